What follows belongs to an exercise in optimizing a design on an open flow for small area and a short achievable clock period; a production flow would make more cautious choices. In this exercise RTL edits were held to simulation tests only and were not proved equivalent to the original. Runs are listed by start time; runs that overlapped did not see each other's results, and the first one shown may already differ from the original design. Some runs may be left out. An edit can pass the tests and still lose a function that they never use. The clock cells of runs 5 and 6 come from the design's own scripts or RTL, not from TritonCTS. The clock input has no modelled driver; a real chip could not lean on it and would need a root buffer or a full tree. Power is estimated from default activity; no workload was simulated.

`flow/config.mk`:
```
export PLATFORM = sky130hd
export DESIGN_NAME = Binary_mul_16_1_uni
export DESIGN_NICKNAME = Binary_mul_16_1_uni
export VERILOG_FILES = /design/flow/design.v
export SDC_FILE = /design/flow/constraint.sdc
export NUM_CORES = 4
export LEC_CHECK = 0
export CAP_MARGIN = 20
export CORE_MARGIN = 2
export CORE_UTILIZATION = 40
export SLEW_MARGIN = 20
```
`flow/run.sh`:
```
#!/bin/bash
# synth_recipe.tcl (not shown) runs the flow's synth.tcl, then flattens the netlist and writes it again
# the make line also repeats each setting of config.mk as NAME=value (left out here)
make -C /OpenROAD-flow-scripts/flow DESIGN_CONFIG=/design/flow/config.mk WORK_HOME=/design/flow/orfs CLKGATE_MAP_FILE= SYNTH_SCRIPT=/design/flow/synth_recipe.tcl finish
```
`flow/design.v`:
```
module FA (Sum, Cout, A, B, Cin);
   input A;
   input B;
   input Cin;   
   output Sum;
   output Cout;
	wire	w1;
	wire	w2;
	wire	w3;
	wire	w4;
	xor	x1(w1, A, B);
	xor	x2(Sum, w1, Cin);
	nand    n1(w2, A, B);
	nand    n2(w3, A, Cin);
	nand	n3(w4, B, Cin);
	nand	n4(Cout, w2, w3, w4);
endmodule  
module MFA (Sum, Cout, A, B, Sin, Cin);
   input A;
   input B;
   input Sin;
   input Cin;   
   output Sum;
   output Cout;
	wire    w0;
	wire	w1;
	wire	w2;
	wire	w3;
	wire	w4;
	and     a1(w0, A, B);
	xor	x1(w1, w0, Sin);
	xor	x2(Sum, w1, Cin);
	nand    n1(w2, w0, Sin);
	nand    n2(w3, w0, Cin);
	nand	n3(w4, Sin, Cin);
	nand	n4(Cout, w2, w3, w4);
endmodule  
module MHA (Sum, Cout, A, B, Sin);
   input A;
   input B;
   input Sin;
   output Sum;
   output Cout;
	wire	w1;
	and	a0(w1, A, B);
	xor	x1(Sum, w1, Sin);
	and	a1(Cout, w1, Sin);
endmodule  
module Binary_mul_16_1_uni (P, A, B, clk, rst_n, en);
    input unsigned [15:0] A;  
    input unsigned [15:0] B;  
    input clk, rst_n, en;
    output reg unsigned [31:0] P;  
    wire  wa10, wa20, wa30, wa40, wa50, wa60, wa70, wa80, wa90, wa100, wa110, wa120, wa130, wa140, wa150, wa160, wa170, wa180, wa190, wa200, wa210, wa220, wa230, wa240, wa250, wa260, wa270, wa280, wa290, wa300, wa310, product_comb_0;
    reg    wa10_p1,wa20_p1,wa30_p1,wa40_p1,wa50_p1,wa60_p1,wa70_p1,wa80_p1,wa90_p1,wa100_p1,wa110_p1,wa120_p1,wa130_p1,wa140_p1,wa150_p1,wa160_p1,wa170_p1,wa180_p1,wa190_p1,wa200_p1,wa210_p1,wa220_p1,wa230_p1,wa240_p1,wa250_p1,wa260_p1,wa270_p1,wa280_p1,wa290_p1,wa300_p1,wa310_p1;
    wire  wmhc001, wmhc101, wmhc201, wmhc301, wmhc401, wmhc501, wmhc601, wmhc701, wmhc801, wmhc901, wmhc1001, wmhc1101, wmhc1201, wmhc1301, wmhc1401, wmhc1501, wmhc1601, wmhc1701, wmhc1801, wmhc1901, wmhc2001, wmhc2101, wmhc2201, wmhc2301, wmhc2401, wmhc2501, wmhc2601, wmhc2701, wmhc2801, wmhc2901, wmhc3001;
    wire  wmhs101, wmhs201, wmhs301, wmhs401, wmhs501, wmhs601, wmhs701, wmhs801, wmhs901, wmhs1001, wmhs1101, wmhs1201, wmhs1301, wmhs1401, wmhs1501, wmhs1601, wmhs1701, wmhs1801, wmhs1901, wmhs2001, wmhs2101, wmhs2201, wmhs2301, wmhs2401, wmhs2501, wmhs2601, wmhs2701, wmhs2801, wmhs2901, wmhs3001, product_comb_1;
    reg   wmhs101_p2,wmhs201_p2,wmhs301_p2,wmhs401_p2,wmhs501_p2,wmhs601_p2,wmhs701_p2,wmhs801_p2,wmhs901_p2,wmhs1001_p2,wmhs1101_p2,wmhs1201_p2,wmhs1301_p2,wmhs1401_p2,wmhs1501_p2,wmhs1601_p2,wmhs1701_p2,wmhs1801_p2,wmhs1901_p2,wmhs2001_p2,wmhs2101_p2,wmhs2201_p2,wmhs2301_p2,wmhs2401_p2,wmhs2501_p2,wmhs2601_p2,wmhs2701_p2,wmhs2801_p2,wmhs2901_p2,wmhs3001_p2;
    reg   wmhc001_p2,wmhc101_p2,wmhc201_p2,wmhc301_p2,wmhc401_p2,wmhc501_p2,wmhc601_p2,wmhc701_p2,wmhc801_p2,wmhc901_p2,wmhc1001_p2,wmhc1101_p2,wmhc1201_p2,wmhc1301_p2,wmhc1401_p2,wmhc1501_p2,wmhc1601_p2,wmhc1701_p2,wmhc1801_p2,wmhc1901_p2,wmhc2001_p2,wmhc2101_p2,wmhc2201_p2,wmhc2301_p2,wmhc2401_p2,wmhc2501_p2,wmhc2601_p2,wmhc2701_p2,wmhc2801_p2,wmhc2901_p2,wmhc3001_p2;
    wire  wmfc002, wmfc102, wmfc202, wmfc302, wmfc402, wmfc502, wmfc602, wmfc702, wmfc802, wmfc902, wmfc1002, wmfc1102, wmfc1202, wmfc1302, wmfc1402, wmfc1502, wmfc1602, wmfc1702, wmfc1802, wmfc1902, wmfc2002, wmfc2102, wmfc2202, wmfc2302, wmfc2402, wmfc2502, wmfc2602, wmfc2702, wmfc2802, wmfc2902;
    wire  wmfs102, wmfs202, wmfs302, wmfs402, wmfs502, wmfs602, wmfs702, wmfs802, wmfs902, wmfs1002, wmfs1102, wmfs1202, wmfs1302, wmfs1402, wmfs1502, wmfs1602, wmfs1702, wmfs1802, wmfs1902, wmfs2002, wmfs2102, wmfs2202, wmfs2302, wmfs2402, wmfs2502, wmfs2602, wmfs2702, wmfs2802, wmfs2902, product_comb_2;
    reg   wmfs102_p3,wmfs202_p3,wmfs302_p3,wmfs402_p3,wmfs502_p3,wmfs602_p3,wmfs702_p3,wmfs802_p3,wmfs902_p3,wmfs1002_p3,wmfs1102_p3,wmfs1202_p3,wmfs1302_p3,wmfs1402_p3,wmfs1502_p3,wmfs1602_p3,wmfs1702_p3,wmfs1802_p3,wmfs1902_p3,wmfs2002_p3,wmfs2102_p3,wmfs2202_p3,wmfs2302_p3,wmfs2402_p3,wmfs2502_p3,wmfs2602_p3,wmfs2702_p3,wmfs2802_p3,wmfs2902_p3;
    reg   wmfc002_p3,wmfc102_p3,wmfc202_p3,wmfc302_p3,wmfc402_p3,wmfc502_p3,wmfc602_p3,wmfc702_p3,wmfc802_p3,wmfc902_p3,wmfc1002_p3,wmfc1102_p3,wmfc1202_p3,wmfc1302_p3,wmfc1402_p3,wmfc1502_p3,wmfc1602_p3,wmfc1702_p3,wmfc1802_p3,wmfc1902_p3,wmfc2002_p3,wmfc2102_p3,wmfc2202_p3,wmfc2302_p3,wmfc2402_p3,wmfc2502_p3,wmfc2602_p3,wmfc2702_p3,wmfc2802_p3,wmfc2902_p3;
    wire  wmfc003, wmfc103, wmfc203, wmfc303, wmfc403, wmfc503, wmfc603, wmfc703, wmfc803, wmfc903, wmfc1003, wmfc1103, wmfc1203, wmfc1303, wmfc1403, wmfc1503, wmfc1603, wmfc1703, wmfc1803, wmfc1903, wmfc2003, wmfc2103, wmfc2203, wmfc2303, wmfc2403, wmfc2503, wmfc2603, wmfc2703, wmfc2803;
    wire  wmfs103, wmfs203, wmfs303, wmfs403, wmfs503, wmfs603, wmfs703, wmfs803, wmfs903, wmfs1003, wmfs1103, wmfs1203, wmfs1303, wmfs1403, wmfs1503, wmfs1603, wmfs1703, wmfs1803, wmfs1903, wmfs2003, wmfs2103, wmfs2203, wmfs2303, wmfs2403, wmfs2503, wmfs2603, wmfs2703, wmfs2803, product_comb_3;
    reg   wmfs103_p4,wmfs203_p4,wmfs303_p4,wmfs403_p4,wmfs503_p4,wmfs603_p4,wmfs703_p4,wmfs803_p4,wmfs903_p4,wmfs1003_p4,wmfs1103_p4,wmfs1203_p4,wmfs1303_p4,wmfs1403_p4,wmfs1503_p4,wmfs1603_p4,wmfs1703_p4,wmfs1803_p4,wmfs1903_p4,wmfs2003_p4,wmfs2103_p4,wmfs2203_p4,wmfs2303_p4,wmfs2403_p4,wmfs2503_p4,wmfs2603_p4,wmfs2703_p4,wmfs2803_p4;
    reg   wmfc003_p4,wmfc103_p4,wmfc203_p4,wmfc303_p4,wmfc403_p4,wmfc503_p4,wmfc603_p4,wmfc703_p4,wmfc803_p4,wmfc903_p4,wmfc1003_p4,wmfc1103_p4,wmfc1203_p4,wmfc1303_p4,wmfc1403_p4,wmfc1503_p4,wmfc1603_p4,wmfc1703_p4,wmfc1803_p4,wmfc1903_p4,wmfc2003_p4,wmfc2103_p4,wmfc2203_p4,wmfc2303_p4,wmfc2403_p4,wmfc2503_p4,wmfc2603_p4,wmfc2703_p4,wmfc2803_p4;
    wire  wmfc004, wmfc104, wmfc204, wmfc304, wmfc404, wmfc504, wmfc604, wmfc704, wmfc804, wmfc904, wmfc1004, wmfc1104, wmfc1204, wmfc1304, wmfc1404, wmfc1504, wmfc1604, wmfc1704, wmfc1804, wmfc1904, wmfc2004, wmfc2104, wmfc2204, wmfc2304, wmfc2404, wmfc2504, wmfc2604, wmfc2704;
    wire  wmfs104, wmfs204, wmfs304, wmfs404, wmfs504, wmfs604, wmfs704, wmfs804, wmfs904, wmfs1004, wmfs1104, wmfs1204, wmfs1304, wmfs1404, wmfs1504, wmfs1604, wmfs1704, wmfs1804, wmfs1904, wmfs2004, wmfs2104, wmfs2204, wmfs2304, wmfs2404, wmfs2504, wmfs2604, wmfs2704, product_comb_4;
    reg   wmfs104_p5,wmfs204_p5,wmfs304_p5,wmfs404_p5,wmfs504_p5,wmfs604_p5,wmfs704_p5,wmfs804_p5,wmfs904_p5,wmfs1004_p5,wmfs1104_p5,wmfs1204_p5,wmfs1304_p5,wmfs1404_p5,wmfs1504_p5,wmfs1604_p5,wmfs1704_p5,wmfs1804_p5,wmfs1904_p5,wmfs2004_p5,wmfs2104_p5,wmfs2204_p5,wmfs2304_p5,wmfs2404_p5,wmfs2504_p5,wmfs2604_p5,wmfs2704_p5;
    reg   wmfc004_p5,wmfc104_p5,wmfc204_p5,wmfc304_p5,wmfc404_p5,wmfc504_p5,wmfc604_p5,wmfc704_p5,wmfc804_p5,wmfc904_p5,wmfc1004_p5,wmfc1104_p5,wmfc1204_p5,wmfc1304_p5,wmfc1404_p5,wmfc1504_p5,wmfc1604_p5,wmfc1704_p5,wmfc1804_p5,wmfc1904_p5,wmfc2004_p5,wmfc2104_p5,wmfc2204_p5,wmfc2304_p5,wmfc2404_p5,wmfc2504_p5,wmfc2604_p5,wmfc2704_p5;
    wire  wmfc005, wmfc105, wmfc205, wmfc305, wmfc405, wmfc505, wmfc605, wmfc705, wmfc805, wmfc905, wmfc1005, wmfc1105, wmfc1205, wmfc1305, wmfc1405, wmfc1505, wmfc1605, wmfc1705, wmfc1805, wmfc1905, wmfc2005, wmfc2105, wmfc2205, wmfc2305, wmfc2405, wmfc2505, wmfc2605;
    wire  wmfs105, wmfs205, wmfs305, wmfs405, wmfs505, wmfs605, wmfs705, wmfs805, wmfs905, wmfs1005, wmfs1105, wmfs1205, wmfs1305, wmfs1405, wmfs1505, wmfs1605, wmfs1705, wmfs1805, wmfs1905, wmfs2005, wmfs2105, wmfs2205, wmfs2305, wmfs2405, wmfs2505, wmfs2605, product_comb_5;
    reg   wmfs105_p6,wmfs205_p6,wmfs305_p6,wmfs405_p6,wmfs505_p6,wmfs605_p6,wmfs705_p6,wmfs805_p6,wmfs905_p6,wmfs1005_p6,wmfs1105_p6,wmfs1205_p6,wmfs1305_p6,wmfs1405_p6,wmfs1505_p6,wmfs1605_p6,wmfs1705_p6,wmfs1805_p6,wmfs1905_p6,wmfs2005_p6,wmfs2105_p6,wmfs2205_p6,wmfs2305_p6,wmfs2405_p6,wmfs2505_p6,wmfs2605_p6;
    reg   wmfc005_p6,wmfc105_p6,wmfc205_p6,wmfc305_p6,wmfc405_p6,wmfc505_p6,wmfc605_p6,wmfc705_p6,wmfc805_p6,wmfc905_p6,wmfc1005_p6,wmfc1105_p6,wmfc1205_p6,wmfc1305_p6,wmfc1405_p6,wmfc1505_p6,wmfc1605_p6,wmfc1705_p6,wmfc1805_p6,wmfc1905_p6,wmfc2005_p6,wmfc2105_p6,wmfc2205_p6,wmfc2305_p6,wmfc2405_p6,wmfc2505_p6,wmfc2605_p6;
    wire  wmfc006, wmfc106, wmfc206, wmfc306, wmfc406, wmfc506, wmfc606, wmfc706, wmfc806, wmfc906, wmfc1006, wmfc1106, wmfc1206, wmfc1306, wmfc1406, wmfc1506, wmfc1606, wmfc1706, wmfc1806, wmfc1906, wmfc2006, wmfc2106, wmfc2206, wmfc2306, wmfc2406, wmfc2506;
    wire  wmfs106, wmfs206, wmfs306, wmfs406, wmfs506, wmfs606, wmfs706, wmfs806, wmfs906, wmfs1006, wmfs1106, wmfs1206, wmfs1306, wmfs1406, wmfs1506, wmfs1606, wmfs1706, wmfs1806, wmfs1906, wmfs2006, wmfs2106, wmfs2206, wmfs2306, wmfs2406, wmfs2506, product_comb_6;
    reg   wmfs106_p7,wmfs206_p7,wmfs306_p7,wmfs406_p7,wmfs506_p7,wmfs606_p7,wmfs706_p7,wmfs806_p7,wmfs906_p7,wmfs1006_p7,wmfs1106_p7,wmfs1206_p7,wmfs1306_p7,wmfs1406_p7,wmfs1506_p7,wmfs1606_p7,wmfs1706_p7,wmfs1806_p7,wmfs1906_p7,wmfs2006_p7,wmfs2106_p7,wmfs2206_p7,wmfs2306_p7,wmfs2406_p7,wmfs2506_p7;
    reg   wmfc006_p7,wmfc106_p7,wmfc206_p7,wmfc306_p7,wmfc406_p7,wmfc506_p7,wmfc606_p7,wmfc706_p7,wmfc806_p7,wmfc906_p7,wmfc1006_p7,wmfc1106_p7,wmfc1206_p7,wmfc1306_p7,wmfc1406_p7,wmfc1506_p7,wmfc1606_p7,wmfc1706_p7,wmfc1806_p7,wmfc1906_p7,wmfc2006_p7,wmfc2106_p7,wmfc2206_p7,wmfc2306_p7,wmfc2406_p7,wmfc2506_p7;
    wire  wmfc007, wmfc107, wmfc207, wmfc307, wmfc407, wmfc507, wmfc607, wmfc707, wmfc807, wmfc907, wmfc1007, wmfc1107, wmfc1207, wmfc1307, wmfc1407, wmfc1507, wmfc1607, wmfc1707, wmfc1807, wmfc1907, wmfc2007, wmfc2107, wmfc2207, wmfc2307, wmfc2407;
    wire  wmfs107, wmfs207, wmfs307, wmfs407, wmfs507, wmfs607, wmfs707, wmfs807, wmfs907, wmfs1007, wmfs1107, wmfs1207, wmfs1307, wmfs1407, wmfs1507, wmfs1607, wmfs1707, wmfs1807, wmfs1907, wmfs2007, wmfs2107, wmfs2207, wmfs2307, wmfs2407, product_comb_7;
    reg   wmfs107_p8,wmfs207_p8,wmfs307_p8,wmfs407_p8,wmfs507_p8,wmfs607_p8,wmfs707_p8,wmfs807_p8,wmfs907_p8,wmfs1007_p8,wmfs1107_p8,wmfs1207_p8,wmfs1307_p8,wmfs1407_p8,wmfs1507_p8,wmfs1607_p8,wmfs1707_p8,wmfs1807_p8,wmfs1907_p8,wmfs2007_p8,wmfs2107_p8,wmfs2207_p8,wmfs2307_p8,wmfs2407_p8;
    reg   wmfc007_p8,wmfc107_p8,wmfc207_p8,wmfc307_p8,wmfc407_p8,wmfc507_p8,wmfc607_p8,wmfc707_p8,wmfc807_p8,wmfc907_p8,wmfc1007_p8,wmfc1107_p8,wmfc1207_p8,wmfc1307_p8,wmfc1407_p8,wmfc1507_p8,wmfc1607_p8,wmfc1707_p8,wmfc1807_p8,wmfc1907_p8,wmfc2007_p8,wmfc2107_p8,wmfc2207_p8,wmfc2307_p8,wmfc2407_p8;
    wire  wmfc008, wmfc108, wmfc208, wmfc308, wmfc408, wmfc508, wmfc608, wmfc708, wmfc808, wmfc908, wmfc1008, wmfc1108, wmfc1208, wmfc1308, wmfc1408, wmfc1508, wmfc1608, wmfc1708, wmfc1808, wmfc1908, wmfc2008, wmfc2108, wmfc2208, wmfc2308;
    wire  wmfs108, wmfs208, wmfs308, wmfs408, wmfs508, wmfs608, wmfs708, wmfs808, wmfs908, wmfs1008, wmfs1108, wmfs1208, wmfs1308, wmfs1408, wmfs1508, wmfs1608, wmfs1708, wmfs1808, wmfs1908, wmfs2008, wmfs2108, wmfs2208, wmfs2308, product_comb_8;
    reg   wmfs108_p9,wmfs208_p9,wmfs308_p9,wmfs408_p9,wmfs508_p9,wmfs608_p9,wmfs708_p9,wmfs808_p9,wmfs908_p9,wmfs1008_p9,wmfs1108_p9,wmfs1208_p9,wmfs1308_p9,wmfs1408_p9,wmfs1508_p9,wmfs1608_p9,wmfs1708_p9,wmfs1808_p9,wmfs1908_p9,wmfs2008_p9,wmfs2108_p9,wmfs2208_p9,wmfs2308_p9;
    reg   wmfc008_p9,wmfc108_p9,wmfc208_p9,wmfc308_p9,wmfc408_p9,wmfc508_p9,wmfc608_p9,wmfc708_p9,wmfc808_p9,wmfc908_p9,wmfc1008_p9,wmfc1108_p9,wmfc1208_p9,wmfc1308_p9,wmfc1408_p9,wmfc1508_p9,wmfc1608_p9,wmfc1708_p9,wmfc1808_p9,wmfc1908_p9,wmfc2008_p9,wmfc2108_p9,wmfc2208_p9,wmfc2308_p9;
    wire  wmfc009, wmfc109, wmfc209, wmfc309, wmfc409, wmfc509, wmfc609, wmfc709, wmfc809, wmfc909, wmfc1009, wmfc1109, wmfc1209, wmfc1309, wmfc1409, wmfc1509, wmfc1609, wmfc1709, wmfc1809, wmfc1909, wmfc2009, wmfc2109, wmfc2209;
    wire  wmfs109, wmfs209, wmfs309, wmfs409, wmfs509, wmfs609, wmfs709, wmfs809, wmfs909, wmfs1009, wmfs1109, wmfs1209, wmfs1309, wmfs1409, wmfs1509, wmfs1609, wmfs1709, wmfs1809, wmfs1909, wmfs2009, wmfs2109, wmfs2209, product_comb_9;
    reg   wmfs109_p10,wmfs209_p10,wmfs309_p10,wmfs409_p10,wmfs509_p10,wmfs609_p10,wmfs709_p10,wmfs809_p10,wmfs909_p10,wmfs1009_p10,wmfs1109_p10,wmfs1209_p10,wmfs1309_p10,wmfs1409_p10,wmfs1509_p10,wmfs1609_p10,wmfs1709_p10,wmfs1809_p10,wmfs1909_p10,wmfs2009_p10,wmfs2109_p10,wmfs2209_p10;
    reg   wmfc009_p10,wmfc109_p10,wmfc209_p10,wmfc309_p10,wmfc409_p10,wmfc509_p10,wmfc609_p10,wmfc709_p10,wmfc809_p10,wmfc909_p10,wmfc1009_p10,wmfc1109_p10,wmfc1209_p10,wmfc1309_p10,wmfc1409_p10,wmfc1509_p10,wmfc1609_p10,wmfc1709_p10,wmfc1809_p10,wmfc1909_p10,wmfc2009_p10,wmfc2109_p10,wmfc2209_p10;
    wire  wmfc010, wmfc110, wmfc210, wmfc310, wmfc410, wmfc510, wmfc610, wmfc710, wmfc810, wmfc910, wmfc1010, wmfc1110, wmfc1210, wmfc1310, wmfc1410, wmfc1510, wmfc1610, wmfc1710, wmfc1810, wmfc1910, wmfc2010, wmfc2110;
    wire  wmfs110, wmfs210, wmfs310, wmfs410, wmfs510, wmfs610, wmfs710, wmfs810, wmfs910, wmfs1010, wmfs1110, wmfs1210, wmfs1310, wmfs1410, wmfs1510, wmfs1610, wmfs1710, wmfs1810, wmfs1910, wmfs2010, wmfs2110, product_comb_10;
    reg   wmfs110_p11,wmfs210_p11,wmfs310_p11,wmfs410_p11,wmfs510_p11,wmfs610_p11,wmfs710_p11,wmfs810_p11,wmfs910_p11,wmfs1010_p11,wmfs1110_p11,wmfs1210_p11,wmfs1310_p11,wmfs1410_p11,wmfs1510_p11,wmfs1610_p11,wmfs1710_p11,wmfs1810_p11,wmfs1910_p11,wmfs2010_p11,wmfs2110_p11;
    reg   wmfc010_p11,wmfc110_p11,wmfc210_p11,wmfc310_p11,wmfc410_p11,wmfc510_p11,wmfc610_p11,wmfc710_p11,wmfc810_p11,wmfc910_p11,wmfc1010_p11,wmfc1110_p11,wmfc1210_p11,wmfc1310_p11,wmfc1410_p11,wmfc1510_p11,wmfc1610_p11,wmfc1710_p11,wmfc1810_p11,wmfc1910_p11,wmfc2010_p11,wmfc2110_p11;
    wire  wmfc011, wmfc111, wmfc211, wmfc311, wmfc411, wmfc511, wmfc611, wmfc711, wmfc811, wmfc911, wmfc1011, wmfc1111, wmfc1211, wmfc1311, wmfc1411, wmfc1511, wmfc1611, wmfc1711, wmfc1811, wmfc1911, wmfc2011;
    wire  wmfs111, wmfs211, wmfs311, wmfs411, wmfs511, wmfs611, wmfs711, wmfs811, wmfs911, wmfs1011, wmfs1111, wmfs1211, wmfs1311, wmfs1411, wmfs1511, wmfs1611, wmfs1711, wmfs1811, wmfs1911, wmfs2011, product_comb_11;
    reg   wmfs111_p12,wmfs211_p12,wmfs311_p12,wmfs411_p12,wmfs511_p12,wmfs611_p12,wmfs711_p12,wmfs811_p12,wmfs911_p12,wmfs1011_p12,wmfs1111_p12,wmfs1211_p12,wmfs1311_p12,wmfs1411_p12,wmfs1511_p12,wmfs1611_p12,wmfs1711_p12,wmfs1811_p12,wmfs1911_p12,wmfs2011_p12;
    reg   wmfc011_p12,wmfc111_p12,wmfc211_p12,wmfc311_p12,wmfc411_p12,wmfc511_p12,wmfc611_p12,wmfc711_p12,wmfc811_p12,wmfc911_p12,wmfc1011_p12,wmfc1111_p12,wmfc1211_p12,wmfc1311_p12,wmfc1411_p12,wmfc1511_p12,wmfc1611_p12,wmfc1711_p12,wmfc1811_p12,wmfc1911_p12,wmfc2011_p12;
    wire  wmfc012, wmfc112, wmfc212, wmfc312, wmfc412, wmfc512, wmfc612, wmfc712, wmfc812, wmfc912, wmfc1012, wmfc1112, wmfc1212, wmfc1312, wmfc1412, wmfc1512, wmfc1612, wmfc1712, wmfc1812, wmfc1912;
    wire  wmfs112, wmfs212, wmfs312, wmfs412, wmfs512, wmfs612, wmfs712, wmfs812, wmfs912, wmfs1012, wmfs1112, wmfs1212, wmfs1312, wmfs1412, wmfs1512, wmfs1612, wmfs1712, wmfs1812, wmfs1912, product_comb_12;
    reg   wmfs112_p13,wmfs212_p13,wmfs312_p13,wmfs412_p13,wmfs512_p13,wmfs612_p13,wmfs712_p13,wmfs812_p13,wmfs912_p13,wmfs1012_p13,wmfs1112_p13,wmfs1212_p13,wmfs1312_p13,wmfs1412_p13,wmfs1512_p13,wmfs1612_p13,wmfs1712_p13,wmfs1812_p13,wmfs1912_p13;
    reg   wmfc012_p13,wmfc112_p13,wmfc212_p13,wmfc312_p13,wmfc412_p13,wmfc512_p13,wmfc612_p13,wmfc712_p13,wmfc812_p13,wmfc912_p13,wmfc1012_p13,wmfc1112_p13,wmfc1212_p13,wmfc1312_p13,wmfc1412_p13,wmfc1512_p13,wmfc1612_p13,wmfc1712_p13,wmfc1812_p13,wmfc1912_p13;
    wire  wmfc013, wmfc113, wmfc213, wmfc313, wmfc413, wmfc513, wmfc613, wmfc713, wmfc813, wmfc913, wmfc1013, wmfc1113, wmfc1213, wmfc1313, wmfc1413, wmfc1513, wmfc1613, wmfc1713, wmfc1813;
    wire  wmfs113, wmfs213, wmfs313, wmfs413, wmfs513, wmfs613, wmfs713, wmfs813, wmfs913, wmfs1013, wmfs1113, wmfs1213, wmfs1313, wmfs1413, wmfs1513, wmfs1613, wmfs1713, wmfs1813, product_comb_13;
    reg   wmfs113_p14,wmfs213_p14,wmfs313_p14,wmfs413_p14,wmfs513_p14,wmfs613_p14,wmfs713_p14,wmfs813_p14,wmfs913_p14,wmfs1013_p14,wmfs1113_p14,wmfs1213_p14,wmfs1313_p14,wmfs1413_p14,wmfs1513_p14,wmfs1613_p14,wmfs1713_p14,wmfs1813_p14;
    reg   wmfc013_p14,wmfc113_p14,wmfc213_p14,wmfc313_p14,wmfc413_p14,wmfc513_p14,wmfc613_p14,wmfc713_p14,wmfc813_p14,wmfc913_p14,wmfc1013_p14,wmfc1113_p14,wmfc1213_p14,wmfc1313_p14,wmfc1413_p14,wmfc1513_p14,wmfc1613_p14,wmfc1713_p14,wmfc1813_p14;
    wire  wmfc014, wmfc114, wmfc214, wmfc314, wmfc414, wmfc514, wmfc614, wmfc714, wmfc814, wmfc914, wmfc1014, wmfc1114, wmfc1214, wmfc1314, wmfc1414, wmfc1514, wmfc1614, wmfc1714;
    wire  wmfs114, wmfs214, wmfs314, wmfs414, wmfs514, wmfs614, wmfs714, wmfs814, wmfs914, wmfs1014, wmfs1114, wmfs1214, wmfs1314, wmfs1414, wmfs1514, wmfs1614, wmfs1714, product_comb_14;
    reg   wmfs114_p15,wmfs214_p15,wmfs314_p15,wmfs414_p15,wmfs514_p15,wmfs614_p15,wmfs714_p15,wmfs814_p15,wmfs914_p15,wmfs1014_p15,wmfs1114_p15,wmfs1214_p15,wmfs1314_p15,wmfs1414_p15,wmfs1514_p15,wmfs1614_p15,wmfs1714_p15;
    reg   wmfc014_p15,wmfc114_p15,wmfc214_p15,wmfc314_p15,wmfc414_p15,wmfc514_p15,wmfc614_p15,wmfc714_p15,wmfc814_p15,wmfc914_p15,wmfc1014_p15,wmfc1114_p15,wmfc1214_p15,wmfc1314_p15,wmfc1414_p15,wmfc1514_p15,wmfc1614_p15,wmfc1714_p15;
    wire  wmfc015, wmfc115, wmfc215, wmfc315, wmfc415, wmfc515, wmfc615, wmfc715, wmfc815, wmfc915, wmfc1015, wmfc1115, wmfc1215, wmfc1315, wmfc1415, wmfc1515, wmfc1615;
    wire  wmfs115, wmfs215, wmfs315, wmfs415, wmfs515, wmfs615, wmfs715, wmfs815, wmfs915, wmfs1015, wmfs1115, wmfs1215, wmfs1315, wmfs1415, wmfs1515, wmfs1615, product_comb_15;
    reg   wmfs115_p16,wmfs215_p16,wmfs315_p16,wmfs415_p16,wmfs515_p16,wmfs615_p16,wmfs715_p16,wmfs815_p16,wmfs915_p16,wmfs1015_p16,wmfs1115_p16,wmfs1215_p16,wmfs1315_p16,wmfs1415_p16,wmfs1515_p16,wmfs1615_p16;
    reg   wmfc015_p16,wmfc115_p16,wmfc215_p16,wmfc315_p16,wmfc415_p16,wmfc515_p16,wmfc615_p16,wmfc715_p16,wmfc815_p16,wmfc915_p16,wmfc1015_p16,wmfc1115_p16,wmfc1215_p16,wmfc1315_p16,wmfc1415_p16,wmfc1515_p16,wmfc1615_p16;
    wire  wfac016, wfac116, wfac216, wfac316, wfac416, wfac516, wfac616, wfac716, wfac816, wfac916, wfac1016, wfac1116, wfac1216, wfac1316, wfac1416, wfac1516, product_comb_16, product_comb_17, product_comb_18, product_comb_19, product_comb_20, product_comb_21, product_comb_22, product_comb_23, product_comb_24, product_comb_25, product_comb_26, product_comb_27, product_comb_28, product_comb_29, product_comb_30, product_comb_31;
    and a00(product_comb_0, A[0], B[0]);
    and a10(wa10 ,A[1], B[0]);
    and a20(wa20 ,A[2], B[0]);
    and a30(wa30, A[3], B[0]);
    and a40(wa40, A[4], B[0]);
    and a50(wa50 ,A[5], B[0]);
    and a60(wa60, A[6], B[0]);
    and a70(wa70, A[7], B[0]);
    and a80(wa80, A[8], B[0]);
    and a90(wa90, A[9], B[0]);
    and a100(wa100, A[10], B[0]);
    and a110(wa110, A[11], B[0]);
    and a120(wa120, A[12], B[0]);
    and a130(wa130, A[13], B[0]);
    and a140(wa140, A[14], B[0]);
    and a150(wa150, A[15], B[0]);
    assign wa160 = 0;
    assign wa170 = 0;
    assign wa180 = 0;
    assign wa190 = 0;
    assign wa200 = 0;
    assign wa210 = 0;
    assign wa220 = 0;
    assign wa230 = 0;
    assign wa240 = 0;
    assign wa250 = 0;
    assign wa260 = 0;
    assign wa270 = 0;
    assign wa280 = 0;
    assign wa290 = 0;
    assign wa300 = 0;
    assign wa310 = 0;
    always @(posedge clk or negedge rst_n) begin
      if (!rst_n) begin
         P[0] <= 1'b0;
         wa10_p1 <= 1'b0;
         wa20_p1 <= 1'b0;
         wa30_p1 <= 1'b0;
         wa40_p1 <= 1'b0;
         wa50_p1 <= 1'b0;
         wa60_p1 <= 1'b0;
         wa70_p1 <= 1'b0;
         wa80_p1 <= 1'b0;
         wa90_p1 <= 1'b0;
         wa100_p1 <= 1'b0;
         wa110_p1 <= 1'b0;
         wa120_p1 <= 1'b0;
         wa130_p1 <= 1'b0;
         wa140_p1 <= 1'b0;
         wa150_p1 <= 1'b0;
         wa160_p1 <= 1'b0;
         wa170_p1 <= 1'b0;
         wa180_p1 <= 1'b0;
         wa190_p1 <= 1'b0;
         wa200_p1 <= 1'b0;
         wa210_p1 <= 1'b0;
         wa220_p1 <= 1'b0;
         wa230_p1 <= 1'b0;
         wa240_p1 <= 1'b0;
         wa250_p1 <= 1'b0;
         wa260_p1 <= 1'b0;
         wa270_p1 <= 1'b0;
         wa280_p1 <= 1'b0;
         wa290_p1 <= 1'b0;
         wa300_p1 <= 1'b0;
         wa310_p1 <= 1'b0;
      end else begin
         P[0] <= product_comb_0;
         wa10_p1 <= wa10;
         wa20_p1 <= wa20;
         wa30_p1 <= wa30;
         wa40_p1 <= wa40;
         wa50_p1 <= wa50;
         wa60_p1 <= wa60;
         wa70_p1 <= wa70;
         wa80_p1 <= wa80;
         wa90_p1 <= wa90;
         wa100_p1 <= wa100;
         wa110_p1 <= wa110;
         wa120_p1 <= wa120;
         wa130_p1 <= wa130;
         wa140_p1 <= wa140;
         wa150_p1 <= wa150;
         wa160_p1 <= wa160;
         wa170_p1 <= wa170;
         wa180_p1 <= wa180;
         wa190_p1 <= wa190;
         wa200_p1 <= wa200;
         wa210_p1 <= wa210;
         wa220_p1 <= wa220;
         wa230_p1 <= wa230;
         wa240_p1 <= wa240;
         wa250_p1 <= wa250;
         wa260_p1 <= wa260;
         wa270_p1 <= wa270;
         wa280_p1 <= wa280;
         wa290_p1 <= wa290;
         wa300_p1 <= wa300;
         wa310_p1 <= wa310;
      end
   end
    MHA     mha001(.Sum(product_comb_1), .Cout(wmhc001), .A(A[0]), .B(B[1]), .Sin(wa10_p1));
    MHA     mha101(.Sum(wmhs101), .Cout(wmhc101), .A(A[1]), .B(B[1]), .Sin(wa20_p1));
    MHA     mha201(.Sum(wmhs201), .Cout(wmhc201), .A(A[2]), .B(B[1]), .Sin(wa30_p1));
    MHA     mha301(.Sum(wmhs301), .Cout(wmhc301), .A(A[3]), .B(B[1]), .Sin(wa40_p1));
    MHA     mha401(.Sum(wmhs401), .Cout(wmhc401), .A(A[4]), .B(B[1]), .Sin(wa50_p1));
    MHA     mha501(.Sum(wmhs501), .Cout(wmhc501), .A(A[5]), .B(B[1]), .Sin(wa60_p1));
    MHA     mha601(.Sum(wmhs601), .Cout(wmhc601), .A(A[6]), .B(B[1]), .Sin(wa70_p1));
    MHA     mha701(.Sum(wmhs701), .Cout(wmhc701), .A(A[7]), .B(B[1]), .Sin(wa80_p1));
    MHA     mha801(.Sum(wmhs801), .Cout(wmhc801), .A(A[8]), .B(B[1]), .Sin(wa90_p1));
    MHA     mha901(.Sum(wmhs901), .Cout(wmhc901), .A(A[9]), .B(B[1]), .Sin(wa100_p1));
    MHA     mha1001(.Sum(wmhs1001), .Cout(wmhc1001), .A(A[10]), .B(B[1]), .Sin(wa110_p1));
    MHA     mha1101(.Sum(wmhs1101), .Cout(wmhc1101), .A(A[11]), .B(B[1]), .Sin(wa120_p1));
    MHA     mha1201(.Sum(wmhs1201), .Cout(wmhc1201), .A(A[12]), .B(B[1]), .Sin(wa130_p1));
    MHA     mha1301(.Sum(wmhs1301), .Cout(wmhc1301), .A(A[13]), .B(B[1]), .Sin(wa140_p1));
    MHA     mha1401(.Sum(wmhs1401), .Cout(wmhc1401), .A(A[14]), .B(B[1]), .Sin(wa150_p1));
    MHA     mha1501(.Sum(wmhs1501), .Cout(wmhc1501), .A(A[15]), .B(B[1]), .Sin(wa160_p1));
    MHA     mha1601(.Sum(wmhs1601), .Cout(wmhc1601), .A(1'b0), .B(B[1]), .Sin(wa170_p1));
    MHA     mha1701(.Sum(wmhs1701), .Cout(wmhc1701), .A(1'b0), .B(B[1]), .Sin(wa180_p1));
    MHA     mha1801(.Sum(wmhs1801), .Cout(wmhc1801), .A(1'b0), .B(B[1]), .Sin(wa190_p1));
    MHA     mha1901(.Sum(wmhs1901), .Cout(wmhc1901), .A(1'b0), .B(B[1]), .Sin(wa200_p1));
    MHA     mha2001(.Sum(wmhs2001), .Cout(wmhc2001), .A(1'b0), .B(B[1]), .Sin(wa210_p1));
    MHA     mha2101(.Sum(wmhs2101), .Cout(wmhc2101), .A(1'b0), .B(B[1]), .Sin(wa220_p1));
    MHA     mha2201(.Sum(wmhs2201), .Cout(wmhc2201), .A(1'b0), .B(B[1]), .Sin(wa230_p1));
    MHA     mha2301(.Sum(wmhs2301), .Cout(wmhc2301), .A(1'b0), .B(B[1]), .Sin(wa240_p1));
    MHA     mha2401(.Sum(wmhs2401), .Cout(wmhc2401), .A(1'b0), .B(B[1]), .Sin(wa250_p1));
    MHA     mha2501(.Sum(wmhs2501), .Cout(wmhc2501), .A(1'b0), .B(B[1]), .Sin(wa260_p1));
    MHA     mha2601(.Sum(wmhs2601), .Cout(wmhc2601), .A(1'b0), .B(B[1]), .Sin(wa270_p1));
    MHA     mha2701(.Sum(wmhs2701), .Cout(wmhc2701), .A(1'b0), .B(B[1]), .Sin(wa280_p1));
    MHA     mha2801(.Sum(wmhs2801), .Cout(wmhc2801), .A(1'b0), .B(B[1]), .Sin(wa290_p1));
    MHA     mha2901(.Sum(wmhs2901), .Cout(wmhc2901), .A(1'b0), .B(B[1]), .Sin(wa300_p1));
    MHA     mha3001(.Sum(wmhs3001), .Cout(wmhc3001), .A(1'b0), .B(B[1]), .Sin(wa310_p1));
    always @(posedge clk or negedge rst_n) begin
      if (!rst_n) begin
         P[1] <= 1'b0;
         wmhs101_p2 <= 1'b0;
         wmhs201_p2 <= 1'b0;
         wmhs301_p2 <= 1'b0;
         wmhs401_p2 <= 1'b0;
         wmhs501_p2 <= 1'b0;
         wmhs601_p2 <= 1'b0;
         wmhs701_p2 <= 1'b0;
         wmhs801_p2 <= 1'b0;
         wmhs901_p2 <= 1'b0;
         wmhs1001_p2 <= 1'b0;
         wmhs1101_p2 <= 1'b0;
         wmhs1201_p2 <= 1'b0;
         wmhs1301_p2 <= 1'b0;
         wmhs1401_p2 <= 1'b0;
         wmhs1501_p2 <= 1'b0;
         wmhs1601_p2 <= 1'b0;
         wmhs1701_p2 <= 1'b0;
         wmhs1801_p2 <= 1'b0;
         wmhs1901_p2 <= 1'b0;
         wmhs2001_p2 <= 1'b0;
         wmhs2101_p2 <= 1'b0;
         wmhs2201_p2 <= 1'b0;
         wmhs2301_p2 <= 1'b0;
         wmhs2401_p2 <= 1'b0;
         wmhs2501_p2 <= 1'b0;
         wmhs2601_p2 <= 1'b0;
         wmhs2701_p2 <= 1'b0;
         wmhs2801_p2 <= 1'b0;
         wmhs2901_p2 <= 1'b0;
         wmhs3001_p2 <= 1'b0;
         wmhc001_p2 <= 1'b0;
         wmhc101_p2 <= 1'b0;
         wmhc201_p2 <= 1'b0;
         wmhc301_p2 <= 1'b0;
         wmhc401_p2 <= 1'b0;
         wmhc501_p2 <= 1'b0;
         wmhc601_p2 <= 1'b0;
         wmhc701_p2 <= 1'b0;
         wmhc801_p2 <= 1'b0;
         wmhc901_p2 <= 1'b0;
         wmhc1001_p2 <= 1'b0;
         wmhc1101_p2 <= 1'b0;
         wmhc1201_p2 <= 1'b0;
         wmhc1301_p2 <= 1'b0;
         wmhc1401_p2 <= 1'b0;
         wmhc1501_p2 <= 1'b0;
         wmhc1601_p2 <= 1'b0;
         wmhc1701_p2 <= 1'b0;
         wmhc1801_p2 <= 1'b0;
         wmhc1901_p2 <= 1'b0;
         wmhc2001_p2 <= 1'b0;
         wmhc2101_p2 <= 1'b0;
         wmhc2201_p2 <= 1'b0;
         wmhc2301_p2 <= 1'b0;
         wmhc2401_p2 <= 1'b0;
         wmhc2501_p2 <= 1'b0;
         wmhc2601_p2 <= 1'b0;
         wmhc2701_p2 <= 1'b0;
         wmhc2801_p2 <= 1'b0;
         wmhc2901_p2 <= 1'b0;
         wmhc3001_p2 <= 1'b0;
      end else begin
         P[1] <= product_comb_1;
         wmhs101_p2 <= wmhs101;
         wmhs201_p2 <= wmhs201;
         wmhs301_p2 <= wmhs301;
         wmhs401_p2 <= wmhs401;
         wmhs501_p2 <= wmhs501;
         wmhs601_p2 <= wmhs601;
         wmhs701_p2 <= wmhs701;
         wmhs801_p2 <= wmhs801;
         wmhs901_p2 <= wmhs901;
         wmhs1001_p2 <= wmhs1001;
         wmhs1101_p2 <= wmhs1101;
         wmhs1201_p2 <= wmhs1201;
         wmhs1301_p2 <= wmhs1301;
         wmhs1401_p2 <= wmhs1401;
         wmhs1501_p2 <= wmhs1501;
         wmhs1601_p2 <= wmhs1601;
         wmhs1701_p2 <= wmhs1701;
         wmhs1801_p2 <= wmhs1801;
         wmhs1901_p2 <= wmhs1901;
         wmhs2001_p2 <= wmhs2001;
         wmhs2101_p2 <= wmhs2101;
         wmhs2201_p2 <= wmhs2201;
         wmhs2301_p2 <= wmhs2301;
         wmhs2401_p2 <= wmhs2401;
         wmhs2501_p2 <= wmhs2501;
         wmhs2601_p2 <= wmhs2601;
         wmhs2701_p2 <= wmhs2701;
         wmhs2801_p2 <= wmhs2801;
         wmhs2901_p2 <= wmhs2901;
         wmhs3001_p2 <= wmhs3001;
         wmhc001_p2 <= wmhc001;
         wmhc101_p2 <= wmhc101;
         wmhc201_p2 <= wmhc201;
         wmhc301_p2 <= wmhc301;
         wmhc401_p2 <= wmhc401;
         wmhc501_p2 <= wmhc501;
         wmhc601_p2 <= wmhc601;
         wmhc701_p2 <= wmhc701;
         wmhc801_p2 <= wmhc801;
         wmhc901_p2 <= wmhc901;
         wmhc1001_p2 <= wmhc1001;
         wmhc1101_p2 <= wmhc1101;
         wmhc1201_p2 <= wmhc1201;
         wmhc1301_p2 <= wmhc1301;
         wmhc1401_p2 <= wmhc1401;
         wmhc1501_p2 <= wmhc1501;
         wmhc1601_p2 <= wmhc1601;
         wmhc1701_p2 <= wmhc1701;
         wmhc1801_p2 <= wmhc1801;
         wmhc1901_p2 <= wmhc1901;
         wmhc2001_p2 <= wmhc2001;
         wmhc2101_p2 <= wmhc2101;
         wmhc2201_p2 <= wmhc2201;
         wmhc2301_p2 <= wmhc2301;
         wmhc2401_p2 <= wmhc2401;
         wmhc2501_p2 <= wmhc2501;
         wmhc2601_p2 <= wmhc2601;
         wmhc2701_p2 <= wmhc2701;
         wmhc2801_p2 <= wmhc2801;
         wmhc2901_p2 <= wmhc2901;
         wmhc3001_p2 <= wmhc3001;
      end
   end
    MFA     mfa002(.Sum(product_comb_2), .Cout(wmfc002), .A(A[0]), .B(B[2]), .Sin(wmhs101_p2), .Cin(wmhc001_p2));
    MFA     mfa102(.Sum(wmfs102), .Cout(wmfc102), .A(A[1]), .B(B[2]), .Sin(wmhs201_p2), .Cin(wmhc101_p2));
    MFA     mfa202(.Sum(wmfs202), .Cout(wmfc202), .A(A[2]), .B(B[2]), .Sin(wmhs301_p2), .Cin(wmhc201_p2));
    MFA     mfa302(.Sum(wmfs302), .Cout(wmfc302), .A(A[3]), .B(B[2]), .Sin(wmhs401_p2), .Cin(wmhc301_p2));
    MFA     mfa402(.Sum(wmfs402), .Cout(wmfc402), .A(A[4]), .B(B[2]), .Sin(wmhs501_p2), .Cin(wmhc401_p2));
    MFA     mfa502(.Sum(wmfs502), .Cout(wmfc502), .A(A[5]), .B(B[2]), .Sin(wmhs601_p2), .Cin(wmhc501_p2));
    MFA     mfa602(.Sum(wmfs602), .Cout(wmfc602), .A(A[6]), .B(B[2]), .Sin(wmhs701_p2), .Cin(wmhc601_p2));
    MFA     mfa702(.Sum(wmfs702), .Cout(wmfc702), .A(A[7]), .B(B[2]), .Sin(wmhs801_p2), .Cin(wmhc701_p2));
    MFA     mfa802(.Sum(wmfs802), .Cout(wmfc802), .A(A[8]), .B(B[2]), .Sin(wmhs901_p2), .Cin(wmhc801_p2));
    MFA     mfa902(.Sum(wmfs902), .Cout(wmfc902), .A(A[9]), .B(B[2]), .Sin(wmhs1001_p2), .Cin(wmhc901_p2));
    MFA     mfa1002(.Sum(wmfs1002), .Cout(wmfc1002), .A(A[10]), .B(B[2]), .Sin(wmhs1101_p2), .Cin(wmhc1001_p2));
    MFA     mfa1102(.Sum(wmfs1102), .Cout(wmfc1102), .A(A[11]), .B(B[2]), .Sin(wmhs1201_p2), .Cin(wmhc1101_p2));
    MFA     mfa1202(.Sum(wmfs1202), .Cout(wmfc1202), .A(A[12]), .B(B[2]), .Sin(wmhs1301_p2), .Cin(wmhc1201_p2));
    MFA     mfa1302(.Sum(wmfs1302), .Cout(wmfc1302), .A(A[13]), .B(B[2]), .Sin(wmhs1401_p2), .Cin(wmhc1301_p2));
    MFA     mfa1402(.Sum(wmfs1402), .Cout(wmfc1402), .A(A[14]), .B(B[2]), .Sin(wmhs1501_p2), .Cin(wmhc1401_p2));
    MFA     mfa1502(.Sum(wmfs1502), .Cout(wmfc1502), .A(A[15]), .B(B[2]), .Sin(wmhs1601_p2), .Cin(wmhc1501_p2));
    MFA     mfa1602(.Sum(wmfs1602), .Cout(wmfc1602), .A(1'b0), .B(B[2]), .Sin(wmhs1701_p2), .Cin(wmhc1601_p2));
    MFA     mfa1702(.Sum(wmfs1702), .Cout(wmfc1702), .A(1'b0), .B(B[2]), .Sin(wmhs1801_p2), .Cin(wmhc1701_p2));
    MFA     mfa1802(.Sum(wmfs1802), .Cout(wmfc1802), .A(1'b0), .B(B[2]), .Sin(wmhs1901_p2), .Cin(wmhc1801_p2));
    MFA     mfa1902(.Sum(wmfs1902), .Cout(wmfc1902), .A(1'b0), .B(B[2]), .Sin(wmhs2001_p2), .Cin(wmhc1901_p2));
    MFA     mfa2002(.Sum(wmfs2002), .Cout(wmfc2002), .A(1'b0), .B(B[2]), .Sin(wmhs2101_p2), .Cin(wmhc2001_p2));
    MFA     mfa2102(.Sum(wmfs2102), .Cout(wmfc2102), .A(1'b0), .B(B[2]), .Sin(wmhs2201_p2), .Cin(wmhc2101_p2));
    MFA     mfa2202(.Sum(wmfs2202), .Cout(wmfc2202), .A(1'b0), .B(B[2]), .Sin(wmhs2301_p2), .Cin(wmhc2201_p2));
    MFA     mfa2302(.Sum(wmfs2302), .Cout(wmfc2302), .A(1'b0), .B(B[2]), .Sin(wmhs2401_p2), .Cin(wmhc2301_p2));
    MFA     mfa2402(.Sum(wmfs2402), .Cout(wmfc2402), .A(1'b0), .B(B[2]), .Sin(wmhs2501_p2), .Cin(wmhc2401_p2));
    MFA     mfa2502(.Sum(wmfs2502), .Cout(wmfc2502), .A(1'b0), .B(B[2]), .Sin(wmhs2601_p2), .Cin(wmhc2501_p2));
    MFA     mfa2602(.Sum(wmfs2602), .Cout(wmfc2602), .A(1'b0), .B(B[2]), .Sin(wmhs2701_p2), .Cin(wmhc2601_p2));
    MFA     mfa2702(.Sum(wmfs2702), .Cout(wmfc2702), .A(1'b0), .B(B[2]), .Sin(wmhs2801_p2), .Cin(wmhc2701_p2));
    MFA     mfa2802(.Sum(wmfs2802), .Cout(wmfc2802), .A(1'b0), .B(B[2]), .Sin(wmhs2901_p2), .Cin(wmhc2801_p2));
    MFA     mfa2902(.Sum(wmfs2902), .Cout(wmfc2902), .A(1'b0), .B(B[2]), .Sin(wmhs3001_p2), .Cin(wmhc2901_p2));
    always @(posedge clk or negedge rst_n) begin
      if (!rst_n) begin
         P[2] <= 1'b0;
         wmfs102_p3 <= 1'b0;
         wmfs202_p3 <= 1'b0;
         wmfs302_p3 <= 1'b0;
         wmfs402_p3 <= 1'b0;
         wmfs502_p3 <= 1'b0;
         wmfs602_p3 <= 1'b0;
         wmfs702_p3 <= 1'b0;
         wmfs802_p3 <= 1'b0;
         wmfs902_p3 <= 1'b0;
         wmfs1002_p3 <= 1'b0;
         wmfs1102_p3 <= 1'b0;
         wmfs1202_p3 <= 1'b0;
         wmfs1302_p3 <= 1'b0;
         wmfs1402_p3 <= 1'b0;
         wmfs1502_p3 <= 1'b0;
         wmfs1602_p3 <= 1'b0;
         wmfs1702_p3 <= 1'b0;
         wmfs1802_p3 <= 1'b0;
         wmfs1902_p3 <= 1'b0;
         wmfs2002_p3 <= 1'b0;
         wmfs2102_p3 <= 1'b0;
         wmfs2202_p3 <= 1'b0;
         wmfs2302_p3 <= 1'b0;
         wmfs2402_p3 <= 1'b0;
         wmfs2502_p3 <= 1'b0;
         wmfs2602_p3 <= 1'b0;
         wmfs2702_p3 <= 1'b0;
         wmfs2802_p3 <= 1'b0;
         wmfs2902_p3 <= 1'b0;
         wmfc002_p3 <= 1'b0;
         wmfc102_p3 <= 1'b0;
         wmfc202_p3 <= 1'b0;
         wmfc302_p3 <= 1'b0;
         wmfc402_p3 <= 1'b0;
         wmfc502_p3 <= 1'b0;
         wmfc602_p3 <= 1'b0;
         wmfc702_p3 <= 1'b0;
         wmfc802_p3 <= 1'b0;
         wmfc902_p3 <= 1'b0;
         wmfc1002_p3 <= 1'b0;
         wmfc1102_p3 <= 1'b0;
         wmfc1202_p3 <= 1'b0;
         wmfc1302_p3 <= 1'b0;
         wmfc1402_p3 <= 1'b0;
         wmfc1502_p3 <= 1'b0;
         wmfc1602_p3 <= 1'b0;
         wmfc1702_p3 <= 1'b0;
         wmfc1802_p3 <= 1'b0;
         wmfc1902_p3 <= 1'b0;
         wmfc2002_p3 <= 1'b0;
         wmfc2102_p3 <= 1'b0;
         wmfc2202_p3 <= 1'b0;
         wmfc2302_p3 <= 1'b0;
         wmfc2402_p3 <= 1'b0;
         wmfc2502_p3 <= 1'b0;
         wmfc2602_p3 <= 1'b0;
         wmfc2702_p3 <= 1'b0;
         wmfc2802_p3 <= 1'b0;
         wmfc2902_p3 <= 1'b0;
      end else begin
         P[2] <= product_comb_2;
         wmfs102_p3 <= wmfs102;
         wmfs202_p3 <= wmfs202;
         wmfs302_p3 <= wmfs302;
         wmfs402_p3 <= wmfs402;
         wmfs502_p3 <= wmfs502;
         wmfs602_p3 <= wmfs602;
         wmfs702_p3 <= wmfs702;
         wmfs802_p3 <= wmfs802;
         wmfs902_p3 <= wmfs902;
         wmfs1002_p3 <= wmfs1002;
         wmfs1102_p3 <= wmfs1102;
         wmfs1202_p3 <= wmfs1202;
         wmfs1302_p3 <= wmfs1302;
         wmfs1402_p3 <= wmfs1402;
         wmfs1502_p3 <= wmfs1502;
         wmfs1602_p3 <= wmfs1602;
         wmfs1702_p3 <= wmfs1702;
         wmfs1802_p3 <= wmfs1802;
         wmfs1902_p3 <= wmfs1902;
         wmfs2002_p3 <= wmfs2002;
         wmfs2102_p3 <= wmfs2102;
         wmfs2202_p3 <= wmfs2202;
         wmfs2302_p3 <= wmfs2302;
         wmfs2402_p3 <= wmfs2402;
         wmfs2502_p3 <= wmfs2502;
         wmfs2602_p3 <= wmfs2602;
         wmfs2702_p3 <= wmfs2702;
         wmfs2802_p3 <= wmfs2802;
         wmfs2902_p3 <= wmfs2902;
         wmfc002_p3 <= wmfc002;
         wmfc102_p3 <= wmfc102;
         wmfc202_p3 <= wmfc202;
         wmfc302_p3 <= wmfc302;
         wmfc402_p3 <= wmfc402;
         wmfc502_p3 <= wmfc502;
         wmfc602_p3 <= wmfc602;
         wmfc702_p3 <= wmfc702;
         wmfc802_p3 <= wmfc802;
         wmfc902_p3 <= wmfc902;
         wmfc1002_p3 <= wmfc1002;
         wmfc1102_p3 <= wmfc1102;
         wmfc1202_p3 <= wmfc1202;
         wmfc1302_p3 <= wmfc1302;
         wmfc1402_p3 <= wmfc1402;
         wmfc1502_p3 <= wmfc1502;
         wmfc1602_p3 <= wmfc1602;
         wmfc1702_p3 <= wmfc1702;
         wmfc1802_p3 <= wmfc1802;
         wmfc1902_p3 <= wmfc1902;
         wmfc2002_p3 <= wmfc2002;
         wmfc2102_p3 <= wmfc2102;
         wmfc2202_p3 <= wmfc2202;
         wmfc2302_p3 <= wmfc2302;
         wmfc2402_p3 <= wmfc2402;
         wmfc2502_p3 <= wmfc2502;
         wmfc2602_p3 <= wmfc2602;
         wmfc2702_p3 <= wmfc2702;
         wmfc2802_p3 <= wmfc2802;
         wmfc2902_p3 <= wmfc2902;
      end
   end
    MFA     mfa003(.Sum(product_comb_3), .Cout(wmfc003), .A(A[0]), .B(B[3]), .Sin(wmfs102_p3), .Cin(wmfc002_p3));
    MFA     mfa103(.Sum(wmfs103), .Cout(wmfc103), .A(A[1]), .B(B[3]), .Sin(wmfs202_p3), .Cin(wmfc102_p3));
    MFA     mfa203(.Sum(wmfs203), .Cout(wmfc203), .A(A[2]), .B(B[3]), .Sin(wmfs302_p3), .Cin(wmfc202_p3));
    MFA     mfa303(.Sum(wmfs303), .Cout(wmfc303), .A(A[3]), .B(B[3]), .Sin(wmfs402_p3), .Cin(wmfc302_p3));
    MFA     mfa403(.Sum(wmfs403), .Cout(wmfc403), .A(A[4]), .B(B[3]), .Sin(wmfs502_p3), .Cin(wmfc402_p3));
    MFA     mfa503(.Sum(wmfs503), .Cout(wmfc503), .A(A[5]), .B(B[3]), .Sin(wmfs602_p3), .Cin(wmfc502_p3));
    MFA     mfa603(.Sum(wmfs603), .Cout(wmfc603), .A(A[6]), .B(B[3]), .Sin(wmfs702_p3), .Cin(wmfc602_p3));
    MFA     mfa703(.Sum(wmfs703), .Cout(wmfc703), .A(A[7]), .B(B[3]), .Sin(wmfs802_p3), .Cin(wmfc702_p3));
    MFA     mfa803(.Sum(wmfs803), .Cout(wmfc803), .A(A[8]), .B(B[3]), .Sin(wmfs902_p3), .Cin(wmfc802_p3));
    MFA     mfa903(.Sum(wmfs903), .Cout(wmfc903), .A(A[9]), .B(B[3]), .Sin(wmfs1002_p3), .Cin(wmfc902_p3));
    MFA     mfa1003(.Sum(wmfs1003), .Cout(wmfc1003), .A(A[10]), .B(B[3]), .Sin(wmfs1102_p3), .Cin(wmfc1002_p3));
    MFA     mfa1103(.Sum(wmfs1103), .Cout(wmfc1103), .A(A[11]), .B(B[3]), .Sin(wmfs1202_p3), .Cin(wmfc1102_p3));
    MFA     mfa1203(.Sum(wmfs1203), .Cout(wmfc1203), .A(A[12]), .B(B[3]), .Sin(wmfs1302_p3), .Cin(wmfc1202_p3));
    MFA     mfa1303(.Sum(wmfs1303), .Cout(wmfc1303), .A(A[13]), .B(B[3]), .Sin(wmfs1402_p3), .Cin(wmfc1302_p3));
    MFA     mfa1403(.Sum(wmfs1403), .Cout(wmfc1403), .A(A[14]), .B(B[3]), .Sin(wmfs1502_p3), .Cin(wmfc1402_p3));
    MFA     mfa1503(.Sum(wmfs1503), .Cout(wmfc1503), .A(A[15]), .B(B[3]), .Sin(wmfs1602_p3), .Cin(wmfc1502_p3));
    MFA     mfa1603(.Sum(wmfs1603), .Cout(wmfc1603), .A(1'b0), .B(B[3]), .Sin(wmfs1702_p3), .Cin(wmfc1602_p3));
    MFA     mfa1703(.Sum(wmfs1703), .Cout(wmfc1703), .A(1'b0), .B(B[3]), .Sin(wmfs1802_p3), .Cin(wmfc1702_p3));
    MFA     mfa1803(.Sum(wmfs1803), .Cout(wmfc1803), .A(1'b0), .B(B[3]), .Sin(wmfs1902_p3), .Cin(wmfc1802_p3));
    MFA     mfa1903(.Sum(wmfs1903), .Cout(wmfc1903), .A(1'b0), .B(B[3]), .Sin(wmfs2002_p3), .Cin(wmfc1902_p3));
    MFA     mfa2003(.Sum(wmfs2003), .Cout(wmfc2003), .A(1'b0), .B(B[3]), .Sin(wmfs2102_p3), .Cin(wmfc2002_p3));
    MFA     mfa2103(.Sum(wmfs2103), .Cout(wmfc2103), .A(1'b0), .B(B[3]), .Sin(wmfs2202_p3), .Cin(wmfc2102_p3));
    MFA     mfa2203(.Sum(wmfs2203), .Cout(wmfc2203), .A(1'b0), .B(B[3]), .Sin(wmfs2302_p3), .Cin(wmfc2202_p3));
    MFA     mfa2303(.Sum(wmfs2303), .Cout(wmfc2303), .A(1'b0), .B(B[3]), .Sin(wmfs2402_p3), .Cin(wmfc2302_p3));
    MFA     mfa2403(.Sum(wmfs2403), .Cout(wmfc2403), .A(1'b0), .B(B[3]), .Sin(wmfs2502_p3), .Cin(wmfc2402_p3));
    MFA     mfa2503(.Sum(wmfs2503), .Cout(wmfc2503), .A(1'b0), .B(B[3]), .Sin(wmfs2602_p3), .Cin(wmfc2502_p3));
    MFA     mfa2603(.Sum(wmfs2603), .Cout(wmfc2603), .A(1'b0), .B(B[3]), .Sin(wmfs2702_p3), .Cin(wmfc2602_p3));
    MFA     mfa2703(.Sum(wmfs2703), .Cout(wmfc2703), .A(1'b0), .B(B[3]), .Sin(wmfs2802_p3), .Cin(wmfc2702_p3));
    MFA     mfa2803(.Sum(wmfs2803), .Cout(wmfc2803), .A(1'b0), .B(B[3]), .Sin(wmfs2902_p3), .Cin(wmfc2802_p3));
    always @(posedge clk or negedge rst_n) begin
      if (!rst_n) begin
         P[3] <= 1'b0;
         wmfs103_p4 <= 1'b0;
         wmfs203_p4 <= 1'b0;
         wmfs303_p4 <= 1'b0;
         wmfs403_p4 <= 1'b0;
         wmfs503_p4 <= 1'b0;
         wmfs603_p4 <= 1'b0;
         wmfs703_p4 <= 1'b0;
         wmfs803_p4 <= 1'b0;
         wmfs903_p4 <= 1'b0;
         wmfs1003_p4 <= 1'b0;
         wmfs1103_p4 <= 1'b0;
         wmfs1203_p4 <= 1'b0;
         wmfs1303_p4 <= 1'b0;
         wmfs1403_p4 <= 1'b0;
         wmfs1503_p4 <= 1'b0;
         wmfs1603_p4 <= 1'b0;
         wmfs1703_p4 <= 1'b0;
         wmfs1803_p4 <= 1'b0;
         wmfs1903_p4 <= 1'b0;
         wmfs2003_p4 <= 1'b0;
         wmfs2103_p4 <= 1'b0;
         wmfs2203_p4 <= 1'b0;
         wmfs2303_p4 <= 1'b0;
         wmfs2403_p4 <= 1'b0;
         wmfs2503_p4 <= 1'b0;
         wmfs2603_p4 <= 1'b0;
         wmfs2703_p4 <= 1'b0;
         wmfs2803_p4 <= 1'b0;
         wmfc003_p4 <= 1'b0;
         wmfc103_p4 <= 1'b0;
         wmfc203_p4 <= 1'b0;
         wmfc303_p4 <= 1'b0;
         wmfc403_p4 <= 1'b0;
         wmfc503_p4 <= 1'b0;
         wmfc603_p4 <= 1'b0;
         wmfc703_p4 <= 1'b0;
         wmfc803_p4 <= 1'b0;
         wmfc903_p4 <= 1'b0;
         wmfc1003_p4 <= 1'b0;
         wmfc1103_p4 <= 1'b0;
         wmfc1203_p4 <= 1'b0;
         wmfc1303_p4 <= 1'b0;
         wmfc1403_p4 <= 1'b0;
         wmfc1503_p4 <= 1'b0;
         wmfc1603_p4 <= 1'b0;
         wmfc1703_p4 <= 1'b0;
         wmfc1803_p4 <= 1'b0;
         wmfc1903_p4 <= 1'b0;
         wmfc2003_p4 <= 1'b0;
         wmfc2103_p4 <= 1'b0;
         wmfc2203_p4 <= 1'b0;
         wmfc2303_p4 <= 1'b0;
         wmfc2403_p4 <= 1'b0;
         wmfc2503_p4 <= 1'b0;
         wmfc2603_p4 <= 1'b0;
         wmfc2703_p4 <= 1'b0;
         wmfc2803_p4 <= 1'b0;
      end else begin
         P[3] <= product_comb_3;
         wmfs103_p4 <= wmfs103;
         wmfs203_p4 <= wmfs203;
         wmfs303_p4 <= wmfs303;
         wmfs403_p4 <= wmfs403;
         wmfs503_p4 <= wmfs503;
         wmfs603_p4 <= wmfs603;
         wmfs703_p4 <= wmfs703;
         wmfs803_p4 <= wmfs803;
         wmfs903_p4 <= wmfs903;
         wmfs1003_p4 <= wmfs1003;
         wmfs1103_p4 <= wmfs1103;
         wmfs1203_p4 <= wmfs1203;
         wmfs1303_p4 <= wmfs1303;
         wmfs1403_p4 <= wmfs1403;
         wmfs1503_p4 <= wmfs1503;
         wmfs1603_p4 <= wmfs1603;
         wmfs1703_p4 <= wmfs1703;
         wmfs1803_p4 <= wmfs1803;
         wmfs1903_p4 <= wmfs1903;
         wmfs2003_p4 <= wmfs2003;
         wmfs2103_p4 <= wmfs2103;
         wmfs2203_p4 <= wmfs2203;
         wmfs2303_p4 <= wmfs2303;
         wmfs2403_p4 <= wmfs2403;
         wmfs2503_p4 <= wmfs2503;
         wmfs2603_p4 <= wmfs2603;
         wmfs2703_p4 <= wmfs2703;
         wmfs2803_p4 <= wmfs2803;
         wmfc003_p4 <= wmfc003;
         wmfc103_p4 <= wmfc103;
         wmfc203_p4 <= wmfc203;
         wmfc303_p4 <= wmfc303;
         wmfc403_p4 <= wmfc403;
         wmfc503_p4 <= wmfc503;
         wmfc603_p4 <= wmfc603;
         wmfc703_p4 <= wmfc703;
         wmfc803_p4 <= wmfc803;
         wmfc903_p4 <= wmfc903;
         wmfc1003_p4 <= wmfc1003;
         wmfc1103_p4 <= wmfc1103;
         wmfc1203_p4 <= wmfc1203;
         wmfc1303_p4 <= wmfc1303;
         wmfc1403_p4 <= wmfc1403;
         wmfc1503_p4 <= wmfc1503;
         wmfc1603_p4 <= wmfc1603;
         wmfc1703_p4 <= wmfc1703;
         wmfc1803_p4 <= wmfc1803;
         wmfc1903_p4 <= wmfc1903;
         wmfc2003_p4 <= wmfc2003;
         wmfc2103_p4 <= wmfc2103;
         wmfc2203_p4 <= wmfc2203;
         wmfc2303_p4 <= wmfc2303;
         wmfc2403_p4 <= wmfc2403;
         wmfc2503_p4 <= wmfc2503;
         wmfc2603_p4 <= wmfc2603;
         wmfc2703_p4 <= wmfc2703;
         wmfc2803_p4 <= wmfc2803;
      end
    end
    MFA     mfa004(.Sum(product_comb_4), .Cout(wmfc004), .A(A[0]), .B(B[4]), .Sin(wmfs103_p4), .Cin(wmfc003_p4));
    MFA     mfa104(.Sum(wmfs104), .Cout(wmfc104), .A(A[1]), .B(B[4]), .Sin(wmfs203_p4), .Cin(wmfc103_p4));
    MFA     mfa204(.Sum(wmfs204), .Cout(wmfc204), .A(A[2]), .B(B[4]), .Sin(wmfs303_p4), .Cin(wmfc203_p4));
    MFA     mfa304(.Sum(wmfs304), .Cout(wmfc304), .A(A[3]), .B(B[4]), .Sin(wmfs403_p4), .Cin(wmfc303_p4));
    MFA     mfa404(.Sum(wmfs404), .Cout(wmfc404), .A(A[4]), .B(B[4]), .Sin(wmfs503_p4), .Cin(wmfc403_p4));
    MFA     mfa504(.Sum(wmfs504), .Cout(wmfc504), .A(A[5]), .B(B[4]), .Sin(wmfs603_p4), .Cin(wmfc503_p4));
    MFA     mfa604(.Sum(wmfs604), .Cout(wmfc604), .A(A[6]), .B(B[4]), .Sin(wmfs703_p4), .Cin(wmfc603_p4));
    MFA     mfa704(.Sum(wmfs704), .Cout(wmfc704), .A(A[7]), .B(B[4]), .Sin(wmfs803_p4), .Cin(wmfc703_p4));
    MFA     mfa804(.Sum(wmfs804), .Cout(wmfc804), .A(A[8]), .B(B[4]), .Sin(wmfs903_p4), .Cin(wmfc803_p4));
    MFA     mfa904(.Sum(wmfs904), .Cout(wmfc904), .A(A[9]), .B(B[4]), .Sin(wmfs1003_p4), .Cin(wmfc903_p4));
    MFA     mfa1004(.Sum(wmfs1004), .Cout(wmfc1004), .A(A[10]), .B(B[4]), .Sin(wmfs1103_p4), .Cin(wmfc1003_p4));
    MFA     mfa1104(.Sum(wmfs1104), .Cout(wmfc1104), .A(A[11]), .B(B[4]), .Sin(wmfs1203_p4), .Cin(wmfc1103_p4));
    MFA     mfa1204(.Sum(wmfs1204), .Cout(wmfc1204), .A(A[12]), .B(B[4]), .Sin(wmfs1303_p4), .Cin(wmfc1203_p4));
    MFA     mfa1304(.Sum(wmfs1304), .Cout(wmfc1304), .A(A[13]), .B(B[4]), .Sin(wmfs1403_p4), .Cin(wmfc1303_p4));
    MFA     mfa1404(.Sum(wmfs1404), .Cout(wmfc1404), .A(A[14]), .B(B[4]), .Sin(wmfs1503_p4), .Cin(wmfc1403_p4));
    MFA     mfa1504(.Sum(wmfs1504), .Cout(wmfc1504), .A(A[15]), .B(B[4]), .Sin(wmfs1603_p4), .Cin(wmfc1503_p4));
    MFA     mfa1604(.Sum(wmfs1604), .Cout(wmfc1604), .A(1'b0), .B(B[4]), .Sin(wmfs1703_p4), .Cin(wmfc1603_p4));
    MFA     mfa1704(.Sum(wmfs1704), .Cout(wmfc1704), .A(1'b0), .B(B[4]), .Sin(wmfs1803_p4), .Cin(wmfc1703_p4));
    MFA     mfa1804(.Sum(wmfs1804), .Cout(wmfc1804), .A(1'b0), .B(B[4]), .Sin(wmfs1903_p4), .Cin(wmfc1803_p4));
    MFA     mfa1904(.Sum(wmfs1904), .Cout(wmfc1904), .A(1'b0), .B(B[4]), .Sin(wmfs2003_p4), .Cin(wmfc1903_p4));
    MFA     mfa2004(.Sum(wmfs2004), .Cout(wmfc2004), .A(1'b0), .B(B[4]), .Sin(wmfs2103_p4), .Cin(wmfc2003_p4));
    MFA     mfa2104(.Sum(wmfs2104), .Cout(wmfc2104), .A(1'b0), .B(B[4]), .Sin(wmfs2203_p4), .Cin(wmfc2103_p4));
    MFA     mfa2204(.Sum(wmfs2204), .Cout(wmfc2204), .A(1'b0), .B(B[4]), .Sin(wmfs2303_p4), .Cin(wmfc2203_p4));
    MFA     mfa2304(.Sum(wmfs2304), .Cout(wmfc2304), .A(1'b0), .B(B[4]), .Sin(wmfs2403_p4), .Cin(wmfc2303_p4));
    MFA     mfa2404(.Sum(wmfs2404), .Cout(wmfc2404), .A(1'b0), .B(B[4]), .Sin(wmfs2503_p4), .Cin(wmfc2403_p4));
    MFA     mfa2504(.Sum(wmfs2504), .Cout(wmfc2504), .A(1'b0), .B(B[4]), .Sin(wmfs2603_p4), .Cin(wmfc2503_p4));
    MFA     mfa2604(.Sum(wmfs2604), .Cout(wmfc2604), .A(1'b0), .B(B[4]), .Sin(wmfs2703_p4), .Cin(wmfc2603_p4));
    MFA     mfa2704(.Sum(wmfs2704), .Cout(wmfc2704), .A(1'b0), .B(B[4]), .Sin(wmfs2803_p4), .Cin(wmfc2703_p4));
    always @(posedge clk or negedge rst_n) begin
        if (!rst_n) begin
            P[4] <= 1'b0;
            wmfs104_p5 <= 1'b0;
            wmfs204_p5 <= 1'b0;
            wmfs304_p5 <= 1'b0;
            wmfs404_p5 <= 1'b0;
            wmfs504_p5 <= 1'b0;
            wmfs604_p5 <= 1'b0;
            wmfs704_p5 <= 1'b0;
            wmfs804_p5 <= 1'b0;
            wmfs904_p5 <= 1'b0;
            wmfs1004_p5 <= 1'b0;
            wmfs1104_p5 <= 1'b0;
            wmfs1204_p5 <= 1'b0;
            wmfs1304_p5 <= 1'b0;
            wmfs1404_p5 <= 1'b0;
            wmfs1504_p5 <= 1'b0;
            wmfs1604_p5 <= 1'b0;
            wmfs1704_p5 <= 1'b0;
            wmfs1804_p5 <= 1'b0;
            wmfs1904_p5 <= 1'b0;
            wmfs2004_p5 <= 1'b0;
            wmfs2104_p5 <= 1'b0;
            wmfs2204_p5 <= 1'b0;
            wmfs2304_p5 <= 1'b0;
            wmfs2404_p5 <= 1'b0;
            wmfs2504_p5 <= 1'b0;
            wmfs2604_p5 <= 1'b0;
            wmfs2704_p5 <= 1'b0;
            wmfc004_p5 <= 1'b0;
            wmfc104_p5 <= 1'b0;
            wmfc204_p5 <= 1'b0;
            wmfc304_p5 <= 1'b0;
            wmfc404_p5 <= 1'b0;
            wmfc504_p5 <= 1'b0;
            wmfc604_p5 <= 1'b0;
            wmfc704_p5 <= 1'b0;
            wmfc804_p5 <= 1'b0;
            wmfc904_p5 <= 1'b0;
            wmfc1004_p5 <= 1'b0;
            wmfc1104_p5 <= 1'b0;
            wmfc1204_p5 <= 1'b0;
            wmfc1304_p5 <= 1'b0;
            wmfc1404_p5 <= 1'b0;
            wmfc1504_p5 <= 1'b0;
            wmfc1604_p5 <= 1'b0;
            wmfc1704_p5 <= 1'b0;
            wmfc1804_p5 <= 1'b0;
            wmfc1904_p5 <= 1'b0;
            wmfc2004_p5 <= 1'b0;
            wmfc2104_p5 <= 1'b0;
            wmfc2204_p5 <= 1'b0;
            wmfc2304_p5 <= 1'b0;
            wmfc2404_p5 <= 1'b0;
            wmfc2504_p5 <= 1'b0;
            wmfc2604_p5 <= 1'b0;
            wmfc2704_p5 <= 1'b0;
        end else begin
            P[4] <= product_comb_4;
            wmfs104_p5 <= wmfs104;
            wmfs204_p5 <= wmfs204;
            wmfs304_p5 <= wmfs304;
            wmfs404_p5 <= wmfs404;
            wmfs504_p5 <= wmfs504;
            wmfs604_p5 <= wmfs604;
            wmfs704_p5 <= wmfs704;
            wmfs804_p5 <= wmfs804;
            wmfs904_p5 <= wmfs904;
            wmfs1004_p5 <= wmfs1004;
            wmfs1104_p5 <= wmfs1104;
            wmfs1204_p5 <= wmfs1204;
            wmfs1304_p5 <= wmfs1304;
            wmfs1404_p5 <= wmfs1404;
            wmfs1504_p5 <= wmfs1504;
            wmfs1604_p5 <= wmfs1604;
            wmfs1704_p5 <= wmfs1704;
            wmfs1804_p5 <= wmfs1804;
            wmfs1904_p5 <= wmfs1904;
            wmfs2004_p5 <= wmfs2004;
            wmfs2104_p5 <= wmfs2104;
            wmfs2204_p5 <= wmfs2204;
            wmfs2304_p5 <= wmfs2304;
            wmfs2404_p5 <= wmfs2404;
            wmfs2504_p5 <= wmfs2504;
            wmfs2604_p5 <= wmfs2604;
            wmfs2704_p5 <= wmfs2704;
            wmfc004_p5 <= wmfc004;
            wmfc104_p5 <= wmfc104;
            wmfc204_p5 <= wmfc204;
            wmfc304_p5 <= wmfc304;
            wmfc404_p5 <= wmfc404;
            wmfc504_p5 <= wmfc504;
            wmfc604_p5 <= wmfc604;
            wmfc704_p5 <= wmfc704;
            wmfc804_p5 <= wmfc804;
            wmfc904_p5 <= wmfc904;
            wmfc1004_p5 <= wmfc1004;
            wmfc1104_p5 <= wmfc1104;
            wmfc1204_p5 <= wmfc1204;
            wmfc1304_p5 <= wmfc1304;
            wmfc1404_p5 <= wmfc1404;
            wmfc1504_p5 <= wmfc1504;
            wmfc1604_p5 <= wmfc1604;
            wmfc1704_p5 <= wmfc1704;
            wmfc1804_p5 <= wmfc1804;
            wmfc1904_p5 <= wmfc1904;
            wmfc2004_p5 <= wmfc2004;
            wmfc2104_p5 <= wmfc2104;
            wmfc2204_p5 <= wmfc2204;
            wmfc2304_p5 <= wmfc2304;
            wmfc2404_p5 <= wmfc2404;
            wmfc2504_p5 <= wmfc2504;
            wmfc2604_p5 <= wmfc2604;
            wmfc2704_p5 <= wmfc2704;
        end
    end
    MFA     mfa005(.Sum(product_comb_5), .Cout(wmfc005), .A(A[0]), .B(B[5]), .Sin(wmfs104_p5), .Cin(wmfc004_p5));
    MFA     mfa105(.Sum(wmfs105), .Cout(wmfc105), .A(A[1]), .B(B[5]), .Sin(wmfs204_p5), .Cin(wmfc104_p5));
    MFA     mfa205(.Sum(wmfs205), .Cout(wmfc205), .A(A[2]), .B(B[5]), .Sin(wmfs304_p5), .Cin(wmfc204_p5));
    MFA     mfa305(.Sum(wmfs305), .Cout(wmfc305), .A(A[3]), .B(B[5]), .Sin(wmfs404_p5), .Cin(wmfc304_p5));
    MFA     mfa405(.Sum(wmfs405), .Cout(wmfc405), .A(A[4]), .B(B[5]), .Sin(wmfs504_p5), .Cin(wmfc404_p5));
    MFA     mfa505(.Sum(wmfs505), .Cout(wmfc505), .A(A[5]), .B(B[5]), .Sin(wmfs604_p5), .Cin(wmfc504_p5));
    MFA     mfa605(.Sum(wmfs605), .Cout(wmfc605), .A(A[6]), .B(B[5]), .Sin(wmfs704_p5), .Cin(wmfc604_p5));
    MFA     mfa705(.Sum(wmfs705), .Cout(wmfc705), .A(A[7]), .B(B[5]), .Sin(wmfs804_p5), .Cin(wmfc704_p5));
    MFA     mfa805(.Sum(wmfs805), .Cout(wmfc805), .A(A[8]), .B(B[5]), .Sin(wmfs904_p5), .Cin(wmfc804_p5));
    MFA     mfa905(.Sum(wmfs905), .Cout(wmfc905), .A(A[9]), .B(B[5]), .Sin(wmfs1004_p5), .Cin(wmfc904_p5));
    MFA     mfa1005(.Sum(wmfs1005), .Cout(wmfc1005), .A(A[10]), .B(B[5]), .Sin(wmfs1104_p5), .Cin(wmfc1004_p5));
    MFA     mfa1105(.Sum(wmfs1105), .Cout(wmfc1105), .A(A[11]), .B(B[5]), .Sin(wmfs1204_p5), .Cin(wmfc1104_p5));
    MFA     mfa1205(.Sum(wmfs1205), .Cout(wmfc1205), .A(A[12]), .B(B[5]), .Sin(wmfs1304_p5), .Cin(wmfc1204_p5));
    MFA     mfa1305(.Sum(wmfs1305), .Cout(wmfc1305), .A(A[13]), .B(B[5]), .Sin(wmfs1404_p5), .Cin(wmfc1304_p5));
    MFA     mfa1405(.Sum(wmfs1405), .Cout(wmfc1405), .A(A[14]), .B(B[5]), .Sin(wmfs1504_p5), .Cin(wmfc1404_p5));
    MFA     mfa1505(.Sum(wmfs1505), .Cout(wmfc1505), .A(A[15]), .B(B[5]), .Sin(wmfs1604_p5), .Cin(wmfc1504_p5));
    MFA     mfa1605(.Sum(wmfs1605), .Cout(wmfc1605), .A(1'b0), .B(B[5]), .Sin(wmfs1704_p5), .Cin(wmfc1604_p5));
    MFA     mfa1705(.Sum(wmfs1705), .Cout(wmfc1705), .A(1'b0), .B(B[5]), .Sin(wmfs1804_p5), .Cin(wmfc1704_p5));
    MFA     mfa1805(.Sum(wmfs1805), .Cout(wmfc1805), .A(1'b0), .B(B[5]), .Sin(wmfs1904_p5), .Cin(wmfc1804_p5));
    MFA     mfa1905(.Sum(wmfs1905), .Cout(wmfc1905), .A(1'b0), .B(B[5]), .Sin(wmfs2004_p5), .Cin(wmfc1904_p5));
    MFA     mfa2005(.Sum(wmfs2005), .Cout(wmfc2005), .A(1'b0), .B(B[5]), .Sin(wmfs2104_p5), .Cin(wmfc2004_p5));
    MFA     mfa2105(.Sum(wmfs2105), .Cout(wmfc2105), .A(1'b0), .B(B[5]), .Sin(wmfs2204_p5), .Cin(wmfc2104_p5));
    MFA     mfa2205(.Sum(wmfs2205), .Cout(wmfc2205), .A(1'b0), .B(B[5]), .Sin(wmfs2304_p5), .Cin(wmfc2204_p5));
    MFA     mfa2305(.Sum(wmfs2305), .Cout(wmfc2305), .A(1'b0), .B(B[5]), .Sin(wmfs2404_p5), .Cin(wmfc2304_p5));
    MFA     mfa2405(.Sum(wmfs2405), .Cout(wmfc2405), .A(1'b0), .B(B[5]), .Sin(wmfs2504_p5), .Cin(wmfc2404_p5));
    MFA     mfa2505(.Sum(wmfs2505), .Cout(wmfc2505), .A(1'b0), .B(B[5]), .Sin(wmfs2604_p5), .Cin(wmfc2504_p5));
    MFA     mfa2605(.Sum(wmfs2605), .Cout(wmfc2605), .A(1'b0), .B(B[5]), .Sin(wmfs2704_p5), .Cin(wmfc2604_p5));
    always @(posedge clk or negedge rst_n) begin
    if (!rst_n) begin
        P[5] <= 1'b0;
        wmfs105_p6 <= 1'b0;
        wmfs205_p6 <= 1'b0;
        wmfs305_p6 <= 1'b0;
        wmfs405_p6 <= 1'b0;
        wmfs505_p6 <= 1'b0;
        wmfs605_p6 <= 1'b0;
        wmfs705_p6 <= 1'b0;
        wmfs805_p6 <= 1'b0;
        wmfs905_p6 <= 1'b0;
        wmfs1005_p6 <= 1'b0;
        wmfs1105_p6 <= 1'b0;
        wmfs1205_p6 <= 1'b0;
        wmfs1305_p6 <= 1'b0;
        wmfs1405_p6 <= 1'b0;
        wmfs1505_p6 <= 1'b0;
        wmfs1605_p6 <= 1'b0;
        wmfs1705_p6 <= 1'b0;
        wmfs1805_p6 <= 1'b0;
        wmfs1905_p6 <= 1'b0;
        wmfs2005_p6 <= 1'b0;
        wmfs2105_p6 <= 1'b0;
        wmfs2205_p6 <= 1'b0;
        wmfs2305_p6 <= 1'b0;
        wmfs2405_p6 <= 1'b0;
        wmfs2505_p6 <= 1'b0;
        wmfs2605_p6 <= 1'b0;
        wmfc005_p6 <= 1'b0;
        wmfc105_p6 <= 1'b0;
        wmfc205_p6 <= 1'b0;
        wmfc305_p6 <= 1'b0;
        wmfc405_p6 <= 1'b0;
        wmfc505_p6 <= 1'b0;
        wmfc605_p6 <= 1'b0;
        wmfc705_p6 <= 1'b0;
        wmfc805_p6 <= 1'b0;
        wmfc905_p6 <= 1'b0;
        wmfc1005_p6 <= 1'b0;
        wmfc1105_p6 <= 1'b0;
        wmfc1205_p6 <= 1'b0;
        wmfc1305_p6 <= 1'b0;
        wmfc1405_p6 <= 1'b0;
        wmfc1505_p6 <= 1'b0;
        wmfc1605_p6 <= 1'b0;
        wmfc1705_p6 <= 1'b0;
        wmfc1805_p6 <= 1'b0;
        wmfc1905_p6 <= 1'b0;
        wmfc2005_p6 <= 1'b0;
        wmfc2105_p6 <= 1'b0;
        wmfc2205_p6 <= 1'b0;
        wmfc2305_p6 <= 1'b0;
        wmfc2405_p6 <= 1'b0;
        wmfc2505_p6 <= 1'b0;
        wmfc2605_p6 <= 1'b0;
    end else begin
        P[5] <= product_comb_5;
        wmfs105_p6 <= wmfs105;
        wmfs205_p6 <= wmfs205;
        wmfs305_p6 <= wmfs305;
        wmfs405_p6 <= wmfs405;
        wmfs505_p6 <= wmfs505;
        wmfs605_p6 <= wmfs605;
        wmfs705_p6 <= wmfs705;
        wmfs805_p6 <= wmfs805;
        wmfs905_p6 <= wmfs905;
        wmfs1005_p6 <= wmfs1005;
        wmfs1105_p6 <= wmfs1105;
        wmfs1205_p6 <= wmfs1205;
        wmfs1305_p6 <= wmfs1305;
        wmfs1405_p6 <= wmfs1405;
        wmfs1505_p6 <= wmfs1505;
        wmfs1605_p6 <= wmfs1605;
        wmfs1705_p6 <= wmfs1705;
        wmfs1805_p6 <= wmfs1805;
        wmfs1905_p6 <= wmfs1905;
        wmfs2005_p6 <= wmfs2005;
        wmfs2105_p6 <= wmfs2105;
        wmfs2205_p6 <= wmfs2205;
        wmfs2305_p6 <= wmfs2305;
        wmfs2405_p6 <= wmfs2405;
        wmfs2505_p6 <= wmfs2505;
        wmfs2605_p6 <= wmfs2605;
        wmfc005_p6 <= wmfc005;
        wmfc105_p6 <= wmfc105;
        wmfc205_p6 <= wmfc205;
        wmfc305_p6 <= wmfc305;
        wmfc405_p6 <= wmfc405;
        wmfc505_p6 <= wmfc505;
        wmfc605_p6 <= wmfc605;
        wmfc705_p6 <= wmfc705;
        wmfc805_p6 <= wmfc805;
        wmfc905_p6 <= wmfc905;
        wmfc1005_p6 <= wmfc1005;
        wmfc1105_p6 <= wmfc1105;
        wmfc1205_p6 <= wmfc1205;
        wmfc1305_p6 <= wmfc1305;
        wmfc1405_p6 <= wmfc1405;
        wmfc1505_p6 <= wmfc1505;
        wmfc1605_p6 <= wmfc1605;
        wmfc1705_p6 <= wmfc1705;
        wmfc1805_p6 <= wmfc1805;
        wmfc1905_p6 <= wmfc1905;
        wmfc2005_p6 <= wmfc2005;
        wmfc2105_p6 <= wmfc2105;
        wmfc2205_p6 <= wmfc2205;
        wmfc2305_p6 <= wmfc2305;
        wmfc2405_p6 <= wmfc2405;
        wmfc2505_p6 <= wmfc2505;
        wmfc2605_p6 <= wmfc2605;
    end
end
    MFA     mfa006(.Sum(product_comb_6), .Cout(wmfc006), .A(A[0]), .B(B[6]), .Sin(wmfs105_p6), .Cin(wmfc005_p6));
    MFA     mfa106(.Sum(wmfs106), .Cout(wmfc106), .A(A[1]), .B(B[6]), .Sin(wmfs205_p6), .Cin(wmfc105_p6));
    MFA     mfa206(.Sum(wmfs206), .Cout(wmfc206), .A(A[2]), .B(B[6]), .Sin(wmfs305_p6), .Cin(wmfc205_p6));
    MFA     mfa306(.Sum(wmfs306), .Cout(wmfc306), .A(A[3]), .B(B[6]), .Sin(wmfs405_p6), .Cin(wmfc305_p6));
    MFA     mfa406(.Sum(wmfs406), .Cout(wmfc406), .A(A[4]), .B(B[6]), .Sin(wmfs505_p6), .Cin(wmfc405_p6));
    MFA     mfa506(.Sum(wmfs506), .Cout(wmfc506), .A(A[5]), .B(B[6]), .Sin(wmfs605_p6), .Cin(wmfc505_p6));
    MFA     mfa606(.Sum(wmfs606), .Cout(wmfc606), .A(A[6]), .B(B[6]), .Sin(wmfs705_p6), .Cin(wmfc605_p6));
    MFA     mfa706(.Sum(wmfs706), .Cout(wmfc706), .A(A[7]), .B(B[6]), .Sin(wmfs805_p6), .Cin(wmfc705_p6));
    MFA     mfa806(.Sum(wmfs806), .Cout(wmfc806), .A(A[8]), .B(B[6]), .Sin(wmfs905_p6), .Cin(wmfc805_p6));
    MFA     mfa906(.Sum(wmfs906), .Cout(wmfc906), .A(A[9]), .B(B[6]), .Sin(wmfs1005_p6), .Cin(wmfc905_p6));
    MFA     mfa1006(.Sum(wmfs1006), .Cout(wmfc1006), .A(A[10]), .B(B[6]), .Sin(wmfs1105_p6), .Cin(wmfc1005_p6));
    MFA     mfa1106(.Sum(wmfs1106), .Cout(wmfc1106), .A(A[11]), .B(B[6]), .Sin(wmfs1205_p6), .Cin(wmfc1105_p6));
    MFA     mfa1206(.Sum(wmfs1206), .Cout(wmfc1206), .A(A[12]), .B(B[6]), .Sin(wmfs1305_p6), .Cin(wmfc1205_p6));
    MFA     mfa1306(.Sum(wmfs1306), .Cout(wmfc1306), .A(A[13]), .B(B[6]), .Sin(wmfs1405_p6), .Cin(wmfc1305_p6));
    MFA     mfa1406(.Sum(wmfs1406), .Cout(wmfc1406), .A(A[14]), .B(B[6]), .Sin(wmfs1505_p6), .Cin(wmfc1405_p6));
    MFA     mfa1506(.Sum(wmfs1506), .Cout(wmfc1506), .A(A[15]), .B(B[6]), .Sin(wmfs1605_p6), .Cin(wmfc1505_p6));
    MFA     mfa1606(.Sum(wmfs1606), .Cout(wmfc1606), .A(1'b0), .B(B[6]), .Sin(wmfs1705_p6), .Cin(wmfc1605_p6));
    MFA     mfa1706(.Sum(wmfs1706), .Cout(wmfc1706), .A(1'b0), .B(B[6]), .Sin(wmfs1805_p6), .Cin(wmfc1705_p6));
    MFA     mfa1806(.Sum(wmfs1806), .Cout(wmfc1806), .A(1'b0), .B(B[6]), .Sin(wmfs1905_p6), .Cin(wmfc1805_p6));
    MFA     mfa1906(.Sum(wmfs1906), .Cout(wmfc1906), .A(1'b0), .B(B[6]), .Sin(wmfs2005_p6), .Cin(wmfc1905_p6));
    MFA     mfa2006(.Sum(wmfs2006), .Cout(wmfc2006), .A(1'b0), .B(B[6]), .Sin(wmfs2105_p6), .Cin(wmfc2005_p6));
    MFA     mfa2106(.Sum(wmfs2106), .Cout(wmfc2106), .A(1'b0), .B(B[6]), .Sin(wmfs2205_p6), .Cin(wmfc2105_p6));
    MFA     mfa2206(.Sum(wmfs2206), .Cout(wmfc2206), .A(1'b0), .B(B[6]), .Sin(wmfs2305_p6), .Cin(wmfc2205_p6));
    MFA     mfa2306(.Sum(wmfs2306), .Cout(wmfc2306), .A(1'b0), .B(B[6]), .Sin(wmfs2405_p6), .Cin(wmfc2305_p6));
    MFA     mfa2406(.Sum(wmfs2406), .Cout(wmfc2406), .A(1'b0), .B(B[6]), .Sin(wmfs2505_p6), .Cin(wmfc2405_p6));
    MFA     mfa2506(.Sum(wmfs2506), .Cout(wmfc2506), .A(1'b0), .B(B[6]), .Sin(wmfs2605_p6), .Cin(wmfc2505_p6));
    always @(posedge clk or negedge rst_n) begin
    if (!rst_n) begin
        P[6] <= 1'b0;
        wmfs106_p7 <= 1'b0;
        wmfs206_p7 <= 1'b0;
        wmfs306_p7 <= 1'b0;
        wmfs406_p7 <= 1'b0;
        wmfs506_p7 <= 1'b0;
        wmfs606_p7 <= 1'b0;
        wmfs706_p7 <= 1'b0;
        wmfs806_p7 <= 1'b0;
        wmfs906_p7 <= 1'b0;
        wmfs1006_p7 <= 1'b0;
        wmfs1106_p7 <= 1'b0;
        wmfs1206_p7 <= 1'b0;
        wmfs1306_p7 <= 1'b0;
        wmfs1406_p7 <= 1'b0;
        wmfs1506_p7 <= 1'b0;
        wmfs1606_p7 <= 1'b0;
        wmfs1706_p7 <= 1'b0;
        wmfs1806_p7 <= 1'b0;
        wmfs1906_p7 <= 1'b0;
        wmfs2006_p7 <= 1'b0;
        wmfs2106_p7 <= 1'b0;
        wmfs2206_p7 <= 1'b0;
        wmfs2306_p7 <= 1'b0;
        wmfs2406_p7 <= 1'b0;
        wmfs2506_p7 <= 1'b0;
        wmfc006_p7 <= 1'b0;
        wmfc106_p7 <= 1'b0;
        wmfc206_p7 <= 1'b0;
        wmfc306_p7 <= 1'b0;
        wmfc406_p7 <= 1'b0;
        wmfc506_p7 <= 1'b0;
        wmfc606_p7 <= 1'b0;
        wmfc706_p7 <= 1'b0;
        wmfc806_p7 <= 1'b0;
        wmfc906_p7 <= 1'b0;
        wmfc1006_p7 <= 1'b0;
        wmfc1106_p7 <= 1'b0;
        wmfc1206_p7 <= 1'b0;
        wmfc1306_p7 <= 1'b0;
        wmfc1406_p7 <= 1'b0;
        wmfc1506_p7 <= 1'b0;
        wmfc1606_p7 <= 1'b0;
        wmfc1706_p7 <= 1'b0;
        wmfc1806_p7 <= 1'b0;
        wmfc1906_p7 <= 1'b0;
        wmfc2006_p7 <= 1'b0;
        wmfc2106_p7 <= 1'b0;
        wmfc2206_p7 <= 1'b0;
        wmfc2306_p7 <= 1'b0;
        wmfc2406_p7 <= 1'b0;
        wmfc2506_p7 <= 1'b0;
    end else begin
        P[6] <= product_comb_6;
        wmfs106_p7 <= wmfs106;
        wmfs206_p7 <= wmfs206;
        wmfs306_p7 <= wmfs306;
        wmfs406_p7 <= wmfs406;
        wmfs506_p7 <= wmfs506;
        wmfs606_p7 <= wmfs606;
        wmfs706_p7 <= wmfs706;
        wmfs806_p7 <= wmfs806;
        wmfs906_p7 <= wmfs906;
        wmfs1006_p7 <= wmfs1006;
        wmfs1106_p7 <= wmfs1106;
        wmfs1206_p7 <= wmfs1206;
        wmfs1306_p7 <= wmfs1306;
        wmfs1406_p7 <= wmfs1406;
        wmfs1506_p7 <= wmfs1506;
        wmfs1606_p7 <= wmfs1606;
        wmfs1706_p7 <= wmfs1706;
        wmfs1806_p7 <= wmfs1806;
        wmfs1906_p7 <= wmfs1906;
        wmfs2006_p7 <= wmfs2006;
        wmfs2106_p7 <= wmfs2106;
        wmfs2206_p7 <= wmfs2206;
        wmfs2306_p7 <= wmfs2306;
        wmfs2406_p7 <= wmfs2406;
        wmfs2506_p7 <= wmfs2506;
        wmfc006_p7 <= wmfc006;
        wmfc106_p7 <= wmfc106;
        wmfc206_p7 <= wmfc206;
        wmfc306_p7 <= wmfc306;
        wmfc406_p7 <= wmfc406;
        wmfc506_p7 <= wmfc506;
        wmfc606_p7 <= wmfc606;
        wmfc706_p7 <= wmfc706;
        wmfc806_p7 <= wmfc806;
        wmfc906_p7 <= wmfc906;
        wmfc1006_p7 <= wmfc1006;
        wmfc1106_p7 <= wmfc1106;
        wmfc1206_p7 <= wmfc1206;
        wmfc1306_p7 <= wmfc1306;
        wmfc1406_p7 <= wmfc1406;
        wmfc1506_p7 <= wmfc1506;
        wmfc1606_p7 <= wmfc1606;
        wmfc1706_p7 <= wmfc1706;
        wmfc1806_p7 <= wmfc1806;
        wmfc1906_p7 <= wmfc1906;
        wmfc2006_p7 <= wmfc2006;
        wmfc2106_p7 <= wmfc2106;
        wmfc2206_p7 <= wmfc2206;
        wmfc2306_p7 <= wmfc2306;
        wmfc2406_p7 <= wmfc2406;
        wmfc2506_p7 <= wmfc2506;
    end
end
    MFA     mfa007(.Sum(product_comb_7), .Cout(wmfc007), .A(A[0]), .B(B[7]), .Sin(wmfs106_p7), .Cin(wmfc006_p7));
    MFA     mfa107(.Sum(wmfs107), .Cout(wmfc107), .A(A[1]), .B(B[7]), .Sin(wmfs206_p7), .Cin(wmfc106_p7));
    MFA     mfa207(.Sum(wmfs207), .Cout(wmfc207), .A(A[2]), .B(B[7]), .Sin(wmfs306_p7), .Cin(wmfc206_p7));
    MFA     mfa307(.Sum(wmfs307), .Cout(wmfc307), .A(A[3]), .B(B[7]), .Sin(wmfs406_p7), .Cin(wmfc306_p7));
    MFA     mfa407(.Sum(wmfs407), .Cout(wmfc407), .A(A[4]), .B(B[7]), .Sin(wmfs506_p7), .Cin(wmfc406_p7));
    MFA     mfa507(.Sum(wmfs507), .Cout(wmfc507), .A(A[5]), .B(B[7]), .Sin(wmfs606_p7), .Cin(wmfc506_p7));
    MFA     mfa607(.Sum(wmfs607), .Cout(wmfc607), .A(A[6]), .B(B[7]), .Sin(wmfs706_p7), .Cin(wmfc606_p7));
    MFA     mfa707(.Sum(wmfs707), .Cout(wmfc707), .A(A[7]), .B(B[7]), .Sin(wmfs806_p7), .Cin(wmfc706_p7));
    MFA     mfa807(.Sum(wmfs807), .Cout(wmfc807), .A(A[8]), .B(B[7]), .Sin(wmfs906_p7), .Cin(wmfc806_p7));
    MFA     mfa907(.Sum(wmfs907), .Cout(wmfc907), .A(A[9]), .B(B[7]), .Sin(wmfs1006_p7), .Cin(wmfc906_p7));
    MFA     mfa1007(.Sum(wmfs1007), .Cout(wmfc1007), .A(A[10]), .B(B[7]), .Sin(wmfs1106_p7), .Cin(wmfc1006_p7));
    MFA     mfa1107(.Sum(wmfs1107), .Cout(wmfc1107), .A(A[11]), .B(B[7]), .Sin(wmfs1206_p7), .Cin(wmfc1106_p7));
    MFA     mfa1207(.Sum(wmfs1207), .Cout(wmfc1207), .A(A[12]), .B(B[7]), .Sin(wmfs1306_p7), .Cin(wmfc1206_p7));
    MFA     mfa1307(.Sum(wmfs1307), .Cout(wmfc1307), .A(A[13]), .B(B[7]), .Sin(wmfs1406_p7), .Cin(wmfc1306_p7));
    MFA     mfa1407(.Sum(wmfs1407), .Cout(wmfc1407), .A(A[14]), .B(B[7]), .Sin(wmfs1506_p7), .Cin(wmfc1406_p7));
    MFA     mfa1507(.Sum(wmfs1507), .Cout(wmfc1507), .A(A[15]), .B(B[7]), .Sin(wmfs1606_p7), .Cin(wmfc1506_p7));
    MFA     mfa1607(.Sum(wmfs1607), .Cout(wmfc1607), .A(1'b0), .B(B[7]), .Sin(wmfs1706_p7), .Cin(wmfc1606_p7));
    MFA     mfa1707(.Sum(wmfs1707), .Cout(wmfc1707), .A(1'b0), .B(B[7]), .Sin(wmfs1806_p7), .Cin(wmfc1706_p7));
    MFA     mfa1807(.Sum(wmfs1807), .Cout(wmfc1807), .A(1'b0), .B(B[7]), .Sin(wmfs1906_p7), .Cin(wmfc1806_p7));
    MFA     mfa1907(.Sum(wmfs1907), .Cout(wmfc1907), .A(1'b0), .B(B[7]), .Sin(wmfs2006_p7), .Cin(wmfc1906_p7));
    MFA     mfa2007(.Sum(wmfs2007), .Cout(wmfc2007), .A(1'b0), .B(B[7]), .Sin(wmfs2106_p7), .Cin(wmfc2006_p7));
    MFA     mfa2107(.Sum(wmfs2107), .Cout(wmfc2107), .A(1'b0), .B(B[7]), .Sin(wmfs2206_p7), .Cin(wmfc2106_p7));
    MFA     mfa2207(.Sum(wmfs2207), .Cout(wmfc2207), .A(1'b0), .B(B[7]), .Sin(wmfs2306_p7), .Cin(wmfc2206_p7));
    MFA     mfa2307(.Sum(wmfs2307), .Cout(wmfc2307), .A(1'b0), .B(B[7]), .Sin(wmfs2406_p7), .Cin(wmfc2306_p7));
    MFA     mfa2407(.Sum(wmfs2407), .Cout(wmfc2407), .A(1'b0), .B(B[7]), .Sin(wmfs2506_p7), .Cin(wmfc2406_p7));
    always @(posedge clk or negedge rst_n) begin
    if (!rst_n) begin
        P[7] <= 1'b0;
        wmfs107_p8 <= 1'b0;
        wmfs207_p8 <= 1'b0;
        wmfs307_p8 <= 1'b0;
        wmfs407_p8 <= 1'b0;
        wmfs507_p8 <= 1'b0;
        wmfs607_p8 <= 1'b0;
        wmfs707_p8 <= 1'b0;
        wmfs807_p8 <= 1'b0;
        wmfs907_p8 <= 1'b0;
        wmfs1007_p8 <= 1'b0;
        wmfs1107_p8 <= 1'b0;
        wmfs1207_p8 <= 1'b0;
        wmfs1307_p8 <= 1'b0;
        wmfs1407_p8 <= 1'b0;
        wmfs1507_p8 <= 1'b0;
        wmfs1607_p8 <= 1'b0;
        wmfs1707_p8 <= 1'b0;
        wmfs1807_p8 <= 1'b0;
        wmfs1907_p8 <= 1'b0;
        wmfs2007_p8 <= 1'b0;
        wmfs2107_p8 <= 1'b0;
        wmfs2207_p8 <= 1'b0;
        wmfs2307_p8 <= 1'b0;
        wmfs2407_p8 <= 1'b0;
        wmfc007_p8 <= 1'b0;
        wmfc107_p8 <= 1'b0;
        wmfc207_p8 <= 1'b0;
        wmfc307_p8 <= 1'b0;
        wmfc407_p8 <= 1'b0;
        wmfc507_p8 <= 1'b0;
        wmfc607_p8 <= 1'b0;
        wmfc707_p8 <= 1'b0;
        wmfc807_p8 <= 1'b0;
        wmfc907_p8 <= 1'b0;
        wmfc1007_p8 <= 1'b0;
        wmfc1107_p8 <= 1'b0;
        wmfc1207_p8 <= 1'b0;
        wmfc1307_p8 <= 1'b0;
        wmfc1407_p8 <= 1'b0;
        wmfc1507_p8 <= 1'b0;
        wmfc1607_p8 <= 1'b0;
        wmfc1707_p8 <= 1'b0;
        wmfc1807_p8 <= 1'b0;
        wmfc1907_p8 <= 1'b0;
        wmfc2007_p8 <= 1'b0;
        wmfc2107_p8 <= 1'b0;
        wmfc2207_p8 <= 1'b0;
        wmfc2307_p8 <= 1'b0;
        wmfc2407_p8 <= 1'b0;
    end else begin
        P[7] <= product_comb_7;
        wmfs107_p8 <= wmfs107;
        wmfs207_p8 <= wmfs207;
        wmfs307_p8 <= wmfs307;
        wmfs407_p8 <= wmfs407;
        wmfs507_p8 <= wmfs507;
        wmfs607_p8 <= wmfs607;
        wmfs707_p8 <= wmfs707;
        wmfs807_p8 <= wmfs807;
        wmfs907_p8 <= wmfs907;
        wmfs1007_p8 <= wmfs1007;
        wmfs1107_p8 <= wmfs1107;
        wmfs1207_p8 <= wmfs1207;
        wmfs1307_p8 <= wmfs1307;
        wmfs1407_p8 <= wmfs1407;
        wmfs1507_p8 <= wmfs1507;
        wmfs1607_p8 <= wmfs1607;
        wmfs1707_p8 <= wmfs1707;
        wmfs1807_p8 <= wmfs1807;
        wmfs1907_p8 <= wmfs1907;
        wmfs2007_p8 <= wmfs2007;
        wmfs2107_p8 <= wmfs2107;
        wmfs2207_p8 <= wmfs2207;
        wmfs2307_p8 <= wmfs2307;
        wmfs2407_p8 <= wmfs2407;
        wmfc007_p8 <= wmfc007;
        wmfc107_p8 <= wmfc107;
        wmfc207_p8 <= wmfc207;
        wmfc307_p8 <= wmfc307;
        wmfc407_p8 <= wmfc407;
        wmfc507_p8 <= wmfc507;
        wmfc607_p8 <= wmfc607;
        wmfc707_p8 <= wmfc707;
        wmfc807_p8 <= wmfc807;
        wmfc907_p8 <= wmfc907;
        wmfc1007_p8 <= wmfc1007;
        wmfc1107_p8 <= wmfc1107;
        wmfc1207_p8 <= wmfc1207;
        wmfc1307_p8 <= wmfc1307;
        wmfc1407_p8 <= wmfc1407;
        wmfc1507_p8 <= wmfc1507;
        wmfc1607_p8 <= wmfc1607;
        wmfc1707_p8 <= wmfc1707;
        wmfc1807_p8 <= wmfc1807;
        wmfc1907_p8 <= wmfc1907;
        wmfc2007_p8 <= wmfc2007;
        wmfc2107_p8 <= wmfc2107;
        wmfc2207_p8 <= wmfc2207;
        wmfc2307_p8 <= wmfc2307;
        wmfc2407_p8 <= wmfc2407;
    end
end
    MFA     mfa008(.Sum(product_comb_8), .Cout(wmfc008), .A(A[0]), .B(B[8]), .Sin(wmfs107_p8), .Cin(wmfc007_p8));
    MFA     mfa108(.Sum(wmfs108), .Cout(wmfc108), .A(A[1]), .B(B[8]), .Sin(wmfs207_p8), .Cin(wmfc107_p8));
    MFA     mfa208(.Sum(wmfs208), .Cout(wmfc208), .A(A[2]), .B(B[8]), .Sin(wmfs307_p8), .Cin(wmfc207_p8));
    MFA     mfa308(.Sum(wmfs308), .Cout(wmfc308), .A(A[3]), .B(B[8]), .Sin(wmfs407_p8), .Cin(wmfc307_p8));
    MFA     mfa408(.Sum(wmfs408), .Cout(wmfc408), .A(A[4]), .B(B[8]), .Sin(wmfs507_p8), .Cin(wmfc407_p8));
    MFA     mfa508(.Sum(wmfs508), .Cout(wmfc508), .A(A[5]), .B(B[8]), .Sin(wmfs607_p8), .Cin(wmfc507_p8));
    MFA     mfa608(.Sum(wmfs608), .Cout(wmfc608), .A(A[6]), .B(B[8]), .Sin(wmfs707_p8), .Cin(wmfc607_p8));
    MFA     mfa708(.Sum(wmfs708), .Cout(wmfc708), .A(A[7]), .B(B[8]), .Sin(wmfs807_p8), .Cin(wmfc707_p8));
    MFA     mfa808(.Sum(wmfs808), .Cout(wmfc808), .A(A[8]), .B(B[8]), .Sin(wmfs907_p8), .Cin(wmfc807_p8));
    MFA     mfa908(.Sum(wmfs908), .Cout(wmfc908), .A(A[9]), .B(B[8]), .Sin(wmfs1007_p8), .Cin(wmfc907_p8));
    MFA     mfa1008(.Sum(wmfs1008), .Cout(wmfc1008), .A(A[10]), .B(B[8]), .Sin(wmfs1107_p8), .Cin(wmfc1007_p8));
    MFA     mfa1108(.Sum(wmfs1108), .Cout(wmfc1108), .A(A[11]), .B(B[8]), .Sin(wmfs1207_p8), .Cin(wmfc1107_p8));
    MFA     mfa1208(.Sum(wmfs1208), .Cout(wmfc1208), .A(A[12]), .B(B[8]), .Sin(wmfs1307_p8), .Cin(wmfc1207_p8));
    MFA     mfa1308(.Sum(wmfs1308), .Cout(wmfc1308), .A(A[13]), .B(B[8]), .Sin(wmfs1407_p8), .Cin(wmfc1307_p8));
    MFA     mfa1408(.Sum(wmfs1408), .Cout(wmfc1408), .A(A[14]), .B(B[8]), .Sin(wmfs1507_p8), .Cin(wmfc1407_p8));
    MFA     mfa1508(.Sum(wmfs1508), .Cout(wmfc1508), .A(A[15]), .B(B[8]), .Sin(wmfs1607_p8), .Cin(wmfc1507_p8));
    MFA     mfa1608(.Sum(wmfs1608), .Cout(wmfc1608), .A(1'b0), .B(B[8]), .Sin(wmfs1707_p8), .Cin(wmfc1607_p8));
    MFA     mfa1708(.Sum(wmfs1708), .Cout(wmfc1708), .A(1'b0), .B(B[8]), .Sin(wmfs1807_p8), .Cin(wmfc1707_p8));
    MFA     mfa1808(.Sum(wmfs1808), .Cout(wmfc1808), .A(1'b0), .B(B[8]), .Sin(wmfs1907_p8), .Cin(wmfc1807_p8));
    MFA     mfa1908(.Sum(wmfs1908), .Cout(wmfc1908), .A(1'b0), .B(B[8]), .Sin(wmfs2007_p8), .Cin(wmfc1907_p8));
    MFA     mfa2008(.Sum(wmfs2008), .Cout(wmfc2008), .A(1'b0), .B(B[8]), .Sin(wmfs2107_p8), .Cin(wmfc2007_p8));
    MFA     mfa2108(.Sum(wmfs2108), .Cout(wmfc2108), .A(1'b0), .B(B[8]), .Sin(wmfs2207_p8), .Cin(wmfc2107_p8));
    MFA     mfa2208(.Sum(wmfs2208), .Cout(wmfc2208), .A(1'b0), .B(B[8]), .Sin(wmfs2307_p8), .Cin(wmfc2207_p8));
    MFA     mfa2308(.Sum(wmfs2308), .Cout(wmfc2308), .A(1'b0), .B(B[8]), .Sin(wmfs2407_p8), .Cin(wmfc2307_p8));
    always @(posedge clk or negedge rst_n) begin
    if (!rst_n) begin
        P[8] <= 1'b0;
        wmfs108_p9 <= 1'b0;
        wmfs208_p9 <= 1'b0;
        wmfs308_p9 <= 1'b0;
        wmfs408_p9 <= 1'b0;
        wmfs508_p9 <= 1'b0;
        wmfs608_p9 <= 1'b0;
        wmfs708_p9 <= 1'b0;
        wmfs808_p9 <= 1'b0;
        wmfs908_p9 <= 1'b0;
        wmfs1008_p9 <= 1'b0;
        wmfs1108_p9 <= 1'b0;
        wmfs1208_p9 <= 1'b0;
        wmfs1308_p9 <= 1'b0;
        wmfs1408_p9 <= 1'b0;
        wmfs1508_p9 <= 1'b0;
        wmfs1608_p9 <= 1'b0;
        wmfs1708_p9 <= 1'b0;
        wmfs1808_p9 <= 1'b0;
        wmfs1908_p9 <= 1'b0;
        wmfs2008_p9 <= 1'b0;
        wmfs2108_p9 <= 1'b0;
        wmfs2208_p9 <= 1'b0;
        wmfs2308_p9 <= 1'b0;
        wmfc008_p9 <= 1'b0;
        wmfc108_p9 <= 1'b0;
        wmfc208_p9 <= 1'b0;
        wmfc308_p9 <= 1'b0;
        wmfc408_p9 <= 1'b0;
        wmfc508_p9 <= 1'b0;
        wmfc608_p9 <= 1'b0;
        wmfc708_p9 <= 1'b0;
        wmfc808_p9 <= 1'b0;
        wmfc908_p9 <= 1'b0;
        wmfc1008_p9 <= 1'b0;
        wmfc1108_p9 <= 1'b0;
        wmfc1208_p9 <= 1'b0;
        wmfc1308_p9 <= 1'b0;
        wmfc1408_p9 <= 1'b0;
        wmfc1508_p9 <= 1'b0;
        wmfc1608_p9 <= 1'b0;
        wmfc1708_p9 <= 1'b0;
        wmfc1808_p9 <= 1'b0;
        wmfc1908_p9 <= 1'b0;
        wmfc2008_p9 <= 1'b0;
        wmfc2108_p9 <= 1'b0;
        wmfc2208_p9 <= 1'b0;
        wmfc2308_p9 <= 1'b0;
    end else begin
        P[8] <= product_comb_8;
        wmfs108_p9 <= wmfs108;
        wmfs208_p9 <= wmfs208;
        wmfs308_p9 <= wmfs308;
        wmfs408_p9 <= wmfs408;
        wmfs508_p9 <= wmfs508;
        wmfs608_p9 <= wmfs608;
        wmfs708_p9 <= wmfs708;
        wmfs808_p9 <= wmfs808;
        wmfs908_p9 <= wmfs908;
        wmfs1008_p9 <= wmfs1008;
        wmfs1108_p9 <= wmfs1108;
        wmfs1208_p9 <= wmfs1208;
        wmfs1308_p9 <= wmfs1308;
        wmfs1408_p9 <= wmfs1408;
        wmfs1508_p9 <= wmfs1508;
        wmfs1608_p9 <= wmfs1608;
        wmfs1708_p9 <= wmfs1708;
        wmfs1808_p9 <= wmfs1808;
        wmfs1908_p9 <= wmfs1908;
        wmfs2008_p9 <= wmfs2008;
        wmfs2108_p9 <= wmfs2108;
        wmfs2208_p9 <= wmfs2208;
        wmfs2308_p9 <= wmfs2308;
        wmfc008_p9 <= wmfc008;
        wmfc108_p9 <= wmfc108;
        wmfc208_p9 <= wmfc208;
        wmfc308_p9 <= wmfc308;
        wmfc408_p9 <= wmfc408;
        wmfc508_p9 <= wmfc508;
        wmfc608_p9 <= wmfc608;
        wmfc708_p9 <= wmfc708;
        wmfc808_p9 <= wmfc808;
        wmfc908_p9 <= wmfc908;
        wmfc1008_p9 <= wmfc1008;
        wmfc1108_p9 <= wmfc1108;
        wmfc1208_p9 <= wmfc1208;
        wmfc1308_p9 <= wmfc1308;
        wmfc1408_p9 <= wmfc1408;
        wmfc1508_p9 <= wmfc1508;
        wmfc1608_p9 <= wmfc1608;
        wmfc1708_p9 <= wmfc1708;
        wmfc1808_p9 <= wmfc1808;
        wmfc1908_p9 <= wmfc1908;
        wmfc2008_p9 <= wmfc2008;
        wmfc2108_p9 <= wmfc2108;
        wmfc2208_p9 <= wmfc2208;
        wmfc2308_p9 <= wmfc2308;
    end
end
    MFA     mfa009(.Sum(product_comb_9), .Cout(wmfc009), .A(A[0]), .B(B[9]), .Sin(wmfs108_p9), .Cin(wmfc008_p9));
    MFA     mfa109(.Sum(wmfs109), .Cout(wmfc109), .A(A[1]), .B(B[9]), .Sin(wmfs208_p9), .Cin(wmfc108_p9));
    MFA     mfa209(.Sum(wmfs209), .Cout(wmfc209), .A(A[2]), .B(B[9]), .Sin(wmfs308_p9), .Cin(wmfc208_p9));
    MFA     mfa309(.Sum(wmfs309), .Cout(wmfc309), .A(A[3]), .B(B[9]), .Sin(wmfs408_p9), .Cin(wmfc308_p9));
    MFA     mfa409(.Sum(wmfs409), .Cout(wmfc409), .A(A[4]), .B(B[9]), .Sin(wmfs508_p9), .Cin(wmfc408_p9));
    MFA     mfa509(.Sum(wmfs509), .Cout(wmfc509), .A(A[5]), .B(B[9]), .Sin(wmfs608_p9), .Cin(wmfc508_p9));
    MFA     mfa609(.Sum(wmfs609), .Cout(wmfc609), .A(A[6]), .B(B[9]), .Sin(wmfs708_p9), .Cin(wmfc608_p9));
    MFA     mfa709(.Sum(wmfs709), .Cout(wmfc709), .A(A[7]), .B(B[9]), .Sin(wmfs808_p9), .Cin(wmfc708_p9));
    MFA     mfa809(.Sum(wmfs809), .Cout(wmfc809), .A(A[8]), .B(B[9]), .Sin(wmfs908_p9), .Cin(wmfc808_p9));
    MFA     mfa909(.Sum(wmfs909), .Cout(wmfc909), .A(A[9]), .B(B[9]), .Sin(wmfs1008_p9), .Cin(wmfc908_p9));
    MFA     mfa1009(.Sum(wmfs1009), .Cout(wmfc1009), .A(A[10]), .B(B[9]), .Sin(wmfs1108_p9), .Cin(wmfc1008_p9));
    MFA     mfa1109(.Sum(wmfs1109), .Cout(wmfc1109), .A(A[11]), .B(B[9]), .Sin(wmfs1208_p9), .Cin(wmfc1108_p9));
    MFA     mfa1209(.Sum(wmfs1209), .Cout(wmfc1209), .A(A[12]), .B(B[9]), .Sin(wmfs1308_p9), .Cin(wmfc1208_p9));
    MFA     mfa1309(.Sum(wmfs1309), .Cout(wmfc1309), .A(A[13]), .B(B[9]), .Sin(wmfs1408_p9), .Cin(wmfc1308_p9));
    MFA     mfa1409(.Sum(wmfs1409), .Cout(wmfc1409), .A(A[14]), .B(B[9]), .Sin(wmfs1508_p9), .Cin(wmfc1408_p9));
    MFA     mfa1509(.Sum(wmfs1509), .Cout(wmfc1509), .A(A[15]), .B(B[9]), .Sin(wmfs1608_p9), .Cin(wmfc1508_p9));
    MFA     mfa1609(.Sum(wmfs1609), .Cout(wmfc1609), .A(1'b0), .B(B[9]), .Sin(wmfs1708_p9), .Cin(wmfc1608_p9));
    MFA     mfa1709(.Sum(wmfs1709), .Cout(wmfc1709), .A(1'b0), .B(B[9]), .Sin(wmfs1808_p9), .Cin(wmfc1708_p9));
    MFA     mfa1809(.Sum(wmfs1809), .Cout(wmfc1809), .A(1'b0), .B(B[9]), .Sin(wmfs1908_p9), .Cin(wmfc1808_p9));
    MFA     mfa1909(.Sum(wmfs1909), .Cout(wmfc1909), .A(1'b0), .B(B[9]), .Sin(wmfs2008_p9), .Cin(wmfc1908_p9));
    MFA     mfa2009(.Sum(wmfs2009), .Cout(wmfc2009), .A(1'b0), .B(B[9]), .Sin(wmfs2108_p9), .Cin(wmfc2008_p9));
    MFA     mfa2109(.Sum(wmfs2109), .Cout(wmfc2109), .A(1'b0), .B(B[9]), .Sin(wmfs2208_p9), .Cin(wmfc2108_p9));
    MFA     mfa2209(.Sum(wmfs2209), .Cout(wmfc2209), .A(1'b0), .B(B[9]), .Sin(wmfs2308_p9), .Cin(wmfc2208_p9));
    always @(posedge clk or negedge rst_n) begin
      if (!rst_n) begin
         P[9] <= 1'b0;
         wmfs109_p10 <= 1'b0;
         wmfs209_p10 <= 1'b0;
         wmfs309_p10 <= 1'b0;
         wmfs409_p10 <= 1'b0;
         wmfs509_p10 <= 1'b0;
         wmfs609_p10 <= 1'b0;
         wmfs709_p10 <= 1'b0;
         wmfs809_p10 <= 1'b0;
         wmfs909_p10 <= 1'b0;
         wmfs1009_p10 <= 1'b0;
         wmfs1109_p10 <= 1'b0;
         wmfs1209_p10 <= 1'b0;
         wmfs1309_p10 <= 1'b0;
         wmfs1409_p10 <= 1'b0;
         wmfs1509_p10 <= 1'b0;
         wmfs1609_p10 <= 1'b0;
         wmfs1709_p10 <= 1'b0;
         wmfs1809_p10 <= 1'b0;
         wmfs1909_p10 <= 1'b0;
         wmfs2009_p10 <= 1'b0;
         wmfs2109_p10 <= 1'b0;
         wmfs2209_p10 <= 1'b0;
         wmfc009_p10 <= 1'b0;
         wmfc109_p10 <= 1'b0;
         wmfc209_p10 <= 1'b0;
         wmfc309_p10 <= 1'b0;
         wmfc409_p10 <= 1'b0;
         wmfc509_p10 <= 1'b0;
         wmfc609_p10 <= 1'b0;
         wmfc709_p10 <= 1'b0;
         wmfc809_p10 <= 1'b0;
         wmfc909_p10 <= 1'b0;
         wmfc1009_p10 <= 1'b0;
         wmfc1109_p10 <= 1'b0;
         wmfc1209_p10 <= 1'b0;
         wmfc1309_p10 <= 1'b0;
         wmfc1409_p10 <= 1'b0;
         wmfc1509_p10 <= 1'b0;
         wmfc1609_p10 <= 1'b0;
         wmfc1709_p10 <= 1'b0;
         wmfc1809_p10 <= 1'b0;
         wmfc1909_p10 <= 1'b0;
         wmfc2009_p10 <= 1'b0;
         wmfc2109_p10 <= 1'b0;
         wmfc2209_p10 <= 1'b0;
      end else begin
         P[9] <= product_comb_9;
         wmfs109_p10 <= wmfs109;
         wmfs209_p10 <= wmfs209;
         wmfs309_p10 <= wmfs309;
         wmfs409_p10 <= wmfs409;
         wmfs509_p10 <= wmfs509;
         wmfs609_p10 <= wmfs609;
         wmfs709_p10 <= wmfs709;
         wmfs809_p10 <= wmfs809;
         wmfs909_p10 <= wmfs909;
         wmfs1009_p10 <= wmfs1009;
         wmfs1109_p10 <= wmfs1109;
         wmfs1209_p10 <= wmfs1209;
         wmfs1309_p10 <= wmfs1309;
         wmfs1409_p10 <= wmfs1409;
         wmfs1509_p10 <= wmfs1509;
         wmfs1609_p10 <= wmfs1609;
         wmfs1709_p10 <= wmfs1709;
         wmfs1809_p10 <= wmfs1809;
         wmfs1909_p10 <= wmfs1909;
         wmfs2009_p10 <= wmfs2009;
         wmfs2109_p10 <= wmfs2109;
         wmfs2209_p10 <= wmfs2209;
         wmfc009_p10 <= wmfc009;
         wmfc109_p10 <= wmfc109;
         wmfc209_p10 <= wmfc209;
         wmfc309_p10 <= wmfc309;
         wmfc409_p10 <= wmfc409;
         wmfc509_p10 <= wmfc509;
         wmfc609_p10 <= wmfc609;
         wmfc709_p10 <= wmfc709;
         wmfc809_p10 <= wmfc809;
         wmfc909_p10 <= wmfc909;
         wmfc1009_p10 <= wmfc1009;
         wmfc1109_p10 <= wmfc1109;
         wmfc1209_p10 <= wmfc1209;
         wmfc1309_p10 <= wmfc1309;
         wmfc1409_p10 <= wmfc1409;
         wmfc1509_p10 <= wmfc1509;
         wmfc1609_p10 <= wmfc1609;
         wmfc1709_p10 <= wmfc1709;
         wmfc1809_p10 <= wmfc1809;
         wmfc1909_p10 <= wmfc1909;
         wmfc2009_p10 <= wmfc2009;
         wmfc2109_p10 <= wmfc2109;
         wmfc2209_p10 <= wmfc2209;
      end
   end
    MFA     mfa010(.Sum(product_comb_10), .Cout(wmfc010), .A(A[0]), .B(B[10]), .Sin(wmfs109_p10), .Cin(wmfc009_p10));
    MFA     mfa110(.Sum(wmfs110), .Cout(wmfc110), .A(A[1]), .B(B[10]), .Sin(wmfs209_p10), .Cin(wmfc109_p10));
    MFA     mfa210(.Sum(wmfs210), .Cout(wmfc210), .A(A[2]), .B(B[10]), .Sin(wmfs309_p10), .Cin(wmfc209_p10));
    MFA     mfa310(.Sum(wmfs310), .Cout(wmfc310), .A(A[3]), .B(B[10]), .Sin(wmfs409_p10), .Cin(wmfc309_p10));
    MFA     mfa410(.Sum(wmfs410), .Cout(wmfc410), .A(A[4]), .B(B[10]), .Sin(wmfs509_p10), .Cin(wmfc409_p10));
    MFA     mfa510(.Sum(wmfs510), .Cout(wmfc510), .A(A[5]), .B(B[10]), .Sin(wmfs609_p10), .Cin(wmfc509_p10));
    MFA     mfa610(.Sum(wmfs610), .Cout(wmfc610), .A(A[6]), .B(B[10]), .Sin(wmfs709_p10), .Cin(wmfc609_p10));
    MFA     mfa710(.Sum(wmfs710), .Cout(wmfc710), .A(A[7]), .B(B[10]), .Sin(wmfs809_p10), .Cin(wmfc709_p10));
    MFA     mfa810(.Sum(wmfs810), .Cout(wmfc810), .A(A[8]), .B(B[10]), .Sin(wmfs909_p10), .Cin(wmfc809_p10));
    MFA     mfa910(.Sum(wmfs910), .Cout(wmfc910), .A(A[9]), .B(B[10]), .Sin(wmfs1009_p10), .Cin(wmfc909_p10));
    MFA     mfa1010(.Sum(wmfs1010), .Cout(wmfc1010), .A(A[10]), .B(B[10]), .Sin(wmfs1109_p10), .Cin(wmfc1009_p10));
    MFA     mfa1110(.Sum(wmfs1110), .Cout(wmfc1110), .A(A[11]), .B(B[10]), .Sin(wmfs1209_p10), .Cin(wmfc1109_p10));
    MFA     mfa1210(.Sum(wmfs1210), .Cout(wmfc1210), .A(A[12]), .B(B[10]), .Sin(wmfs1309_p10), .Cin(wmfc1209_p10));
    MFA     mfa1310(.Sum(wmfs1310), .Cout(wmfc1310), .A(A[13]), .B(B[10]), .Sin(wmfs1409_p10), .Cin(wmfc1309_p10));
    MFA     mfa1410(.Sum(wmfs1410), .Cout(wmfc1410), .A(A[14]), .B(B[10]), .Sin(wmfs1509_p10), .Cin(wmfc1409_p10));
    MFA     mfa1510(.Sum(wmfs1510), .Cout(wmfc1510), .A(A[15]), .B(B[10]), .Sin(wmfs1609_p10), .Cin(wmfc1509_p10));
    MFA     mfa1610(.Sum(wmfs1610), .Cout(wmfc1610), .A(1'b0), .B(B[10]), .Sin(wmfs1709_p10), .Cin(wmfc1609_p10));
    MFA     mfa1710(.Sum(wmfs1710), .Cout(wmfc1710), .A(1'b0), .B(B[10]), .Sin(wmfs1809_p10), .Cin(wmfc1709_p10));
    MFA     mfa1810(.Sum(wmfs1810), .Cout(wmfc1810), .A(1'b0), .B(B[10]), .Sin(wmfs1909_p10), .Cin(wmfc1809_p10));
    MFA     mfa1910(.Sum(wmfs1910), .Cout(wmfc1910), .A(1'b0), .B(B[10]), .Sin(wmfs2009_p10), .Cin(wmfc1909_p10));
    MFA     mfa2010(.Sum(wmfs2010), .Cout(wmfc2010), .A(1'b0), .B(B[10]), .Sin(wmfs2109_p10), .Cin(wmfc2009_p10));
    MFA     mfa2110(.Sum(wmfs2110), .Cout(wmfc2110), .A(1'b0), .B(B[10]), .Sin(wmfs2209_p10), .Cin(wmfc2109_p10));
    always @(posedge clk or negedge rst_n) begin
      if (!rst_n) begin
         P[10] <= 1'b0;
         wmfs110_p11 <= 1'b0;
         wmfs210_p11 <= 1'b0;
         wmfs310_p11 <= 1'b0;
         wmfs410_p11 <= 1'b0;
         wmfs510_p11 <= 1'b0;
         wmfs610_p11 <= 1'b0;
         wmfs710_p11 <= 1'b0;
         wmfs810_p11 <= 1'b0;
         wmfs910_p11 <= 1'b0;
         wmfs1010_p11 <= 1'b0;
         wmfs1110_p11 <= 1'b0;
         wmfs1210_p11 <= 1'b0;
         wmfs1310_p11 <= 1'b0;
         wmfs1410_p11 <= 1'b0;
         wmfs1510_p11 <= 1'b0;
         wmfs1610_p11 <= 1'b0;
         wmfs1710_p11 <= 1'b0;
         wmfs1810_p11 <= 1'b0;
         wmfs1910_p11 <= 1'b0;
         wmfs2010_p11 <= 1'b0;
         wmfs2110_p11 <= 1'b0;
         wmfc010_p11 <= 1'b0;
         wmfc110_p11 <= 1'b0;
         wmfc210_p11 <= 1'b0;
         wmfc310_p11 <= 1'b0;
         wmfc410_p11 <= 1'b0;
         wmfc510_p11 <= 1'b0;
         wmfc610_p11 <= 1'b0;
         wmfc710_p11 <= 1'b0;
         wmfc810_p11 <= 1'b0;
         wmfc910_p11 <= 1'b0;
         wmfc1010_p11 <= 1'b0;
         wmfc1110_p11 <= 1'b0;
         wmfc1210_p11 <= 1'b0;
         wmfc1310_p11 <= 1'b0;
         wmfc1410_p11 <= 1'b0;
         wmfc1510_p11 <= 1'b0;
         wmfc1610_p11 <= 1'b0;
         wmfc1710_p11 <= 1'b0;
         wmfc1810_p11 <= 1'b0;
         wmfc1910_p11 <= 1'b0;
         wmfc2010_p11 <= 1'b0;
         wmfc2110_p11 <= 1'b0;
      end else begin
         P[10] <= product_comb_10;
         wmfs110_p11 <= wmfs110;
         wmfs210_p11 <= wmfs210;
         wmfs310_p11 <= wmfs310;
         wmfs410_p11 <= wmfs410;
         wmfs510_p11 <= wmfs510;
         wmfs610_p11 <= wmfs610;
         wmfs710_p11 <= wmfs710;
         wmfs810_p11 <= wmfs810;
         wmfs910_p11 <= wmfs910;
         wmfs1010_p11 <= wmfs1010;
         wmfs1110_p11 <= wmfs1110;
         wmfs1210_p11 <= wmfs1210;
         wmfs1310_p11 <= wmfs1310;
         wmfs1410_p11 <= wmfs1410;
         wmfs1510_p11 <= wmfs1510;
         wmfs1610_p11 <= wmfs1610;
         wmfs1710_p11 <= wmfs1710;
         wmfs1810_p11 <= wmfs1810;
         wmfs1910_p11 <= wmfs1910;
         wmfs2010_p11 <= wmfs2010;
         wmfs2110_p11 <= wmfs2110;
         wmfc010_p11 <= wmfc010;
         wmfc110_p11 <= wmfc110;
         wmfc210_p11 <= wmfc210;
         wmfc310_p11 <= wmfc310;
         wmfc410_p11 <= wmfc410;
         wmfc510_p11 <= wmfc510;
         wmfc610_p11 <= wmfc610;
         wmfc710_p11 <= wmfc710;
         wmfc810_p11 <= wmfc810;
         wmfc910_p11 <= wmfc910;
         wmfc1010_p11 <= wmfc1010;
         wmfc1110_p11 <= wmfc1110;
         wmfc1210_p11 <= wmfc1210;
         wmfc1310_p11 <= wmfc1310;
         wmfc1410_p11 <= wmfc1410;
         wmfc1510_p11 <= wmfc1510;
         wmfc1610_p11 <= wmfc1610;
         wmfc1710_p11 <= wmfc1710;
         wmfc1810_p11 <= wmfc1810;
         wmfc1910_p11 <= wmfc1910;
         wmfc2010_p11 <= wmfc2010;
         wmfc2110_p11 <= wmfc2110;
      end
   end
    MFA 	  mfa011(.Sum(product_comb_11), .Cout(wmfc011), .A(A[0]), .B(B[11]), .Sin(wmfs110_p11), .Cin(wmfc010_p11));
	MFA 	  mfa111(.Sum(wmfs111), .Cout(wmfc111), .A(A[1]), .B(B[11]), .Sin(wmfs210_p11), .Cin(wmfc110_p11));
	MFA 	  mfa211(.Sum(wmfs211), .Cout(wmfc211), .A(A[2]), .B(B[11]), .Sin(wmfs310_p11), .Cin(wmfc210_p11));
    MFA 	  mfa311(.Sum(wmfs311), .Cout(wmfc311), .A(A[3]), .B(B[11]), .Sin(wmfs410_p11), .Cin(wmfc310_p11));
	MFA 	  mfa411(.Sum(wmfs411), .Cout(wmfc411), .A(A[4]), .B(B[11]), .Sin(wmfs510_p11), .Cin(wmfc410_p11));
    MFA 	  mfa511(.Sum(wmfs511), .Cout(wmfc511), .A(A[5]), .B(B[11]), .Sin(wmfs610_p11), .Cin(wmfc510_p11));
    MFA 	  mfa611(.Sum(wmfs611), .Cout(wmfc611), .A(A[6]), .B(B[11]), .Sin(wmfs710_p11), .Cin(wmfc610_p11));
    MFA 	  mfa711(.Sum(wmfs711), .Cout(wmfc711), .A(A[7]), .B(B[11]), .Sin(wmfs810_p11), .Cin(wmfc710_p11));
    MFA 	  mfa811(.Sum(wmfs811), .Cout(wmfc811), .A(A[8]), .B(B[11]), .Sin(wmfs910_p11), .Cin(wmfc810_p11));
    MFA 	  mfa911(.Sum(wmfs911), .Cout(wmfc911), .A(A[9]), .B(B[11]), .Sin(wmfs1010_p11), .Cin(wmfc910_p11));
    MFA 	  mfa1011(.Sum(wmfs1011), .Cout(wmfc1011), .A(A[10]), .B(B[11]), .Sin(wmfs1110_p11), .Cin(wmfc1010_p11));
    MFA 	  mfa1111(.Sum(wmfs1111), .Cout(wmfc1111), .A(A[11]), .B(B[11]), .Sin(wmfs1210_p11), .Cin(wmfc1110_p11));
    MFA 	  mfa1211(.Sum(wmfs1211), .Cout(wmfc1211), .A(A[12]), .B(B[11]), .Sin(wmfs1310_p11), .Cin(wmfc1210_p11));
    MFA 	  mfa1311(.Sum(wmfs1311), .Cout(wmfc1311), .A(A[13]), .B(B[11]), .Sin(wmfs1410_p11), .Cin(wmfc1310_p11));
    MFA 	  mfa1411(.Sum(wmfs1411), .Cout(wmfc1411), .A(A[14]), .B(B[11]), .Sin(wmfs1510_p11), .Cin(wmfc1410_p11));
    MFA 	  mfa1511(.Sum(wmfs1511), .Cout(wmfc1511), .A(A[15]), .B(B[11]), .Sin(wmfs1610_p11), .Cin(wmfc1510_p11));
    MFA 	  mfa1611(.Sum(wmfs1611), .Cout(wmfc1611), .A(1'b0), .B(B[11]), .Sin(wmfs1710_p11), .Cin(wmfc1610_p11));
    MFA 	  mfa1711(.Sum(wmfs1711), .Cout(wmfc1711), .A(1'b0), .B(B[11]), .Sin(wmfs1810_p11), .Cin(wmfc1710_p11));
    MFA 	  mfa1811(.Sum(wmfs1811), .Cout(wmfc1811), .A(1'b0), .B(B[11]), .Sin(wmfs1910_p11), .Cin(wmfc1810_p11));
    MFA 	  mfa1911(.Sum(wmfs1911), .Cout(wmfc1911), .A(1'b0), .B(B[11]), .Sin(wmfs2010_p11), .Cin(wmfc1910_p11));
    MFA 	  mfa2011(.Sum(wmfs2011), .Cout(wmfc2011), .A(1'b0), .B(B[11]), .Sin(wmfs2110_p11), .Cin(wmfc2010_p11));
    always @(posedge clk or negedge rst_n) begin
      if (!rst_n) begin
         P[11] <= 1'b0;
         wmfs111_p12 <= 1'b0;
         wmfs211_p12 <= 1'b0;
         wmfs311_p12 <= 1'b0;
         wmfs411_p12 <= 1'b0;
         wmfs511_p12 <= 1'b0;
         wmfs611_p12 <= 1'b0;
         wmfs711_p12 <= 1'b0;
         wmfs811_p12 <= 1'b0;
         wmfs911_p12 <= 1'b0;
         wmfs1011_p12 <= 1'b0;
         wmfs1111_p12 <= 1'b0;
         wmfs1211_p12 <= 1'b0;
         wmfs1311_p12 <= 1'b0;
         wmfs1411_p12 <= 1'b0;
         wmfs1511_p12 <= 1'b0;
         wmfs1611_p12 <= 1'b0;
         wmfs1711_p12 <= 1'b0;
         wmfs1811_p12 <= 1'b0;
         wmfs1911_p12 <= 1'b0;
         wmfs2011_p12 <= 1'b0;
         wmfc011_p12 <= 1'b0;
         wmfc111_p12 <= 1'b0;
         wmfc211_p12 <= 1'b0;
         wmfc311_p12 <= 1'b0;
         wmfc411_p12 <= 1'b0;
         wmfc511_p12 <= 1'b0;
         wmfc611_p12 <= 1'b0;
         wmfc711_p12 <= 1'b0;
         wmfc811_p12 <= 1'b0;
         wmfc911_p12 <= 1'b0;
         wmfc1011_p12 <= 1'b0;
         wmfc1111_p12 <= 1'b0;
         wmfc1211_p12 <= 1'b0;
         wmfc1311_p12 <= 1'b0;
         wmfc1411_p12 <= 1'b0;
         wmfc1511_p12 <= 1'b0;
         wmfc1611_p12 <= 1'b0;
         wmfc1711_p12 <= 1'b0;
         wmfc1811_p12 <= 1'b0;
         wmfc1911_p12 <= 1'b0;
         wmfc2011_p12 <= 1'b0;
      end else begin
         P[11] <= product_comb_11;
         wmfs111_p12 <= wmfs111;
         wmfs211_p12 <= wmfs211;
         wmfs311_p12 <= wmfs311;
         wmfs411_p12 <= wmfs411;
         wmfs511_p12 <= wmfs511;
         wmfs611_p12 <= wmfs611;
         wmfs711_p12 <= wmfs711;
         wmfs811_p12 <= wmfs811;
         wmfs911_p12 <= wmfs911;
         wmfs1011_p12 <= wmfs1011;
         wmfs1111_p12 <= wmfs1111;
         wmfs1211_p12 <= wmfs1211;
         wmfs1311_p12 <= wmfs1311;
         wmfs1411_p12 <= wmfs1411;
         wmfs1511_p12 <= wmfs1511;
         wmfs1611_p12 <= wmfs1611;
         wmfs1711_p12 <= wmfs1711;
         wmfs1811_p12 <= wmfs1811;
         wmfs1911_p12 <= wmfs1911;
         wmfs2011_p12 <= wmfs2011;
         wmfc011_p12 <= wmfc011;
         wmfc111_p12 <= wmfc111;
         wmfc211_p12 <= wmfc211;
         wmfc311_p12 <= wmfc311;
         wmfc411_p12 <= wmfc411;
         wmfc511_p12 <= wmfc511;
         wmfc611_p12 <= wmfc611;
         wmfc711_p12 <= wmfc711;
         wmfc811_p12 <= wmfc811;
         wmfc911_p12 <= wmfc911;
         wmfc1011_p12 <= wmfc1011;
         wmfc1111_p12 <= wmfc1111;
         wmfc1211_p12 <= wmfc1211;
         wmfc1311_p12 <= wmfc1311;
         wmfc1411_p12 <= wmfc1411;
         wmfc1511_p12 <= wmfc1511;
         wmfc1611_p12 <= wmfc1611;
         wmfc1711_p12 <= wmfc1711;
         wmfc1811_p12 <= wmfc1811;
         wmfc1911_p12 <= wmfc1911;
         wmfc2011_p12 <= wmfc2011;
      end
   end
    MFA 	  mfa012(.Sum(product_comb_12), .Cout(wmfc012), .A(A[0]), .B(B[12]), .Sin(wmfs111_p12), .Cin(wmfc011_p12));
	MFA 	  mfa112(.Sum(wmfs112), .Cout(wmfc112), .A(A[1]), .B(B[12]), .Sin(wmfs211_p12), .Cin(wmfc111_p12));
	MFA 	  mfa212(.Sum(wmfs212), .Cout(wmfc212), .A(A[2]), .B(B[12]), .Sin(wmfs311_p12), .Cin(wmfc211_p12));
    MFA 	  mfa312(.Sum(wmfs312), .Cout(wmfc312), .A(A[3]), .B(B[12]), .Sin(wmfs411_p12), .Cin(wmfc311_p12));
	MFA 	  mfa412(.Sum(wmfs412), .Cout(wmfc412), .A(A[4]), .B(B[12]), .Sin(wmfs511_p12), .Cin(wmfc411_p12));
    MFA 	  mfa512(.Sum(wmfs512), .Cout(wmfc512), .A(A[5]), .B(B[12]), .Sin(wmfs611_p12), .Cin(wmfc511_p12));
    MFA 	  mfa612(.Sum(wmfs612), .Cout(wmfc612), .A(A[6]), .B(B[12]), .Sin(wmfs711_p12), .Cin(wmfc611_p12));
    MFA 	  mfa712(.Sum(wmfs712), .Cout(wmfc712), .A(A[7]), .B(B[12]), .Sin(wmfs811_p12), .Cin(wmfc711_p12));
    MFA 	  mfa812(.Sum(wmfs812), .Cout(wmfc812), .A(A[8]), .B(B[12]), .Sin(wmfs911_p12), .Cin(wmfc811_p12));
    MFA 	  mfa912(.Sum(wmfs912), .Cout(wmfc912), .A(A[9]), .B(B[12]), .Sin(wmfs1011_p12), .Cin(wmfc911_p12));
    MFA 	  mfa1012(.Sum(wmfs1012), .Cout(wmfc1012), .A(A[10]), .B(B[12]), .Sin(wmfs1111_p12), .Cin(wmfc1011_p12));
    MFA 	  mfa1112(.Sum(wmfs1112), .Cout(wmfc1112), .A(A[11]), .B(B[12]), .Sin(wmfs1211_p12), .Cin(wmfc1111_p12));
    MFA 	  mfa1212(.Sum(wmfs1212), .Cout(wmfc1212), .A(A[12]), .B(B[12]), .Sin(wmfs1311_p12), .Cin(wmfc1211_p12));
    MFA 	  mfa1312(.Sum(wmfs1312), .Cout(wmfc1312), .A(A[13]), .B(B[12]), .Sin(wmfs1411_p12), .Cin(wmfc1311_p12));
    MFA 	  mfa1412(.Sum(wmfs1412), .Cout(wmfc1412), .A(A[14]), .B(B[12]), .Sin(wmfs1511_p12), .Cin(wmfc1411_p12));
    MFA 	  mfa1512(.Sum(wmfs1512), .Cout(wmfc1512), .A(A[15]), .B(B[12]), .Sin(wmfs1611_p12), .Cin(wmfc1511_p12));
    MFA 	  mfa1612(.Sum(wmfs1612), .Cout(wmfc1612), .A(1'b0), .B(B[12]), .Sin(wmfs1711_p12), .Cin(wmfc1611_p12));
    MFA 	  mfa1712(.Sum(wmfs1712), .Cout(wmfc1712), .A(1'b0), .B(B[12]), .Sin(wmfs1811_p12), .Cin(wmfc1711_p12));
    MFA 	  mfa1812(.Sum(wmfs1812), .Cout(wmfc1812), .A(1'b0), .B(B[12]), .Sin(wmfs1911_p12), .Cin(wmfc1811_p12));
    MFA 	  mfa1912(.Sum(wmfs1912), .Cout(wmfc1912), .A(1'b0), .B(B[12]), .Sin(wmfs2011_p12), .Cin(wmfc1911_p12));
    always @(posedge clk or negedge rst_n) begin
      if (!rst_n) begin
         P[12] <= 1'b0;
         wmfs112_p13 <= 1'b0;
         wmfs212_p13 <= 1'b0;
         wmfs312_p13 <= 1'b0;
         wmfs412_p13 <= 1'b0;
         wmfs512_p13 <= 1'b0;
         wmfs612_p13 <= 1'b0;
         wmfs712_p13 <= 1'b0;
         wmfs812_p13 <= 1'b0;
         wmfs912_p13 <= 1'b0;
         wmfs1012_p13 <= 1'b0;
         wmfs1112_p13 <= 1'b0;
         wmfs1212_p13 <= 1'b0;
         wmfs1312_p13 <= 1'b0;
         wmfs1412_p13 <= 1'b0;
         wmfs1512_p13 <= 1'b0;
         wmfs1612_p13 <= 1'b0;
         wmfs1712_p13 <= 1'b0;
         wmfs1812_p13 <= 1'b0;
         wmfs1912_p13 <= 1'b0;
         wmfc012_p13 <= 1'b0;
         wmfc112_p13 <= 1'b0;
         wmfc212_p13 <= 1'b0;
         wmfc312_p13 <= 1'b0;
         wmfc412_p13 <= 1'b0;
         wmfc512_p13 <= 1'b0;
         wmfc612_p13 <= 1'b0;
         wmfc712_p13 <= 1'b0;
         wmfc812_p13 <= 1'b0;
         wmfc912_p13 <= 1'b0;
         wmfc1012_p13 <= 1'b0;
         wmfc1112_p13 <= 1'b0;
         wmfc1212_p13 <= 1'b0;
         wmfc1312_p13 <= 1'b0;
         wmfc1412_p13 <= 1'b0;
         wmfc1512_p13 <= 1'b0;
         wmfc1612_p13 <= 1'b0;
         wmfc1712_p13 <= 1'b0;
         wmfc1812_p13 <= 1'b0;
         wmfc1912_p13 <= 1'b0;
      end else begin
         P[12] <= product_comb_12;
         wmfs112_p13 <= wmfs112;
         wmfs212_p13 <= wmfs212;
         wmfs312_p13 <= wmfs312;
         wmfs412_p13 <= wmfs412;
         wmfs512_p13 <= wmfs512;
         wmfs612_p13 <= wmfs612;
         wmfs712_p13 <= wmfs712;
         wmfs812_p13 <= wmfs812;
         wmfs912_p13 <= wmfs912;
         wmfs1012_p13 <= wmfs1012;
         wmfs1112_p13 <= wmfs1112;
         wmfs1212_p13 <= wmfs1212;
         wmfs1312_p13 <= wmfs1312;
         wmfs1412_p13 <= wmfs1412;
         wmfs1512_p13 <= wmfs1512;
         wmfs1612_p13 <= wmfs1612;
         wmfs1712_p13 <= wmfs1712;
         wmfs1812_p13 <= wmfs1812;
         wmfs1912_p13 <= wmfs1912;
         wmfc012_p13 <= wmfc012;
         wmfc112_p13 <= wmfc112;
         wmfc212_p13 <= wmfc212;
         wmfc312_p13 <= wmfc312;
         wmfc412_p13 <= wmfc412;
         wmfc512_p13 <= wmfc512;
         wmfc612_p13 <= wmfc612;
         wmfc712_p13 <= wmfc712;
         wmfc812_p13 <= wmfc812;
         wmfc912_p13 <= wmfc912;
         wmfc1012_p13 <= wmfc1012;
         wmfc1112_p13 <= wmfc1112;
         wmfc1212_p13 <= wmfc1212;
         wmfc1312_p13 <= wmfc1312;
         wmfc1412_p13 <= wmfc1412;
         wmfc1512_p13 <= wmfc1512;
         wmfc1612_p13 <= wmfc1612;
         wmfc1712_p13 <= wmfc1712;
         wmfc1812_p13 <= wmfc1812;
         wmfc1912_p13 <= wmfc1912;
      end
   end
    MFA 	  mfa013(.Sum(product_comb_13), .Cout(wmfc013), .A(A[0]), .B(B[13]), .Sin(wmfs112_p13), .Cin(wmfc012_p13));
	MFA 	  mfa113(.Sum(wmfs113), .Cout(wmfc113), .A(A[1]), .B(B[13]), .Sin(wmfs212_p13), .Cin(wmfc112_p13));
	MFA 	  mfa213(.Sum(wmfs213), .Cout(wmfc213), .A(A[2]), .B(B[13]), .Sin(wmfs312_p13), .Cin(wmfc212_p13));
    MFA 	  mfa313(.Sum(wmfs313), .Cout(wmfc313), .A(A[3]), .B(B[13]), .Sin(wmfs412_p13), .Cin(wmfc312_p13));
	MFA 	  mfa413(.Sum(wmfs413), .Cout(wmfc413), .A(A[4]), .B(B[13]), .Sin(wmfs512_p13), .Cin(wmfc412_p13));
    MFA 	  mfa513(.Sum(wmfs513), .Cout(wmfc513), .A(A[5]), .B(B[13]), .Sin(wmfs612_p13), .Cin(wmfc512_p13));
    MFA 	  mfa613(.Sum(wmfs613), .Cout(wmfc613), .A(A[6]), .B(B[13]), .Sin(wmfs712_p13), .Cin(wmfc612_p13));
    MFA 	  mfa713(.Sum(wmfs713), .Cout(wmfc713), .A(A[7]), .B(B[13]), .Sin(wmfs812_p13), .Cin(wmfc712_p13));
    MFA 	  mfa813(.Sum(wmfs813), .Cout(wmfc813), .A(A[8]), .B(B[13]), .Sin(wmfs912_p13), .Cin(wmfc812_p13));
    MFA 	  mfa913(.Sum(wmfs913), .Cout(wmfc913), .A(A[9]), .B(B[13]), .Sin(wmfs1012_p13), .Cin(wmfc912_p13));
    MFA 	  mfa1013(.Sum(wmfs1013), .Cout(wmfc1013), .A(A[10]), .B(B[13]), .Sin(wmfs1112_p13), .Cin(wmfc1012_p13));
    MFA 	  mfa1113(.Sum(wmfs1113), .Cout(wmfc1113), .A(A[11]), .B(B[13]), .Sin(wmfs1212_p13), .Cin(wmfc1112_p13));
    MFA 	  mfa1213(.Sum(wmfs1213), .Cout(wmfc1213), .A(A[12]), .B(B[13]), .Sin(wmfs1312_p13), .Cin(wmfc1212_p13));
    MFA 	  mfa1313(.Sum(wmfs1313), .Cout(wmfc1313), .A(A[13]), .B(B[13]), .Sin(wmfs1412_p13), .Cin(wmfc1312_p13));
    MFA 	  mfa1413(.Sum(wmfs1413), .Cout(wmfc1413), .A(A[14]), .B(B[13]), .Sin(wmfs1512_p13), .Cin(wmfc1412_p13));
    MFA 	  mfa1513(.Sum(wmfs1513), .Cout(wmfc1513), .A(A[15]), .B(B[13]), .Sin(wmfs1612_p13), .Cin(wmfc1512_p13));
    MFA 	  mfa1613(.Sum(wmfs1613), .Cout(wmfc1613), .A(1'b0), .B(B[13]), .Sin(wmfs1712_p13), .Cin(wmfc1612_p13));
    MFA 	  mfa1713(.Sum(wmfs1713), .Cout(wmfc1713), .A(1'b0), .B(B[13]), .Sin(wmfs1812_p13), .Cin(wmfc1712_p13));
    MFA 	  mfa1813(.Sum(wmfs1813), .Cout(wmfc1813), .A(1'b0), .B(B[13]), .Sin(wmfs1912_p13), .Cin(wmfc1812_p13));
    always @(posedge clk or negedge rst_n) begin
      if (!rst_n) begin
         P[13] <= 1'b0;
         wmfs113_p14 <= 1'b0;
         wmfs213_p14 <= 1'b0;
         wmfs313_p14 <= 1'b0;
         wmfs413_p14 <= 1'b0;
         wmfs513_p14 <= 1'b0;
         wmfs613_p14 <= 1'b0;
         wmfs713_p14 <= 1'b0;
         wmfs813_p14 <= 1'b0;
         wmfs913_p14 <= 1'b0;
         wmfs1013_p14 <= 1'b0;
         wmfs1113_p14 <= 1'b0;
         wmfs1213_p14 <= 1'b0;
         wmfs1313_p14 <= 1'b0;
         wmfs1413_p14 <= 1'b0;
         wmfs1513_p14 <= 1'b0;
         wmfs1613_p14 <= 1'b0;
         wmfs1713_p14 <= 1'b0;
         wmfs1813_p14 <= 1'b0;
         wmfc013_p14 <= 1'b0;
         wmfc113_p14 <= 1'b0;
         wmfc213_p14 <= 1'b0;
         wmfc313_p14 <= 1'b0;
         wmfc413_p14 <= 1'b0;
         wmfc513_p14 <= 1'b0;
         wmfc613_p14 <= 1'b0;
         wmfc713_p14 <= 1'b0;
         wmfc813_p14 <= 1'b0;
         wmfc913_p14 <= 1'b0;
         wmfc1013_p14 <= 1'b0;
         wmfc1113_p14 <= 1'b0;
         wmfc1213_p14 <= 1'b0;
         wmfc1313_p14 <= 1'b0;
         wmfc1413_p14 <= 1'b0;
         wmfc1513_p14 <= 1'b0;
         wmfc1613_p14 <= 1'b0;
         wmfc1713_p14 <= 1'b0;
         wmfc1813_p14 <= 1'b0;
      end else begin
         P[13] <= product_comb_13;
         wmfs113_p14 <= wmfs113;
         wmfs213_p14 <= wmfs213;
         wmfs313_p14 <= wmfs313;
         wmfs413_p14 <= wmfs413;
         wmfs513_p14 <= wmfs513;
         wmfs613_p14 <= wmfs613;
         wmfs713_p14 <= wmfs713;
         wmfs813_p14 <= wmfs813;
         wmfs913_p14 <= wmfs913;
         wmfs1013_p14 <= wmfs1013;
         wmfs1113_p14 <= wmfs1113;
         wmfs1213_p14 <= wmfs1213;
         wmfs1313_p14 <= wmfs1313;
         wmfs1413_p14 <= wmfs1413;
         wmfs1513_p14 <= wmfs1513;
         wmfs1613_p14 <= wmfs1613;
         wmfs1713_p14 <= wmfs1713;
         wmfs1813_p14 <= wmfs1813;
         wmfc013_p14 <= wmfc013;
         wmfc113_p14 <= wmfc113;
         wmfc213_p14 <= wmfc213;
         wmfc313_p14 <= wmfc313;
         wmfc413_p14 <= wmfc413;
         wmfc513_p14 <= wmfc513;
         wmfc613_p14 <= wmfc613;
         wmfc713_p14 <= wmfc713;
         wmfc813_p14 <= wmfc813;
         wmfc913_p14 <= wmfc913;
         wmfc1013_p14 <= wmfc1013;
         wmfc1113_p14 <= wmfc1113;
         wmfc1213_p14 <= wmfc1213;
         wmfc1313_p14 <= wmfc1313;
         wmfc1413_p14 <= wmfc1413;
         wmfc1513_p14 <= wmfc1513;
         wmfc1613_p14 <= wmfc1613;
         wmfc1713_p14 <= wmfc1713;
         wmfc1813_p14 <= wmfc1813;
      end
   end
    MFA 	  mfa014(.Sum(product_comb_14), .Cout(wmfc014), .A(A[0]), .B(B[14]), .Sin(wmfs113_p14), .Cin(wmfc013_p14));
	MFA 	  mfa114(.Sum(wmfs114), .Cout(wmfc114), .A(A[1]), .B(B[14]), .Sin(wmfs213_p14), .Cin(wmfc113_p14));
	MFA 	  mfa214(.Sum(wmfs214), .Cout(wmfc214), .A(A[2]), .B(B[14]), .Sin(wmfs313_p14), .Cin(wmfc213_p14));
    MFA 	  mfa314(.Sum(wmfs314), .Cout(wmfc314), .A(A[3]), .B(B[14]), .Sin(wmfs413_p14), .Cin(wmfc313_p14));
	MFA 	  mfa414(.Sum(wmfs414), .Cout(wmfc414), .A(A[4]), .B(B[14]), .Sin(wmfs513_p14), .Cin(wmfc413_p14));
    MFA 	  mfa514(.Sum(wmfs514), .Cout(wmfc514), .A(A[5]), .B(B[14]), .Sin(wmfs613_p14), .Cin(wmfc513_p14));
    MFA 	  mfa614(.Sum(wmfs614), .Cout(wmfc614), .A(A[6]), .B(B[14]), .Sin(wmfs713_p14), .Cin(wmfc613_p14));
    MFA 	  mfa714(.Sum(wmfs714), .Cout(wmfc714), .A(A[7]), .B(B[14]), .Sin(wmfs813_p14), .Cin(wmfc713_p14));
    MFA 	  mfa814(.Sum(wmfs814), .Cout(wmfc814), .A(A[8]), .B(B[14]), .Sin(wmfs913_p14), .Cin(wmfc813_p14));
    MFA 	  mfa914(.Sum(wmfs914), .Cout(wmfc914), .A(A[9]), .B(B[14]), .Sin(wmfs1013_p14), .Cin(wmfc913_p14));
    MFA 	  mfa1014(.Sum(wmfs1014), .Cout(wmfc1014), .A(A[10]), .B(B[14]), .Sin(wmfs1113_p14), .Cin(wmfc1013_p14));
    MFA 	  mfa1114(.Sum(wmfs1114), .Cout(wmfc1114), .A(A[11]), .B(B[14]), .Sin(wmfs1213_p14), .Cin(wmfc1113_p14));
    MFA 	  mfa1214(.Sum(wmfs1214), .Cout(wmfc1214), .A(A[12]), .B(B[14]), .Sin(wmfs1313_p14), .Cin(wmfc1213_p14));
    MFA 	  mfa1314(.Sum(wmfs1314), .Cout(wmfc1314), .A(A[13]), .B(B[14]), .Sin(wmfs1413_p14), .Cin(wmfc1313_p14));
    MFA 	  mfa1414(.Sum(wmfs1414), .Cout(wmfc1414), .A(A[14]), .B(B[14]), .Sin(wmfs1513_p14), .Cin(wmfc1413_p14));
    MFA 	  mfa1514(.Sum(wmfs1514), .Cout(wmfc1514), .A(A[15]), .B(B[14]), .Sin(wmfs1613_p14), .Cin(wmfc1513_p14));
    MFA 	  mfa1614(.Sum(wmfs1614), .Cout(wmfc1614), .A(1'b0), .B(B[14]), .Sin(wmfs1713_p14), .Cin(wmfc1613_p14));
    MFA 	  mfa1714(.Sum(wmfs1714), .Cout(wmfc1714), .A(1'b0), .B(B[14]), .Sin(wmfs1813_p14), .Cin(wmfc1713_p14));
    always @(posedge clk or negedge rst_n) begin
      if (!rst_n) begin
         P[14] <= 1'b0;
         wmfs114_p15 <= 1'b0;
         wmfs214_p15 <= 1'b0;
         wmfs314_p15 <= 1'b0;
         wmfs414_p15 <= 1'b0;
         wmfs514_p15 <= 1'b0;
         wmfs614_p15 <= 1'b0;
         wmfs714_p15 <= 1'b0;
         wmfs814_p15 <= 1'b0;
         wmfs914_p15 <= 1'b0;
         wmfs1014_p15 <= 1'b0;
         wmfs1114_p15 <= 1'b0;
         wmfs1214_p15 <= 1'b0;
         wmfs1314_p15 <= 1'b0;
         wmfs1414_p15 <= 1'b0;
         wmfs1514_p15 <= 1'b0;
         wmfs1614_p15 <= 1'b0;
         wmfs1714_p15 <= 1'b0;
         wmfc014_p15 <= 1'b0;
         wmfc114_p15 <= 1'b0;
         wmfc214_p15 <= 1'b0;
         wmfc314_p15 <= 1'b0;
         wmfc414_p15 <= 1'b0;
         wmfc514_p15 <= 1'b0;
         wmfc614_p15 <= 1'b0;
         wmfc714_p15 <= 1'b0;
         wmfc814_p15 <= 1'b0;
         wmfc914_p15 <= 1'b0;
         wmfc1014_p15 <= 1'b0;
         wmfc1114_p15 <= 1'b0;
         wmfc1214_p15 <= 1'b0;
         wmfc1314_p15 <= 1'b0;
         wmfc1414_p15 <= 1'b0;
         wmfc1514_p15 <= 1'b0;
         wmfc1614_p15 <= 1'b0;
         wmfc1714_p15 <= 1'b0;
      end else begin
         P[14] <= product_comb_14;
         wmfs114_p15 <= wmfs114;
         wmfs214_p15 <= wmfs214;
         wmfs314_p15 <= wmfs314;
         wmfs414_p15 <= wmfs414;
         wmfs514_p15 <= wmfs514;
         wmfs614_p15 <= wmfs614;
         wmfs714_p15 <= wmfs714;
         wmfs814_p15 <= wmfs814;
         wmfs914_p15 <= wmfs914;
         wmfs1014_p15 <= wmfs1014;
         wmfs1114_p15 <= wmfs1114;
         wmfs1214_p15 <= wmfs1214;
         wmfs1314_p15 <= wmfs1314;
         wmfs1414_p15 <= wmfs1414;
         wmfs1514_p15 <= wmfs1514;
         wmfs1614_p15 <= wmfs1614;
         wmfs1714_p15 <= wmfs1714;
         wmfc014_p15 <= wmfc014;
         wmfc114_p15 <= wmfc114;
         wmfc214_p15 <= wmfc214;
         wmfc314_p15 <= wmfc314;
         wmfc414_p15 <= wmfc414;
         wmfc514_p15 <= wmfc514;
         wmfc614_p15 <= wmfc614;
         wmfc714_p15 <= wmfc714;
         wmfc814_p15 <= wmfc814;
         wmfc914_p15 <= wmfc914;
         wmfc1014_p15 <= wmfc1014;
         wmfc1114_p15 <= wmfc1114;
         wmfc1214_p15 <= wmfc1214;
         wmfc1314_p15 <= wmfc1314;
         wmfc1414_p15 <= wmfc1414;
         wmfc1514_p15 <= wmfc1514;
         wmfc1614_p15 <= wmfc1614;
         wmfc1714_p15 <= wmfc1714;
      end
   end
    MFA 	  mfa015(.Sum(product_comb_15), .Cout(wmfc015), .A(A[0]), .B(B[15]), .Sin(wmfs114_p15), .Cin(wmfc014_p15));
	MFA 	  mfa115(.Sum(wmfs115), .Cout(wmfc115), .A(A[1]), .B(B[15]), .Sin(wmfs214_p15), .Cin(wmfc114_p15));
	MFA 	  mfa215(.Sum(wmfs215), .Cout(wmfc215), .A(A[2]), .B(B[15]), .Sin(wmfs314_p15), .Cin(wmfc214_p15));
    MFA 	  mfa315(.Sum(wmfs315), .Cout(wmfc315), .A(A[3]), .B(B[15]), .Sin(wmfs414_p15), .Cin(wmfc314_p15));
	MFA 	  mfa415(.Sum(wmfs415), .Cout(wmfc415), .A(A[4]), .B(B[15]), .Sin(wmfs514_p15), .Cin(wmfc414_p15));
    MFA 	  mfa515(.Sum(wmfs515), .Cout(wmfc515), .A(A[5]), .B(B[15]), .Sin(wmfs614_p15), .Cin(wmfc514_p15));
    MFA 	  mfa615(.Sum(wmfs615), .Cout(wmfc615), .A(A[6]), .B(B[15]), .Sin(wmfs714_p15), .Cin(wmfc614_p15));
    MFA 	  mfa715(.Sum(wmfs715), .Cout(wmfc715), .A(A[7]), .B(B[15]), .Sin(wmfs814_p15), .Cin(wmfc714_p15));
    MFA 	  mfa815(.Sum(wmfs815), .Cout(wmfc815), .A(A[8]), .B(B[15]), .Sin(wmfs914_p15), .Cin(wmfc814_p15));
    MFA 	  mfa915(.Sum(wmfs915), .Cout(wmfc915), .A(A[9]), .B(B[15]), .Sin(wmfs1014_p15), .Cin(wmfc914_p15));
    MFA 	  mfa1015(.Sum(wmfs1015), .Cout(wmfc1015), .A(A[10]), .B(B[15]), .Sin(wmfs1114_p15), .Cin(wmfc1014_p15));
    MFA 	  mfa1115(.Sum(wmfs1115), .Cout(wmfc1115), .A(A[11]), .B(B[15]), .Sin(wmfs1214_p15), .Cin(wmfc1114_p15));
    MFA 	  mfa1215(.Sum(wmfs1215), .Cout(wmfc1215), .A(A[12]), .B(B[15]), .Sin(wmfs1314_p15), .Cin(wmfc1214_p15));
    MFA 	  mfa1315(.Sum(wmfs1315), .Cout(wmfc1315), .A(A[13]), .B(B[15]), .Sin(wmfs1414_p15), .Cin(wmfc1314_p15));
    MFA 	  mfa1415(.Sum(wmfs1415), .Cout(wmfc1415), .A(A[14]), .B(B[15]), .Sin(wmfs1514_p15), .Cin(wmfc1414_p15));
    MFA 	  mfa1515(.Sum(wmfs1515), .Cout(wmfc1515), .A(A[15]), .B(B[15]), .Sin(wmfs1614_p15), .Cin(wmfc1514_p15));
    MFA 	  mfa1615(.Sum(wmfs1615), .Cout(wmfc1615), .A(1'b0), .B(B[15]), .Sin(wmfs1714_p15), .Cin(wmfc1614_p15));
    always @(posedge clk or negedge rst_n) begin
      if (!rst_n) begin
         P[15] <= 1'b0;
         wmfs115_p16 <= 1'b0;
         wmfs215_p16 <= 1'b0;
         wmfs315_p16 <= 1'b0;
         wmfs415_p16 <= 1'b0;
         wmfs515_p16 <= 1'b0;
         wmfs615_p16 <= 1'b0;
         wmfs715_p16 <= 1'b0;
         wmfs815_p16 <= 1'b0;
         wmfs915_p16 <= 1'b0;
         wmfs1015_p16 <= 1'b0;
         wmfs1115_p16 <= 1'b0;
         wmfs1215_p16 <= 1'b0;
         wmfs1315_p16 <= 1'b0;
         wmfs1415_p16 <= 1'b0;
         wmfs1515_p16 <= 1'b0;
         wmfs1615_p16 <= 1'b0;
         wmfc015_p16 <= 1'b0;
         wmfc115_p16 <= 1'b0;
         wmfc215_p16 <= 1'b0;
         wmfc315_p16 <= 1'b0;
         wmfc415_p16 <= 1'b0;
         wmfc515_p16 <= 1'b0;
         wmfc615_p16 <= 1'b0;
         wmfc715_p16 <= 1'b0;
         wmfc815_p16 <= 1'b0;
         wmfc915_p16 <= 1'b0;
         wmfc1015_p16 <= 1'b0;
         wmfc1115_p16 <= 1'b0;
         wmfc1215_p16 <= 1'b0;
         wmfc1315_p16 <= 1'b0;
         wmfc1415_p16 <= 1'b0;
         wmfc1515_p16 <= 1'b0;
         wmfc1615_p16 <= 1'b0;
      end else begin
         P[15] <= product_comb_15;
         wmfs115_p16 <= wmfs115;
         wmfs215_p16 <= wmfs215;
         wmfs315_p16 <= wmfs315;
         wmfs415_p16 <= wmfs415;
         wmfs515_p16 <= wmfs515;
         wmfs615_p16 <= wmfs615;
         wmfs715_p16 <= wmfs715;
         wmfs815_p16 <= wmfs815;
         wmfs915_p16 <= wmfs915;
         wmfs1015_p16 <= wmfs1015;
         wmfs1115_p16 <= wmfs1115;
         wmfs1215_p16 <= wmfs1215;
         wmfs1315_p16 <= wmfs1315;
         wmfs1415_p16 <= wmfs1415;
         wmfs1515_p16 <= wmfs1515;
         wmfs1615_p16 <= wmfs1615;
         wmfc015_p16 <= wmfc015;
         wmfc115_p16 <= wmfc115;
         wmfc215_p16 <= wmfc215;
         wmfc315_p16 <= wmfc315;
         wmfc415_p16 <= wmfc415;
         wmfc515_p16 <= wmfc515;
         wmfc615_p16 <= wmfc615;
         wmfc715_p16 <= wmfc715;
         wmfc815_p16 <= wmfc815;
         wmfc915_p16 <= wmfc915;
         wmfc1015_p16 <= wmfc1015;
         wmfc1115_p16 <= wmfc1115;
         wmfc1215_p16 <= wmfc1215;
         wmfc1315_p16 <= wmfc1315;
         wmfc1415_p16 <= wmfc1415;
         wmfc1515_p16 <= wmfc1515;
         wmfc1615_p16 <= wmfc1615;
      end
   end
    FA 	  fa016(.Sum(product_comb_16), .Cout(wfac016), .A(wmfc015_p16), .B(wmfs115_p16), .Cin(1'b0));
    FA 	  fa116(.Sum(product_comb_17), .Cout(wfac116), .A(wmfc115_p16), .B(wmfs215_p16), .Cin(wfac016));
    FA 	  fa216(.Sum(product_comb_18), .Cout(wfac216), .A(wmfc215_p16), .B(wmfs315_p16), .Cin(wfac116));
    FA 	  fa316(.Sum(product_comb_19), .Cout(wfac316), .A(wmfc315_p16), .B(wmfs415_p16), .Cin(wfac216));
    FA 	  fa416(.Sum(product_comb_20), .Cout(wfac416), .A(wmfc415_p16), .B(wmfs515_p16), .Cin(wfac316));
    FA 	  fa516(.Sum(product_comb_21), .Cout(wfac516), .A(wmfc515_p16), .B(wmfs615_p16), .Cin(wfac416));
    FA 	  fa616(.Sum(product_comb_22), .Cout(wfac616), .A(wmfc615_p16), .B(wmfs715_p16), .Cin(wfac516));
    FA 	  fa716(.Sum(product_comb_23), .Cout(wfac716), .A(wmfc715_p16), .B(wmfs815_p16), .Cin(wfac616));
    FA 	  fa816(.Sum(product_comb_24), .Cout(wfac816), .A(wmfc815_p16), .B(wmfs915_p16), .Cin(wfac716));
    FA 	  fa916(.Sum(product_comb_25), .Cout(wfac916), .A(wmfc915_p16), .B(wmfs1015_p16), .Cin(wfac816));
    FA 	  fa1016(.Sum(product_comb_26), .Cout(wfac1016), .A(wmfc1015_p16), .B(wmfs1115_p16), .Cin(wfac916));
    FA 	  fa1116(.Sum(product_comb_27), .Cout(wfac1116), .A(wmfc1115_p16), .B(wmfs1215_p16), .Cin(wfac1016));
    FA 	  fa1216(.Sum(product_comb_28), .Cout(wfac1216), .A(wmfc1215_p16), .B(wmfs1315_p16), .Cin(wfac1116));
    FA 	  fa1316(.Sum(product_comb_29), .Cout(wfac1316), .A(wmfc1315_p16), .B(wmfs1415_p16), .Cin(wfac1216));
    FA 	  fa1416(.Sum(product_comb_30), .Cout(wfac1416), .A(wmfc1415_p16), .B(wmfs1515_p16), .Cin(wfac1316));
    FA 	  fa1516(.Sum(product_comb_31), .Cout(wfac1516), .A(wmfc1515_p16), .B(wmfs1615_p16), .Cin(wfac1416));
    always @(posedge clk or negedge rst_n) begin
      if (!rst_n) begin
         P[16] <= 1'b0;
         P[17] <= 1'b0;
         P[18] <= 1'b0;
         P[19] <= 1'b0;
         P[20] <= 1'b0;
         P[21] <= 1'b0;
         P[22] <= 1'b0;
         P[23] <= 1'b0;
         P[24] <= 1'b0;
         P[25] <= 1'b0;
         P[26] <= 1'b0;
         P[27] <= 1'b0;
         P[28] <= 1'b0;
         P[29] <= 1'b0;
         P[30] <= 1'b0;
         P[31] <= 1'b0;
      end else begin
         P[16] <= product_comb_16;
         P[17] <= product_comb_17;
         P[18] <= product_comb_18;
         P[19] <= product_comb_19;
         P[20] <= product_comb_20;
         P[21] <= product_comb_21;
         P[22] <= product_comb_22;
         P[23] <= product_comb_23;
         P[24] <= product_comb_24;
         P[25] <= product_comb_25;
         P[26] <= product_comb_26;
         P[27] <= product_comb_27;
         P[28] <= product_comb_28;
         P[29] <= product_comb_29;
         P[30] <= product_comb_30;
         P[31] <= product_comb_31;
      end
   end
endmodule
```
`flow/constraint.sdc`:
```
create_clock -name core_clock -period 10.0 [get_ports {clk}]
set_input_delay 2.0000 -clock core_clock [delete_from_list [all_inputs] [get_ports {clk}]]
set_output_delay 2.0000 -clock core_clock [all_outputs]
set_load 0.01 [all_outputs]
```
==> summary.txt, run 1 <==
Yosys
  – Compound-Gate Fraction of Synth Area: 0
  – Synth Cell Area: 0.0190 mm^2
  – Dominant cells by area after synthesis: dfrtp_1, fa_1, and2_1
  – Area leader, netlist: dfrtp_1
  – Synthesized area per cell: 18.5 um^2
  – Main combinational cell family by area after synthesis: adder cells
  – Syn Nets: between 1000 and 1500
  – Post-synthesis simple-gate area fraction: 0.0841
  – Yosys Warn Count: 1
  – Yosys top cell area share: 0.653
  – Sequential share of the synthesized area: 0.653
  – Post-synthesis mux area share: 0
  – Distinct cells, synth: 7
  – XOR/XNOR share of the synthesized area: 0
  – Post-Synth Adder-Cell Area: 0.246
  – Register bit total from synthesis: 497
  – Mapped Cells: about 1000

Floorplanning
  – Ports: 67
  – Die ar.: 0.0494 mm^2
  – Starting Density: 0.407
  – Rows: 79
  – Die Ht: 222 um
  – Core outline area: ~0.047 mm^2
  – Die X: ~220 um

Layout
  – ANT cells: 0
  – Util after Layout: 0.467
  – Most frequent cells in the layout: dfrtp_1, and2_1, fa_1
  – Final Cell Area: around 0.022 mm^2
  – Share of layout cells above drive strength 1: 0.0667
  – Max FFs per register: 32
  – Final Non-Filler Cells: 1761
  – Most common cell after layout, fill and taps aside: dfrtp_1
  – Biggest register: P
  – Nets: 1395
  – Synthesis-to-finish area growth: 14.6%

Power
  – Power Density: 259 mW/mm^2
  – Leakage: 10.1 nW
  – Maximum VDD drop: roughly 0.00012 V

Clocking
  – Clock Tree Buf Depth: 3
  – Clock Latency Late Sink: 0.57 ns
  – Worst-path clk slew: around 0.060 ns
  – Hold_buf cts: 0
  – Post-CTS setup repair buffer count: 0
  – Root Buffer: clkbuf_16
  – CTS sink cnt: 497
  – CTS H-tree lvls: 2
  – CTS tree: yes
  – CTS resizes: 0
  – TritonCTS Buffers: 51

Global route
  – First-pass GRT wire length: 45100 um
  – Total GRT Usage: 0.112
  – Vias in the first global route: between 9000 and 10000
  – Initial antenna violation count: 0
  – Largest net degree at the start of global routing: 180
  – GR Overflow Total: 0

STA
  – Unrepaired setup endpoints after global routing: false
  – Final worst slack: between 2 and 3 ns
  – Final Setup Violations: 0
  – Setup TNS: 0 ns
  – Rel. slew slack: 0.370
  – Max Freq: 140 MHz
  – Worst Skew: 0.00988 ns
  – Number of hold-slack violations in the final timing report: 0
  – Post-layout minimum cycle time: 7.14 ns
  – Final Slew Violations: 0
  – Worst Max-Slew Pin Slew: 0.945 ns
  – Final Cycle Share: 0.714

Place
  – Post-DP HPWL: 16700 um
  – Port Buffers: 65
  – Routability cong.: 0.675
  – Pre-CTS setup slack: 2.74 ns
  – DP Area: between 0.02 and 0.025 mm^2
  – Placed Cells incl. Taps: 1674

Route
  – Via density: between 4 and 5
  – DRC violations left: 0
  – Initial DRC count: 372
  – Routed Antenna Nets: 0
  – Total Wirelength: around 24000 um
  – Routed vias: 7679
  – WL per Instance: 13.9 um
  – Pre-antenna DRT Iters: 4

Worst hold path
  – Worst Hold Class: flip-flop to flip-flop

Setup path
  – Critical path type: flip-flop to flip-flop
  – CP Launch Type: flip-flop
  – Critical Path Sink Type: flip-flop
  – Highest net fanout along the worst path: 1
  – Crit path DAT: 7.64 ns
  – Req. time, crit path: approximately 11 ns

Job
  – Max_cap viols: 0

Run status
  – Outcome: complete, no violations
path summary, 6_finish.rpt:
kind,from,to,slack (ns),depth (start not counted)
max,wmfs115_p16$_DFF_PN0_,P[30]$_DFF_PN0_,2.86,17
min,wmfc015_p16$_DFF_PN0_,P[16]$_DFF_PN0_,0.47,1
max reg2reg,wmfs115_p16$_DFF_PN0_,P[30]$_DFF_PN0_,2.86,17
min reg2reg,wmfc015_p16$_DFF_PN0_,P[16]$_DFF_PN0_,0.47,1
max in group asynchronous,rst_n,P[9]$_DFF_PN0_,7.00,2
min in group asynchronous,rst_n,wmfs1414_p15$_DFF_PN0_,1.54,1
metrics by stage:
step	hold slack (ns)	power, mW
after floorplan	0.443	3.52
after global placement	0.455	3.90
after detailed placement	0.462	3.94
after CTS	0.478	5.79
after global routing	0.479	6.10
final	0.469	5.65
synthesized netlist by cell type:
cell and number:
buf_4 15, and2_1 256, dfrtp_1 497, fa_1 224
buf_6 17, inv_1 5, ha_1 16
worst max-delay path: stages (launching register included):
cell	delay (ns)
dfrtp_1	0.36
ha_1	0.21
fa_1	0.45
fa_1	0.46
fa_1	0.47
fa_1	0.47
fa_1	0.46
fa_1	0.46
fa_1	0.46
fa_1	0.46
fa_1	0.47
fa_1	0.46
fa_1	0.46
fa_1	0.46
fa_1	0.42
inv_1	0.09
fa_1	0.38
inv_1	0.06
power breakdown:
part / leakage (nW) / switching [mW] / internal (mW)
Clock: 0.804 / 0.722 / 1.09
Combinational: 3.10 / 0.377 / 0.424
Sequential: 6.18 / 0.320 / 2.71
Total: 10.1 / 1.42 / 4.23
kinds of logic (layout without fill, tap and decap cells):
kind of cell / Yosys count / count (layout)
fa+ha+maj: 240 / 240
buf+inv: 37 / 161
flops: 497 / 497
simple gates: 256 / 256
final cells by class:
| cell class | instances | area (um^2) |
|---|---|---|
| tap | 607 | 759 |
| sequential | 497 | 12400 |
| multi-input combinational | 496 | 6290 |
| fill | 3968 | 24900 |
| timing repair buffer | 69 | 698 |
| inverter | 5 | 18.8 |
| clock inverter | 5 | 61.3 |
| clock buffer | 82 | 1580 |
metal layers:
metal / part of all wire / wire length [um] / track usage / vias to the layer above
met5: 0 / 0 / 0 / -
met4: 0.027 / 659 / 0.0464 / 0
met3: 0.038 / 938 / 0.0242 / 47
met2: 0.52 / 12800 / 0.195 / 95
met1: 0.41 / 10100 / 0.137 / 4228
li1: - / - / - / 3309
==> inputs of run 2 (changes only) <==
==> flow/design.v (replaced) <==
module Binary_mul_16_1_uni (P, A, B, clk, rst_n, en);
    input unsigned [15:0] A;
    input unsigned [15:0] B;
    input clk, rst_n, en;
    output reg unsigned [31:0] P;
    reg  [2:0]  c;       
    reg         last;    
    reg  [15:0] ar;      
    reg  [1:0]  bd;      
    reg  [15:0] h;       
    wire [2:0]  cn = c + 3'd1;
    wire [16:0] pp0 = {1'b0, ar & {16{bd[0]}}};
    wire [16:0] pp1 = {ar & {16{bd[1]}}, 1'b0};
    wire [16:0] hx  = {1'b0, h};
    wire [16:0] s   = hx ^ pp0 ^ pp1;
    wire [16:0] cy  = (hx & pp0) | (hx & pp1) | (pp0 & pp1);
    wire [17:0] x = {1'b0, s};
    wire [17:0] y = {cy, 1'b0};
    wire [17:0] g0 = x & y, p0 = x ^ y;
    wire [17:0] g1 = g0 | (p0 & {g0[16:0], 1'b0}),  q1 = p0 & {p0[16:0], 1'b0};
    wire [17:0] g2 = g1 | (q1 & {g1[15:0], 2'b0}),  q2 = q1 & {q1[15:0], 2'b0};
    wire [17:0] g3 = g2 | (q2 & {g2[13:0], 4'b0}),  q3 = q2 & {q2[13:0], 4'b0};
    wire [17:0] g4 = g3 | (q3 & {g3[9:0], 8'b0}),   q4 = q3 & {q3[9:0], 8'b0};
    wire [17:0] g5 = g4 | (q4 & {g4[1:0], 16'b0});
    wire [17:0] t  = p0 ^ {g5[16:0], 1'b0};
    always @(posedge clk or negedge rst_n) begin
        if (!rst_n) begin
            c    <= 3'd0;
            last <= 1'b0;
        end else begin
            c    <= cn;
            last <= (cn == 3'd7);
        end
    end
    always @(posedge clk) begin
        ar <= A;
        bd <= B[2*cn +: 2];
        h  <= last ? 16'd0 : t[17:2];
        P[2*c +: 2] <= t[1:0];
        if (last)
            P[31:16] <= t[17:2];
    end
endmodule
==> summary.txt, run 2 <==
Run status
  – Outcome: complete, no violations (unchanged)

Setup path
  – Crit-path cells: nand2_1 -> fa_1 -> inv_1 -> ha_1 -> fa_1 -> a21o_1 -> a31o_4 -> and3b_1 -> nor3_1 -> o31ai_1 (was ha_1 -> fa_1 -> fa_1 -> fa_1 -> fa_1 -> fa_1 -> fa_1 -> fa_1 -> fa_1 -> fa_1 -> fa_1 -> fa_1 -> fa_1 -> fa_1 -> inv_1 -> fa_1 -> inv_1)
  – Crit path DAT: 3.62 ns (was 7.64 ns)
  – Highest net fanout along the worst path: 16 (was 1)
  – Req. time, crit path: 10.23 ns (was 10.50 ns)
  – Most used cell, CP: fa_1 (unchanged)
  – CP Launch Type: flip-flop (unchanged)
  – Critical path type: flip-flop to flip-flop (unchanged)
  – Critical Path Sink Type: flip-flop (unchanged)
  – Crit path max-delay cell type: dfxtp_1 (was fa_1)
  – Buf+Inv Stages, Crit Path: 1 (was 2)
  – Max stage delay on crit path: 0.77 ns (was 0.47 ns)
  – Top Family by Delay on Critical Path: adder cells (unchanged)

Route
  – Total Wirelength: 8780 um (was 24500 um)
  – Initial DRC count: 74 (was 372)
  – WL per Instance: 14.0 um (was 13.9 um)
  – Highest Signal Layer: met4 (unchanged)
  – Met3 wire len: 457 um (was 938 um)
  – Met2 WL: 4170 um (was 12800 um)
  – Routed vias: 3161 (was 7679)
  – Routed Antenna Nets: 0 (unchanged)
  – Via density: 5.04 (was 4.36)
  – Pre-antenna DRT Iters: 4 (unchanged)
  – DRC violations left: 0 (unchanged)
  – M1 WL: 3950 um (was 10100 um)

Floorplanning
  – Die ar.: 0.0108 mm^2 (was 0.0494 mm^2)
  – Die Ht: 104 um (was 222 um)
  – Starting Density: 0.409 (was 0.407)
  – Die X: 104 um (was 222 um)
  – Ports: 67 (unchanged)
  – Rows: 36 (was 79)
  – Core outline area: 0.00973 mm^2 (was 0.0468 mm^2)

Yosys
  – Mapped Cells: 428 (was 1030)
  – Distinct cells, synth: 69 (was 7)
  – Synth Cell Area: 0.00398 mm^2 (was 0.0190 mm^2)
  – Syn Nets: 502 (was 1305)
  – Yosys top cell area share: 0.332 (was 0.653)
  – Async S/R FF share, synth: 0.0571 (was 1.00)
  – Sequential share of the synthesized area: 0.357 (was 0.653)
  – Area leader, netlist: dfxtp_1 (was dfrtp_1)
  – Primary FF master, synth: dfxtp_1 (was dfrtp_1)
  – Synthesized area per cell: 9.30 um^2 (was 18.5 um^2)
  – Synth top cells by count: dfxtp_1, nand2_1, inv_1, ha_1 (was dfrtp_1, and2_1, fa_1, buf_6, ha_1)
  – Dominant cells by area after synthesis: dfxtp_1, fa_1, ha_1 (was dfrtp_1, fa_1, and2_1)
  – Register bit total from synthesis: 70 (was 497)
  – Post-synth EDFFs: 0 (unchanged)
  – Yosys Warn Count: 1 (unchanged)
  – Top-count cell post-synth: dfxtp_1 (was dfrtp_1)

Place
  – Post-DP HPWL: 6520 um (was 16700 um)
  – Routability cong.: 0.842 (was 0.675)
  – Port Buffers: 65 (unchanged)
  – Placed Cells incl. Taps: 611 (was 1674)

Power
  – Maximum VDD drop: 0.000161 V (was 0.000123 V)
  – Power Density: 228 mW/mm^2 (was 259 mW/mm^2)
  – Leakage: 2.21 nW (was 10.1 nW)

STA
  – Final Slew Violations: 0 (unchanged)
  – Unrepaired setup endpoints after global routing: false (unchanged)
  – Final Setup Violations: 0 (unchanged)
  – Number of hold-slack violations in the final timing report: 0 (unchanged)
  – Post-layout minimum cycle time: 3.40 ns (was 7.14 ns)
  – Setup TNS: 0 ns (unchanged)
  – Worst Max-Slew Pin Slew: 0.722 ns (was 0.945 ns)
  – Rel. slew slack: 0.518 (was 0.370)
  – Final Cycle Share: 0.340 (was 0.714)
  – Worst Skew: 0.0110 ns (was 0.00988 ns)
  – Max Freq: 294 MHz (was 140 MHz)

Layout
  – Most common cell after layout, fill and taps aside: dfxtp_1 (was dfrtp_1)
  – Area occupied by multi-input gates: 0.00223 mm^2 (was 0.00629 mm^2)
  – Max FFs per register: 32 (unchanged)
  – ANT cells: 0 (unchanged)
  – Fill cells: 961 (was 3968)
  – Synthesis-to-finish area growth: 22.9% (was 14.6%)
  – Register area: 0.00142 mm^2 (was 0.0124 mm^2)
  – Final Non-Filler Cells: 627 (was 1761)
  – Share of layout cells above drive strength 1: 0.0830 (was 0.0667)
  – Largest registers: P x32, ar x16, h x16
  – Biggest register: P (unchanged)
  – Nets: 563 (was 1395)
  – Most frequent cells in the layout: dfxtp_1, clkdlybuf4s50_1, nand2_1 (was dfrtp_1, and2_1, fa_1)

Global route
  – GR Overflow Total: 0 (unchanged)
  – First-pass GRT wire length: 15000 um (was 45100 um)
  – Largest net degree at the start of global routing: 40 (was 180)
  – Initial antenna violation count: 0 (unchanged)
  – Vias in the first global route: 3234 (was 9393)
  – Total GRT Usage: 0.173 (was 0.112)

Worst hold path
  – Worst Hold Class: flip-flop to flip-flop (unchanged)

Clocking
  – CTS resizes: 0 (unchanged)
  – Root Buffer: clkbuf_8 (was clkbuf_16)
  – Worst-path clk slew: 0.08 ns (was 0.06 ns)
  – CTS tree: yes (unchanged)
  – Post-CTS setup repair buffer count: 0 (unchanged)
  – CTS sink cnt: 70 (was 497)
  – Clock Tree Buf Depth: 2 (was 3)
  – TritonCTS Buffers: 9 (was 51)
  – Hold_buf cts: 0 (unchanged)
  – Clock Latency Late Sink: 0.37 ns (was 0.57 ns)
  – CTS H-tree lvls: 3 (was 2)

Job
  – Max_cap viols: 0 (unchanged)
-- run 2: report_power, final --
| group | internal, mW | switching [mW] |
|---|---|---|
| Clock | 0.135 | 0.108 |
| Sequential | 0.357 | 0.0409 |
| Combinational | 0.250 | 0.222 |
| Total | 0.742 | 0.371 |
-- run 2: worst reg2reg max path, delay by kind of cell, from the launching register on --
family / cells / cell delay [ns]
compound gates: 3 / 0.62
flops: 1 / 0.77
simple gates: 3 / 0.66
buf+inv: 1 / 0.04
fa+ha+maj: 3 / 1.18
-- run 2: final cells by class --
| class | count | area share |
|---|---|---|
| Tap cell | 133 | 0.0340 |
| Inverter | 54 | 0.0414 |
| Clock buffer | 13 | 0.0345 |
| Sequential cell | 70 | 0.290 |
| Multi-Input combinational cell | 288 | 0.457 |
| Clock inverter | 3 | 0.00869 |
| Timing Repair Buffer | 66 | 0.134 |
-- run 2: cells by family (layout without fill, tap and decap cells) --
| logic type | Yosys count | in the layout | share of synthesized area |
|---|---|---|---|
| AOI/OAI and AO/OA | 83 | 83 | 0.163 |
| xor gates and xnor gates | 10 | 10 | 0.0220 |
| adders and majority gates | 39 | 39 | 0.153 |
| buffers and inverters | 70 | 136 | 0.0817 |
| DFF | 70 | 70 | 0.357 |
| muxes | 13 | 13 | 0.0484 |
| and+or+nand+nor | 143 | 143 | 0.175 |
-- run 2: per-layer routing --
layer  track usage  vias up
li1              -     1576
met1         0.208     1510
met2         0.286       57
met3        0.0629       18
met4        0.0627        0
met5             0        -
-- run 2: per-stage QoR --
stage                     worst slack, ns  total power, mW  cell area [um^2]  hold slack, ns  utilization
final                                6.60             1.11              4890           0.477        0.503
after global routing                 6.37             1.19              4890           0.502        0.503
after CTS                            6.53             1.12              4890           0.475        0.503
after detailed placement             6.56            0.874              4680           0.451        0.481
after global placement               6.61            0.870              4680           0.453        0.481
after floorplan                      6.99            0.698              3980           0.483            -
-- run 2: path summary, 6_finish.rpt --
path                            cells past startpoint             end  slack (ns)          start
worst max-delay path                               10   P[27]$_DFF_P_        6.60  bd[0]$_DFF_P_
worst min-delay path                                2   P[27]$_DFF_P_        0.48  P[27]$_DFF_P_
worst max register to register                     10   P[27]$_DFF_P_        6.60  bd[0]$_DFF_P_
worst min register to register                      2   P[27]$_DFF_P_        0.48  P[27]$_DFF_P_
max in group asynchronous                           1  c[2]$_DFF_PN0_        7.99          rst_n
min in group asynchronous                           1  c[0]$_DFF_PN0_        1.83          rst_n
==> inputs of run 3 (changes only) <==
==> flow/flow/run.sh (new file) <==
#!/bin/bash
bash standard.sh > standard.log 2>&1
==> flow/standard.sh (new file) <==
#!/bin/bash
# synth_recipe.tcl (not shown) runs the flow's synth.tcl, then flattens the netlist and writes it again
# the make line also repeats each setting of config.mk as NAME=value (left out here)
make -C /OpenROAD-flow-scripts/flow DESIGN_CONFIG=/design/flow/config.mk WORK_HOME=/design/flow/orfs CLKGATE_MAP_FILE= SYNTH_SCRIPT=/design/flow/synth_recipe.tcl "${@:-finish}"
removed: flow/run.sh
==> summary.txt, run 3 <==
Yosys
  – Synth top cells by count: dfxtp_1, nand2_1, inv_1, ha_1 (unchanged)
  – Synthesized area per cell: 9.30 um^2 (unchanged)
  – Post-synthesis mux area share: 0.0484 (unchanged)
  – Yosys Warn Count: 1 (unchanged)
  – Compound-Gate Fraction of Synth Area: 0.163 (unchanged)
  – Primary FF master, synth: dfxtp_1 (unchanged)
  – Yosys top cell area share: 0.332 (unchanged)
  – Mapped Cells: 428 (unchanged)
  – Syn Nets: 502 (unchanged)
  – Top-count cell post-synth: dfxtp_1 (unchanged)
  – Dominant cells by area after synthesis: dfxtp_1, fa_1, ha_1 (unchanged)
  – Post-Synth Adder-Cell Area: 0.153 (unchanged)
  – Async S/R FF share, synth: 0.0571 (unchanged)
  – XOR/XNOR share of the synthesized area: 0.0220 (unchanged)
  – Post-synthesis simple-gate area fraction: 0.175 (unchanged)
  – Area leader, netlist: dfxtp_1 (unchanged)
  – Distinct cells, synth: 69 (unchanged)
  – Synth Cell Area: 0.00398 mm^2 (unchanged)
  – Register bit total from synthesis: 70 (unchanged)
  – Main combinational cell family by area after synthesis: simple AND/OR/NAND/NOR gates (unchanged)
  – Sequential share of the synthesized area: 0.357 (unchanged)
  – Post-synth EDFFs: 0 (unchanged)

Route
  – Routed vias: 3161 (unchanged)
  – Total Wirelength: 8780 um (unchanged)
  – Routed Antenna Nets: 0 (unchanged)
  – Via density: 5.04 (unchanged)
  – Pre-antenna DRT Iters: 4 (unchanged)
  – DRC violations left: 0 (unchanged)
  – WL per Instance: 14.0 um (unchanged)
  – Initial DRC count: 74 (unchanged)

Clocking
  – Clock Tree Buf Depth: 2 (unchanged)
  – TritonCTS Buffers: 9 (unchanged)
  – CTS sink cnt: 70 (unchanged)
  – CTS resizes: 0 (unchanged)
  – CTS tree: yes (unchanged)
  – Root Buffer: clkbuf_8 (unchanged)
  – Post-CTS setup repair buffer count: 0 (unchanged)
  – CTS H-tree lvls: 3 (unchanged)
  – Worst-path clk slew: 0.08 ns (about the same)
  – Clock Latency Late Sink: 0.37 ns (about the same)
  – Hold_buf cts: 0 (unchanged)

STA
  – Final Slew Violations: 0 (unchanged)
  – Max Freq: 294 MHz (unchanged)
  – Worst hold slack: 0.477 ns (unchanged)
  – Post-layout minimum cycle time: 3.40 ns (unchanged)
  – Number of hold-slack violations in the final timing report: 0 (unchanged)
  – Final worst slack: 6.60 ns (unchanged)
  – Setup TNS: 0 ns (unchanged)
  – Worst Max-Slew Pin Slew: 0.722 ns (unchanged)
  – Worst Skew: 0.0110 ns (unchanged)
  – Rel. slew slack: 0.518 (unchanged)
  – Final Cycle Share: 0.340 (unchanged)
  – Final Setup Violations: 0 (unchanged)
  – Unrepaired setup endpoints after global routing: false (unchanged)

Global route
  – Total GRT Usage: 0.173 (unchanged)
  – Initial antenna violation count: 0 (unchanged)
  – GR Overflow Total: 0 (unchanged)
  – Largest net degree at the start of global routing: 40 (unchanged)
  – Vias in the first global route: 3234 (unchanged)
  – First-pass GRT wire length: 15000 um (unchanged)

Layout
  – Largest registers: P x32, ar x16, h x16 (unchanged)
  – Biggest register: P (unchanged)
  – Register area: 0.00142 mm^2 (unchanged)
  – Share of layout cells above drive strength 1: 0.0830 (unchanged)
  – Fill cells: 961 (unchanged)
  – Nets: 563 (unchanged)
  – Area occupied by multi-input gates: 0.00223 mm^2 (unchanged)
  – Max FFs per register: 32 (unchanged)
  – Synthesis-to-finish area growth: 22.9% (unchanged)
  – ANT cells: 0 (unchanged)
  – Most common cell after layout, fill and taps aside: dfxtp_1 (unchanged)
  – Most frequent cells in the layout: dfxtp_1, clkdlybuf4s50_1, nand2_1 (unchanged)

Power
  – Leakage: 2.21 nW (unchanged)
  – Maximum VDD drop: 0.000161 V (unchanged)
  – Power Density: 228 mW/mm^2 (unchanged)
  – Power consumption: 1.11 mW (unchanged)

Floorplanning
  – Rows: 36 (unchanged)
  – Ports: 67 (unchanged)
  – Die X: 104 um (unchanged)
  – Die ar.: 0.0108 mm^2 (unchanged)
  – Die Ht: 104 um (unchanged)
  – Starting Density: 0.409 (unchanged)
  – Core outline area: 0.00973 mm^2 (unchanged)

Place
  – Post-DP HPWL: 6520 um (unchanged)
  – Routability cong.: 0.842 (unchanged)
  – Port Buffers: 65 (unchanged)
  – Pre-CTS setup slack: 6.56 ns (unchanged)

Setup path
  – Req. time, crit path: 10.23 ns (about the same)
  – Crit path DAT: 3.62 ns (about the same)
  – Highest net fanout along the worst path: 16 (unchanged)
  – Critical path type: flip-flop to flip-flop (unchanged)
  – CP Launch Type: flip-flop (unchanged)
  – Worst R2R Path Depth: 10 (unchanged)
  – Critical Path Sink Type: flip-flop (unchanged)

Run status
  – Outcome: complete, no violations (unchanged)

Worst hold path
  – Worst Hold Class: flip-flop to flip-flop (unchanged)
  – Hold depth: 2 (unchanged)

Job
  – Max_cap viols: 0 (unchanged)
run 3: logic make-up (layout without fill, tap and decap cells):
group                    after synthesis  in the layout
AO/OA/AOI/OAI                         83             83
XOR/XNOR                              10             10
multiplexers                          13             13
buffers and inverters                 70            136
AND/OR/NAND/NOR                      143            143
adder cells (fa/ha/maj)               39             39
flip-flops                            70             70
run 3: where the power goes:
part	leakage, nW	total (mW)	switching, mW	internal (mW)
Combinational	1.49	0.472	0.222	0.250
Sequential	0.608	0.398	0.0409	0.357
Clock	0.106	0.244	0.108	0.135
run 3: area by class of cell:
cell class | instances | area share
clock buffers | 13 | 0.0345
clock inverters | 3 | 0.00869
inverters | 54 | 0.0414
multi-input cells | 288 | 0.457
flip-flops and latches | 70 | 0.290
well taps | 133 | 0.0340
repair buffers | 66 | 0.134
run 3: worst paths after layout:
path                               start             end  slack, ns
min                        P[27]$_DFF_P_   P[27]$_DFF_P_       0.48
max                        bd[0]$_DFF_P_   P[27]$_DFF_P_       6.60
max reg2reg                bd[0]$_DFF_P_   P[27]$_DFF_P_       6.60
max in group asynchronous          rst_n  c[2]$_DFF_PN0_       7.99
min reg2reg                P[27]$_DFF_P_   P[27]$_DFF_P_       0.48
min in group asynchronous          rst_n  c[0]$_DFF_PN0_       1.83
run 3: through the flow:
| step | cell area, um^2 | utilization | cells |
|---|---|---|---|
| 6_report | 4890 | 0.503 | 627 |
| 5_1_grt | 4890 | 0.503 | 627 |
| 4_1_cts | 4890 | 0.503 | 627 |
| 3_5_place_dp | 4680 | 0.481 | 611 |
| 3_3_place_gp | 4680 | 0.481 | 611 |
| 2_1_floorplan | 3980 | - | 428 |
run 3: per-layer routing:
metal  wire, um  up-vias  track usage  share of wire
li1           -     1576            -              -
met1       3950     1510        0.208           0.45
met3        457       18       0.0629          0.052
met2       4170       57        0.286           0.48
met5          0        -            0              0
met4        189        0       0.0627          0.022
run 3: worst max-delay path, stage by stage, from the launching register on:
cell and delay (ns):
dfxtp_1 0.77, nand2_1 0.19, fa_1 0.54, inv_1 0.04, ha_1 0.22, fa_1 0.42
a21o_1 0.24, a31o_4 0.29, and3b_1 0.22, nor3_1 0.24, o31ai_1 0.09
==> inputs of run 4 (changes only) <==
==> flow/design.v (replaced) <==
module Binary_mul_16_1_uni (P, A, B, clk, rst_n, en);
    input unsigned [15:0] A;
    input unsigned [15:0] B;
    input clk, rst_n, en;
    output reg unsigned [31:0] P;
    reg  [2:0]  c;       
    reg         first;   
    reg  [15:0] ar;      
    reg  [1:0]  bd;      
    reg  [15:0] h;       
    wire [2:0]  cn = c + 3'd1;
    wire [16:0] pp0 = {1'b0, ar & {16{bd[0]}}};
    wire [16:0] pp1 = {ar & {16{bd[1]}}, 1'b0};
    wire [16:0] hx  = {1'b0, h & {16{~first}}};
    wire [16:0] s   = hx ^ pp0 ^ pp1;
    wire [16:0] cy  = (hx & pp0) | (hx & pp1) | (pp0 & pp1);
    wire [17:0] x = {1'b0, s};
    wire [17:0] y = {cy, 1'b0};
    wire [17:0] g0 = x & y, p0 = x ^ y;
    wire gg0 = g0[1] | (p0[1] & g0[0]);
    wire gg1 = g0[2] | (p0[2] & g0[1]);
    wire pg1 = p0[2] & p0[1];
    wire gg2 = g0[3] | (p0[3] & g0[2]);
    wire pg2 = p0[3] & p0[2];
    wire gg3 = g0[4] | (p0[4] & g0[3]);
    wire pg3 = p0[4] & p0[3];
    wire gg4 = g0[5] | (p0[5] & g0[4]);
    wire pg4 = p0[5] & p0[4];
    wire gg5 = g0[6] | (p0[6] & g0[5]);
    wire pg5 = p0[6] & p0[5];
    wire gg6 = g0[7] | (p0[7] & g0[6]);
    wire pg6 = p0[7] & p0[6];
    wire gg7 = g0[8] | (p0[8] & g0[7]);
    wire pg7 = p0[8] & p0[7];
    wire gg8 = g0[9] | (p0[9] & g0[8]);
    wire pg8 = p0[9] & p0[8];
    wire gg9 = g0[10] | (p0[10] & g0[9]);
    wire pg9 = p0[10] & p0[9];
    wire gg10 = g0[11] | (p0[11] & g0[10]);
    wire pg10 = p0[11] & p0[10];
    wire gg11 = g0[12] | (p0[12] & g0[11]);
    wire pg11 = p0[12] & p0[11];
    wire gg12 = g0[13] | (p0[13] & g0[12]);
    wire pg12 = p0[13] & p0[12];
    wire gg13 = g0[14] | (p0[14] & g0[13]);
    wire pg13 = p0[14] & p0[13];
    wire gg14 = g0[15] | (p0[15] & g0[14]);
    wire pg14 = p0[15] & p0[14];
    wire gg15 = g0[16] | (p0[16] & g0[15]);
    wire pg15 = p0[16] & p0[15];
    wire gg16 = g0[17] | (p0[17] & g0[16]);
    wire pg16 = p0[17] & p0[16];
    wire gg17 = gg1 | (pg1 & g0[0]);
    wire gg18 = gg2 | (pg2 & gg0);
    wire gg19 = gg3 | (pg3 & gg1);
    wire pg19 = pg3 & pg1;
    wire gg20 = gg4 | (pg4 & gg2);
    wire pg20 = pg4 & pg2;
    wire gg21 = gg5 | (pg5 & gg3);
    wire pg21 = pg5 & pg3;
    wire gg22 = gg6 | (pg6 & gg4);
    wire pg22 = pg6 & pg4;
    wire gg23 = gg7 | (pg7 & gg5);
    wire pg23 = pg7 & pg5;
    wire gg24 = gg8 | (pg8 & gg6);
    wire pg24 = pg8 & pg6;
    wire gg25 = gg9 | (pg9 & gg7);
    wire pg25 = pg9 & pg7;
    wire gg26 = gg10 | (pg10 & gg8);
    wire pg26 = pg10 & pg8;
    wire gg27 = gg11 | (pg11 & gg9);
    wire pg27 = pg11 & pg9;
    wire gg28 = gg12 | (pg12 & gg10);
    wire pg28 = pg12 & pg10;
    wire gg29 = gg13 | (pg13 & gg11);
    wire pg29 = pg13 & pg11;
    wire gg30 = gg14 | (pg14 & gg12);
    wire pg30 = pg14 & pg12;
    wire gg31 = gg15 | (pg15 & gg13);
    wire pg31 = pg15 & pg13;
    wire gg32 = gg16 | (pg16 & gg14);
    wire pg32 = pg16 & pg14;
    wire gg33 = gg19 | (pg19 & g0[0]);
    wire gg34 = gg20 | (pg20 & gg0);
    wire gg35 = gg21 | (pg21 & gg17);
    wire gg36 = gg22 | (pg22 & gg18);
    wire gg37 = gg23 | (pg23 & gg19);
    wire pg37 = pg23 & pg19;
    wire gg38 = gg24 | (pg24 & gg20);
    wire pg38 = pg24 & pg20;
    wire gg39 = gg25 | (pg25 & gg21);
    wire pg39 = pg25 & pg21;
    wire gg40 = gg26 | (pg26 & gg22);
    wire pg40 = pg26 & pg22;
    wire gg41 = gg27 | (pg27 & gg23);
    wire pg41 = pg27 & pg23;
    wire gg42 = gg28 | (pg28 & gg24);
    wire pg42 = pg28 & pg24;
    wire gg43 = gg29 | (pg29 & gg25);
    wire pg43 = pg29 & pg25;
    wire gg44 = gg30 | (pg30 & gg26);
    wire pg44 = pg30 & pg26;
    wire gg45 = gg31 | (pg31 & gg27);
    wire pg45 = pg31 & pg27;
    wire gg46 = gg32 | (pg32 & gg28);
    wire pg46 = pg32 & pg28;
    wire gg47 = gg37 | (pg37 & g0[0]);
    wire gg48 = gg38 | (pg38 & gg0);
    wire gg49 = gg39 | (pg39 & gg17);
    wire gg50 = gg40 | (pg40 & gg18);
    wire gg51 = gg41 | (pg41 & gg33);
    wire gg52 = gg42 | (pg42 & gg34);
    wire gg53 = gg43 | (pg43 & gg35);
    wire gg54 = gg44 | (pg44 & gg36);
    wire gg55 = gg45 | (pg45 & gg37);
    wire pg55 = pg45 & pg37;
    wire gg56 = gg46 | (pg46 & gg38);
    wire pg56 = pg46 & pg38;
    wire gg57 = gg55 | (pg55 & g0[0]);
    wire gg58 = gg56 | (pg56 & gg0);
    wire [17:0] gc = {gg57, gg54, gg53, gg52, gg51, gg50, gg49, gg48, gg47, gg36, gg35, gg34, gg33, gg18, gg17, gg0, g0[0], 1'b0};
    wire [17:0] t  = p0 ^ gc;
    always @(posedge clk or negedge rst_n) begin
        if (!rst_n) begin
            c    <= 3'd0;
        end else begin
            c    <= cn;
        end
    end
    always @(posedge clk) begin
        first <= (cn == 3'd0);
        ar <= A;
        bd <= B[2*cn +: 2];
        h  <= t[17:2];
        P[2*c +: 2] <= t[1:0];
        if (first)
            P[31:16] <= h;
    end
endmodule
==> flow/flow/run.sh (replaced) <==
#!/bin/bash
# The standard layout, with two changes to how it is made:
# - ports are buffered with the smallest buffer (buf_1) rather than the
#   delay-cell buffer the resizer picks by default;
# - the timing repair aims below the clock period (setup margin), so the
#   resizer also fixes the slowest paths of the design.
# The clock period, constraints and synthesis are the standard flow's own.
set -uo pipefail
bash standard.sh \
  BUFFER_PORTS_ARGS="-buffer_cell sky130_fd_sc_hd__buf_1" \
  SETUP_SLACK_MARGIN=7.0 \
  finish > standard_flow.log 2>&1
==> summary.txt, run 4 <==
Worst hold path
  – Hold path startpoint: h[4]$_DFF_P_ (was P[27]$_DFF_P_)
  – Worst Hold Class: flip-flop to flip-flop (unchanged)
  – Hold depth: 2 (unchanged)

Setup path
  – Highest net fanout along the worst path: 2 (was 16)
  – Critical path type: flip-flop to output pin (was flip-flop to flip-flop)
  – Top Family by Delay on Critical Path: flip-flops (was adder cells)
  – Critical Path Sink Type: output pin (was flip-flop)
  – Crit path max-delay cell type: dfxtp_1 (unchanged)
  – Crit-path cells: buf_1 (was nand2_1 -> fa_1 -> inv_1 -> ha_1 -> fa_1 -> a21o_1 -> a31o_4 -> and3b_1 -> nor3_1 -> o31ai_1)
  – Crit path DAT: 0.88 ns (was 3.62 ns)
  – Max stage delay on crit path: 0.37 ns (was 0.77 ns)
  – Critical path origin: P[25]$_DFF_P_ (was bd[0]$_DFF_P_)
  – CP Launch Type: flip-flop (unchanged)
  – Crit. path cell count: 1 (was 10)
  – Req. time, crit path: 8.00 ns (was 10.23 ns)
  – Buf+Inv Stages, Crit Path: 1 (unchanged)
  – R2r startpoint: first$_DFF_P_ (was bd[0]$_DFF_P_)
  – Worst R2R Path Depth: 11 (was 10)

STA
  – Final Slew Violations: 0 (unchanged)
  – Unrepaired setup endpoints after global routing: false (unchanged)
  – Rel. slew slack: 0.555 (was 0.518)
  – Worst Max-Slew Pin Slew: 0.667 ns (was 0.722 ns)
  – Worst Skew: 0.0125 ns (was 0.0110 ns)
  – Final Cycle Share: 0.288 (was 0.340)
  – Max Freq: 347 MHz (was 294 MHz)
  – Number of hold-slack violations in the final timing report: 0 (unchanged)
  – Setup TNS: 0 ns (unchanged)
  – Post-layout minimum cycle time: 2.88 ns (was 3.40 ns)
  – Final Setup Violations: 0 (unchanged)

Yosys
  – Yosys top cell area share: 0.371 (was 0.332)
  – Synth Cell Area: 0.00361 mm^2 (was 0.00398 mm^2)
  – Async S/R FF share, synth: 0.0429 (was 0.0571)
  – Post-Synth Adder-Cell Area: 0.168 (was 0.153)
  – Top-count cell post-synth: dfxtp_1 (unchanged)
  – Register bit total from synthesis: 70 (unchanged)
  – Distinct cells, synth: 48 (was 69)
  – Area leader, netlist: dfxtp_1 (unchanged)
  – Primary FF master, synth: dfxtp_1 (unchanged)
  – Synthesized area per cell: 10.2 um^2 (was 9.30 um^2)
  – Post-synthesis mux area share: 0.0561 (was 0.0484)
  – Sequential share of the synthesized area: 0.392 (was 0.357)
  – XOR/XNOR share of the synthesized area: 0.0364 (was 0.0220)
  – Post-synth EDFFs: 0 (unchanged)
  – Syn Nets: 427 (was 502)
  – Main combinational cell family by area after synthesis: simple AND/OR/NAND/NOR gates (unchanged)
  – Compound-Gate Fraction of Synth Area: 0.121 (was 0.163)
  – Dominant cells by area after synthesis: dfxtp_1, fa_1, ha_1 (unchanged)
  – Synth top cells by count: dfxtp_1, nand2_1, and2_1, ha_1, nor2b_1 (was dfxtp_1, nand2_1, inv_1, ha_1)
  – Post-synthesis simple-gate area fraction: 0.200 (was 0.175)
  – Yosys Warn Count: 1 (unchanged)
  – Mapped Cells: 353 (was 428)

Clocking
  – Worst-path clk slew: 0.08 ns (about the same)
  – Root Buffer: clkbuf_8 (unchanged)
  – CTS H-tree lvls: 3 (unchanged)
  – TritonCTS Buffers: 9 (unchanged)
  – Clock Latency Late Sink: 0.35 ns (was 0.37 ns)
  – CTS tree: yes (unchanged)
  – CTS sink cnt: 70 (unchanged)
  – Clock Tree Buf Depth: 2 (unchanged)

Place
  – Routability cong.: 0.843 (was 0.842)
  – Port Buffers: 65 (unchanged)
  – Post-DP HPWL: 5240 um (was 6520 um)
  – DP Area: 0.00395 mm^2 (was 0.00468 mm^2)

Route
  – Total Wirelength: 7030 um (was 8780 um)
  – WL per Instance: 13.2 um (was 14.0 um)
  – Routed vias: 2585 (was 3161)
  – Routed Antenna Nets: 0 (unchanged)
  – Pre-antenna DRT Iters: 4 (unchanged)
  – Via density: 4.86 (was 5.04)
  – Initial DRC count: 54 (was 74)
  – DRC violations left: 0 (unchanged)

Layout
  – Biggest register: P (unchanged)
  – ANT cells: 0 (unchanged)
  – Nets: 493 (was 563)
  – Synthesis-to-finish area growth: 15.4% (was 22.9%)
  – Max FFs per register: 32 (unchanged)
  – Largest registers: P x32, ar x16, h x16 (unchanged)
  – Final Cell Area: 0.00417 mm^2 (was 0.00489 mm^2)
  – Most frequent cells in the layout: dfxtp_1, buf_1, nand2_1 (was dfxtp_1, clkdlybuf4s50_1, nand2_1)
  – Share of layout cells above drive strength 1: 0.127 (was 0.0830)

Power
  – Power consumption: 922 uW (was 1.11 mW)
  – Maximum VDD drop: 0.0000915 V (was 0.000161 V)
  – Leakage: 1.77 nW (was 2.21 nW)
  – Power Density: 221 mW/mm^2 (was 228 mW/mm^2)

Job
  – Max_cap viols: 0 (unchanged)

Floorplanning
  – Rows: 34 (was 36)
  – Starting Density: 0.414 (was 0.409)
  – Die Ht: 99.0 um (was 104 um)
  – Core outline area: 0.00872 mm^2 (was 0.00973 mm^2)
  – Ports: 67 (unchanged)
  – Die X: 99.0 um (was 104 um)
  – Die ar.: 0.00980 mm^2 (was 0.0108 mm^2)

Run status
  – Outcome: complete, no violations (unchanged)

Global route
  – Total GRT Usage: 0.153 (was 0.173)
  – Largest net degree at the start of global routing: 41 (was 40)
  – Initial antenna violation count: 0 (unchanged)
  – Vias in the first global route: 2657 (was 3234)
  – GR Overflow Total: 0 (unchanged)
  – First-pass GRT wire length: 12000 um (was 15000 um)
==> run 4: cells by family (layout without fill, tap and decap cells) <==
group / Yosys count / after routing
DFF: 70 / 70
xor gates and xnor gates: 15 / 15
AOI/OAI and AO/OA: 60 / 60
muxes: 14 / 14
buffers and inverters: 24 / 95
adders and majority gates: 39 / 39
and+or+nand+nor: 131 / 131
==> run 4: where the power goes <==
part	internal [mW]	switching (mW)
Sequential	0.357	0.0379
Combinational	0.134	0.166
Clock	0.116	0.111
Total	0.607	0.315
==> run 4: cell type report <==
class                   count  area, um^2
clock buffers               9         124
well taps                 108         135
repair buffers             66         264
fillers                   872        4550
inverters                  13        48.8
multi-input cells         259        2100
clock inverters             7        73.8
flip-flops and latches     70        1420
==> run 4: path summary, 6_finish.rpt <==
check	endpoint	slack, ns
hold reg to reg	P[20]$_DFF_P_	0.45
setup reg to reg	h[15]$_DFF_P_	7.15
setup / recovery	P[25]	7.12
hold / removal	P[20]$_DFF_P_	0.45
min in group asynchronous	c[0]$_DFF_PN0_	1.43
max in group asynchronous	c[2]$_DFF_PN0_	8.41
==> run 4: per-stage QoR <==
stage | setup WS (ns) | instances | util | hold WS [ns]
floorplan | 7.19 | 353 | - | 0.421
global placement | 6.92 | 516 | 0.453 | 0.432
detailed placement | 6.96 | 516 | 0.453 | 0.443
CTS | 7.06 | 532 | 0.476 | 0.452
global route | 7.02 | 532 | 0.478 | 0.473
finish | 7.12 | 532 | 0.478 | 0.446
==> run 4: per-layer routing <==
layer / vias up / routed length (um) / global-route usage
met5: - / 0 / 0
met4: 0 / 113 / 0.0569
met3: 11 / 289 / 0.0404
met2: 42 / 3310 / 0.251
met1: 1181 / 3320 / 0.194
li1: 1351 / - / -
==> run 4: timing repair <==
| item | 4_1_cts | 5_1_grt |
|---|---|---|
| endpoints found under the setup margin | 1 | 1 |
| hold buffers | 0 | 0 |
| hold endpoints to repair | 0 | 0 |
| setup buffers | 0 | 0 |
| resized for setup | 3 | 4 |
==> inputs of run 5 (changes only) <==
--- a/flow/design.v
+++ b/flow/design.v
@@ -133,7 +133,7 @@
         bd <= B[2*cn +: 2];
         h  <= t[17:2];
         P[2*c +: 2] <= t[1:0];
-        if (first)
+        if (c == 3'd0)
             P[31:16] <= h;
     end
 endmodule
==> flow/flow/run.sh (replaced) <==
#!/bin/bash
# The standard layout (the standard flow's synthesis, constraints and clock period), with
# these changes to how it is made:
# - ports are buffered with the smallest buffer (buf_1) rather than the
#   delay-cell buffer the resizer picks by default;
# - the timing repair aims below the clock period (setup margin), so the
#   resizer also fixes the slowest paths of the design;
# - after clock tree synthesis, post_cts.tcl replaces the clock tree with a
#   flat, balanced one: four clkbuf_16 fed from the clock port, each driving
#   one cluster of flip-flops (flat_cts.tcl), then repairs timing again.
# Make's output goes to standard_flow.log; each tool's own log is kept by
# ORFS under orfs/logs/.
set -uo pipefail
here=$(pwd)
bash standard.sh \
  BUFFER_PORTS_ARGS="-buffer_cell sky130_fd_sc_hd__buf_1" \
  SETUP_SLACK_MARGIN=7.0 \
  POST_CTS_TCL="$here/flow/post_cts.tcl" \
  FLAT_CTS_TCL="$here/flow/flat_cts.tcl" \
  finish > standard_flow.log 2>&1
==> flow/flow/flat_cts.tcl (new file) <==
# Replace the clock tree with one level of NBUF clock buffers fed straight
# from the clock port, each driving one cluster of flip-flops.
proc flat_clock_tree { nbuf master_name } {
  set block [ord::get_db_block]
  set db [ord::get_db]
  set master [$db findMaster $master_name]
  set clk_port_net [$block findNet clk]
  # 1. dissolve the existing clock buffers: move their sinks to the port net
  set changed 1
  while { $changed } {
    set changed 0
    foreach it [$clk_port_net getITerms] {
      set inst [$it getInst]
      set m [[$inst getMaster] getName]
      if { [string match "*clkbuf*" $m] || [string match "*clkinv*" $m] } {
        set onet "NULL"
        foreach oit [$inst getITerms] {
          if { [$oit getIoType] == "OUTPUT" && [$oit getNet] != "NULL" } { set onet [$oit getNet] }
        }
        if { $onet != "NULL" } {
          foreach sit [$onet getITerms] {
            if { [$sit getInst] != $inst } {
              $sit disconnect
              $sit connect $clk_port_net
            }
          }
        }
        foreach sit [$inst getITerms] { $sit disconnect }
        odb::dbInst_destroy $inst
        if { $onet != "NULL" } { odb::dbNet_destroy $onet }
        set changed 1
        break
      }
    }
  }
  # 2. collect sinks with locations
  set sinks {}
  foreach it [$clk_port_net getITerms] {
    set inst [$it getInst]
    set loc [$inst getLocation]
    lappend sinks [list $it [lindex $loc 0] [lindex $loc 1]]
  }
  set n [llength $sinks]
  puts "flat_clock_tree: $n sinks, $nbuf buffers"
  # 3. k-means on locations
  set cents {}
  set sorted [lsort -real -index 1 $sinks]
  for {set k 0} {$k < $nbuf} {incr k} {
    set s [lindex $sorted [expr {int(($k + 0.5) * $n / $nbuf)}]]
    lappend cents [list [lindex $s 1] [lindex $s 2]]
  }
  for {set iter 0} {$iter < 30} {incr iter} {
    set assign {}
    foreach s $sinks {
      set best 0; set bd 1e18
      for {set k 0} {$k < $nbuf} {incr k} {
        set c [lindex $cents $k]
        set d [expr {abs([lindex $s 1]-[lindex $c 0]) + abs([lindex $s 2]-[lindex $c 1])}]
        if { $d < $bd } { set bd $d; set best $k }
      }
      lappend assign $best
    }
    set new {}
    for {set k 0} {$k < $nbuf} {incr k} {
      set sx 0; set sy 0; set cnt 0
      foreach s $sinks a $assign {
        if { $a == $k } { set sx [expr {$sx + [lindex $s 1]}]; set sy [expr {$sy + [lindex $s 2]}]; incr cnt }
      }
      if { $cnt > 0 } { lappend new [list [expr {$sx / $cnt}] [expr {$sy / $cnt}]] } else { lappend new [lindex $cents $k] }
    }
    set cents $new
  }
  # 4. create the buffers
  for {set k 0} {$k < $nbuf} {incr k} {
    set inst [odb::dbInst_create $block $master "clkflat_$k"]
    set net [odb::dbNet_create $block "clkflat_net_$k"]
    $net setSigType CLOCK
    [$inst findITerm A] connect $clk_port_net
    [$inst findITerm X] connect $net
    set c [lindex $cents $k]
    $inst setLocation [expr {int([lindex $c 0])}] [expr {int([lindex $c 1])}]
    $inst setPlacementStatus PLACED
    foreach s $sinks a $assign {
      if { $a == $k } {
        set it [lindex $s 0]
        $it disconnect
        $it connect $net
      }
    }
  }
}
==> flow/flow/post_cts.tcl (new file) <==
# Replace the clock tree that clock_tree_synthesis built with a flat one:
# four clkbuf_16 fed from the clock port, each driving one cluster of
# flip-flops. Then legalize and repair timing again with the new clock.
source $::env(FLAT_CTS_TCL)
flat_clock_tree 4 sky130_fd_sc_hd__clkbuf_16
detailed_placement
estimate_parasitics -placement
repair_timing_helper
detailed_placement
check_placement -verbose
==> summary.txt, run 5 <==
Clocking
  – CTS sink cnt: 70 (unchanged)
  – Clock Latency Late Sink: 0.15 ns (was 0.35 ns)
  – Worst-path clk slew: 0.08 ns (about the same)

Setup path
  – Max stage delay on crit path: 0.54 ns (was 0.37 ns)
  – Critical Path Sink Type: flip-flop (was output pin)
  – Crit path max-delay cell type: fa_1 (was dfxtp_1)
  – Critical path type: flip-flop to flip-flop (was flip-flop to output pin)
  – R2r startpoint: first$_DFF_P_ (unchanged)
  – Worst R2R Path Depth: 10 (was 11)
  – Most used cell, CP: fa_1
  – RR Endpoint: h[15]$_DFF_P_ (unchanged)
  – Req. time, crit path: 10.04 ns (was 8.00 ns)
  – Crit-path cells: nand2b_1 -> fa_1 -> inv_1 -> ha_1 -> fa_1 -> a21o_2 -> nand3_2 -> a31o_4 -> o21ai_2 -> a221o_1 (was buf_1)
  – CP Launch Type: flip-flop (unchanged)
  – Highest net fanout along the worst path: 16 (was 2)
  – R2R Setup Slk: 7.14 ns (was 7.15 ns)
  – Crit path DAT: 2.90 ns (was 0.88 ns)

Yosys
  – Synth top cells by count: dfxtp_1, nand2_1, and2_1, o21ai_0, ha_1 (was dfxtp_1, nand2_1, and2_1, ha_1, nor2b_1)
  – Top-count cell post-synth: dfxtp_1 (unchanged)
  – Yosys Warn Count: 1 (unchanged)
  – Mapped Cells: 352 (was 353)
  – Post-synth EDFFs: 0 (unchanged)
  – Async S/R FF share, synth: 0.0429 (unchanged)
  – Register bit total from synthesis: 70 (unchanged)
  – Synth Cell Area: 0.00361 mm^2 (about the same)
  – Area leader, netlist: dfxtp_1 (unchanged)
  – Sequential share of the synthesized area: 0.393 (was 0.392)
  – Yosys top cell area share: 0.372 (was 0.371)
  – Synthesized area per cell: 10.2 um^2 (about the same)
  – Primary FF master, synth: dfxtp_1 (unchanged)
  – Syn Nets: 426 (was 427)
  – Dominant cells by area after synthesis: dfxtp_1, fa_1, ha_1 (unchanged)
  – Distinct cells, synth: 51 (was 48)

Floorplanning
  – Starting Density: 0.413 (was 0.414)
  – Core outline area: 0.00872 mm^2 (unchanged)
  – Die ar.: 0.00979 mm^2 (was 0.00980 mm^2)
  – Die Ht: 98.9 um (was 99.0 um)
  – Ports: 67 (unchanged)
  – Die X: 98.9 um (was 99.0 um)
  – Rows: 34 (unchanged)

Worst hold path
  – Worst Hold End: P[25]$_DFF_P_ (was P[20]$_DFF_P_)
  – Worst Hold Class: flip-flop to flip-flop (unchanged)
  – Hold path startpoint: h[9]$_DFF_P_ (was h[4]$_DFF_P_)
  – Hold depth: 2 (unchanged)

STA
  – Max Freq: 349 MHz (was 347 MHz)
  – Worst Max-Slew Pin Slew: 0.455 ns (was 0.667 ns)
  – Rel. slew slack: 0.695 (was 0.555)
  – Unrepaired setup endpoints after global routing: false (unchanged)
  – Worst Skew: 0.0239 ns (was 0.0125 ns)
  – Final worst slack: 7.14 ns (was 7.12 ns)
  – Final Cycle Share: 0.286 (was 0.288)
  – Number of hold-slack violations in the final timing report: 0 (unchanged)
  – Final Setup Violations: 0 (unchanged)
  – Setup TNS: 0 ns (unchanged)
  – Post-layout minimum cycle time: 2.86 ns (was 2.88 ns)
  – Final Slew Violations: 0 (unchanged)

Layout
  – Biggest register: P (unchanged)
  – Fill cells: 850 (was 872)
  – ANT cells: 0 (unchanged)
  – Synthesis-to-finish area growth: 12.7% (was 15.4%)
  – Share of layout cells above drive strength 1: 0.0775 (was 0.127)
  – Util after Layout: 0.466 (was 0.478)
  – Nets: 489 (was 493)
  – Final Cell Area: 0.00406 mm^2 (was 0.00417 mm^2)
  – Most frequent cells in the layout: buf_1, dfxtp_1, nand2_1 (was dfxtp_1, buf_1, nand2_1)
  – Most common cell after layout, fill and taps aside: buf_1
  – Largest registers: P x32, ar x16, h x16 (unchanged)
  – Max FFs per register: 32 (unchanged)

Route
  – Total Wirelength: 7170 um (was 7030 um)
  – WL per Instance: 13.8 um (was 13.2 um)
  – Routed Antenna Nets: 0 (unchanged)
  – Pre-antenna DRT Iters: 4 (unchanged)
  – DRC violations left: 0 (unchanged)
  – Routed vias: 2585 (unchanged)
  – Initial DRC count: 71 (was 54)
  – Via density: 4.96 (was 4.86)

Power
  – Maximum VDD drop: 0.000124 V (was 0.0000915 V)
  – Power Density: 205 mW/mm^2 (was 221 mW/mm^2)
  – Leakage: 1.74 nW (was 1.77 nW)

Place
  – Port Buffers: 65 (unchanged)
  – Post-DP HPWL: 5510 um (was 5240 um)
  – Routability cong.: 0.839 (was 0.843)
  – DP Area: 0.00395 mm^2 (about the same)
  – Pre-CTS setup slack: 6.90 ns (was 6.96 ns)

Global route
  – GR Overflow Total: 0 (unchanged)
  – Initial antenna violation count: 0 (unchanged)
  – Total GRT Usage: 0.149 (was 0.153)
  – Vias in the first global route: 2570 (was 2657)
  – Largest net degree at the start of global routing: 29 (was 41)
  – First-pass GRT wire length: 11800 um (was 12000 um)

Run status
  – Outcome: complete, no violations (unchanged)

Job
  – Max_cap viols: 0 (unchanged)
## run 5: cell count changes after synthesis, moves of 3 or more
| cell | change |
|---|---|
| nand2_1 | -3 |
| nand3_1 | -4 |
| mux4_2 | -4 |
| inv_1 | +3 |
| nand2b_1 | +3 |
| inv_2 | -4 |
| o21ai_0 | +22 |
| mux4_1 | +4 |
| a32o_1 | -4 |
| o21ai_1 | -14 |
## run 5: routing by layer
metal	GRT usage	vias up	part of all wire	wire length (um)
met1	0.195	1202	0.47	3400
met3	0.0277	6	0.045	324
li1	-	1331	-	-
met4	0.0485	0	0.013	93
met2	0.249	46	0.47	3350
met5	0	-	0	0
## run 5: through the flow
step / power [mW] / hold slack (ns) / cells
after floorplan: 0.608 / 0.417 / 352
after global placement: 0.694 / 0.433 / 517
after detailed placement: 0.699 / 0.436 / 517
after global routing: 0.895 / 0.480 / 521
final: 0.832 / 0.448 / 521
## run 5: kinds of logic (layout without fill, tap and decap cells)
group                      count (synthesis)  count (layout)  share of synthesized area
buffers and inverters                     21              82                     0.0250
muxes                                     14              14                     0.0604
AOI/OAI and AO/OA                         66              66                      0.121
xor gates and xnor gates                  15              15                     0.0364
and+or+nand+nor                          127             127                      0.195
DFF                                       70              70                      0.393
adders and majority gates                 39              39                      0.169
## run 5: worst max path at each step
stage               slack, ns     startpoint             to
finish                   7.14  first$_DFF_P_  h[15]$_DFF_P_
global route             7.01  first$_DFF_P_  h[15]$_DFF_P_
detailed placement       6.90  bd[0]$_DFF_P_  h[15]$_DFF_P_
global placement         6.93  bd[0]$_DFF_P_  h[15]$_DFF_P_
floorplan                7.16           B[8]  bd[0]$_DFF_P_
## run 5: final cells by class
type / instances / area [um^2] / area share
buffer: 4 / 100 / 0.0246
inverter: 12 / 45.0 / 0.0111
multi-input combinational: 261 / 2100 / 0.518
sequential: 70 / 1430 / 0.351
tap: 108 / 135 / 0.0333
timing repair buffer: 66 / 251 / 0.0619
## run 5: where the power goes
group,internal [mW],total (mW),switching (mW)
clock,0.0722,0.142,0.0694
combinational,0.131,0.296,0.164
sequential,0.357,0.395,0.0379
total,0.561,0.832,0.272
## run 5: critical path: cells and delay by family, from the launching register on
kind / cells / cell delay, ns
buffers and inverters: 1 / 0.04
DFF: 1 / 0.42
AOI/OAI and AO/OA: 4 / 0.82
adders and majority gates: 3 / 1.17
and+or+nand+nor: 2 / 0.29
==> inputs of run 6 (changes only) <==
--- a/flow/flow/run.sh
+++ b/flow/flow/run.sh
@@ -4,7 +4,8 @@
 # - ports are buffered with the smallest buffer (buf_1) rather than the
 #   delay-cell buffer the resizer picks by default;
 # - the timing repair aims below the clock period (setup margin), so the
-#   resizer also fixes the slowest paths of the design;
+#   resizer also fixes the slowest paths of the design; it only resizes
+#   and swaps pins (no new buffers) and works on the worst path only;
 # - after clock tree synthesis, post_cts.tcl replaces the clock tree with a
 #   flat, balanced one: four clkbuf_16 fed from the clock port, each driving
 #   one cluster of flip-flops (flat_cts.tcl), then repairs timing again.
@@ -14,7 +15,9 @@
 here=$(pwd)
 bash standard.sh \
   BUFFER_PORTS_ARGS="-buffer_cell sky130_fd_sc_hd__buf_1" \
-  SETUP_SLACK_MARGIN=7.0 \
+  SETUP_SLACK_MARGIN=7.2 \
+  SETUP_MOVE_SEQUENCE=unbuffer,sizeup,swap \
+  TNS_END_PERCENT=0 \
   POST_CTS_TCL="$here/flow/post_cts.tcl" \
   FLAT_CTS_TCL="$here/flow/flat_cts.tcl" \
   finish > standard_flow.log 2>&1
==> summary.txt, run 6 <==
Run status
  – Outcome: complete, no violations (unchanged)

STA
  – Rel. slew slack: 0.700 (was 0.695)
  – Setup TNS: 0 ns (unchanged)
  – Max Freq: 362 MHz (was 349 MHz)
  – Final Cycle Share: 0.276 (was 0.286)
  – Worst Skew: 0.0237 ns (was 0.0239 ns)
  – Final worst slack: 7.24 ns (was 7.14 ns)
  – Unrepaired setup endpoints after global routing: true (was false)
  – Worst Max-Slew Pin Slew: 0.448 ns (was 0.455 ns)
  – Final Slew Violations: 0 (unchanged)
  – Final Setup Violations: 0 (unchanged)
  – Number of hold-slack violations in the final timing report: 0 (unchanged)
  – Post-layout minimum cycle time: 2.76 ns (was 2.86 ns)

Route
  – Via density: 5.02 (was 4.96)
  – WL per Instance: 14.0 um (was 13.8 um)
  – Initial DRC count: 80 (was 71)
  – Routed Antenna Nets: 0 (unchanged)
  – DRC violations left: 0 (unchanged)
  – Pre-antenna DRT Iters: 4 (unchanged)
  – Total Wirelength: 7320 um (was 7170 um)
  – Routed vias: 2633 (was 2585)

Floorplanning
  – Die X: 98.9 um (unchanged)
  – Die Ht: 98.9 um (unchanged)
  – Starting Density: 0.413 (unchanged)
  – Die ar.: 0.00979 mm^2 (unchanged)
  – Ports: 67 (unchanged)
  – Rows: 34 (unchanged)
  – Core outline area: 0.00872 mm^2 (unchanged)

Setup path
  – Crit-path cells: buf_1 -> mux4_2 -> mux2_4 (was nand2b_1 -> fa_1 -> inv_1 -> ha_1 -> fa_1 -> a21o_2 -> nand3_2 -> a31o_4 -> o21ai_2 -> a221o_1)
  – Req. time, crit path: 10.05 ns (was 10.04 ns)
  – Top Family by Delay on Critical Path: multiplexers (was adder cells)
  – CP Launch Type: input port (was flip-flop)
  – Critical Path Sink Type: flip-flop (unchanged)
  – Buf+Inv Stages, Crit Path: 1 (unchanged)
  – Max stage delay on crit path: 0.46 ns (was 0.54 ns)
  – Crit path DAT: 2.81 ns (was 2.90 ns)
  – Highest net fanout along the worst path: 1 (was 16)
  – Crit path max-delay cell type: mux4_2 (was fa_1)
  – Critical path type: input port to flip-flop (was flip-flop to flip-flop)

Yosys
  – Yosys Warn Count: 1 (unchanged)
  – Area leader, netlist: dfxtp_1 (unchanged)
  – Distinct cells, synth: 51 (unchanged)
  – Primary FF master, synth: dfxtp_1 (unchanged)
  – Post-synth EDFFs: 0 (unchanged)
  – Mapped Cells: 352 (unchanged)
  – Yosys top cell area share: 0.372 (unchanged)
  – Synth top cells by count: dfxtp_1, nand2_1, and2_1, o21ai_0, ha_1 (unchanged)
  – Synth Cell Area: 0.00361 mm^2 (unchanged)
  – Syn Nets: 426 (unchanged)
  – Sequential share of the synthesized area: 0.393 (unchanged)
  – Dominant cells by area after synthesis: dfxtp_1, fa_1, ha_1 (unchanged)
  – Synthesized area per cell: 10.2 um^2 (unchanged)
  – Register bit total from synthesis: 70 (unchanged)
  – Async S/R FF share, synth: 0.0429 (unchanged)
  – Top-count cell post-synth: dfxtp_1 (unchanged)

Global route
  – Initial antenna violation count: 0 (unchanged)
  – GR Overflow Total: 0 (unchanged)
  – Largest net degree at the start of global routing: 29 (unchanged)
  – Vias in the first global route: 2696 (was 2570)
  – Total GRT Usage: 0.157 (was 0.149)
  – First-pass GRT wire length: 12400 um (was 11800 um)

Layout
  – Synthesis-to-finish area growth: 16.5% (was 12.7%)
  – Largest registers: P x32, ar x16, h x16 (unchanged)
  – ANT cells: 0 (unchanged)
  – Fill cells: 856 (was 850)
  – Biggest register: P (unchanged)
  – Most frequent cells in the layout: dfxtp_1, buf_1, nand2_1 (was buf_1, dfxtp_1, nand2_1)
  – Final Cell Area: 0.00420 mm^2 (was 0.00406 mm^2)
  – Max FFs per register: 32 (unchanged)
  – Most common cell after layout, fill and taps aside: dfxtp_1 (was buf_1)
  – Nets: 489 (unchanged)
  – Share of layout cells above drive strength 1: 0.171 (was 0.0775)
  – Util after Layout: 0.482 (was 0.466)

Clocking
  – Clock Latency Late Sink: 0.16 ns (was 0.15 ns)
  – CTS sink cnt: 70 (unchanged)
  – Worst-path clk slew: 0.10 ns (was 0.08 ns)

Job
  – Max_cap viols: 0 (unchanged)

Place
  – Pre-CTS setup slack: 6.90 ns (about the same)
  – Port Buffers: 65 (unchanged)
  – Routability cong.: 0.839 (about the same)
  – Post-DP HPWL: 5550 um (was 5510 um)
  – DP Area: 0.00394 mm^2 (was 0.00395 mm^2)

Power
  – Combinational share of power: 0.340 (was 0.355)
  – Sw frac: 0.311 (was 0.326)
  – Leakage: 1.81 nW (was 1.74 nW)
  – Maximum VDD drop: 0.0000963 V (was 0.000124 V)
  – Power Density: 218 mW/mm^2 (was 205 mW/mm^2)
  – P_sw: 285 uW (was 272 uW)
  – Flop pwr share: 0.434 (was 0.475)
  – Clk pwr share: 0.226 (was 0.170)
  – Internal power: 630 uW (was 561 uW)

Worst hold path
  – Worst Hold Class: flip-flop to flip-flop (unchanged)
run 6: cell counts after synthesis:
Identical to the previous run, type by type.
run 6: tightest hold or removal path, cell delays in order, from the launching register on:
cell,delay (ns)
dfxtp_1,0.31
nand2_1,0.05
o21ai_0,0.06
run 6: final cells by class:
type	count	area, um^2	area share
multi-input cells	261	2140	0.509
flip-flops and latches	70	1430	0.341
repair buffers	66	279	0.0664
well taps	108	135	0.0322
plain buffers	4	100	0.0238
clock inverters	3	68.8	0.0164
inverters	12	45.0	0.0107
run 6: final timing paths:
kind / from / slack (ns) / cells past startpoint / to
max in group asynchronous: rst_n / 8.19 / 1 / c[0]$_DFF_PN0_
min: P[21]$_DFF_P_ / 0.46 / 2 / P[21]$_DFF_P_
min in group asynchronous: rst_n / 1.63 / 1 / c[0]$_DFF_PN0_
max: B[5] / 7.24 / 3 / bd[1]$_DFF_P_
min reg2reg: P[21]$_DFF_P_ / 0.46 / 2 / P[21]$_DFF_P_
max reg2reg: first$_DFF_P_ / 7.25 / 10 / h[15]$_DFF_P_
run 6: metal layers:
layer / wire length [um] / track usage
met5: 0 / 0
met4: 78 / 0.0411
met3: 287 / 0.0319
met2: 3500 / 0.268
met1: 3460 / 0.203
run 6: logic make-up (layout without fill, tap and decap cells):
group                      after synthesis  count (layout)  share of synthesized area
AOI/OAI and AO/OA                       66              66                      0.121
xor gates and xnor gates                15              15                     0.0364
adders and majority gates               39              39                      0.169
buffers and inverters                   21              85                     0.0250
DFF                                     70              70                      0.393
muxes                                   14              14                     0.0604
and+or+nand+nor                        127             127                      0.195
run 6: power groups by stage:
stage          Combinational, mW  Clock, mW  Sequential (mW)
6_report                   0.311      0.207            0.397
3_5_place_dp               0.298          0            0.404
5_1_grt                    0.348      0.222            0.406
2_1_floorplan              0.184          0            0.424
3_3_place_gp               0.293          0            0.401
run 6: through the flow:
step | hold slack, ns | instances | power [mW]
after floorplan | 0.417 | 352 | 0.609
after global placement | 0.436 | 517 | 0.694
after detailed placement | 0.443 | 517 | 0.702
after global routing | 0.484 | 524 | 0.977
final | 0.461 | 524 | 0.915

[static timing again, ports no longer ideal]
How much do the figures lean on ideal ports? The routed layouts below were timed once more, with nothing changed but the port constraints.
Step 1, drivers: a clkbuf_16 drives clk and a buf_2 each remaining input, both assumed.
Step 2 adds t to the input delays and takes it off the output delays; t is the mean of the earliest and latest rising clock arrival at the registers after step 1. Input paths then give back, and output paths get back, about the clock's delay inside the block.
a / b / c = no drivers / after step 1 / after step 2; a / b = the first two.
run	t, ns	slack for setup (ns)	latest minus earliest clock arrival (ns)	worst register clock-pin slew, ns	cell pins on the clock port's net
run 1	0.614	2.861 / 2.861 / 2.861	0.014 / 0.014	0.06 / 0.06	1
run 2	0.392	6.603 / 6.603 / 6.603	0.011 / 0.011	0.08 / 0.08	1
run 3	0.392	6.603 / 6.603 / 6.603	0.011 / 0.011	0.08 / 0.08	1
run 4	0.375	7.122 / 7.093 / 7.079	0.015 / 0.014	0.09 / 0.09	1
run 5	0.215	7.137 / 7.137 / 7.027	0.024 / 0.024	0.08 / 0.08	4
run 6	0.228	7.240 / 7.254 / 7.067	0.024 / 0.024	0.10 / 0.10	4
After both steps every run listed still meets setup and hold. The setup slack of run 6, which loses most, moves by +0.014 ns with the drivers and by -0.173 ns with both steps.
